Background: an optimization exercise with open tools, aiming at small area. Do not read the settings as production practice.
The RTL was checked by simulation tests, not by an equivalence proof against the original design.
Order is by start time. A run may have started before the one above it ended, and the first run may already hold edits.
The series may have gaps, and a smaller design here may also do less where the tests do not look.
Power and IR drop assume default switching activity.

$ cat design/flow/config.mk
export PLATFORM = sky130hd
export DESIGN_NAME = STOPWATCH
export DESIGN_NICKNAME = STOPWATCH
export VERILOG_FILES = /design/flow/design.v
export SDC_FILE = /design/flow/constraint.sdc
export NUM_CORES = 4
export LEC_CHECK = 0
export CAP_MARGIN = 20
export CORE_MARGIN = 2
export CORE_UTILIZATION = 40
export SLEW_MARGIN = 20
$ cat design/flow/constraint.sdc
create_clock -name core_clock -period 10.0 [get_ports {in_clk}]
set_input_delay 2.0000 -clock core_clock [delete_from_list [all_inputs] [get_ports {in_clk}]]
set_output_delay 2.0000 -clock core_clock [all_outputs]
set_load 0.01 [all_outputs]
$ cat design/flow/design.v
module MUX2(a0, a1, sel, y);
parameter WIDTH=4;  
input logic [WIDTH-1:0] a0, a1;   
input logic sel;                  
output logic [WIDTH-1:0] y;       
assign y = sel ? a1 : a0;         
endmodule
module MUX4(a0, a1, a2, a3, sel, y);
parameter WIDTH=4;  
input logic [WIDTH-1:0] a0, a1, a2, a3;   
input logic [1:0] sel;                    
output logic [WIDTH-1:0] y;               
wire [3:0] y1, y2;
MUX2 #(WIDTH) M1(a0, a1, sel[0], y1);
MUX2 #(WIDTH) M2(a2, a3, sel[0], y2);
MUX2 #(WIDTH) M3(y1, y2, sel[1], y);
endmodule
module FA(Cin, A, B, Cout, S);
input logic Cin, A, B;    
output logic Cout, S;     
wire w1, w2, w3, w4, o5;
xor M1(w1, A, B);
xor M2(S, w1, Cin);
and M3(w2, A, B);
and M4(w3, A, Cin);
and M5(w4, B, Cin);
or M6(o5, w2, w3);
or M7(Cout, o5, w4);
endmodule
module FA4(Cin, A, B, Cout, S);
input logic [3:0] A, B;   
input logic Cin;          
output logic [3:0] S;     
output logic Cout;        
wire c1, c2, c3;
FA A1(Cin, A[0], B[0], c1, S[0]);    
FA A2(c1, A[1], B[1], c2, S[1]);
FA A3(c2, A[2], B[2], c3, S[2]);
FA A4(c3, A[3], B[3], Cout, S[3]);
endmodule
module Subtractor4(A, B, y);
input logic [3:0] A, B;    
output logic [3:0] y;      
wire Cout;
wire [3:0] B_bar;
not(B_bar[0], B[0]);
not(B_bar[1], B[1]);
not(B_bar[2], B[2]);
not(B_bar[3], B[3]);
FA4 A1(1'b1, A, B_bar, Cout, y);    
endmodule
module Comparator4(A, B, y);
input logic [3:0] A, B;   
output logic y;
wire [3:0] res;           
Subtractor4 M1(A, B, res);    
assign y = res[3];            
endmodule
module AND4_mod (a0, a1, a2, a3, y);
input logic a0, a1, a2, a3;  
output logic y;              
wire w1, w2;
and M1(w1, a0, a1);
and M2(w2, a2, a3);
and M3(y, w1, w2);
endmodule
module OR3_mod(A, B, C, y);
input logic A, B, C;   
output logic y;        
wire w1;
or M1(w1, A, B);
or M2(y, w1, C);
endmodule
module D_FF_SyncR( clk, tick, reset, EN, D, Q);
input logic clk, tick, reset, EN, D;
output logic Q;
always_ff @(posedge clk)
if (tick) begin
  if (reset) Q <= 0;
  else if (EN) Q <= D;
end
endmodule
module DFF_mod( clk, tick, reset, set, EN, D, Q);
input logic clk, tick, reset, EN, D, set;
output logic Q;
always_ff @(posedge clk)
if (set) Q <= 1;
else if (reset) Q <= 0;
else if (tick & EN) Q <= D;
endmodule
module Register4_SyncR( clk, tick, reset, EN, set, out);
input logic clk, tick, reset, EN;
input logic [3:0] set;
output reg [3:0] out;
D_FF_SyncR M1(clk, tick, reset, EN, set[0], out[0]);
D_FF_SyncR M2(clk, tick, reset, EN, set[1], out[1]);
D_FF_SyncR M3(clk, tick, reset, EN, set[2], out[2]);
D_FF_SyncR M4(clk, tick, reset, EN, set[3], out[3]);
endmodule
module JK_FF(clk,tick,reset,EN,J,K,Q);
input logic clk, tick, J,K,reset,EN;   
output logic Q;                  
wire D,and1,not_K,not_Q;
D_FF_SyncR DFF(clk,tick,reset,EN,D,Q);
not gate0(not_K,K);
not gate1(not_Q,Q);
and gate2(and1,not_K,Q);
and gate3(and2,not_Q,J);
or gate4(D,and1,and2);
endmodule
module clckdivider1hz(clock_in,reset,clock_out);
input clock_in;        
input reset;           
output reg clock_out;  
parameter division = 1000;
localparam W = $clog2(division);
reg[W-1:0] counter;   
always @(posedge clock_in)
begin
 counter <= counter + 1'b1;
 if(reset || counter>=(division-1))
  counter <= 0;
 clock_out <= (counter<division/2)?1'b1:1'b0;
end
endmodule
module clckdivider2hz(clock_in,reset,clock_out);
input clock_in;        
input reset;           
output reg clock_out;  
parameter division = 500;
localparam W = $clog2(division);
reg[W-1:0] counter;   
always @(posedge clock_in)
begin
 counter <= counter + 1'b1;
 if(reset || counter>=(division-1))
  counter <= 0;
 clock_out <= (counter<division/2)?1'b1:1'b0;
end
endmodule
module clckdividerhalfhz(clock_in,reset,clock_out);
input clock_in;        
input reset;           
output reg clock_out;  
parameter division = 2000;
localparam W = $clog2(division);
reg[W-1:0] counter;   
always @(posedge clock_in)
begin
 counter <= counter + 1'b1;
 if(reset || counter>=(division-1))
  counter <= 0;
 clock_out <= (counter<division/2)?1'b1:1'b0;
end
endmodule
module clock_dividor(clk,reset,speedup,slowdown,tick);
input clk, reset, speedup, slowdown;   
output tick;                           
wire  w0,w1,w2;                 
wire outputclk;
reg prev;
clckdivider1hz clk1(clk,reset,w0);      
clckdividerhalfhz clk2(clk,reset,w1);   
clckdivider2hz clk3(clk,reset,w2);      
MUX4 #(1) mux(w0,w1,w2,w0,{speedup,slowdown},outputclk);
always @(posedge clk)
 prev <= outputclk;
assign tick = reset | (outputclk & ~prev);
endmodule
module S0_block(clk, tick, reset, start, ups, in_sig_S1, in_comp_sig_S1, out_sig_S1, out_S0);
input logic clk, tick, reset, start, ups, in_sig_S1, in_comp_sig_S1;    
output reg [3:0] out_S0;                                          
output logic out_sig_S1;                                          
wire [3:0] M1_out, M2_out;
wire cout_M2, M3_out, M4_out, M5_out, M6_out, M7_out, M11_out, M13_out, M14_out, M15_out,M16_out;
wire down, reset_signal, enable_signal;
wire [3:0] set_reg;
assign down = ~ups;
MUX2 #(4) M1(4'b1111, 4'b0001, ups, M1_out);
FA4 M2(1'b0, out_S0, M1_out, cout_M2, M2_out);
AND4_mod M3(~out_S0[0], ~out_S0[1], ~out_S0[2], ~out_S0[3], M3_out);
AND4_mod M4(out_S0[0], ~out_S0[1], ~out_S0[2], out_S0[3], M4_out);
and M5(M5_out, ~down, M4_out);
and M6(M6_out, down, M3_out);
and M7(M7_out, ups, M5_out);
or M8(M16_out, M7_out, M6_out);  
and M16(out_sig_S1,M16_out,enable_signal);
OR3_mod M9(M5_out, reset, in_comp_sig_S1, reset_signal);   
and M13(M13_out, ups, in_sig_S1);
and M14(M14_out, M6_out, in_sig_S1);
or M15(M15_out, M13_out, M14_out);
and M10(enable_signal, start, ~M15_out);   
and M11(M11_out, down, M3_out);
MUX2 #(4) M12(M2_out, 4'b1001, M11_out, set_reg);
Register4_SyncR RR(clk, tick, reset_signal, enable_signal, set_reg, out_S0);
endmodule
module S1_block(clk, tick, reset, start, ups, force_reset, in_sig_S0, in_sig_M0, out_sig_S0, out_comp_sig_S0, out_sig_M0, out_S1,M_set, plus_min2);
input logic clk, tick, reset, start, ups, force_reset, in_sig_S0, in_sig_M0,M_set, plus_min2;   
output reg [3:0] out_S1;                                                                  
output logic out_sig_S0, out_comp_sig_S0, out_sig_M0;                                     
wire [3:0] M1_out, M2_out, M3_out;
wire cout_M3, M4_out, M5_out, M6_out, M8_out, M9_out, M10_out, M11_out, M12_out, M13_out, S_3, S_2,M50_out,M66_out;
wire M17_out, M18_out, M19_out, M20_out, M21_out, M22_out, M23_out, M24_out, M26_out, M27_out, M28_out, M30_out, M7_out, M72_out, M71_out;
wire down, reset_signal, enable_signal;
wire [3:0] set_reg;
assign down = ~ups;
MUX2 #(4) M1(4'b1111, 4'b0001, ups, M1_out);
MUX2 #(4) M2(4'b0000, M1_out, in_sig_S0, M2_out);
FA4 M3(1'b0, out_S1, M2_out, cout_M3, M3_out);
AND4_mod M4(out_S1[0], ~out_S1[1], out_S1[2], ~out_S1[3], M4_out);
AND4_mod M5(~out_S1[0], ~out_S1[1], ~out_S1[2], ~out_S1[3], M5_out);
and M6(M6_out, ~down, M4_out);
and M7(M7_out, in_sig_S0, M6_out);  
or M70(reset_signal, M7_out, force_reset);    
and M8(M8_out, ups, M6_out);
and M9(M9_out, down, M5_out);
or M10(M10_out, M9_out, M8_out);   
and M50(M50_out,  M10_out, in_sig_S0);
and M51(out_sig_M0,M50_out,enable_signal);
Comparator4 M11(out_S1, 4'b0010, M11_out);
Comparator4 M12(4'b0010, out_S1, M12_out);
MUX2 #(1) M13(M11_out, M12_out, ups, M13_out);  
and M14(M66_out, M13_out, in_sig_M0);
or M66(out_comp_sig_S0,M66_out,M_set);
and M15(S_3, down, out_comp_sig_S0);   
and M16(S_2, ups, out_comp_sig_S0);     
and M17(M40_out, down, M5_out);
and M40(M17_out, M40_out, in_sig_S0);
and M18(M18_out, ups, reset);
and M19(M19_out, down, reset);
or M20(M20_out, S_2, M19_out);
or M22(M22_out, M18_out, S_3);
or M21(M21_out, M22_out, M20_out);   
and M23(M23_out, ~M22_out, M17_out);  
or M24(M24_out, M23_out, M20_out);   
MUX4 #(4) M25(M3_out, 4'b0101, 4'b0010, 4'b0011, {M21_out, M24_out}, set_reg);   
AND4_mod M26(out_S1[0], out_S1[1], ~out_S1[2], ~out_S1[3], M26_out);
AND4_mod M27(~out_S1[0], out_S1[1], ~out_S1[2], ~out_S1[3], M27_out);
MUX2 #(1) M28(M27_out, M26_out, ups, M28_out);
and M29(out_sig_S0, M28_out, in_sig_M0);   
or M71(M71_out, plus_min2, start);
and M30(M30_out, ~out_sig_S0, start);   
wire M31_out;
or M31(enable_signal, M30_out, reset);
Register4_SyncR RR(clk, tick, reset_signal, 1'b1, set_reg, out_S1);
endmodule
module M0_block(clk, tick, reset, start, ups, plus_min2, force_reset, in_sig_S1, in_sig_M1, out_sig_S1, out_sig_M1, out_M0,M_set);
input logic clk, tick, reset, start, ups, plus_min2, force_reset, in_sig_S1, in_sig_M1;
output reg [3:0] out_M0;
output logic out_sig_S1, out_sig_M1,M_set;
wire [3:0] M1_out, M2_out, M3_out, M4_out, M5_out, M6_out, M17_out, M18_out;
wire cout_M3, cout_M6, M7_out, M8_out, M9_out, M10_out, M11_out, M12_out, M13_out, M14_out, M15_out, M16_out, M20_out,M44_out, M50_out,M67_out;
wire M21_out, M22_out, M23_out, M24_out, M25_out, M26_out,M35_out ,M28_out, M29_out,M36_out,M38_out,M39_out,M40_out,M41_out,M42_out,M43_out; 
wire down, reset_signal, enable_signal,M66_out,M70_out,M30_out;
wire [3:0] set_reg;
assign down = ~ups;
MUX2 #(4) M1(4'b1111, 4'b0001, ups, M1_out);
MUX2 #(4) M2(4'b0000, M1_out, in_sig_S1, M2_out);
FA4 M3(1'b0, out_M0, M2_out, cout_M3, M3_out);
MUX2 #(4) M4(4'b1110, 4'b0010, ups, M4_out);
MUX2 #(4) M5(4'b0000, M4_out, plus_min2, M5_out);
FA4 M6(1'b0, M3_out, M5_out, cout_M6, M6_out);
AND4_mod M7(~M6_out[0], M6_out[1], ~M6_out[2], M6_out[3], M7_out);
AND4_mod M8(M6_out[0], M6_out[1], ~M6_out[2], M6_out[3], M8_out);
AND4_mod M9(~M6_out[0], ~M6_out[1], M6_out[2], M6_out[3], M9_out);
OR3_mod M10(M7_out, M8_out, M9_out, M10_out);
AND4_mod M11(M6_out[0], M6_out[1], M6_out[2], M6_out[3], M11_out);
AND4_mod M12(M6_out[3], M6_out[2], M6_out[1], ~M6_out[0], M12_out);
AND4_mod M13(M6_out[3], M6_out[2], ~M6_out[1], M6_out[0], M13_out);
OR3_mod M14(M11_out, M12_out, M13_out, M14_out);
MUX2 #(1) M15(M14_out, M10_out, ups, M15_out);
and (M39_out,M20_out,ups);
or M16(out_sig_M1, M39_out, M15_out);
MUX2 #(4) M17({~M13_out, M13_out, M13_out, ~M12_out} , {1'b0,1'b0, M9_out, M8_out}, ups, M17_out);
MUX2 #(4) M18(M6_out, M17_out, M15_out, M18_out);
or M67(M67_out,in_sig_S1,reset);
and M66(M66_out,M40_out,M67_out);
or M43(M43_out,M66_out,M41_out);
MUX2 #(4) M19(M18_out, 4'b1001, M43_out, set_reg);  
AND4_mod M20(out_M0[0], ~out_M0[1], ~out_M0[2], out_M0[3], M20_out);
and M38(M38_out,M50_out,~plus_min2);
and M21(M21_out, M38_out, ~in_sig_M1);
and M36(M36_out,M21_out,ups);
and M22(M22_out, ups, reset);
and M44(M44_out,M41_out,down);
OR3_mod M23(M44_out, M36_out, M22_out,M23_out);    
or O1(reset_signal, force_reset, M23_out);
and M24(M24_out, down, reset); 
AND4_mod M25(~out_M0[0], ~out_M0[1], ~out_M0[2], ~out_M0[3], M25_out);
or M26(M26_out, M25_out, M24_out);
and M35(M35_out,M26_out,down);
or M70(M70_out,~plus_min2,down);
and M40(M40_out,M35_out,M70_out);
and M41(M41_out,out_sig_M1,in_sig_M1);
or M42(M42_out,M20_out,M41_out);
MUX2 #(1) M28(M40_out, M20_out, ups, M28_out);
and M27(out_sig_S1, M28_out, in_sig_M1);
and M50(M50_out, out_sig_S1, in_sig_S1);
or M29(M29_out, start, plus_min2);
and M30(M30_out, ~M50_out, M29_out);
or M31(enable_signal, M30_out, reset);   
and Mset(M_set,M15_out,in_sig_M1);    
Register4_SyncR RR(clk, tick, reset_signal, enable_signal, set_reg, out_M0);
endmodule
module M1_block(clk, tick, reset, start, ups, plus_min2, force_reset, in_sig_M0, out_sig_M0, out_M1);
input logic clk, tick, reset, start, ups, plus_min2, force_reset, in_sig_M0;
output reg [3:0] out_M1;
output logic out_sig_M0;
wire [3:0] M1_out, M2_out, M3_out;
wire cout_M3, M4_out, M5_out, M7_out, M8_out, M9_out, M10_out, M12_out,M13_out;
wire down, reset_signal, enable_signal;
wire [3:0] set_reg;
assign down = ~ups;
assign reset_signal = force_reset;
MUX2 #(4) M1(4'b1111, 4'b0001, ups, M1_out);
MUX2 #(4) M2(4'b0000, M1_out, in_sig_M0, M2_out);
FA4 M3(1'b0, out_M1, M2_out, cout_M3, M3_out);
and M4(M4_out, ups, reset);   
and M5(M5_out, down, reset);    
MUX4 #(4) M6(M3_out, 4'b0001, 4'b0100, 4'b0000, {M5_out, M4_out}, set_reg);   
AND4_mod M7(~out_M1[0], ~out_M1[1], out_M1[2], ~out_M1[3], M7_out);
AND4_mod M8(out_M1[0], ~out_M1[1], ~out_M1[2], ~out_M1[3], M8_out);
and M9(M9_out, down, M8_out);
and M10(M10_out, ups, M7_out);
or M11(out_sig_M0, M10_out, M9_out);
and M41(M41_out, out_sig_M0, in_sig_M0);
or M12(M12_out, plus_min2, start);
and M13(M13_out, ~M41_out, M12_out);   
or (enable_signal,M13_out,reset);
Register4_SyncR RR(clk, tick, reset_signal, enable_signal, set_reg, out_M1);
endmodule
module Error1( clk, tick, reset, up, start, err1);
input logic clk, tick, reset, up, start;   
output logic err1;                   
wire M1_out, M2_out, M3_out, M4_out, M5_out, M6_out, M7_out, M8_out;
D_FF_SyncR M1(clk, tick, 1'b0, 1'b1, up, M1_out);
xnor M2(M2_out, M1_out, ~up);
and M3(M3_out, M2_out, start);
D_FF_SyncR M4(clk, tick, reset, 1'b1, M3_out, M4_out);
or M5(M5_out, M4_out, M3_out);
D_FF_SyncR M6(clk, tick, reset, 1'b1, M5_out, M6_out);
or M7(M7_out, M5_out, M6_out);
D_FF_SyncR M8(clk, tick, reset, 1'b1, M7_out, M8_out);
or M9(err1, M7_out, M8_out);
endmodule
module Error1_out(clk, tick, reset, up, start, seven_seg, SI0, SI1, MI0, MI1, SS0_out, SS1_out, MM0_out, MM1_out);
input logic clk, tick, reset, up, start, seven_seg;   
input reg [3:0] SI0, SI1, MI0, MI1;             
output reg [3:0] SS0_out, SS1_out, MM0_out, MM1_out;   
wire M1_out, e7, error1;
wire [3:0] M3_out, M4_out, M6_out, M7_out, M9_out, M10_out, M12_out, M13_out;
Error1 M20( clk, tick, reset, up, start, error1);
JK_FF M1(clk, tick, reset, 1'b1, error1, 1'b1, M1_out);
MUX2 #(1) M2(1'b1, M1_out, error1, e7);
MUX2 #(4) M3(SI0, 4'b0011, error1, M3_out);
MUX2 #(4) M4(4'b0000, 4'b1010, seven_seg, M4_out);
MUX2 #(4) M5(M4_out, M3_out, e7, SS0_out);
MUX2 #(4) M6(SI1, 4'b1111, error1, M6_out);
MUX2 #(4) M7(4'b0000, 4'b1010, seven_seg, M7_out);
MUX2 #(4) M8(M7_out, M6_out, e7, SS1_out);
MUX2 #(4) M9(MI0, 4'b0011, error1, M9_out);
MUX2 #(4) M10(4'b0000, 4'b1010, seven_seg, M10_out);
MUX2 #(4) M11(M10_out, M9_out, e7, MM0_out);
MUX2 #(4) M12(MI1, 4'b1111, error1, M12_out);
MUX2 #(4) M13(4'b0000, 4'b1010, seven_seg, M13_out);
MUX2 #(4) M14(M13_out, M12_out, e7, MM1_out);
endmodule
module seven_seg_decoder(A, c, d, e, b, a, f, g);
input logic [3:0] A;    
output logic a, b, c, d, e, f, g;      
wire M1_out, M2_out, M3_out, M4_out, M6_out, M7_out, M8_out, M9_out, M10_out, M11_out, M13_out, M14_out, M16_out, M17_out, M18_out, M19_out, M20_out, M21_out;
wire M23_out, M24_out, M25_out, M27_out, M28_out, M29_out, M30_out, M31_out, M33_out, M34_out, M35_out, M36_out, M37_out, M38_out;
xor M1(M1_out, A[3], A[1]);
and M2(M2_out, A[2], A[0]);
and M3(M3_out, ~A[3], ~A[2]);
and M4(M4_out, M3_out, ~A[0]);
OR3_mod M5(M1_out, M2_out, M4_out, a);  
and M6(M6_out, ~A[3], ~A[2]);
and M7(M7_out, ~A[2], ~A[1]);
and M8(M8_out, ~A[3], A[1]);
and M9(M9_out, M8_out, A[0]);
and M10(M10_out, ~A[1], ~A[0]);
OR3_mod M11(M10_out, M9_out, M7_out, M11_out);
or M12(b, M11_out, M6_out);   
and M13(M13_out, ~A[3], A[0]);
and M14(M14_out, ~A[3], A[2]);
OR3_mod M15(M13_out, M14_out, ~A[1], c);  
and M16(M16_out, A[3], ~A[1]);
AND4_mod M17(~A[3], ~A[2], ~A[0], 1'b1, M17_out);
AND4_mod M18(~A[3], ~A[2], A[1], 1'b1, M18_out);
AND4_mod M19(~A[3], A[1], ~A[0], 1'b1, M19_out);
AND4_mod M20(A[2], ~A[1], A[0], 1'b1, M20_out);
OR3_mod M21(M16_out, M17_out, M18_out, M21_out);
OR3_mod M22(M21_out, M19_out, M20_out, d);  
and M23(M23_out, A[3], A[2]);
AND4_mod M24(~A[2], ~A[1], ~A[0], 1'b1, M24_out);
AND4_mod M25(~A[3], A[1], ~A[0], 1'b1, M25_out);
OR3_mod M26(M23_out, M24_out, M25_out, e);  
and M27(M27_out, ~A[1], ~A[0]);
and M28(M28_out, A[2], ~A[1]);
and M29(M29_out, A[2], ~A[0]);
and M30(M30_out, A[3], A[0]);
OR3_mod M31(M27_out, M28_out, M29_out, M31_out); 
or M32(f, M31_out, M30_out);  
and M33(M33_out, A[2], ~A[1]);
and M34(M34_out, A[2], ~A[0]);
and M35(M35_out, A[3], ~A[1]);
and M36(M36_out, A[3], A[0]);
AND4_mod M37(~A[3], ~A[2], A[1], 1'b1, M37_out);
OR3_mod M38(M33_out, M34_out, M35_out, M38_out); 
OR3_mod M39(M38_out, M36_out, M37_out, g);   
endmodule
module STOPWATCH_LEDS(in_clk, reset, start, up, plus_min2, speedup, slowdown , SS0, SS1, MM0, MM1);
input logic in_clk, reset, start, up, plus_min2, speedup, slowdown;
output reg [3:0] SS0, SS1, MM0, MM1;
wire ups, sig_S1_S0, sig_S0_S1, comp_sig_S1_S0, sig_S1_M0, sig_M0_M1, sig_M1_M0, sig_M0_S1,setting,M_set, force_reset;
wire [3:0] out_S0, out_S1, out_M0, out_M1;
assign force_reset = 0;
wire tick;
clock_dividor H1(in_clk,~reset,speedup,slowdown,tick);
wire clk;
assign clk = in_clk;
wire seven_segment_flag;
assign seven_segment_flag = 1'b1;
and (setting,up,~reset);
DFF_mod H2(clk, tick, ~reset, setting, ~start, up, ups);
S0_block H3(clk, tick, ~reset, start, ups, sig_S1_S0, comp_sig_S1_S0, sig_S0_S1, out_S0);
S1_block H4(clk, tick, ~reset, start, ups, force_reset, sig_S0_S1, sig_M0_S1, sig_S1_S0, comp_sig_S1_S0, sig_S1_M0, out_S1,M_set, ~plus_min2);
M0_block H5(clk, tick, ~reset, start, ups, ~plus_min2, force_reset, sig_S1_M0, sig_M1_M0, sig_M0_S1, sig_M0_M1, out_M0,M_set);
M1_block H6(clk, tick, ~reset, start, ups, ~plus_min2, force_reset, sig_M0_M1, sig_M1_M0, out_M1);
Error1_out H7(clk, tick, ~reset, up, start, seven_segment_flag, out_S0, out_S1, out_M0, out_M1, SS0, SS1, MM0, MM1);
endmodule
module STOPWATCH(in_clk, reset, start, up, plus_min2, speedup, slowdown,  out_S0, out_S1, out_M0, out_M1);
input logic in_clk, reset, start, up, plus_min2, speedup, slowdown;   
output reg [6:0] out_S0, out_S1, out_M0, out_M1;                      
wire [3:0] SS0, SS1, MM0, MM1;
wire seven_segment_flag;
assign seven_segment_flag = 1'b1;
wire ups, sig_S1_S0, sig_S0_S1, comp_sig_S1_S0, sig_S1_M0, sig_M0_M1, sig_M1_M0, sig_M0_S1,setting,M_set, force_reset;
STOPWATCH_LEDS K1(in_clk, reset, start, up, plus_min2, speedup, slowdown , SS0, SS1, MM0, MM1);  
seven_seg_decoder KS0(SS0, out_S0[0], out_S0[1], out_S0[2], out_S0[3], out_S0[4], out_S0[5] ,out_S0[6]);
seven_seg_decoder KS1(SS1, out_S1[0], out_S1[1], out_S1[2], out_S1[3], out_S1[4], out_S1[5] ,out_S1[6]);
seven_seg_decoder KM0(MM0, out_M0[0], out_M0[1], out_M0[2], out_M0[3], out_M0[4], out_M0[5] ,out_M0[6]);
seven_seg_decoder KM1(MM1, out_M1[0], out_M1[1], out_M1[2], out_M1[3], out_M1[4], out_M1[5] ,out_M1[6]);
endmodule
$ cat design/flow/run.sh
#!/bin/bash
# synth_recipe.tcl (not shown) runs the flow's synth.tcl, then flattens the netlist and writes it again
# the make line also repeats each setting of config.mk as NAME=value (left out here)
make -C /OpenROAD-flow-scripts/flow DESIGN_CONFIG=/design/flow/config.mk WORK_HOME=/design/flow/orfs CLKGATE_MAP_FILE= SYNTH_SCRIPT=/design/flow/synth_recipe.tcl finish
==> results.json, run 1 <==
{
  "status": "no timing/DRC/antenna violations",
  "ant_nets": 0,
  "cts_resized": 0,
  "clk_pin_slew_ns": 0.11,
  "drv_cap": 0,
  "synthesis.area_um2": 4370,
  "synth_area_leaders": "dfxtp_1 (16%), edfxtp_1 (14%), nor2_1 (6.2%)",
  "required_ns": 8.00,
  "cts_root_buffer": "clkbuf_8",
  "cts_tree": "done",
  "drv_slew": 0,
  "cp_max_fo": 18,
  "fin_crit_sh_pct": 75.9,
  "finClkSkew_ns": 0.0122,
  "gp_congestion": 0.833,
  "grt_usage_pct": 16.6,
  "reg.largest.list": "K1.H1.clk2.counter x11, K1.H1.clk1.counter x10, K1.H1.clk3.counter x9",
  "drcViolationCount": 0,
  "fin_cells": 667,
  "dr.pass1.iters": 5,
  "hold_depth": 1,
  "clk_latency_ns": 0.33,
  "core_um2": 10700,
  "clkSinkCount": 56,
  "antenna_found_initial": 0,
  "min_path_type": "register to register",
  "finalSetupViolCount": 0,
  "drive_above_1_share_pct": 3.80,
  "drt_iter0_drc": 275,
  "synth-edff-count": 21,
  "max_freq_ghz": 0.132,
  "cts_setup_buffers": 0,
  "n_fill_cell": 1094,
  "hold_viol_final": 0,
  "synth_cells": 543,
  "port_buffers": 34,
  "nNetsFinal": 555,
  "io_pins": 35,
  "htree_levels": 2,
  "ys_types": 70,
  "p_per_area_nw_per_um2": 134,
  "ys_seq_area_share_pct": 30.4,
  "grt_max_degree": 34,
  "ys_ff_latch": 56,
  "cts_made_buffers": 5,
  "yosys_warnings": 13,
  "worst_setup_path_start_kind": "input port",
  "wl_per_cell_um": 13.9,
  "worst_slew_pin_slew_ns": 1.02,
  "dieArea_um2": 11800,
  "wirelength_mm": 9.25,
  "chipHeight_um": 109,
  "dp_cells": 659,
  "yosys.area.top_type_share_pct": 16.0,
  "reg2regPathDepth": 15,
  "crit_arrival_ns": 5.59,
  "start_util_pct": 40.7,
  "top_register": "K1.H1.clk2.counter",
  "grt_remaining_overflow": 0,
  "synth_nets": 572,
  "cts.path.max_buffers": 2,
  "routed_via_density": 5.49,
  "rsz0062_at_grt": "no",
  "worstSetupEndpointType": "output port",
  "die_width_um": 109,
  "vdd_drop_max_v": 0.0000620,
  "async_flop_share_pct": 0,
  "dp_hpwl_mm": 6.84,
  "relSlewSlack_pct": 31.8,
  "regToRegStartpoint": "K1.H6.RR.M3.Q",
  "critPathLaunch": "up",
  "finalSetupTns_ns": 0,
  "synth_area_per_cell_um2": 8.06,
  "largest_register_ffs": 11,
  "synth_flop_cell": "dfxtp_1",
  "fp-row-count": 38,
  "diodes": 0,
  "power.leakage_nw": 1.75,
  "holdBufCountCts": 0,
  "period_needed_ns": 7.59,
  "grt_pass1_wl_mm": 15.9,
  "syn2layout_area_growth_pct": 6.32,
  "num_vias": 3662,
  "setup.worst_path.class": "input port to output port",
  "hold_start": "K1.H1.clk3.counter[0]",
  "grt_pass1_vias": 3348,
  "yosys.area.top_type": "dfxtp_1"
}
[Yosys cell counts (8+ instances only)]
| library cell | count |
|---|---|
| nor2_1 | 72 |
| nand2_1 | 42 |
| dfxtp_1 | 35 |
| inv_1 | 34 |
| o21ai_0 | 34 |
| buf_4 | 28 |
| a21oi_1 | 26 |
| clkbuf_1 | 23 |
| edfxtp_1 | 21 |
| xnor2_1 | 21 |
| nor3_1 | 19 |
| ha_1 | 15 |
| and3_1 | 12 |
| nand3_1 | 11 |
| xor2_1 | 10 |
| nand4_1 | 9 |
| a31oi_1 | 8 |
| nand2b_1 | 8 |
[area by class of cell]
class                           instances  area [um2]  share of cell area (%)
Inverter                               36         135                    2.91
Clock inverter                          3        33.8                   0.726
Timing Repair Buffer                   35         348                    7.48
Multi-Input combinational cell        392        2560                    55.0
Sequential cell                        56        1330                    28.6
Tap cell                              140         175                    3.77
Clock buffer                            5        68.8                    1.48
[critical path: stages]
cell,delay [ns]
clkdlybuf4s50_1,0.45
xor2_1,0.24
a2111oi_4,0.97
nor2_1,0.39
a21oi_1,0.33
inv_1,0.09
ha_1,0.20
a311oi_1,0.25
o21ai_0,0.14
clkdlybuf4s50_1,0.51
[power breakdown]
group	total [W]	internal (W)	switching [W]
combinational	0.000205	0.0000957	0.000109
sequential	0.000284	0.000253	0.0000312
clock	0.000136	0.0000529	0.0000831
[metal layers]
layer  wire [um]  up-vias  global-route usage (%)
li1            -     1845                       -
met5           0        -                       0
met2        4120      103                    27.1
met4         155        0                    5.68
met3         456       11                    2.11
met1        4520     1703                    22.7
[cell families (layout without fill, tap and decap cells)]
| group | Yosys count | in the layout | synth area share (%) |
|---|---|---|---|
| fa+ha+maj | 22 | 22 | 7.49 |
| simple gates | 206 | 206 | 23.3 |
| xor+xnor | 34 | 34 | 7.67 |
| buf+inv | 95 | 79 | 11.1 |
| compound gates | 128 | 128 | 19.6 |
| flops | 56 | 56 | 30.4 |
| mux | 2 | 2 | 0.458 |
[layout by cell type, fill, tap and decap left out, types with 8 or more instances in the layout]
master and n:
nand2b_1 8, xnor2_1 21, clkdlybuf4s50_1 34, edfxtp_1 21
xor2_1 10, and3_1 12, dfxtp_1 35, nor2_1 72
ha_1 15, a31oi_1 8, nor3_1 19, a21oi_1 26
o21ai_0 34, inv_1 34, nand4_1 9, nand2_1 42
nand3_1 11
[path summary, 6_finish.rpt]
kind                                end  slack, ns
setup / recovery              out_M0[6]       2.41
hold / removal    K1.H1.clk3.counter[0]       0.45
setup reg to reg          K1.H6.RR.M3.Q       4.44
hold reg to reg   K1.H1.clk3.counter[0]       0.45
[per-stage QoR]
stage / cell area, um2 / setup WS (ns) / util, % / total power (W) / hold WS (ns)
after floorplan: 4370 / 3.94 / - / 0.000449 / 0.413
after global placement: 4550 / 2.48 / 42.3 / 0.000488 / 0.424
after detailed placement: 4550 / 2.31 / 42.3 / 0.000493 / 0.434
after CTS: 4650 / 2.41 / 43.3 / 0.000630 / 0.450
after global routing: 4650 / 2.12 / 43.3 / 0.000668 / 0.470
final: 4650 / 2.41 / 43.3 / 0.000625 / 0.448
==> inputs of run 2 (changes only) <==
==> design/flow/design.v (replaced) <==
module clock_dividor(clk, rst, speedup, slowdown, tick);
input  logic clk, rst, speedup, slowdown;    
output logic tick;                           
logic [7:0] lo;
logic [2:0] ph;
logic prev, w, last;
assign last = (lo[7:3] == 5'b11111) & ~lo[1] & lo[0];    
always_comb
  case ({speedup, slowdown})
    2'b01:   w = ~ph[2];
    2'b10:   w = ~ph[0];
    default: w = ~ph[1];
  endcase
always_ff @(posedge clk)
  if (rst) begin
    lo <= 8'd255;
    ph <= 3'd0;
  end else begin
    lo <= last ? 8'd0 : lo + 8'd1;
    ph <= ph + {2'b00, last};
  end
always_ff @(posedge clk)
  prev <= w;
assign tick = w & ~prev;
endmodule
module seven_seg_decoder(v, y);
input  logic [3:0] v;
output logic [6:0] y;
localparam logic [111:0] T = {7'h19, 7'h77, 7'h73, 7'h69, 7'h5b, 7'h5e, 7'h7b, 7'h7f,
                              7'h19, 7'h77, 7'h73, 7'h69, 7'h5b, 7'h5e, 7'h09, 7'h3f};
assign y = T[v*7 +: 7];
endmodule
module seven_seg_decoder6(v, y);
input  logic [2:0] v;
output logic [6:0] y;
localparam logic [55:0] T = {7'h73, 7'h68, 7'h73, 7'h69, 7'h5b, 7'h5e, 7'h09, 7'h3f};
assign y = T[v*7 +: 7];
endmodule
module seven_seg_decoder4(v, y);
input  logic [1:0] v;
output logic [6:0] y;
localparam logic [27:0] T = {7'h69, 7'h5b, 7'h5e, 7'h09};
assign y = T[v*7 +: 7];
endmodule
module STOPWATCH(in_clk, reset, start, up, plus_min2, speedup, slowdown, out_S0, out_S1, out_M0, out_M1);
input  logic in_clk, reset, start, up, plus_min2, speedup, slowdown;
output logic [6:0] out_S0, out_S1, out_M0, out_M1;
logic tick;
clock_dividor div (.clk(in_clk), .rst(~reset), .speedup(speedup), .slowdown(slowdown), .tick(tick));
sw_core core (.clk(in_clk), .tick(tick), .reset(reset), .start(start), .up(up), .plus_min2(plus_min2),
              .out_S0(out_S0), .out_S1(out_S1), .out_M0(out_M0), .out_M1(out_M1));
endmodule
module sw_core(clk, tick, reset, start, up, plus_min2, out_S0, out_S1, out_M0, out_M1);
input  logic clk, tick, reset, start, up, plus_min2;
output logic [6:0] out_S0, out_S1, out_M0, out_M1;
logic rst, pm;
assign rst = ~reset;
assign pm  = ~plus_min2;
logic [3:0] S0, M0;
logic [2:0] S1;
logic [1:0] M1;         
logic ups;              
logic upp;              
logic [1:0] k;          
logic q;                
logic m1_hi, m0_lim, A, B, s0_wrap, en0, C, D, ovf, E, M41, M50, comp, en_M0;
logic [3:0] t, set0, m17;
logic [2:0] s1n;
logic [3:0] s0n;
always_comb begin
  m1_hi   = ups ? (M1 == 2'd3) : (M1 == 2'd0);
  m0_lim  = ups ? (M0 == 4'd9) : (M0 == 4'd0);
  A       = m0_lim & m1_hi;
  B       = (ups ? (S1 == 3'd3) : (S1 == 3'd2)) & A;
  s0_wrap = ups ? (S0 == 4'd9) : (S0 == 4'd0);
  en0     = start & ~(B & (ups | (S0 == 4'd0)));
  C       = s0_wrap & en0;
  D       = (ups ? (S1 == 3'd5) : (S1 == 3'd0)) & C & start & ~B;
  t       = M0 + (D ? (ups ? 4'd1 : 4'd15) : 4'd0) + (pm ? (ups ? 4'd2 : 4'd14) : 4'd0);
  ovf     = ups ? (t == 4'd10 || t == 4'd11 || t == 4'd12) : (t == 4'd13 || t == 4'd14 || t == 4'd15);
  E       = (ups & (M0 == 4'd9)) | ovf;
  case (t)
    4'd10: m17 = 4'd0;  4'd11: m17 = 4'd1;  4'd12: m17 = 4'd2;
    4'd13: m17 = 4'd6;  4'd14: m17 = 4'd8;  default: m17 = 4'd9;
  endcase
  M41     = E & m1_hi;
  M50     = A & D;
  set0    = ((~ups & (M0 == 4'd0) & D) | M41) ? 4'd9 : (ovf ? m17 : t);
  en_M0   = ~M50 & (start | pm);
  comp    = ((ups ? (S1 > 3'd2) : (S1 < 3'd2)) & A) | (ovf & m1_hi);
  if (C & ups & (S1 == 3'd5))           s1n = 3'd0;
  else if (comp)                        s1n = ups ? 3'd3 : 3'd2;
  else if (C & ~ups & (S1 == 3'd0))     s1n = 3'd5;
  else                                  s1n = S1 + (C ? (ups ? 3'd1 : 3'd7) : 3'd0);
  s0n     = (~ups & (S0 == 4'd0)) ? 4'd9 : S0 + (ups ? 4'd1 : 4'd15);
end
logic M3, error1;
assign M3     = (upp ^ up) & start;
assign error1 = M3 | (k != 2'd0);
always_ff @(posedge clk)
  if (rst) begin
    S0  <= 4'd0;
    S1  <= up ? 3'd2 : 3'd3;
    M0  <= up ? 4'd0 : 4'd9;
    M1  <= up ? 2'd0 : 2'd3;
    ups <= up;
    upp <= up;
    k   <= 2'd0;
    q   <= 1'b0;
  end else if (tick) begin
    if ((ups & (S0 == 4'd9)) | comp) S0 <= 4'd0;
    else if (en0)                    S0 <= s0n;
    S1 <= s1n;
    if (~ups & M41)                  M0 <= 4'd0;
    else if (en_M0)                  M0 <= set0;
    if (~M41 & (pm | start))         M1 <= M1 + (E ? (ups ? 2'd1 : 2'd3) : 2'd0);
    if (~start)                      ups <= up;
    upp <= up;
    k   <= M3 ? 2'd3 : (k == 2'd0 ? 2'd0 : k - 2'd1);
    q   <= ~q & error1;
  end
logic [6:0] d_S0, d_S1, d_M0, d_M1;
seven_seg_decoder dS0 (.v(S0), .y(d_S0));
seven_seg_decoder6 dS1 (.v(S1), .y(d_S1));
seven_seg_decoder dM0 (.v(M0), .y(d_M0));
seven_seg_decoder4 dM1 (.v(M1), .y(d_M1));
assign out_S0 = error1 ? (q ? 7'h5b : 7'h00) : d_S0;
assign out_S1 = error1 ? (q ? 7'h74 : 7'h00) : d_S1;
assign out_M0 = error1 ? (q ? 7'h5b : 7'h00) : d_M0;
assign out_M1 = error1 ? (q ? 7'h74 : 7'h00) : d_M1;
endmodule
==> run 2 against run 1 <==
Effect of this change:
- via count fell by 37%
- first-iteration DRC count is 45% lower
- synthesized cell count down 41%
- clock-buffer cell count rose by 1
- wire length down 30%
- area after synthesis fell by 39%
- global-route usage grew 1.7 points
- worst setup slack better by 0.91 ns
- flip-flop and latch count down 26
==> results.json, run 2 <==
{
  "p_int_w": 0.000389,
  "cts_root_buffer": "clkbuf_8",
  "die_width_um": 85.6,
  "ys_seq_area_share_pct": 26.7,
  "clk_pin_slew_ns": 0.07,
  "hold_depth": 1,
  "ys_types": 64,
  "yosys.area.top_type": "dfxtp_1",
  "dp_hpwl_mm": 4.85,
  "r2r_setup_slack_ns": 5.00,
  "layout_common_cells": "clkdlybuf4s50_1 (34), nor2_1 (32), nand2_1 (30)",
  "worstSetupEndpointType": "output port",
  "worstSetupPathDepth": 8,
  "synthesis.area_um2": 2670,
  "drv_slew": 0,
  "yosys.cell_count.top_type": "nor2_1",
  "grt_remaining_overflow": 0,
  "power.switching_w": 0.000275,
  "synth_area_leaders": "dfxtp_1 (14%), edfxtp_1 (12%), ha_1 (12%)",
  "reg.largest.list": "div.lo x8, core.M0 x4, core.S0 x4",
  "hold_start": "div.lo[0]",
  "drt_iter0_drc": 152,
  "regToRegStartpoint": "core.ups",
  "finClkSkew_ns": 0.00475,
  "synth_cells": 322,
  "io_pins": 35,
  "yosys.area.top_type_share_pct": 14.3,
  "gp_congestion": 0.849,
  "cts_tree": "done",
  "path_delay_family": "buffers and inverters",
  "synth_common_cells": "nor2_1 (32), nand2_1 (30), ha_1 (26)",
  "grt_max_degree": 29,
  "start_util_pct": 41.8,
  "worst_slew_pin_slew_ns": 0.815,
  "min_path_type": "register to register",
  "synth_flop_cell": "dfxtp_1",
  "hold_viol_final": 0,
  "async_flop_share_pct": 0,
  "finalWorstSetupSlack_ns": 3.32,
  "crit_arrival_ns": 4.68,
  "switching_share_pct": 41.4,
  "cts.path.max_buffers": 2,
  "cp_slowest_cell": "clkdlybuf4s50_1",
  "path_cells": "clkdlybuf4s50_1 -> xnor2_1 -> nor2_1 -> or3_1 -> inv_1 -> nor2_1 -> a31oi_1 -> clkdlybuf4s50_1",
  "cts_made_buffers": 5,
  "core_um2": 6390,
  "routed_via_density": 5.46,
  "grt_pass1_wl_mm": 10.7,
  "worst_setup_path_start_kind": "input port",
  "p_per_area_nw_per_um2": 213,
  "diodes": 0,
  "wirelength_mm": 6.44,
  "reg2regPathDepth": 13,
  "crit_path_max_incr_delay_ns": 0.56,
  "antenna_found_initial": 0,
  "relSlewSlack_pct": 45.6,
  "finalSetupViolCount": 0,
  "ff_latch_area_um2": 711,
  "drive_above_1_share_pct": 6.90,
  "cp_num_buf_inv": 3,
  "multi_input_area_um2": 1780,
  "dr.pass1.iters": 4,
  "dp_cells": 417,
  "place_ws_ns": 3.34,
  "nNetsFinal": 383,
  "drcViolationCount": 0,
  "period_needed_ns": 6.68,
  "cts_resized": 0,
  "rsz0062_at_grt": "no",
  "finalSetupTns_ns": 0,
  "synth-edff-count": 11,
  "fp-row-count": 29,
  "clkSinkCount": 30,
  "clk_latency_ns": 0.28,
  "wl_per_cell_um": 15.2,
  "ys_ff_latch": 30,
  "grt_usage_pct": 18.3,
  "fin_crit_sh_pct": 66.8,
  "port_buffers": 34,
  "drv_cap": 0,
  "fin_cells": 425,
  "synth_nets": 358,
  "combinationalPowerShare_pct": 52.9,
  "n_fill_cell": 646,
  "p_total_w": 0.000664,
  "r2r-end": "core.M0[2]",
  "vdd_drop_max_v": 0.0000936,
  "chipHeight_um": 85.6,
  "layout_commonest_cell": "clkdlybuf4s50_1",
  "synth_area_per_cell_um2": 8.28,
  "htree_levels": 2,
  "num_vias": 2320,
  "setup.worst_path.class": "input port to output port",
  "max_freq_ghz": 0.150,
  "cp_max_fo": 14,
  "clkPwrFrac_pct": 16.1,
  "status": "no timing/DRC/antenna violations",
  "holdBufCountCts": 0,
  "ant_nets": 0,
  "hold_path_end": "div.lo[0]",
  "p_seq_share_pct": 31.0,
  "cts_setup_buffers": 0,
  "required_ns": 8.00,
  "syn2layout_area_growth_pct": 17.0,
  "top_register": "div.lo",
  "largest_register_ffs": 8,
  "yosys_warnings": 2,
  "power.leakage_nw": 1.31,
  "dieArea_um2": 7340,
  "grt_pass1_vias": 2133
}
==> run 2: routing by layer <==
metal | share of wire, % | track usage [%]
met1 | 51 | 28.0
met2 | 42 | 26.8
met3 | 5.4 | 2.98
met4 | 1.3 | 4.33
met5 | 0 | 0
==> run 2: power groups by stage <==
| stage | Clock [W] | Sequential, W | Combinational (W) |
|---|---|---|---|
| 2_1_floorplan | 0 | 0.000182 | 0.000248 |
| 3_3_place_gp | 0 | 0.000207 | 0.000347 |
| 3_5_place_dp | 0 | 0.000207 | 0.000350 |
| 4_1_cts | 0.000111 | 0.000205 | 0.000352 |
| 5_1_grt | 0.000116 | 0.000211 | 0.000391 |
| 6_report | 0.000107 | 0.000206 | 0.000351 |
==> run 2: layout make-up <==
class                   count  share of cell area [%]
clock buffers               6                    2.65
clock inverters             2                   0.361
inverters                  22                    2.65
multi-input cells         252                    57.1
flip-flops and latches     30                    22.8
well taps                  77                    3.09
repair buffers             36                    11.4
==> run 2: logic make-up after synthesis <==
kind of cell | after synthesis | synth area share, %
AOI/OAI and AO/OA | 93 | 23.7
xor gates and xnor gates | 14 | 4.60
adders and majority gates | 29 | 14.5
buffers and inverters | 40 | 6.52
DFF | 30 | 26.7
muxes | 5 | 1.97
and+or+nand+nor | 111 | 22.1
==> run 2: per-stage QoR <==
| stage | hold WS, ns | util [%] | instance area, um2 |
|---|---|---|---|
| 6_report | 0.426 | 48.9 | 3120 |
| 5_1_grt | 0.472 | 48.9 | 3120 |
| 4_1_cts | 0.428 | 48.9 | 3120 |
| 3_5_place_dp | 0.409 | 47.4 | 3030 |
| 3_3_place_gp | 0.407 | 47.4 | 3030 |
| 2_1_floorplan | 0.392 | - | 2670 |
==> run 2: worst max-delay path by stage <==
stage	from	to
after floorplan	up	out_M1[4]
after global placement	up	out_M0[3]
after detailed placement	up	out_S0[3]
after CTS	up	out_M0[3]
after global routing	start	out_S1[5]
final	up	out_S0[3]
==> inputs of run 3 (changes only) <==
==> design/flow/design.v (replaced) <==
module clock_dividor(clk, rst, speedup, slowdown, tick);
input  logic clk, rst, speedup, slowdown;    
output logic tick;                           
logic [7:0] lo;
logic [2:0] ph;
logic prev, w, last, fb;
assign last = (lo == 8'h67);
assign fb   = lo[7] ^ lo[3] ^ lo[2] ^ lo[1] ^ last;
always_comb
  case ({speedup, slowdown})
    2'b01:   w = ~ph[2];
    2'b10:   w = ~ph[0];
    default: w = ~ph[1];
  endcase
always_ff @(posedge clk) begin
  lo[0]   <= rst | fb;
  lo[2:1] <= lo[1:0];
  lo[3]   <= ~rst & lo[2];
  lo[4]   <= lo[3];
  lo[5]   <= rst | lo[4];
  lo[7:6] <= lo[6:5];
  if (rst) ph <= 3'd0;
  else if (last) begin
    ph[0] <= ~ph[0];
    ph[1] <= ph[1] ^ ph[0];
    ph[2] <= ph[2] ^ (ph[1] & ph[0]);
  end
  prev <= w;
end
assign tick = w & ~prev;
endmodule
module seven_seg_decoder(v, y);
input  logic [3:0] v;
output logic [6:0] y;
assign y[0] = ~((~v[0] & v[1] & ~v[2]));
assign y[1] = ~((~v[0] & ~v[1] & v[2]) | (v[0] & ~v[1] & ~v[2] & ~v[3]) | (v[0] & v[1] & v[2]));
assign y[2] = ~((~v[1] & v[2]) | (v[0]));
assign y[3] = (~v[0] & ~v[1]) | (~v[2]) | (v[0] & v[1]);
assign y[4] = ~((v[0] & ~v[1] & ~v[2] & ~v[3]) | (~v[0] & ~v[1] & v[2]));
assign y[5] = ~((v[1] & ~v[2]) | (v[0] & ~v[2] & ~v[3]) | (v[0] & v[1]));
assign y[6] = ~((~v[1] & ~v[2] & ~v[3]) | (v[0] & v[1] & v[2]));
endmodule
module seven_seg_decoder6(v, y);
input  logic [2:0] v;
output logic [6:0] y;
assign y[0] = ~((~v[0] & v[1]));
assign y[1] = ~((v[0] & ~v[1] & ~v[2]) | (~v[0] & v[2]));
assign y[2] = (~v[0] & ~v[2]);
assign y[3] = ~((v[0] & v[2]));
assign y[4] = ~((v[0] & ~v[1] & ~v[2]) | (~v[0] & v[2]));
assign y[5] = (~v[0] & ~v[1]) | (v[2]);
assign y[6] = ~((~v[1] & ~v[2]));
endmodule
module seven_seg_decoder4(v, y);
input  logic [1:0] v;
output logic [6:0] y;
assign y[0] = ~((v[0] & ~v[1]));
assign y[1] = (v[0] & ~v[1]) | (~v[0] & v[1]);
assign y[2] = (v[0] & ~v[1]);
assign y[3] = 1'b1;
assign y[4] = (v[0] & ~v[1]) | (~v[0] & v[1]);
assign y[5] = (v[0] & v[1]);
assign y[6] = ~((~v[0] & ~v[1]));
endmodule
module STOPWATCH(in_clk, reset, start, up, plus_min2, speedup, slowdown, out_S0, out_S1, out_M0, out_M1);
input  logic in_clk, reset, start, up, plus_min2, speedup, slowdown;
output logic [6:0] out_S0, out_S1, out_M0, out_M1;
logic tick;
clock_dividor div (.clk(in_clk), .rst(~reset), .speedup(speedup), .slowdown(slowdown), .tick(tick));
sw_core core (.clk(in_clk), .tick(tick), .reset(reset), .start(start), .up(up), .plus_min2(plus_min2),
              .out_S0(out_S0), .out_S1(out_S1), .out_M0(out_M0), .out_M1(out_M1));
endmodule
module sw_core(clk, tick, reset, start, up, plus_min2, out_S0, out_S1, out_M0, out_M1);
input  logic clk, tick, reset, start, up, plus_min2;
output logic [6:0] out_S0, out_S1, out_M0, out_M1;
logic rst, pm;
assign rst = ~reset;
assign pm  = ~plus_min2;
logic [3:0] S0, M0;
logic [2:0] S1;
logic [1:0] M1;
logic ups;              
logic upp;              
logic [1:0] k;          
logic q;                
logic m1_hi, m1_step_up, m0_lim, m0_zero, s0_wrap, s0_z, s0_9, s1_b, s1_c, s1_wrap, s1_5;
logic A, B, C, D, E, ovf, M41, comp, en0;
logic [3:0] s0_step, m0_raw, m0_n;
logic [2:0] s1_step;
logic [1:0] m1_step;
assign s0_step[0] = (~S0[0]);
assign s0_step[1] = (~S0[0] & S0[1] & ups) | (~S0[0] & ~S0[1] & S0[2] & ~ups) | (~S0[0] & S0[3] & ~ups) | (S0[0] & S0[1] & ~ups) | (S0[0] & ~S0[1] & ~S0[3] & ups);
assign s0_step[2] = (S0[0] & S0[1] & ~S0[2] & ups) | (S0[0] & ~S0[1] & S0[2]) | (~S0[0] & S0[2] & ups) | (~S0[0] & S0[3] & ~ups) | (S0[1] & S0[2] & ~ups);
assign s0_step[3] = (~S0[0] & ~S0[1] & ~S0[2] & ~S0[3] & ~ups) | (S0[0] & S0[3] & ~ups) | (S0[0] & S0[1] & S0[2] & ups) | (~S0[0] & S0[3] & ups);
assign s0_wrap = (S0[0] & S0[3] & ups) | (~S0[0] & ~S0[1] & ~S0[2] & ~S0[3] & ~ups);
assign s0_z = (~S0[0] & ~S0[1] & ~S0[2] & ~S0[3]);
assign s0_9 = (S0[0] & S0[3]);
assign s1_step[0] = (~S1[0]);
assign s1_step[1] = (S1[0] & ~S1[1] & ~S1[2] & ups) | (S1[0] & S1[1] & ~ups) | (~S1[0] & S1[1] & ups) | (~S1[0] & S1[2] & ~ups);
assign s1_step[2] = (~S1[0] & S1[2] & ups) | (~S1[0] & ~S1[1] & ~S1[2] & ~ups) | (S1[0] & S1[1] & ups) | (S1[0] & S1[2] & ~ups);
assign s1_wrap = (S1[0] & S1[2] & ups) | (~S1[0] & ~S1[1] & ~S1[2] & ~ups);
assign s1_b = (~S1[0] & S1[1] & ~ups) | (S1[0] & S1[1] & ups);
assign s1_c = (~S1[1] & ~S1[2] & ~ups) | (S1[0] & S1[1] & ups) | (S1[2] & ups);
assign s1_5 = (S1[0] & S1[2]);
assign m1_hi = (M1[0] & M1[1] & ups) | (~M1[0] & ~M1[1] & ~ups);
assign m1_step[0] = (~M1[0]);
assign m1_step[1] = (M1[1] & ups) | (M1[0] & ups) | (M1[0] & M1[1]);
assign m0_lim = (M0[0] & M0[3] & ups) | (~M0[0] & ~M0[1] & ~M0[2] & ~M0[3] & ~ups);
assign m0_zero = (~M0[0] & ~M0[1] & ~M0[2] & ~M0[3]);
assign m0_raw[0] = (~M0[0] & D) | (M0[0] & ~D);
assign m0_raw[1] = ~((~M0[1] & ~D & ~pm) | (M0[1] & ~D & pm) | (~M0[1] & ~M0[2] & ~M0[3] & ~ups) | (~M0[0] & M0[3] & ups) | (M0[0] & M0[3] & ~pm) | (~M0[0] & M0[1] & ups & pm) | (~M0[0] & ~M0[1] & ups & ~pm) | (~M0[2] & ~M0[3] & ~ups & pm) | (M0[0] & M0[1] & M0[2] & pm) | (M0[0] & M0[1] & ups & D & ~pm) | (~M0[0] & ~M0[1] & ~ups & D & pm) | (~M0[0] & M0[1] & ~ups & D & ~pm) | (M0[0] & ~M0[1] & ~M0[3] & ups & D & pm) | (M0[3] & ups & ~D) | (M0[0] & ~M0[1] & ~ups & ~pm));
assign m0_raw[2] = (M0[0] & ~M0[1] & M0[2] & ~pm) | (~M0[0] & ~M0[1] & M0[2] & ups) | (~M0[0] & M0[1] & M0[2] & ~pm) | (M0[0] & M0[1] & M0[2] & ~ups) | (M0[0] & M0[1] & ~M0[2] & ups & D) | (M0[0] & ~M0[2] & ~M0[3] & ups & D & pm) | (~M0[0] & M0[3] & ~ups & D) | (M0[1] & ~M0[2] & ups & pm) | (M0[3] & ~ups & pm) | (M0[2] & ~D & ~pm) | (~M0[1] & M0[2] & ups & ~D) | (M0[1] & M0[2] & ~ups & ~D);
assign m0_raw[3] = ~((M0[2] & ~ups) | (~M0[2] & ~M0[3] & ups) | (M0[3] & pm) | (~M0[3] & ~D & ~pm) | (M0[0] & M0[1] & ~M0[2]) | (~M0[0] & ~M0[1] & M0[2]) | (~M0[0] & M0[1] & ~pm) | (M0[0] & ~M0[1] & ~M0[3] & ~pm) | (M0[1] & ~ups & ~D) | (~M0[1] & M0[2] & ~D) | (~M0[0] & M0[3] & ~ups & D) | (M0[0] & M0[1] & D & pm) | (M0[0] & ~M0[2] & ups & D));
assign ovf = ~((~D & ~pm) | (~M0[0] & M0[2]) | (~M0[2] & ~M0[3] & ups) | (~M0[1] & M0[2]) | (M0[3] & ~ups) | (M0[0] & M0[1] & ~ups) | (M0[1] & ~pm) | (M0[1] & ~D) | (M0[0] & ~ups & ~pm) | (~M0[0] & M0[3] & ~pm));
assign E = (M0[0] & M0[1] & M0[2] & ups & D & pm) | (~M0[0] & M0[1] & ~M0[2] & ~ups & D & pm) | (M0[3] & ups & pm) | (~M0[1] & ~M0[2] & ~M0[3] & ~ups & pm) | (M0[0] & M0[3] & ups) | (~M0[0] & ~M0[1] & ~M0[2] & ~M0[3] & ~ups & D);
assign A    = m1_hi & m0_lim;                  
assign B    = A & s1_b;                        
assign en0  = start & ~(B & (ups | s0_z));
assign C    = en0 & s0_wrap;                   
assign D    = C & s1_wrap;                     
assign M41  = E & m1_hi;
assign comp = (s1_c & A) | (ovf & m1_hi);      
assign m0_n = M41 ? 4'd9 : m0_raw;
logic M3, error1;
assign M3     = (upp ^ up) & start;
assign error1 = M3 | k[1] | k[0];
always_ff @(posedge clk)
  if (rst) begin
    S0  <= 4'd0;
    S1  <= up ? 3'd2 : 3'd3;
    M0  <= up ? 4'd0 : 4'd9;
    M1  <= up ? 2'd0 : 2'd3;
    ups <= up;
    upp <= up;
    k   <= 2'd0;
    q   <= 1'b0;
  end else if (tick) begin
    if (comp)                        S0 <= 4'd0;
    else if (en0 | (ups & s0_9))     S0 <= s0_step;
    if (comp & ~(C & ups & s1_5))    S1 <= ups ? 3'd3 : 3'd2;
    else if (C)                      S1 <= s1_step;
    if (~ups & M41)                  M0 <= 4'd0;
    else if (~(A & D) & (start | pm)) M0 <= m0_n;
    if (E & ~m1_hi & (pm | start))   M1 <= m1_step;
    if (~start)                      ups <= up;
    upp  <= up;
    k[1] <= M3 | (k[1] & k[0]);
    k[0] <= M3 | (k[1] & ~k[0]);
    q    <= ~q & error1;
  end
logic [6:0] d_S0, d_S1, d_M0, d_M1;
seven_seg_decoder  dS0 (.v(S0), .y(d_S0));
seven_seg_decoder6 dS1 (.v(S1), .y(d_S1));
seven_seg_decoder  dM0 (.v(M0), .y(d_M0));
seven_seg_decoder4 dM1 (.v(M1), .y(d_M1));
assign out_S0 = error1 ? (q ? 7'h5b : 7'h00) : d_S0;
assign out_S1 = error1 ? (q ? 7'h74 : 7'h00) : d_S1;
assign out_M0 = error1 ? (q ? 7'h5b : 7'h00) : d_M0;
assign out_M1 = error1 ? (q ? 7'h74 : 7'h00) : d_M1;
endmodule
==> design/flow/flow/run.sh (new file) <==
#!/bin/bash
# Own layout flow: the standard layout (standard.sh), with two changes:
#  - synthesis is synth_recipe.tcl with ABC's mapping script replaced by flow/abc_area.script
#    (an area-oriented script); everything before ABC, including the flip-flop mapping and
#    register names, is the standard synthesis unchanged;
#  - the input and output port buffers are sky130_fd_sc_hd__buf_1.
# Each tool's output goes to orfs/logs/ as in the standard flow; make's output to flow_make.log.
set -euo pipefail
W=$PWD
# synthesis script: synth_recipe.tcl with an abc wrapper after its first line
{
  head -n 1 synth_recipe.tcl
  cat <<'T'
proc abc {args} {
  set i [lsearch -exact $args -script]
  if { $i >= 0 } { lset args [expr {$i + 1}] $::env(MY_ABC_SCRIPT) }
  set j [lsearch -exact $args -D]
  if { $j >= 0 } { set args [lreplace $args $j [expr {$j + 1}]] }
  puts "abc with the area script: $args"
  yosys abc {*}$args
}
T
  tail -n +2 synth_recipe.tcl
} > my_synth.tcl
# standard.sh with that synthesis script and the port buffer cell
sed -e "s#SYNTH_SCRIPT=[^ ]*synth_recipe.tcl#SYNTH_SCRIPT=$W/my_synth.tcl MY_ABC_SCRIPT=$W/flow/abc_area.script 'BUFFER_PORTS_ARGS=-buffer_cell sky130_fd_sc_hd__buf_1'#" standard.sh > my_standard.sh
grep -q "my_synth.tcl" my_standard.sh
bash my_standard.sh finish > flow_make.log 2>&1
test -s out/final.def
==> design/flow/flow/abc_area.script (new file) <==
strash; &get -n; &deepsyn -T 20; &put; balance -l; resub -K 6 -l; rewrite -l; resub -K 6 -N 2 -l; refactor -l; resub -K 8 -l; balance -l; resub -K 8 -N 2 -l; rewrite -l; resub -K 10 -l; rewrite -z -l; resub -K 10 -N 2 -l; balance -l; resub -K 12 -l; refactor -z -l; resub -K 12 -N 2 -l; rewrite -z -l; balance -l; dch -f; map -a
==> design/flow/standard.sh (new file) <==
#!/bin/bash
# synth_recipe.tcl (not shown) runs the flow's synth.tcl, then flattens the netlist and writes it again
# the make line also repeats each setting of config.mk as NAME=value (left out here)
make -C /OpenROAD-flow-scripts/flow DESIGN_CONFIG=/design/flow/config.mk WORK_HOME=/design/flow/orfs CLKGATE_MAP_FILE= SYNTH_SCRIPT=/design/flow/synth_recipe.tcl "${@:-finish}"
--- a/design/flow/config.mk
+++ b/design/flow/config.mk
@@ -8,4 +8,5 @@
 export CAP_MARGIN = 20
 export CORE_MARGIN = 2
 export CORE_UTILIZATION = 40
+export CTS_BUF_LIST = sky130_fd_sc_hd__clkbuf_2 sky130_fd_sc_hd__clkbuf_4
 export SLEW_MARGIN = 20
removed: design/flow/run.sh
==> run 3 against run 2 <==
Effect of this change:
- clock power is 34% lower
- flip-flop and latch count stayed put
- area after synthesis is 27% lower
==> results.json, run 3 <==
{
  "status": "no timing/DRC/antenna violations",
  "combinationalPowerShare_pct": 36.7,
  "layout_commonest_cell": "clkinv_1",
  "grt.met1_usage_pct": 26.9,
  "finalSetupTns_ns": 0,
  "largest_register_ffs": 8,
  "post-route-util_pct": 47.0,
  "vdd_drop_max_v": 0.000106,
  "wirelength_mm": 5.02,
  "port_buffers": 34,
  "reg2regPathDepth": 21,
  "synth_nets": 291,
  "reg.largest.list": "div.lo x8, core.M0 x4, core.S0 x4",
  "crit_arrival_ns": 4.34,
  "chipHeight_um": 73.9,
  "worstSetupPathDepth": 10,
  "core_um2": 4720,
  "clk_latency_ns": 0.33,
  "num_vias": 2057,
  "cts_made_buffers": 5,
  "p_per_area_nw_per_um2": 167,
  "routed_via_density": 5.32,
  "drcViolationCount": 0,
  "ys_seq_area_share_pct": 36.4,
  "diodes": 0,
  "power.leakage_nw": 0.813,
  "place_area_um2": 2170,
  "finClkSkew_ns": 0.0121,
  "grt_max_degree": 15,
  "use_met3_pct": 3.84,
  "dp_hpwl_mm": 3.90,
  "synth_flop_cell": "dfxtp_1",
  "yosys.area.top_type": "dfxtp_1",
  "drive_above_1_share_pct": 3.13,
  "path_cells": "buf_1 -> xor2_1 -> nand2_1 -> nand3_1 -> clkinv_1 -> nor2_1 -> clkinv_1 -> nand3_1 -> a21oi_1 -> buf_1",
  "cts_setup_buffers": 0,
  "ant_nets": 0,
  "gp_congestion": 0.902,
  "synthesis.area_um2": 1950,
  "die_width_um": 73.9,
  "required_ns": 8.00,
  "cp_slowest_cell": "nor2_1",
  "synth_area_leaders": "dfxtp_1 (19%), edfxtp_1 (17%), clkinv_1 (9.6%)",
  "path_delay_family": "simple AND/OR/NAND/NOR gates",
  "antenna_found_initial": 0,
  "cts_root_buffer": "clkbuf_4",
  "yosys.cell_count.top_type": "clkinv_1",
  "period_needed_ns": 6.34,
  "p_seq_share_pct": 44.3,
  "n_fill_cell": 495,
  "drt_iter0_drc": 167,
  "cp_max_fo": 11,
  "grt_pass1_vias": 1911,
  "dieArea_um2": 5460,
  "yosys_warnings": 2,
  "cts_resized": 0,
  "cts_tree": "done",
  "crit_path_max_incr_delay_ns": 0.59,
  "htree_levels": 2,
  "top_register": "div.lo",
  "io_pins": 35,
  "synth_area_per_cell_um2": 7.03,
  "drv_cap": 0,
  "cts.path.max_buffers": 2,
  "hold_depth": 0,
  "wl_per_cell_um": 13.0,
  "grt_pass1_wl_mm": 8.62,
  "nNetsFinal": 332,
  "start_util_pct": 41.4,
  "max_freq_ghz": 0.158,
  "rsz0062_at_grt": "no",
  "clkPwrFrac_pct": 19.0,
  "fin_area_um2": 2220,
  "synth-edff-count": 11,
  "worstSetupEndpointType": "output port",
  "hold_viol_final": 0,
  "clk_pin_slew_ns": 0.09,
  "fp-row-count": 25,
  "grt-busiest-layer": "met2",
  "grt_usage_pct": 20.3,
  "setup.worst_path.class": "input port to output port",
  "dr.pass1.iters": 5,
  "ys_types": 30,
  "gr-usage-met2_pct": 33.4,
  "synth_cells": 278,
  "layout_common_cells": "clkinv_1 (51), nand2_1 (40), nor2_1 (39)",
  "min_path_type": "register to register",
  "switching_share_pct": 41.0,
  "syn2layout_area_growth_pct": 13.5,
  "finalSetupViolCount": 0,
  "power.switching_w": 0.000152,
  "clkSinkCount": 30,
  "worst_slew_pin_slew_ns": 0.630,
  "ys_ff_latch": 30,
  "fin_crit_sh_pct": 63.4,
  "async_flop_share_pct": 0,
  "grt_remaining_overflow": 0,
  "synth_common_cells": "clkinv_1 (50), nand2_1 (40), nor2_1 (39)",
  "relSlewSlack_pct": 57.9,
  "yosys.area.top_type_share_pct": 19.5,
  "worst_setup_path_start_kind": "input port",
  "cp_num_buf_inv": 4,
  "drv_slew": 0,
  "holdBufCountCts": 0,
  "p_int_w": 0.000219
}
==> run 3: per-stage QoR <==
stage | hold WS [ns] | worst slack [ns] | power [W] | std cells
2_1_floorplan | 0.331 | 4.44 | 0.000259 | 278
5_1_grt | 0.367 | 3.29 | 0.000402 | 387
4_1_cts | 0.360 | 3.59 | 0.000374 | 387
3_5_place_dp | 0.338 | 3.60 | 0.000302 | 379
3_3_place_gp | 0.335 | 3.77 | 0.000303 | 379
6_report | 0.356 | 3.66 | 0.000370 | 387
==> run 3: power groups by stage <==
stage	registers, W	clock network (W)	logic [W]
2_1_floorplan	0.000162	0	0.0000972
6_report	0.000164	0.0000705	0.000136
3_3_place_gp	0.000167	0	0.000136
5_1_grt	0.000166	0.0000789	0.000157
4_1_cts	0.000164	0.0000741	0.000136
3_5_place_dp	0.000167	0	0.000135
==> run 3: area by class of cell <==
| cell class | count | area, um2 | area share, % |
|---|---|---|---|
| multi-input combinational | 198 | 1060 | 47.6 |
| inverter | 50 | 188 | 8.46 |
| clock inverter | 3 | 15.0 | 0.677 |
| timing repair buffer | 34 | 128 | 5.75 |
| clock buffer | 5 | 37.5 | 1.69 |
| sequential | 30 | 711 | 32.0 |
| tap | 67 | 83.8 | 3.78 |
==> run 3: logic make-up (layout without fill, tap and decap cells) <==
family	Yosys count	count (layout)	share of synthesized area (%)
and+or+nand+nor	104	104	22.1
AOI/OAI and AO/OA	82	82	25.4
xor gates and xnor gates	5	5	2.24
DFF	30	30	36.4
buffers and inverters	50	92	9.60
adders and majority gates	6	6	3.84
muxes	1	1	0.512
==> run 3: routing by layer <==
layer / wire [um] / vias to the layer above / part of all wire [%]
li1: - / 1044 / -
met1: 2340 / 946 / 47
met2: 2340 / 60 / 47
met3: 278 / 7 / 5.5
met4: 51 / 0 / 1.0
met5: 0 / - / 0
==> run 3: final timing paths <==
| path | startpoint | to | slack, ns |
|---|---|---|---|
| worst max-delay path | up | out_S0[1] | 3.66 |
| worst min-delay path | div.lo[5] | div.lo[6] | 0.36 |
| worst max register to register | core.ups | core.S0[3] | 4.97 |
| worst min register to register | div.lo[5] | div.lo[6] | 0.36 |
==> inputs of run 4 (changes only) <==
==> design/flow/flow/abc_area.script (replaced) <==
strash; &get -n; &deepsyn -T 20; &put; balance -l; resub -K 6 -l; rewrite -l; resub -K 6 -N 2 -l; refactor -l; resub -K 8 -l; balance -l; resub -K 8 -N 2 -l; rewrite -l; resub -K 10 -l; rewrite -z -l; resub -K 10 -N 2 -l; balance -l; resub -K 12 -l; refactor -z -l; resub -K 12 -N 2 -l; rewrite -z -l; balance -l; &get -n; &dch -f; &nf -a -R 1000; &put
==> run 4 against run 3 <==
Effect of this change:
- largest cell class unchanged
- final cell count down 10%
- worst hold slack improved by 0.00087 ns
- global-route usage is 1.2 points lower
- flip-flop and latch count unchanged
- sequential power is 4% higher
- clock power shrank 4.1%
- largest power group unchanged
- still clean
- non-clock buffer count did not move
- maximum frequency rose by 3.0%
- core utilization down 0.43 points
==> results.json, run 4 <==
{
  "status": "no timing/DRC/antenna violations",
  "grt_usage_pct": 19.1,
  "cts_resized": 0,
  "layout_commonest_cell": "nand2_1",
  "cts_made_buffers": 5,
  "port_buffers": 34,
  "combinationalPowerShare_pct": 36.0,
  "required_ns": 8.00,
  "drt-met1-wl_mm": 2.33,
  "rsz0062_at_grt": "no",
  "antenna_found_initial": 0,
  "grt_max_degree": 22,
  "clkPwrFrac_pct": 18.2,
  "post_synth_xor_area_fraction_pct": 3.17,
  "period_needed_ns": 6.16,
  "fin_crit_sh_pct": 61.6,
  "finClkSkew_ns": 0.00534,
  "p_int_w": 0.000224,
  "reg2regPathDepth": 14,
  "dr_wl_met2_mm": 2.12,
  "r2r_setup_slack_ns": 5.31,
  "cts_setup_buffers": 0,
  "fin_area_um2": 2180,
  "wl_per_cell_um": 13.6,
  "yosys_warnings": 2,
  "clk_latency_ns": 0.32,
  "synth_area_per_cell_um2": 7.71,
  "io_pins": 35,
  "largest_register_ffs": 8,
  "yosys.area.top_type": "dfxtp_1",
  "hold_path_end": "div.lo[6]",
  "hold_start": "div.lo[5]",
  "muxShareOfSynthArea_pct": 1.03,
  "htree_levels": 2,
  "synthesis.area_um2": 1930,
  "ys_seq_area_share_pct": 36.7,
  "drt_iter0_drc": 120,
  "fp-row-count": 25,
  "chipHeight_um": 73.5,
  "synth-edff-count": 11,
  "dp_hpwl_mm": 3.67,
  "yosys.cell_count.top_type": "nand2_1",
  "max_freq_ghz": 0.162,
  "wirelength_mm": 4.74,
  "die_width_um": 73.5,
  "gp_congestion": 0.850,
  "drv_slew": 0,
  "setup.worst_path.class": "input port to output port",
  "worstSetupEndpointType": "output port",
  "yosys.area.top_type_share_pct": 19.7,
  "worst_slew_pin_slew_ns": 0.910,
  "switching_share_pct": 39.6,
  "hold_depth": 0,
  "vdd_drop_max_v": 0.0000869,
  "synth-compound-area-share_pct": 26.6,
  "hold_viol_final": 0,
  "layout_common_cells": "nand2_1 (40), buf_1 (34), a21oi_1 (26)",
  "ys_types": 43,
  "cts.path.max_buffers": 2,
  "worst_setup_path_start_kind": "input port",
  "drv_cap": 0,
  "num_vias": 1953,
  "synth_cells": 251,
  "synth_common_cells": "nand2_1 (40), a21oi_1 (26), nor2_1 (24)",
  "nNetsFinal": 305,
  "holdBufCountCts": 0,
  "top_register": "div.lo",
  "power.leakage_nw": 0.834,
  "start_util_pct": 41.2,
  "clkSinkCount": 30,
  "r2r-end": "core.S0[1]",
  "regToRegStartpoint": "core.ups",
  "highest_layer": "met4",
  "synthAdderAreaFrac_pct": 3.88,
  "cts_tree": "done",
  "finalSetupTns_ns": 0,
  "grt_pass1_wl_mm": 8.12,
  "power.switching_w": 0.000147,
  "reg.largest.list": "div.lo x8, core.M0 x4, core.S0 x4",
  "ant_nets": 0,
  "synth_top_family_by_area": "compound AO/OA/AOI/OAI gates",
  "grt_pass1_vias": 1752,
  "ys_ff_latch": 30,
  "relSlewSlack_pct": 38.8,
  "cp_max_fo": 13,
  "syn2layout_area_growth_pct": 12.9,
  "synth_nets": 264,
  "synth_area_leaders": "dfxtp_1 (20%), edfxtp_1 (17%), nand2_1 (7.8%)",
  "routed_via_density": 5.63,
  "core_um2": 4690,
  "drcViolationCount": 0,
  "min_path_type": "register to register",
  "synth-simple-area-share_pct": 24.5,
  "n_fill_cell": 489,
  "p_per_area_nw_per_um2": 170,
  "crit_arrival_ns": 4.16,
  "finalSetupViolCount": 0,
  "drive_above_1_share_pct": 2.39,
  "async_flop_share_pct": 0,
  "clk_pin_slew_ns": 0.10,
  "dr_wl_met3_um": 220,
  "p_seq_share_pct": 45.8,
  "cts_root_buffer": "clkbuf_4",
  "diodes": 0,
  "dieArea_um2": 5410,
  "place_area_um2": 2130,
  "dr.pass1.iters": 4,
  "synth_flop_cell": "dfxtp_1",
  "grt_remaining_overflow": 0
}
## run 4: changes by cell type after synthesis, sizes merged, moves of 4 or more
cell,delta
o211ai,-6
nor3,-5
o21ai,-4
nor2,-15
clkinv,-29
or3,+4
nand2b,+8
## run 4: worst max-delay path, cell delays in order
cell and delay (ns):
buf_1 0.21, clkinv_1 0.13, nor2_1 0.14, or3_1 0.34
clkinv_1 0.39, o21ai_0 0.32, o31ai_1 0.14, o21bai_1 0.18
o21a_1 0.15, buf_1 0.14
## run 4: through the flow
stage	hold WS, ns	cells	utilization [%]	worst slack (ns)	power, W
floorplan	0.331	251	-	4.35	0.000263
global placement	0.334	339	45.4	4.01	0.000305
detailed placement	0.340	339	45.4	3.88	0.000306
CTS	0.357	347	46.5	3.87	0.000375
global route	0.365	347	46.5	3.58	0.000402
finish	0.357	347	46.5	3.84	0.000370
## run 4: metal layers
layer / vias to the layer above / track usage [%]
li1: 996 / -
met1: 896 / 27.3
met2: 55 / 29.6
met3: 6 / 2.88
met4: 0 / 5.66
met5: - / 0
## run 4: how the worst max path moves through the flow
stage | endpoint | slack (ns) | cells after the start | start
after floorplan | out_S0[1] | 4.35 | 8 | up
after global placement | out_S0[1] | 4.01 | 10 | start
after detailed placement | out_S0[1] | 3.88 | 10 | start
after CTS | out_S0[1] | 3.87 | 10 | start
after global routing | out_S0[1] | 3.58 | 10 | start
final | out_S0[1] | 3.84 | 10 | start
## run 4: logic make-up (layout without fill, tap and decap cells)
logic type      after synthesis  count (layout)
fa+ha+maj                     6               6
simple gates                103             103
xor+xnor                      7               7
flops                        30              30
compound gates               82              82
mux                           2               2
buf+inv                      21              63
## run 4: cell type report
type	count	area, um2	area share [%]
flip-flops and latches	30	711	32.6
clock inverters	3	16.3	0.745
inverters	21	78.8	3.61
clock buffers	5	37.5	1.72
well taps	54	67.6	3.09
repair buffers	34	128	5.85
multi-input cells	200	1140	52.4
## run 4: power groups by stage
stage	sequential (W)	combinational, W	clock (W)
4_1_cts	0.000170	0.000134	0.0000711
6_report	0.000170	0.000133	0.0000676
2_1_floorplan	0.000166	0.0000969	0
3_5_place_dp	0.000172	0.000134	0
3_3_place_gp	0.000172	0.000133	0
5_1_grt	0.000173	0.000152	0.0000770
==> inputs of run 5 (changes only) <==
--- a/design/flow/config.mk
+++ b/design/flow/config.mk
@@ -8,5 +8,7 @@
 export CAP_MARGIN = 20
 export CORE_MARGIN = 2
 export CORE_UTILIZATION = 40
-export CTS_BUF_LIST = sky130_fd_sc_hd__clkbuf_2 sky130_fd_sc_hd__clkbuf_4
+export CTS_BUF_LIST = sky130_fd_sc_hd__clkbuf_4 sky130_fd_sc_hd__clkbuf_8 sky130_fd_sc_hd__clkbuf_16
+export CTS_CLUSTER_DIAMETER = 200
+export CTS_CLUSTER_SIZE = 30
 export SLEW_MARGIN = 20
==> run 5 against run 4 <==
Effect of this change:
- clock power rose by 38%
- maximum frequency is 0.20% lower
- largest power group unchanged
- via count decreased by 0.10%
- still clean
- critical path type unchanged
- die area did not move
- power up 7.0%
- synthesized cell count unchanged
- cell area grew 1.4%
- global-route usage grew 0.20 points
- final cell count unchanged
- combinational power is essentially flat
==> results.json, run 5 <==
{
  "status": "no timing/DRC/antenna violations",
  "p_per_area_nw_per_um2": 179,
  "gr-usage-met2_pct": 29.8,
  "reg.largest.list": "div.lo x8, core.M0 x4, core.S0 x4",
  "worstSetupEndpointType": "output port",
  "layout_common_cells": "nand2_1 (40), buf_1 (34), a21oi_1 (26)",
  "core_um2": 4690,
  "hold_viol_final": 0,
  "synth_cells": 251,
  "htree_levels": 2,
  "power.leakage_nw": 0.847,
  "synthesis.area_um2": 1930,
  "drive_above_1_share_pct": 2.39,
  "cp_max_fo": 13,
  "finalSetupViolCount": 0,
  "yosys.cell_count.top_type": "nand2_1",
  "synth_flop_cell": "dfxtp_1",
  "multi_input_area_um2": 1140,
  "io_pins": 35,
  "place_area_um2": 2130,
  "antenna_found_initial": 0,
  "path_delay_family": "buffers and inverters",
  "syn2layout_area_growth_pct": 14.5,
  "ff_latch_area_um2": 711,
  "dieArea_um2": 5410,
  "cts_tree": "done",
  "port_buffers": 34,
  "holdBufCountCts": 0,
  "period_needed_ns": 6.17,
  "yosys_warnings": 2,
  "cp_num_buf_inv": 4,
  "finalSetupTns_ns": 0,
  "drcViolationCount": 0,
  "clk_pin_slew_ns": 0.06,
  "synth_area_per_cell_um2": 7.71,
  "nNetsFinal": 305,
  "use_met3_pct": 3.29,
  "cts.path.max_buffers": 2,
  "drv_cap": 0,
  "synth-compound-area-share_pct": 26.6,
  "n_fill_cell": 484,
  "ys_types": 43,
  "grt-busiest-layer": "met2",
  "layout_commonest_cell": "nand2_1",
  "wirelength_mm": 4.80,
  "clkSinkCount": 30,
  "ys_seq_area_share_pct": 36.7,
  "synth_top_family_by_area": "compound AO/OA/AOI/OAI gates",
  "start_util_pct": 41.2,
  "routed_via_density": 5.62,
  "synth-simple-area-share_pct": 24.5,
  "rsz0062_at_grt": "no",
  "p_total_w": 0.000396,
  "clk_latency_ns": 0.28,
  "fin_crit_sh_pct": 61.7,
  "dr.pass1.iters": 4,
  "relSlewSlack_pct": 38.7,
  "wl_per_cell_um": 13.8,
  "vdd_drop_max_v": 0.0000791,
  "yosys.area.top_type_share_pct": 19.7,
  "largest_register_ffs": 8,
  "fp-row-count": 25,
  "cts_setup_buffers": 0,
  "chipHeight_um": 73.5,
  "die_width_um": 73.5,
  "max_freq_ghz": 0.162,
  "muxShareOfSynthArea_pct": 1.03,
  "grt.met1_usage_pct": 27.2,
  "required_ns": 8.00,
  "grt_remaining_overflow": 0,
  "cts_resized": 0,
  "async_flop_share_pct": 0,
  "worst_setup_path_start_kind": "input port",
  "diodes": 0,
  "grt_max_degree": 22,
  "fin_area_um2": 2210,
  "crit_arrival_ns": 4.17,
  "cts_made_buffers": 5,
  "cp_slowest_cell": "clkinv_1",
  "setup.worst_path.class": "input port to output port",
  "crit_path_max_incr_delay_ns": 0.40,
  "grt_usage_pct": 19.3,
  "min_path_type": "register to register",
  "synth-edff-count": 11,
  "synth_nets": 264,
  "gp_congestion": 0.850,
  "synth_area_leaders": "dfxtp_1 (20%), edfxtp_1 (17%), nand2_1 (7.8%)",
  "cts_root_buffer": "clkbuf_8",
  "finClkSkew_ns": 0.00258,
  "ant_nets": 0,
  "drt_iter0_drc": 119,
  "dp_hpwl_mm": 3.67,
  "post-route-util_pct": 47.2,
  "grt_pass1_vias": 1755,
  "grt_pass1_wl_mm": 8.16,
  "post_synth_xor_area_fraction_pct": 3.17,
  "top_register": "div.lo",
  "yosys.area.top_type": "dfxtp_1",
  "ys_ff_latch": 30,
  "num_vias": 1951,
  "path_cells": "buf_1 -> clkinv_1 -> nor2_1 -> or3_1 -> clkinv_1 -> o21ai_0 -> o31ai_1 -> o21bai_1 -> o21a_1 -> buf_1",
  "synthAdderAreaFrac_pct": 3.88,
  "drv_slew": 0,
  "synth_common_cells": "nand2_1 (40), a21oi_1 (26), nor2_1 (24)",
  "worst_slew_pin_slew_ns": 0.911
}
run 5: worst paths after layout:
path	endpoint	slack, ns	cells after the start	from
hold reg to reg	div.lo[6]	0.35	0	div.lo[5]
setup reg to reg	core.S0[1]	5.31	14	core.ups
setup / recovery	out_S0[1]	3.83	10	start
hold / removal	div.lo[6]	0.35	0	div.lo[5]
run 5: cell type report:
type | count | share of cell area, %
Clock inverter | 3 | 0.734
Timing Repair Buffer | 34 | 5.76
Clock buffer | 5 | 3.11
Sequential cell | 30 | 32.1
Tap cell | 54 | 3.05
Inverter | 21 | 3.56
Multi-Input combinational cell | 200 | 51.7
run 5: routing by layer:
layer,part of all wire [%],vias to the layer above
li1,-,1000
met1,49,899
met2,46,47
met3,3.5,5
met4,1.5,0
met5,0,-
run 5: kinds of logic (layout without fill, tap and decap cells):
group | Yosys count | in the layout
compound gates | 82 | 82
simple gates | 103 | 103
xor+xnor | 7 | 7
fa+ha+maj | 6 | 6
flops | 30 | 30
buf+inv | 21 | 63
mux | 2 | 2
run 5: stage by stage:
step / setup slack [ns] / cells / hold slack [ns]
CTS: 3.87 / 347 / 0.352
global route: 3.58 / 347 / 0.359
detailed placement: 3.88 / 339 / 0.340
floorplan: 4.35 / 251 / 0.331
finish: 3.83 / 347 / 0.352
global placement: 4.01 / 339 / 0.334
run 5: power breakdown:
| group | switching (W) | internal [W] | leakage [nW] |
|---|---|---|---|
| Clock | 0.0000456 | 0.0000475 | 0.0416 |
| Sequential | 0.0000228 | 0.000147 | 0.264 |
| Combinational | 0.0000827 | 0.0000507 | 0.541 |
==> inputs of run 6 (changes only) <==
--- a/design/flow/design.v
+++ b/design/flow/design.v
@@ -30,6 +30,17 @@
 assign tick = w & ~prev;
 endmodule
 module seven_seg_decoder(v, y);
+input  logic [3:0] v;
+output logic [6:0] y;
+assign y[0] = ~((~v[0] & v[1] & ~v[2]));
+assign y[1] = ~((~v[0] & ~v[1] & v[2]) | (v[0] & ~v[1] & ~v[2] & ~v[3]) | (v[0] & v[1] & v[2]));
+assign y[2] = ~((~v[1] & v[2]) | (v[0]));
+assign y[3] = (~v[0] & ~v[1]) | (~v[2]) | (v[0] & v[1]);
+assign y[4] = ~((v[0] & ~v[1] & ~v[2] & ~v[3]) | (~v[0] & ~v[1] & v[2]));
+assign y[5] = ~((v[1] & ~v[2]) | (v[0] & ~v[2] & ~v[3]) | (v[0] & v[1]));
+assign y[6] = ~((~v[1] & ~v[2] & ~v[3]) | (v[0] & v[1] & v[2]));
+endmodule
+module seven_seg_decoder_m0(v, y);
 input  logic [3:0] v;
 output logic [6:0] y;
 assign y[0] = ~((~v[0] & v[1] & ~v[2]));
@@ -151,7 +162,7 @@
 logic [6:0] d_S0, d_S1, d_M0, d_M1;
 seven_seg_decoder  dS0 (.v(S0), .y(d_S0));
 seven_seg_decoder6 dS1 (.v(S1), .y(d_S1));
-seven_seg_decoder  dM0 (.v(M0), .y(d_M0));
+seven_seg_decoder_m0 dM0 (.v(M0), .y(d_M0));
 seven_seg_decoder4 dM1 (.v(M1), .y(d_M1));
 assign out_S0 = error1 ? (q ? 7'h5b : 7'h00) : d_S0;
 assign out_S1 = error1 ? (q ? 7'h74 : 7'h00) : d_S1;
==> design/flow/flow/run.sh (replaced) <==
#!/bin/bash
# Own layout flow: the standard layout (standard.sh), with three changes:
#  - synthesis is synth_recipe.tcl with ABC's mapping script replaced by flow/abc_area.script
#    (an area-oriented script); the flip-flop mapping and register names are the standard
#    synthesis's, unchanged;
#  - the input and output port buffers are sky130_fd_sc_hd__buf_1;
#  - no adder extraction (ADDER_MAP_FILE empty): ABC maps all the logic.
# Each tool's output goes to orfs/logs/ as in the standard flow; make's output to flow_make.log.
set -euo pipefail
W=$PWD
# synthesis script: synth_recipe.tcl with an abc wrapper after its first line
{
  head -n 1 synth_recipe.tcl
  cat <<'T'
proc abc {args} {
  set i [lsearch -exact $args -script]
  if { $i >= 0 } { lset args [expr {$i + 1}] $::env(MY_ABC_SCRIPT) }
  set j [lsearch -exact $args -D]
  if { $j >= 0 } { set args [lreplace $args $j [expr {$j + 1}]] }
  puts "abc with the area script: $args"
  yosys abc {*}$args
}
T
  tail -n +2 synth_recipe.tcl
} > my_synth.tcl
# standard.sh with that synthesis script and the port buffer cell
sed -e "s#SYNTH_SCRIPT=[^ ]*synth_recipe.tcl#SYNTH_SCRIPT=$W/my_synth.tcl MY_ABC_SCRIPT=$W/flow/abc_area.script 'BUFFER_PORTS_ARGS=-buffer_cell sky130_fd_sc_hd__buf_1' ADDER_MAP_FILE=#" standard.sh > my_standard.sh
grep -q "my_synth.tcl" my_standard.sh
bash my_standard.sh finish > flow_make.log 2>&1
test -s out/final.def
==> design/flow/config.mk (replaced) <==
export PLATFORM = sky130hd
export DESIGN_NAME = STOPWATCH
export DESIGN_NICKNAME = STOPWATCH
export VERILOG_FILES = /design/flow/design.v
export SDC_FILE = /design/flow/constraint.sdc
export NUM_CORES = 4
export LEC_CHECK = 0
export CAP_MARGIN = 20
export CORE_MARGIN = 2
export CORE_UTILIZATION = 40
export CTS_BUF_LIST = sky130_fd_sc_hd__clkbuf_2 sky130_fd_sc_hd__clkbuf_4
export SLEW_MARGIN = 20
==> run 6 against run 5 <==
Effect of this change:
- still clean
- maximum frequency is 2.3% lower
- area after synthesis is 6.5% lower
- critical path depth is 1 lower
- clock-buffer cell count stayed put
- clock power is 26% lower
- critical path type unchanged
==> results.json, run 6 <==
{
  "status": "no timing/DRC/antenna violations",
  "die_width_um": 71.3,
  "num_vias": 1815,
  "clk_pin_slew_ns": 0.10,
  "synth_area_per_cell_um2": 7.90,
  "ys_seq_area_share_pct": 39.3,
  "dp_cells": 316,
  "grt_pass1_wl_mm": 7.59,
  "p_per_area_nw_per_um2": 198,
  "synthesis.area_um2": 1810,
  "async_flop_share_pct": 0,
  "required_ns": 8.00,
  "port_buffers": 34,
  "yosys_warnings": 2,
  "clk_latency_ns": 0.32,
  "dr.pass1.iters": 4,
  "ys_ff_latch": 30,
  "finalSetupTns_ns": 0,
  "min_path_type": "register to register",
  "grt_remaining_overflow": 0,
  "finalSetupViolCount": 0,
  "yosys.cell_count.top_type": "o21ai_0",
  "fin_cells": 324,
  "power.switching_w": 0.000169,
  "combinationalPowerShare_pct": 38.3,
  "ys_types": 39,
  "rsz0062_at_grt": "no",
  "syn2layout_area_growth_pct": 14.0,
  "io_pins": 35,
  "period_needed_ns": 6.31,
  "cts_root_buffer": "clkbuf_4",
  "layout_common_cells": "buf_1 (34), o21ai_0 (28), nor2_1 (26)",
  "diodes": 0,
  "fp-row-count": 24,
  "cp_max_fo": 15,
  "p_seq_share_pct": 44.8,
  "cts_setup_buffers": 0,
  "cts_resized": 0,
  "drive_above_1_share_pct": 2.94,
  "yosys.area.top_type_share_pct": 21.0,
  "worst_slew_pin_slew_ns": 0.688,
  "drt_iter0_drc": 211,
  "gp_congestion": 0.808,
  "dieArea_um2": 5080,
  "post_synth_xor_area_fraction_pct": 3.39,
  "drv_cap": 0,
  "drv_slew": 0,
  "yosys.area.top_type": "dfxtp_1",
  "hold_start": "div.lo[5]",
  "switching_share_pct": 41.5,
  "antenna_found_initial": 0,
  "fin_area_um2": 2060,
  "synth_top_family_by_area": "compound AO/OA/AOI/OAI gates",
  "drcViolationCount": 0,
  "top_register": "div.lo",
  "cts_made_buffers": 5,
  "wirelength_mm": 4.46,
  "muxShareOfSynthArea_pct": 2.35,
  "grt_usage_pct": 18.7,
  "place_area_um2": 2010,
  "cts_tree": "done",
  "p_int_w": 0.000239,
  "cts.path.max_buffers": 2,
  "layout_commonest_cell": "buf_1",
  "synth_flop_cell": "dfxtp_1",
  "largest_register_ffs": 8,
  "clkPwrFrac_pct": 16.9,
  "regToRegStartpoint": "core.ups",
  "fin_crit_sh_pct": 63.1,
  "holdBufCountCts": 0,
  "dp_hpwl_mm": 3.28,
  "synth-edff-count": 11,
  "synth_cells": 229,
  "nNetsFinal": 278,
  "synth_nets": 236,
  "critPathLaunch": "up",
  "power.leakage_nw": 0.722,
  "worstSetupEndpointType": "output port",
  "routed_via_density": 5.60,
  "finClkSkew_ns": 0.00548,
  "ant_nets": 0,
  "start_util_pct": 41.6,
  "synth-simple-area-share_pct": 23.2,
  "vdd_drop_max_v": 0.000103,
  "grt_max_degree": 21,
  "grt_pass1_vias": 1618,
  "synth_common_cells": "o21ai_0 (28), nor2_1 (26), a21oi_1 (24)",
  "setup.worst_path.class": "input port to output port",
  "synth_area_leaders": "dfxtp_1 (21%), edfxtp_1 (18%), o21ai_0 (7.7%)",
  "htree_levels": 2,
  "max_freq_ghz": 0.158,
  "worst_setup_path_start_kind": "input port",
  "clkSinkCount": 30,
  "synth-compound-area-share_pct": 28.3,
  "chipHeight_um": 71.3,
  "relSlewSlack_pct": 54.0,
  "crit_arrival_ns": 4.31,
  "wl_per_cell_um": 13.8,
  "synthAdderAreaFrac_pct": 0.553,
  "post-route-util_pct": 47.4,
  "core_um2": 4350,
  "hold_viol_final": 0,
  "reg.largest.list": "div.lo x8, core.M0 x4, core.S0 x4"
}
## run 6: final cells by class
type	count	area, um2
clock inverters	3	15.0
clock buffers	5	37.5
flip-flops and latches	30	711
well taps	52	65.1
multi-input cells	185	1050
fillers	448	2290
inverters	14	52.6
repair buffers	35	135
## run 6: per-stage QoR
step | total power (W) | setup WS [ns] | hold WS, ns
5_1_grt | 0.000445 | 3.39 | 0.374
2_1_floorplan | 0.000290 | 4.39 | 0.331
6_report | 0.000408 | 3.69 | 0.355
3_5_place_dp | 0.000340 | 3.71 | 0.340
4_1_cts | 0.000410 | 3.71 | 0.359
3_3_place_gp | 0.000339 | 3.81 | 0.340
## run 6: cell families after synthesis
logic type	count (synthesis)
muxes	4
DFF	30
AOI/OAI and AO/OA	84
xor gates and xnor gates	7
buffers and inverters	14
and+or+nand+nor	89
adders and majority gates	1
## run 6: power groups by stage
| stage | clock network, W | logic, W | registers [W] |
|---|---|---|---|
| 3_5_place_dp | 0 | 0.000155 | 0.000185 |
| 2_1_floorplan | 0 | 0.000113 | 0.000176 |
| 4_1_cts | 0.0000723 | 0.000156 | 0.000182 |
| 3_3_place_gp | 0 | 0.000154 | 0.000185 |
| 6_report | 0.0000690 | 0.000156 | 0.000183 |
| 5_1_grt | 0.0000804 | 0.000177 | 0.000188 |
## run 6: worst paths after layout
kind         cells past startpoint  slack [ns]         end
max                              9        3.69   out_M1[6]
min                              0        0.35   div.lo[6]
min reg2reg                      0        0.35   div.lo[6]
max reg2reg                     10        6.27  core.M1[0]
## run 6: critical path, cell delays in order
cell      delay (ns)
buf_1           0.16
xor2_1          0.14
and2_0          0.17
a21oi_1         0.06
nand2_1         0.38
clkinv_1        0.41
nor2_1          0.64
o21ai_0         0.18
buf_1           0.16
## run 6: metal layers
layer / GRT usage [%] / share of wire, % / routed length [um]
met1: 27.5 / 50 / 2220
met4: 7.55 / 1.8 / 80
met3: 4.64 / 4.3 / 192
met2: 26.3 / 44 / 1970
met5: 0 / 0 / 0
==> inputs of run 7 (changes only) <==
--- a/design/flow/config.mk
+++ b/design/flow/config.mk
@@ -8,5 +8,7 @@
 export CAP_MARGIN = 20
 export CORE_MARGIN = 2
 export CORE_UTILIZATION = 40
-export CTS_BUF_LIST = sky130_fd_sc_hd__clkbuf_2 sky130_fd_sc_hd__clkbuf_4
+export CTS_BUF_LIST = sky130_fd_sc_hd__clkbuf_4
+export CTS_CLUSTER_DIAMETER = 100
+export CTS_CLUSTER_SIZE = 16
 export SLEW_MARGIN = 20
==> run 7 against run 6 <==
Effect of this change:
- worst hold slack better by 0.0017 ns
- clock-buffer cell count did not move
- clock power grew 0.6%
- sequential share of layout area fell by 0.29 points
- sequential power down 4%
- die area rose by 1.3%
- critical endpoint is now out_M1[2]
==> results.json, run 7 <==
{
  "status": "no timing/DRC/antenna violations",
  "finClkSkew_ns": 0.00828,
  "layout_common_cells": "buf_1 (34), a21oi_1 (32), nand2_1 (31)",
  "num_vias": 1830,
  "cts_tree": "done",
  "min_path_type": "register to register",
  "worst_setup_path_start_kind": "input port",
  "fp-row-count": 24,
  "cts_resized": 0,
  "core_um2": 4380,
  "chipHeight_um": 71.7,
  "worst_slew_pin_slew_ns": 0.793,
  "dp_hpwl_mm": 3.30,
  "p_per_area_nw_per_um2": 182,
  "hold_viol_final": 0,
  "layout_commonest_cell": "buf_1",
  "async_flop_share_pct": 0,
  "synthesis.area_um2": 1830,
  "clk_latency_ns": 0.33,
  "rsz0062_at_grt": "no",
  "routed_via_density": 5.45,
  "yosys.cell_count.top_type": "a21oi_1",
  "gp_congestion": 0.867,
  "drive_above_1_share_pct": 2.46,
  "reg2regPathDepth": 13,
  "crit_arrival_ns": 4.16,
  "clk_pin_slew_ns": 0.09,
  "diodes": 0,
  "hold_start": "div.lo[5]",
  "reg.largest.list": "div.lo x8, core.M0 x4, core.S0 x4",
  "p_int_w": 0.000228,
  "cts_setup_buffers": 0,
  "r2r-end": "core.M0[3]",
  "combinationalPowerShare_pct": 35.5,
  "period_needed_ns": 6.16,
  "yosys.area.top_type": "dfxtp_1",
  "relSlewSlack_pct": 47.1,
  "clkPwrFrac_pct": 18.3,
  "synth_nets": 249,
  "drcViolationCount": 0,
  "start_util_pct": 41.8,
  "grt_usage_pct": 17.9,
  "holdBufCountCts": 0,
  "cts_made_buffers": 5,
  "grt_max_degree": 22,
  "clkSinkCount": 30,
  "cp_max_fo": 12,
  "io_pins": 35,
  "vdd_drop_max_v": 0.000100,
  "p_seq_share_pct": 46.2,
  "max_freq_ghz": 0.162,
  "port_buffers": 34,
  "required_ns": 8.00,
  "regToRegStartpoint": "core.ups",
  "grt_remaining_overflow": 0,
  "synth_common_cells": "a21oi_1 (32), nand2_1 (31), nor2_1 (26), o21ai_0 (26), dfxtp_1 (19)",
  "ant_nets": 0,
  "wirelength_mm": 4.40,
  "grt_pass1_vias": 1613,
  "synth-edff-count": 11,
  "worstSetupEndpointType": "output port",
  "drv_cap": 0,
  "die_width_um": 71.7,
  "drt_iter0_drc": 151,
  "finalSetupTns_ns": 0,
  "ys_types": 35,
  "syn2layout_area_growth_pct": 13.4,
  "critPathLaunch": "up",
  "drv_slew": 0,
  "switching_share_pct": 39.7,
  "grt_pass1_wl_mm": 7.34,
  "synth_area_leaders": "dfxtp_1 (21%), edfxtp_1 (18%), a21oi_1 (8.7%)",
  "dieArea_um2": 5140,
  "crit_path_end": "out_M1[2]",
  "finalSetupViolCount": 0,
  "htree_levels": 2,
  "hold_slack_ns": 0.356,
  "largest_register_ffs": 8,
  "yosys.area.top_type_share_pct": 20.7,
  "fin_area_um2": 2080,
  "ys_ff_latch": 30,
  "n_fill_cell": 465,
  "synth_flop_cell": "dfxtp_1",
  "dr.pass1.iters": 4,
  "dp_cells": 328,
  "ys_seq_area_share_pct": 38.7,
  "power.leakage_nw": 0.755,
  "synth_area_per_cell_um2": 7.58,
  "place_area_um2": 2030,
  "cts_root_buffer": "clkbuf_4",
  "top_register": "div.lo",
  "power.switching_w": 0.000150,
  "synth_cells": 242,
  "antenna_found_initial": 0,
  "nNetsFinal": 290,
  "cts.path.max_buffers": 2,
  "yosys_warnings": 2,
  "wl_per_cell_um": 13.1,
  "r2r_setup_slack_ns": 6.09,
  "fin_crit_sh_pct": 61.6,
  "setup.worst_path.class": "input port to output port",
  "fin_cells": 336
}
## run 7: changes by cell type after synthesis, sizes merged, moves of 3 or more
cell,delta
nand2,+9
or2,+3
o31ai,-3
a21oi,+8
a31oi,+3
clkinv,+4
nor3,-3
## run 7: area by class of cell
type	count	area, um2	area share [%]
clock buffers	5	37.5	1.81
clock inverters	3	15.0	0.722
inverters	18	67.6	3.25
multi-input cells	194	1060	50.8
flip-flops and latches	30	711	34.2
well taps	52	65.1	3.13
repair buffers	34	128	6.14
## run 7: worst min-delay path by stage
| stage | slack [ns] | depth (start not counted) | to |
|---|---|---|---|
| after floorplan | 0.33 | 0 | div.lo[6] |
| after global placement | 0.34 | 0 | div.lo[7] |
| after detailed placement | 0.34 | 0 | div.lo[7] |
| after CTS | 0.36 | 0 | div.lo[6] |
| after global routing | 0.37 | 0 | div.lo[6] |
| final | 0.36 | 0 | div.lo[6] |
## run 7: power by group through the flow
stage / Clock (W) / Combinational (W) / Sequential, W
detailed placement: 0 / 0.000134 / 0.000177
global placement: 0 / 0.000134 / 0.000176
CTS: 0.0000719 / 0.000134 / 0.000174
global route: 0.0000770 / 0.000151 / 0.000179
floorplan: 0 / 0.0000983 / 0.000170
finish: 0.0000694 / 0.000134 / 0.000175
## run 7: cells by family after synthesis
logic type	synth area share (%)
AND/OR/NAND/NOR	23.8
AO/OA/AOI/OAI	27.6
flip-flops	38.7
buffers and inverters	3.68
XOR/XNOR	3.82
multiplexers	2.39
## run 7: critical path: stages
cell      delay [ns]
buf_1           0.14
xor2_1          0.14
and2_0          0.16
a21oi_1         0.06
nand2_1         0.30
clkinv_1        0.41
nor2_1          0.64
nor2_1          0.13
buf_1           0.16
## run 7: through the flow
step / total power, W / worst slack [ns] / util (%)
CTS: 0.000381 / 3.84 / 47.4
finish: 0.000378 / 3.84 / 47.4
global route: 0.000407 / 3.52 / 47.4
detailed placement: 0.000311 / 3.85 / 46.2
floorplan: 0.000268 / 4.41 / -
global placement: 0.000310 / 3.89 / 46.2
## run 7: metal layers
| metal | routed length, um | up-vias | share of wire [%] | global-route usage [%] |
|---|---|---|---|---|
| met5 | 0 | - | 0 | 0 |
| met4 | 57 | 0 | 1.3 | 7.76 |
| met3 | 219 | 6 | 5.0 | 4.36 |
| met2 | 1860 | 51 | 42 | 25.0 |
| met1 | 2260 | 809 | 51 | 26.1 |
| li1 | - | 964 | - | - |
==> inputs of run 8 (changes only) <==
--- a/design/flow/config.mk
+++ b/design/flow/config.mk
@@ -8,7 +8,7 @@
 export CAP_MARGIN = 20
 export CORE_MARGIN = 2
 export CORE_UTILIZATION = 40
-export CTS_BUF_LIST = sky130_fd_sc_hd__clkbuf_4
-export CTS_CLUSTER_DIAMETER = 100
-export CTS_CLUSTER_SIZE = 16
+export CTS_BUF_LIST = sky130_fd_sc_hd__clkbuf_8
+export CTS_CLUSTER_DIAMETER = 500
+export CTS_CLUSTER_SIZE = 30
 export SLEW_MARGIN = 20
==> run 8 against run 7 <==
Effect of this change:
- combinational power increased by 16%
- first-iteration DRC count rose by 37%
- core utilization up 0.87 points
- final cell count down 3.6%
- area after synthesis is 1.4% lower
- sequential power increased by 5%
- wire length grew 1.4%
- cell area up 1.1%
- sequential share of layout area is 0.39 points lower
- critical path type unchanged
- critical endpoint is now out_M1[6]
==> results.json, run 8 <==
{
  "combinationalPowerShare_pct": 35.6,
  "die_width_um": 71.3,
  "p_int_w": 0.000268,
  "routed_via_density": 5.59,
  "grt_max_degree": 21,
  "power.switching_w": 0.000171,
  "fin_crit_sh_pct": 63.3,
  "ant_nets": 0,
  "r2r_setup_slack_ns": 6.27,
  "port_buffers": 34,
  "fp-row-count": 24,
  "yosys.cell_count.top_type": "o21ai_0",
  "core_um2": 4350,
  "clkSinkCount": 30,
  "cp_slowest_cell": "nor2_1",
  "reg2regPathDepth": 11,
  "clkPwrFrac_pct": 22.8,
  "fin_area_um2": 2100,
  "finalSetupViolCount": 0,
  "n_fill_cell": 449,
  "synth_nets": 236,
  "synth_cells": 229,
  "htree_levels": 2,
  "period_needed_ns": 6.33,
  "worst_slew_pin_slew_ns": 0.708,
  "drt_iter0_drc": 207,
  "drcViolationCount": 0,
  "yosys.area.top_type_share_pct": 21.0,
  "worst_setup_path_start_kind": "input port",
  "drv_cap": 0,
  "grt_pass1_vias": 1635,
  "chipHeight_um": 71.3,
  "cts_root_buffer": "clkbuf_8",
  "grt_remaining_overflow": 0,
  "finalSetupTns_ns": 0,
  "cp_max_fo": 15,
  "crit_arrival_ns": 4.33,
  "nNetsFinal": 278,
  "yosys.area.top_type": "dfxtp_1",
  "top_register": "div.lo",
  "synthesis.area_um2": 1810,
  "drive_above_1_share_pct": 3.31,
  "synth-edff-count": 11,
  "drv_slew": 0,
  "cts_resized": 0,
  "crit_path_max_incr_delay_ns": 0.65,
  "num_vias": 1810,
  "dp_hpwl_mm": 3.28,
  "reg.largest.list": "div.lo x8, core.M0 x4, core.S0 x4",
  "cp_common_cell": "buf_1",
  "antenna_found_initial": 0,
  "vdd_drop_max_v": 0.000111,
  "min_path_type": "register to register",
  "synth_flop_cell": "dfxtp_1",
  "gp_congestion": 0.808,
  "ys_seq_area_share_pct": 39.3,
  "power.leakage_nw": 0.740,
  "place_area_um2": 2010,
  "hold_path_end": "div.lo[6]",
  "max_freq_ghz": 0.158,
  "cts_made_buffers": 5,
  "ys_types": 39,
  "cts_setup_buffers": 0,
  "p_total_w": 0.000439,
  "wirelength_mm": 4.46,
  "status": "no timing/DRC/antenna violations",
  "regToRegStartpoint": "core.ups",
  "relSlewSlack_pct": 52.6,
  "switching_share_pct": 39.0,
  "hold_start": "div.lo[5]",
  "syn2layout_area_growth_pct": 16.3,
  "synth_common_cells": "o21ai_0 (28), nor2_1 (26), a21oi_1 (24)",
  "io_pins": 35,
  "p_seq_share_pct": 41.6,
  "p_per_area_nw_per_um2": 209,
  "layout_commonest_cell": "buf_1",
  "cts_tree": "done",
  "r2r-end": "core.M0[0]",
  "holdBufCountCts": 0,
  "diodes": 0,
  "largest_register_ffs": 8,
  "finClkSkew_ns": 0.00228,
  "grt_usage_pct": 18.7,
  "async_flop_share_pct": 0,
  "dieArea_um2": 5080,
  "required_ns": 8.00,
  "hold_viol_final": 0,
  "clk_pin_slew_ns": 0.06,
  "layout_common_cells": "buf_1 (34), o21ai_0 (28), nor2_1 (26)",
  "wl_per_cell_um": 13.8,
  "worstSetupEndpointType": "output port",
  "hold_depth": 0,
  "yosys_warnings": 2,
  "start_util_pct": 41.6,
  "setup.worst_path.class": "input port to output port",
  "rsz0062_at_grt": "no",
  "grt_pass1_wl_mm": 7.58,
  "synth_area_leaders": "dfxtp_1 (21%), edfxtp_1 (18%), o21ai_0 (7.7%)",
  "path_cells": "buf_1 -> xor2_1 -> and2_0 -> a21oi_1 -> nand2_1 -> clkinv_1 -> nor2_1 -> o21ai_0 -> buf_1",
  "synth_area_per_cell_um2": 7.90,
  "cts.path.max_buffers": 2,
  "ys_ff_latch": 30,
  "clk_latency_ns": 0.27,
  "dr.pass1.iters": 4
}
## run 8: cell count changes after synthesis, sizes merged, moves of 3 or more
cell / delta
nand2: -9
a21oi: -8
clkinv: -4
a31oi: -3
nor3: +3
o31ai: +3
or2: -3
## run 8: final cells by class
type                            count  area (um2)  share of cell area [%]
Multi-Input combinational cell    185        1050                    49.7
Sequential cell                    30         711                    33.8
Timing Repair Buffer               35         135                    6.42
Tap cell                           52        65.1                    3.09
Clock buffer                        6        82.6                    3.93
Inverter                           14        52.6                    2.50
Clock inverter                      2        11.3                   0.535
## run 8: through the flow
step	utilization (%)	instances	hold WS, ns	setup WS [ns]
floorplan	-	229	0.331	4.39
global placement	46.1	316	0.340	3.81
detailed placement	46.1	316	0.340	3.71
CTS	48.3	324	0.352	3.71
global route	48.3	324	0.368	3.39
finish	48.3	324	0.352	3.67
## run 8: worst max-delay path, delay by kind of cell
kind            cells  cell delay, ns
simple gates        3            1.20
buf+inv             3            0.73
compound gates      2            0.24
xor+xnor            1            0.14
## run 8: worst max-delay path by stage
stage               from        end  depth (start not counted)
floorplan             up  out_S0[4]                          9
global placement      up  out_M1[6]                          9
detailed placement    up  out_M1[6]                          9
CTS                   up  out_M1[6]                          9
global route          up  out_M1[6]                          9
finish                up  out_M1[6]                          9
## run 8: cells by family after synthesis
kind of cell,share of synthesized area [%]
fa+ha+maj,0.553
compound gates,28.3
mux,2.35
xor+xnor,3.39
buf+inv,2.90
flops,39.3
simple gates,23.2
## run 8: power by group through the flow
stage          clock network (W)  logic, W  registers (W)
2_1_floorplan                  0  0.000113       0.000176
3_3_place_gp                   0  0.000154       0.000185
3_5_place_dp                   0  0.000155       0.000185
4_1_cts                 0.000104  0.000156       0.000182
5_1_grt                 0.000112  0.000177       0.000188
6_report                0.000100  0.000156       0.000183
## run 8: metal layers
layer	wire, um	share of wire [%]	vias to the layer above	GRT usage (%)
met4	50	1.1	0	6.92
met1	2180	49	834	27.5
met2	1990	45	39	26.5
met5	0	0	-	0
met3	239	5.4	4	4.64
li1	-	-	933	-
==> inputs of run 9 (changes only) <==
--- a/design/flow/config.mk
+++ b/design/flow/config.mk
@@ -5,10 +5,10 @@
 export SDC_FILE = /design/flow/constraint.sdc
 export NUM_CORES = 4
 export LEC_CHECK = 0
-export CAP_MARGIN = 20
+export CAP_MARGIN = 0
 export CORE_MARGIN = 2
 export CORE_UTILIZATION = 40
 export CTS_BUF_LIST = sky130_fd_sc_hd__clkbuf_8
 export CTS_CLUSTER_DIAMETER = 500
 export CTS_CLUSTER_SIZE = 30
-export SLEW_MARGIN = 20
+export SLEW_MARGIN = 0
==> run 9 against run 8 <==
Effect of this change:
- sequential share of layout area stayed put
- power stayed put
- clock-buffer cell count stayed put
- core utilization stayed put
- final cell count stayed put
- clock skew stayed put
- sequential power hardly changed
- critical endpoint unchanged
==> results.json, run 9 <==
{
  "top_register": "div.lo",
  "wirelength_mm": 4.46,
  "switching_share_pct": 39.0,
  "grt_pass1_wl_mm": 7.58,
  "synth_common_cells": "o21ai_0 (28), nor2_1 (26), a21oi_1 (24)",
  "cts_root_buffer": "clkbuf_8",
  "synth-edff-count": 11,
  "hold_viol_final": 0,
  "finalSetupTns_ns": 0,
  "clk_pin_slew_ns": 0.06,
  "p_int_w": 0.000268,
  "synth_nets": 236,
  "power.switching_w": 0.000171,
  "synthesis.area_um2": 1810,
  "grt_remaining_overflow": 0,
  "period_needed_ns": 6.33,
  "io_pins": 35,
  "htree_levels": 2,
  "drv_cap": 0,
  "p_per_area_nw_per_um2": 209,
  "grt_usage_pct": 18.7,
  "dp_cells": 316,
  "layout_commonest_cell": "buf_1",
  "drive_above_1_share_pct": 3.31,
  "path_cells": "buf_1 -> xor2_1 -> and2_0 -> a21oi_1 -> nand2_1 -> clkinv_1 -> nor2_1 -> o21ai_0 -> buf_1",
  "clkPwrFrac_pct": 22.8,
  "ff_latch_area_um2": 711,
  "required_ns": 8.00,
  "finalSetupViolCount": 0,
  "grt_max_degree": 21,
  "status": "no timing/DRC/antenna violations",
  "fin_area_um2": 2100,
  "yosys.area.top_type_share_pct": 21.0,
  "synth_area_leaders": "dfxtp_1 (21%), edfxtp_1 (18%), o21ai_0 (7.7%)",
  "cp_max_fo": 15,
  "power.leakage_nw": 0.740,
  "ys_seq_area_share_pct": 39.3,
  "yosys_warnings": 2,
  "ys_ff_latch": 30,
  "crit_arrival_ns": 4.33,
  "nNetsFinal": 278,
  "cp_common_cell": "buf_1",
  "n_fill_cell": 449,
  "largest_register_ffs": 8,
  "chipHeight_um": 71.3,
  "cts.path.max_buffers": 2,
  "antenna_found_initial": 0,
  "synth_cells": 229,
  "ant_nets": 0,
  "grt_pass1_vias": 1635,
  "cp_slowest_cell": "nor2_1",
  "relSlewSlack_pct": 52.6,
  "worstSetupEndpointType": "output port",
  "synth_flop_cell": "dfxtp_1",
  "yosys.cell_count.top_type": "o21ai_0",
  "die_width_um": 71.3,
  "vdd_drop_max_v": 0.000111,
  "diodes": 0,
  "min_path_type": "register to register",
  "crit_path_max_incr_delay_ns": 0.65,
  "syn2layout_area_growth_pct": 16.3,
  "place_area_um2": 2010,
  "core_um2": 4350,
  "clkSinkCount": 30,
  "multi_input_area_um2": 1050,
  "dp_hpwl_mm": 3.28,
  "setup.worst_path.class": "input port to output port",
  "worst_slew_pin_slew_ns": 0.708,
  "fin_cells": 324,
  "fin_crit_sh_pct": 63.3,
  "port_buffers": 34,
  "layout_common_cells": "buf_1 (34), o21ai_0 (28), nor2_1 (26)",
  "p_seq_share_pct": 41.6,
  "yosys.area.top_type": "dfxtp_1",
  "dieArea_um2": 5080,
  "async_flop_share_pct": 0,
  "worst_setup_path_start_kind": "input port",
  "cts_setup_buffers": 0,
  "reg2regPathDepth": 11,
  "fp-row-count": 24,
  "finClkSkew_ns": 0.00228,
  "cts_tree": "done",
  "max_freq_ghz": 0.158,
  "cts_resized": 0,
  "post-route-util_pct": 48.3,
  "cts_made_buffers": 5,
  "hold_slack_ns": 0.352,
  "drt_iter0_drc": 207,
  "wl_per_cell_um": 13.8,
  "hold_depth": 0,
  "gp_congestion": 0.808,
  "rsz0062_at_grt": "no",
  "ys_types": 39,
  "combinationalPowerShare_pct": 35.6,
  "dr.pass1.iters": 4,
  "start_util_pct": 41.6,
  "reg.largest.list": "div.lo x8, core.M0 x4, core.S0 x4",
  "drv_slew": 0,
  "routed_via_density": 5.59,
  "holdBufCountCts": 0,
  "num_vias": 1810,
  "clk_latency_ns": 0.27,
  "drcViolationCount": 0,
  "synth_area_per_cell_um2": 7.90
}
## run 9: cell type report
type | count | share of cell area (%)
Multi-Input combinational cell | 185 | 49.7
Sequential cell | 30 | 33.8
Timing Repair Buffer | 35 | 6.42
Clock buffer | 6 | 3.93
Tap cell | 52 | 3.09
Inverter | 14 | 2.50
Clock inverter | 2 | 0.535
## run 9: worst max-delay path, delay by kind of cell
kind	cells	cell delay (ns)
compound gates	2	0.24
xor+xnor	1	0.14
buf+inv	3	0.73
simple gates	3	1.20
## run 9: logic make-up after synthesis
kind of cell,after synthesis,synth area share (%)
buffers and inverters,14,2.90
AO/OA/AOI/OAI,84,28.3
AND/OR/NAND/NOR,89,23.2
flip-flops,30,39.3
XOR/XNOR,7,3.39
multiplexers,4,2.35
adder cells (fa/ha/maj),1,0.553
## run 9: power groups by stage
stage | sequential, W | clock, W | combinational (W)
global placement | 0.000185 | 0 | 0.000154
finish | 0.000183 | 0.000100 | 0.000156
detailed placement | 0.000185 | 0 | 0.000155
global route | 0.000188 | 0.000112 | 0.000177
CTS | 0.000182 | 0.000104 | 0.000156
floorplan | 0.000176 | 0 | 0.000113
## run 9: metrics by stage
stage	setup slack [ns]	power, W
after global placement	3.81	0.000339
final	3.67	0.000439
after detailed placement	3.71	0.000340
after CTS	3.71	0.000442
after global routing	3.39	0.000477
after floorplan	4.39	0.000290
## run 9: layer usage
layer / up-vias / global-route usage [%] / part of all wire [%]
met2: 39 / 26.5 / 45
met4: 0 / 6.92 / 1.1
met5: - / 0 / 0
li1: 933 / - / -
met1: 834 / 27.5 / 49
met3: 4 / 4.64 / 5.4
## run 9: worst paths after layout
kind             start          to  slack, ns
max                 up   out_M1[6]       3.67
min          div.lo[5]   div.lo[6]       0.35
max reg2reg   core.ups  core.M0[0]       6.27
min reg2reg  div.lo[5]   div.lo[6]       0.35
==> inputs of run 10 (changes only) <==
--- a/design/flow/flow/run.sh
+++ b/design/flow/flow/run.sh
@@ -26,5 +26,9 @@
 # standard.sh with that synthesis script and the port buffer cell
 sed -e "s#SYNTH_SCRIPT=[^ ]*synth_recipe.tcl#SYNTH_SCRIPT=$W/my_synth.tcl MY_ABC_SCRIPT=$W/flow/abc_area.script 'BUFFER_PORTS_ARGS=-buffer_cell sky130_fd_sc_hd__buf_1' ADDER_MAP_FILE=#" standard.sh > my_standard.sh
 grep -q "my_synth.tcl" my_standard.sh
+# optional clock tree arguments
+if [[ -f flow/cts_args.txt ]]; then
+  sed -i -e "s#ADDER_MAP_FILE=#ADDER_MAP_FILE= 'CTS_ARGS=$(cat flow/cts_args.txt)'#" my_standard.sh
+fi
 bash my_standard.sh finish > flow_make.log 2>&1
 test -s out/final.def
==> design/flow/flow/cts_args.txt (new file) <==
-buf_list sky130_fd_sc_hd__clkbuf_16 -root_buf sky130_fd_sc_hd__clkbuf_16 -repair_clock_nets
==> design/flow/config.mk (replaced) <==
export PLATFORM = sky130hd
export DESIGN_NAME = STOPWATCH
export DESIGN_NICKNAME = STOPWATCH
export VERILOG_FILES = /design/flow/design.v
export SDC_FILE = /design/flow/constraint.sdc
export NUM_CORES = 4
export LEC_CHECK = 0
export CAP_MARGIN = 20
export CORE_MARGIN = 2
export CORE_UTILIZATION = 40
export CTS_BUF_LIST = sky130_fd_sc_hd__clkbuf_2 sky130_fd_sc_hd__clkbuf_4
export SLEW_MARGIN = 20
==> run 10 against run 9 <==
Effect of this change:
- area after synthesis unchanged
- critical endpoint unchanged
- critical path depth unchanged
- die area did not move
- critical path type unchanged
- clock power rose by 41%
- power up 9.3%
- largest power group unchanged
- wire length is 0.16% lower
- clock skew rose by 0.00066 ns
- core utilization increased by 1.1 points
- register-to-register slack is essentially flat
- maximum frequency hardly changed
==> results.json, run 10 <==
{
  "synth_area_per_cell_um2": 7.90,
  "drv_cap": 0,
  "yosys.cell_count.top_type": "o21ai_0",
  "finalSetupViolCount": 0,
  "required_ns": 8.00,
  "nNetsFinal": 278,
  "p_int_w": 0.000303,
  "synth_cells": 229,
  "relSlewSlack_pct": 51.8,
  "holdBufCountCts": 0,
  "power.switching_w": 0.000176,
  "drcViolationCount": 0,
  "n_fill_cell": 444,
  "grt_max_degree": 21,
  "ys_types": 39,
  "min_path_type": "register to register",
  "p_seq_share_pct": 38.2,
  "cp_max_fo": 15,
  "grt_usage_pct": 18.6,
  "cts.path.max_buffers": 2,
  "clk_latency_ns": 0.27,
  "synth-edff-count": 11,
  "fin_crit_sh_pct": 63.3,
  "yosys_warnings": 2,
  "cts_setup_buffers": 0,
  "crit_arrival_ns": 4.33,
  "p_per_area_nw_per_um2": 223,
  "io_pins": 35,
  "clkPwrFrac_pct": 29.4,
  "grt_remaining_overflow": 0,
  "worstSetupEndpointType": "output port",
  "reg.largest.list": "div.lo x8, core.M0 x4, core.S0 x4",
  "chipHeight_um": 71.3,
  "finalWorstSetupSlack_ns": 3.67,
  "status": "no timing/DRC/antenna violations",
  "combinationalPowerShare_pct": 32.4,
  "yosys.area.top_type": "dfxtp_1",
  "num_vias": 1827,
  "die_width_um": 71.3,
  "period_needed_ns": 6.33,
  "ys_ff_latch": 30,
  "cts_resized": 0,
  "power.leakage_nw": 0.760,
  "top_register": "div.lo",
  "layout_commonest_cell": "buf_1",
  "htree_levels": 2,
  "worst_slew_pin_slew_ns": 0.720,
  "synth_flop_cell": "dfxtp_1",
  "async_flop_share_pct": 0,
  "drt_iter0_drc": 210,
  "synth_nets": 236,
  "max_freq_ghz": 0.158,
  "clkSinkCount": 30,
  "drv_slew": 0,
  "grt_pass1_wl_mm": 7.59,
  "switching_share_pct": 36.8,
  "rsz0062_at_grt": "no",
  "start_util_pct": 41.6,
  "synth_common_cells": "o21ai_0 (28), nor2_1 (26), a21oi_1 (24)",
  "synth_area_leaders": "dfxtp_1 (21%), edfxtp_1 (18%), o21ai_0 (7.7%)",
  "ant_nets": 0,
  "ys_seq_area_share_pct": 39.3,
  "reg2regPathDepth": 11,
  "routed_via_density": 5.64,
  "dp_hpwl_mm": 3.28,
  "hold_viol_final": 0,
  "hold_depth": 0,
  "p_total_w": 0.000480,
  "multi_input_area_um2": 1050,
  "diodes": 0,
  "fp-row-count": 24,
  "vdd_drop_max_v": 0.000137,
  "setup.worst_path.class": "input port to output port",
  "antenna_found_initial": 0,
  "finClkSkew_ns": 0.00294,
  "cts_tree": "done",
  "dieArea_um2": 5080,
  "dr.pass1.iters": 4,
  "cts_made_buffers": 5,
  "finalSetupTns_ns": 0,
  "layout_common_cells": "buf_1 (34), o21ai_0 (28), nor2_1 (26)",
  "wirelength_mm": 4.46,
  "grt_pass1_vias": 1637,
  "place_ws_ns": 3.71,
  "core_um2": 4350,
  "worst_setup_path_start_kind": "input port",
  "synthesis.area_um2": 1810,
  "wl_per_cell_um": 13.8,
  "port_buffers": 34,
  "syn2layout_area_growth_pct": 18.8,
  "yosys.area.top_type_share_pct": 21.0,
  "gp_congestion": 0.808,
  "ff_latch_area_um2": 711,
  "largest_register_ffs": 8,
  "drive_above_1_share_pct": 2.94,
  "clk_pin_slew_ns": 0.05,
  "cts_root_buffer": "clkbuf_16"
}
## run 10: cell count changes in the layout (fill, tap and decap cells not counted), sizes merged
cell,change
clkbuf,-1
clkinv,+1
## run 10: layout make-up
type / instances / share of cell area (%)
Clock buffer: 5 / 5.82
Sequential cell: 30 / 33.1
Inverter: 14 / 2.44
Multi-Input combinational cell: 185 / 48.7
Tap cell: 52 / 3.03
Clock inverter: 3 / 0.698
Timing Repair Buffer: 35 / 6.29
## run 10: final timing paths
| kind | start | endpoint | slack [ns] |
|---|---|---|---|
| max | up | out_M1[6] | 3.67 |
| min | div.lo[5] | div.lo[6] | 0.35 |
| max reg2reg | core.ups | core.M0[0] | 6.26 |
| min reg2reg | div.lo[5] | div.lo[6] | 0.35 |
## run 10: logic make-up after synthesis
kind of cell | share of synthesized area [%]
AND/OR/NAND/NOR | 23.2
XOR/XNOR | 3.39
buffers and inverters | 2.90
flip-flops | 39.3
adder cells (fa/ha/maj) | 0.553
multiplexers | 2.35
AO/OA/AOI/OAI | 28.3
## run 10: worst max-delay path, stage by stage
cell and delay, ns:
buf_1 0.15, xor2_1 0.14, and2_0 0.17, a21oi_1 0.06, nand2_1 0.38, clkinv_1 0.41, nor2_1 0.66, o21ai_0 0.19
buf_1 0.16
## run 10: layer usage
layer | vias up | global-route usage [%] | share of wire, %
li1 | 934 | - | -
met1 | 840 | 27.5 | 48
met2 | 51 | 26.7 | 46
met3 | 2 | 4.50 | 5.7
met4 | 0 | 5.66 | 0.18
met5 | - | 0 | 0
## run 10: stage by stage
stage / hold slack, ns / area (um2) / std cells / utilization (%)
6_report: 0.352 / 2150 / 324 / 49.4
5_1_grt: 0.365 / 2150 / 324 / 49.4
4_1_cts: 0.351 / 2150 / 324 / 49.4
3_5_place_dp: 0.340 / 2010 / 316 / 46.1
3_3_place_gp: 0.340 / 2010 / 316 / 46.1
2_1_floorplan: 0.331 / 1810 / 229 / -
## run 10: power groups by stage
stage	clock (W)	combinational, W	sequential (W)
floorplan	0	0.000113	0.000176
global placement	0	0.000154	0.000185
detailed placement	0	0.000155	0.000185
CTS	0.000145	0.000156	0.000183
global route	0.000152	0.000177	0.000188
finish	0.000141	0.000156	0.000183
==> inputs of run 11 (changes only) <==
==> design/flow/flow/cts_args.txt (replaced) <==
-buf_list sky130_fd_sc_hd__clkbuf_8 -root_buf sky130_fd_sc_hd__clkbuf_8 -sink_clustering_enable -sink_clustering_size 30 -sink_clustering_max_diameter 1000 -sink_clustering_levels 1 -repair_clock_nets
==> run 11 against run 10 <==
Effect of this change:
- combinational power about the same
- cell area decreased by 2.2%
- sequential power about the same
- critical path depth unchanged
- worst hold slack improved by 0.00096 ns
- largest power group unchanged
- maximum frequency about the same
- core utilization decreased by 1.1 points
- die area unchanged
==> results.json, run 11 <==
{
  "status": "no timing/DRC/antenna violations",
  "largest_register_ffs": 8,
  "core_um2": 4350,
  "ant_nets": 0,
  "start_util_pct": 41.6,
  "synthesis.area_um2": 1810,
  "drcViolationCount": 0,
  "cts_setup_buffers": 0,
  "clk_latency_ns": 0.27,
  "dieArea_um2": 5080,
  "min_path_type": "register to register",
  "grt_usage_pct": 18.7,
  "antenna_found_initial": 0,
  "port_buffers": 34,
  "diodes": 0,
  "cts_resized": 0,
  "grt_pass1_vias": 1635,
  "cp_max_fo": 15,
  "dr.pass1.iters": 4,
  "ys_ff_latch": 30,
  "syn2layout_area_growth_pct": 16.3,
  "htree_levels": 2,
  "grt_remaining_overflow": 0,
  "yosys.area.top_type_share_pct": 21.0,
  "drv_slew": 0,
  "routed_via_density": 5.59,
  "crit_path_max_incr_delay_ns": 0.65,
  "reg.largest.list": "div.lo x8, core.M0 x4, core.S0 x4",
  "period_needed_ns": 6.33,
  "dp_hpwl_mm": 3.28,
  "vdd_drop_max_v": 0.000111,
  "synth_area_leaders": "dfxtp_1 (21%), edfxtp_1 (18%), o21ai_0 (7.7%)",
  "cp_common_cell": "buf_1",
  "cp_slowest_cell": "nor2_1",
  "gp_congestion": 0.808,
  "grt_max_degree": 21,
  "relSlewSlack_pct": 52.6,
  "synth_nets": 236,
  "crit_arrival_ns": 4.33,
  "cts.path.max_buffers": 2,
  "drv_cap": 0,
  "synth-edff-count": 11,
  "chipHeight_um": 71.3,
  "layout_commonest_cell": "buf_1",
  "holdBufCountCts": 0,
  "ys_seq_area_share_pct": 39.3,
  "p_per_area_nw_per_um2": 209,
  "nNetsFinal": 278,
  "synth_cells": 229,
  "wirelength_mm": 4.46,
  "cts_made_buffers": 5,
  "cts_tree": "done",
  "hold_viol_final": 0,
  "clk_pin_slew_ns": 0.06,
  "clkSinkCount": 30,
  "worst_slew_pin_slew_ns": 0.708,
  "setup.worst_path.class": "input port to output port",
  "worstSetupEndpointType": "output port",
  "fin_crit_sh_pct": 63.3,
  "io_pins": 35,
  "yosys_warnings": 2,
  "synth_area_per_cell_um2": 7.90,
  "reg2regPathDepth": 11,
  "fp-row-count": 24,
  "num_vias": 1810,
  "place_ws_ns": 3.71,
  "wl_per_cell_um": 13.8,
  "yosys.cell_count.top_type": "o21ai_0",
  "yosys.area.top_type": "dfxtp_1",
  "finalWorstSetupSlack_ns": 3.67,
  "worst_setup_path_start_kind": "input port",
  "finalSetupViolCount": 0,
  "required_ns": 8.00,
  "cts_root_buffer": "clkbuf_8",
  "die_width_um": 71.3,
  "max_freq_ghz": 0.158,
  "power.leakage_nw": 0.740,
  "finClkSkew_ns": 0.00228,
  "top_register": "div.lo",
  "async_flop_share_pct": 0,
  "grt_pass1_wl_mm": 7.58,
  "drive_above_1_share_pct": 3.31,
  "rsz0062_at_grt": "no",
  "ys_types": 39,
  "synth_common_cells": "o21ai_0 (28), nor2_1 (26), a21oi_1 (24)",
  "synth_flop_cell": "dfxtp_1",
  "drt_iter0_drc": 207,
  "layout_common_cells": "buf_1 (34), o21ai_0 (28), nor2_1 (26)",
  "path_cells": "buf_1 -> xor2_1 -> and2_0 -> a21oi_1 -> nand2_1 -> clkinv_1 -> nor2_1 -> o21ai_0 -> buf_1",
  "hold_depth": 0,
  "finalSetupTns_ns": 0
}
[run 11: changes by cell type in the layout (fill, tap and decap cells not counted)]
cell	before	now
clkbuf_8	0	6
clkinv_1	15	14
clkbuf_16	5	0
[run 11: layer usage]
| layer | vias to the layer above | share of wire (%) | global-route usage, % |
|---|---|---|---|
| li1 | 933 | - | - |
| met1 | 834 | 49 | 27.5 |
| met2 | 39 | 45 | 26.5 |
| met3 | 4 | 5.4 | 4.64 |
| met4 | 0 | 1.1 | 6.92 |
| met5 | - | 0 | 0 |
[run 11: path summary, 6_finish.rpt]
kind / from / endpoint / slack, ns
worst max register to register: core.ups / core.M0[0] / 6.27
worst max-delay path: up / out_M1[6] / 3.67
worst min-delay path: div.lo[5] / div.lo[6] / 0.35
worst min register to register: div.lo[5] / div.lo[6] / 0.35
[run 11: cell families after synthesis]
kind of cell               share of synthesized area [%]
DFF                                                 39.3
adders and majority gates                          0.553
buffers and inverters                               2.90
AOI/OAI and AO/OA                                   28.3
xor gates and xnor gates                            3.39
and+or+nand+nor                                     23.2
muxes                                               2.35
[run 11: stage by stage]
stage	total power, W	utilization (%)	std cells	instance area, um2	hold slack, ns
final	0.000439	48.3	324	2100	0.352
after global routing	0.000477	48.3	324	2100	0.368
after CTS	0.000442	48.3	324	2100	0.352
after detailed placement	0.000340	46.1	316	2010	0.340
after global placement	0.000339	46.1	316	2010	0.340
after floorplan	0.000290	-	229	1810	0.331
[run 11: final cells by class]
class | count | area [um2]
clock buffer | 6 | 82.6
multi-input combinational | 185 | 1050
timing repair buffer | 35 | 135
tap | 52 | 65.1
sequential | 30 | 711
inverter | 14 | 52.6
clock inverter | 2 | 11.3
fill | 449 | 2250
[run 11: critical path: cells and delay by family]
family                 cells  cell delay [ns]
buffers and inverters      3             0.73
AND/OR/NAND/NOR            3             1.20
XOR/XNOR                   1             0.14
AO/OA/AOI/OAI              2             0.24
[run 11: power by group]
group          internal [W]  total, W  switching [W]  leakage (nW)
logic             0.0000607  0.000156      0.0000953         0.423
registers          0.000152  0.000183      0.0000310         0.266
clock network     0.0000554  0.000100      0.0000448        0.0515
total              0.000268  0.000439       0.000171         0.740
==> inputs of run 12 (changes only) <==
==> design/flow/flow/abc_area.script (replaced) <==
strash; &get -n; &deepsyn -J 200 -S 2 -T 100; &put; balance -l; resub -K 6 -l; rewrite -l; resub -K 6 -N 2 -l; refactor -l; resub -K 8 -l; balance -l; resub -K 8 -N 2 -l; rewrite -l; resub -K 10 -l; rewrite -z -l; resub -K 10 -N 2 -l; balance -l; resub -K 12 -l; refactor -z -l; resub -K 12 -N 2 -l; rewrite -z -l; balance -l; &get -n; &dch -f; &nf -a -R 1000; &put
removed: design/flow/flow/cts_args.txt
==> run 12 against run 11 <==
Effect of this change:
- clock skew is 0.014 ns higher
- still clean on timing, DRC and antenna
- largest cell class unchanged
- largest power group unchanged
- clock power is 29% lower
- sequential power is 9% lower
- first-iteration DRC count is 16% lower
- worst hold slack worse by 0.014 ns
- die area is 1.4% higher
- power is 21% lower
- global-route usage is 0.45 points higher
- sequential share of layout area is 0.22 points higher
- via count is 4.3% higher
- highest routed layer unchanged
==> results.json, run 12 <==
{
  "drt_iter0_drc": 173,
  "synth_area_leaders": "dfxtp_1 (21%), edfxtp_1 (18%), a21oi_1 (7.4%)",
  "synth_nets": 240,
  "r2r-end": "core.S0[1]",
  "grt_max_degree": 22,
  "cts.path.max_buffers": 2,
  "worst_slew_pin_slew_ns": 0.741,
  "drv_slew": 0,
  "dieArea_um2": 5150,
  "cts_tree": "done",
  "grt_pass1_wl_mm": 7.76,
  "chipHeight_um": 71.8,
  "synth-edff-count": 11,
  "min_path_type": "register to register",
  "hold_depth": 0,
  "r2r_setup_slack_ns": 5.86,
  "finalSetupTns_ns": 0,
  "power.leakage_nw": 0.756,
  "antenna_found_initial": 0,
  "holdBufCountCts": 0,
  "reg.largest.list": "div.lo x8, core.M0 x4, core.S0 x4",
  "synth_top_family_by_area": "compound AO/OA/AOI/OAI gates",
  "synth_flop_cell": "dfxtp_1",
  "yosys.area.top_type": "dfxtp_1",
  "cp_max_fo": 17,
  "hold_path_end": "div.lo[7]",
  "finClkSkew_ns": 0.0162,
  "synthesis.area_um2": 1840,
  "ys_ff_latch": 30,
  "layout_common_cells": "buf_1 (34), nor2_1 (28), a21oi_1 (27)",
  "ys_types": 41,
  "synth_cells": 233,
  "yosys.area.top_type_share_pct": 20.7,
  "yosys_warnings": 2,
  "cts_setup_buffers": 0,
  "routed_via_density": 5.76,
  "core_um2": 4380,
  "cts_resized": 0,
  "relSlewSlack_pct": 50.6,
  "n_fill_cell": 466,
  "nNetsFinal": 282,
  "synth_area_per_cell_um2": 7.88,
  "clkSinkCount": 30,
  "fp-row-count": 24,
  "dr.pass1.iters": 4,
  "synth-simple-area-share_pct": 24.2,
  "hold_start": "div.lo[6]",
  "required_ns": 8.00,
  "io_pins": 35,
  "setup.worst_path.class": "input port to output port",
  "drv_cap": 0,
  "top_register": "div.lo",
  "muxShareOfSynthArea_pct": 2.18,
  "synth-compound-area-share_pct": 29.6,
  "largest_register_ffs": 8,
  "start_util_pct": 41.9,
  "cts_root_buffer": "clkbuf_4",
  "fin_crit_sh_pct": 64.2,
  "htree_levels": 2,
  "reg2regPathDepth": 15,
  "drive_above_1_share_pct": 2.90,
  "cts_made_buffers": 5,
  "num_vias": 1888,
  "place_area_um2": 2040,
  "finalSetupViolCount": 0,
  "period_needed_ns": 6.42,
  "regToRegStartpoint": "core.ups",
  "rsz0062_at_grt": "no",
  "grt_usage_pct": 19.2,
  "drcViolationCount": 0,
  "wl_per_cell_um": 14.3,
  "die_width_um": 71.8,
  "wirelength_mm": 4.68,
  "port_buffers": 34,
  "gp_congestion": 0.919,
  "syn2layout_area_growth_pct": 13.8,
  "p_total_w": 0.000348,
  "yosys.cell_count.top_type": "nor2_1",
  "ant_nets": 0,
  "dp_hpwl_mm": 3.43,
  "clk_latency_ns": 0.35,
  "async_flop_share_pct": 0,
  "diodes": 0,
  "worst_setup_path_start_kind": "input port",
  "layout_commonest_cell": "buf_1",
  "crit_arrival_ns": 4.42,
  "vdd_drop_max_v": 0.000103,
  "grt_remaining_overflow": 0,
  "synth_common_cells": "nor2_1 (28), a21oi_1 (27), nand2_1 (25)",
  "max_freq_ghz": 0.156,
  "ys_seq_area_share_pct": 38.7,
  "status": "no timing/DRC/antenna violations",
  "fin_cells": 328,
  "worstSetupEndpointType": "output port",
  "dp_cells": 320,
  "synthAdderAreaFrac_pct": 0,
  "p_per_area_nw_per_um2": 167,
  "post_synth_xor_area_fraction_pct": 2.86,
  "fin_area_um2": 2090,
  "hold_slack_ns": 0.339,
  "hold_viol_final": 0,
  "grt_pass1_vias": 1636,
  "clk_pin_slew_ns": 0.11
}
## run 12: cell count changes after synthesis, sizes merged, moves of 3 or more
cell	change
a21oi	+3
a22o	+3
a22oi	+3
nand2	+3
nand3	-5
o21ai	-7
or2	+4
or3	-3
## run 12: worst max path at each step
stage	end	slack, ns	from
finish	out_M0[4]	3.58	start
global route	out_M0[4]	3.29	start
CTS	out_M0[4]	3.61	start
detailed placement	out_M0[4]	3.62	start
global placement	out_M0[4]	3.74	start
floorplan	out_M0[4]	4.27	up
## run 12: metal layers
metal  up-vias  GRT usage, %  routed length [um]
met1       855          26.6                2090
met5         -             0                   0
met2        73          29.1                2160
li1        952             -                   -
met4         0          6.92                  82
met3         8          4.50                 340
## run 12: report_power, final
part | total [W] | leakage [nW] | switching (W) | internal (W)
Combinational | 0.000110 | 0.459 | 0.0000660 | 0.0000440
Sequential | 0.000167 | 0.264 | 0.0000223 | 0.000145
Clock | 0.0000712 | 0.0329 | 0.0000449 | 0.0000263
Total | 0.000348 | 0.756 | 0.000133 | 0.000215
## run 12: critical path, stage by stage
cell	delay (ns)
buf_1	0.17
clkinv_1	0.14
nor2_1	0.12
a21oi_1	0.06
nand2_1	0.44
clkinv_1	0.43
nor2_1	0.46
nor3_1	0.10
or2_0	0.23
a21o_1	0.15
buf_1	0.12
## run 12: area by class of cell
type / count / area [um2] / share of cell area [%]
Multi-Input combinational cell: 191 / 1080 / 51.7
Sequential cell: 30 / 711 / 34.0
Timing Repair Buffer: 35 / 135 / 6.47
Tap cell: 52 / 65.1 / 3.11
Inverter: 12 / 45.0 / 2.16
Clock buffer: 5 / 37.5 / 1.80
Clock inverter: 3 / 15.0 / 0.719
## run 12: cell families after synthesis
kind of cell,count (synthesis)
AOI/OAI and AO/OA,87
DFF,30
muxes,4
buffers and inverters,12
and+or+nand+nor,94
xor gates and xnor gates,6
## run 12: per-stage QoR
step                      utilization, %  worst slack (ns)
final                               47.7              3.58
after global routing                47.7              3.29
after CTS                           47.7              3.61
after detailed placement            46.5              3.62
after global placement              46.5              3.74
after floorplan                        -              4.27
==> inputs of run 13 (changes only) <==
--- a/design/flow/config.mk
+++ b/design/flow/config.mk
@@ -7,6 +7,6 @@
 export LEC_CHECK = 0
 export CAP_MARGIN = 20
 export CORE_MARGIN = 2
-export CORE_UTILIZATION = 40
+export CORE_UTILIZATION = 60
 export CTS_BUF_LIST = sky130_fd_sc_hd__clkbuf_2 sky130_fd_sc_hd__clkbuf_4
 export SLEW_MARGIN = 20
==> run 13 against run 12 <==
Effect of this change:
- largest cell class unchanged
- synthesized cell count did not move
- power fell by 0.34%
- critical path type unchanged
- final cell count fell by 5.8%
- largest power group unchanged
- wire length fell by 3.8%
- global-route usage rose by 8.1 points
- flip-flop and latch count did not move
- maximum frequency rose by 0.53%
- still clean
- clock power fell by 3.2%
- area after synthesis did not move
==> results.json, run 13 <==
{
  "status": "no timing/DRC/antenna violations",
  "cts_resized": 0,
  "cts_tree": "done",
  "synth-edff-count": 11,
  "finalWorstSetupSlack_ns": 3.61,
  "dieArea_um2": 3520,
  "p_total_w": 0.000347,
  "ant_nets": 0,
  "dp_hpwl_mm": 3.32,
  "start_util_pct": 61.7,
  "cts_root_buffer": "clkbuf_4",
  "hold_slack_ns": 0.355,
  "fin_crit_sh_pct": 63.9,
  "worstSetupEndpointType": "output port",
  "synth_cells": 233,
  "core_um2": 2980,
  "num_vias": 1904,
  "fp-row-count": 20,
  "ys_seq_area_share_pct": 38.7,
  "synth_area_per_cell_um2": 7.88,
  "port_buffers": 34,
  "cts.path.max_buffers": 2,
  "synth_flop_cell": "dfxtp_1",
  "worstSetupPathDepth": 11,
  "drcViolationCount": 0,
  "min_path_type": "register to register",
  "grt_pass1_wl_mm": 7.27,
  "synthesis.area_um2": 1840,
  "top_register": "div.lo",
  "wirelength_mm": 4.50,
  "grt_max_degree": 22,
  "n_fill_cell": 256,
  "wl_per_cell_um": 14.6,
  "period_needed_ns": 6.39,
  "cts_setup_buffers": 0,
  "post-route-util_pct": 69.4,
  "ys_ff_latch": 30,
  "ys_types": 41,
  "syn2layout_area_growth_pct": 12.5,
  "finClkSkew_ns": 0.00546,
  "grt_usage_pct": 27.3,
  "yosys.area.top_type": "dfxtp_1",
  "antenna_found_initial": 0,
  "drv_slew": 0,
  "drv_cap": 0,
  "cp_num_buf_inv": 4,
  "crit_path_max_incr_delay_ns": 0.44,
  "power.leakage_nw": 0.756,
  "dr.pass1.iters": 4,
  "finalSetupTns_ns": 0,
  "yosys.cell_count.top_type": "nor2_1",
  "clkSinkCount": 30,
  "critPathLaunch": "start",
  "layout_commonest_cell": "buf_1",
  "async_flop_share_pct": 0,
  "diodes": 0,
  "hold_viol_final": 0,
  "reg.largest.list": "div.lo x8, core.M0 x4, core.S0 x4",
  "routed_via_density": 6.16,
  "synth_common_cells": "nor2_1 (28), a21oi_1 (27), nand2_1 (25)",
  "place_ws_ns": 3.67,
  "grt_remaining_overflow": 0,
  "grt_pass1_vias": 1619,
  "clk_pin_slew_ns": 0.09,
  "finalSetupViolCount": 0,
  "rsz0062_at_grt": "no",
  "path_delay_family": "simple AND/OR/NAND/NOR gates",
  "path_cells": "buf_1 -> clkinv_1 -> nor2_1 -> a21oi_1 -> nand2_1 -> clkinv_1 -> nor2_1 -> nor3_1 -> or2_0 -> a21o_1 -> buf_1",
  "p_per_area_nw_per_um2": 168,
  "hold_depth": 0,
  "yosys.area.top_type_share_pct": 20.7,
  "reg2regPathDepth": 15,
  "multi_input_area_um2": 1080,
  "r2r_setup_slack_ns": 5.84,
  "cp_max_fo": 17,
  "worst_setup_path_start_kind": "input port",
  "r2r-end": "core.S0[1]",
  "cp_slowest_cell": "nor2_1",
  "crit_path_end": "out_M0[4]",
  "relSlewSlack_pct": 51.7,
  "largest_register_ffs": 8,
  "ff_latch_area_um2": 711,
  "htree_levels": 2,
  "vdd_drop_max_v": 0.000137,
  "crit_arrival_ns": 4.39,
  "synth_nets": 240,
  "required_ns": 8.00,
  "gp_congestion": 0.886,
  "regToRegStartpoint": "core.ups",
  "layout_common_cells": "buf_1 (34), nor2_1 (28), a21oi_1 (27)",
  "setup.worst_path.class": "input port to output port",
  "worst_slew_pin_slew_ns": 0.724,
  "cts_made_buffers": 5,
  "io_pins": 35,
  "clk_latency_ns": 0.33,
  "max_freq_ghz": 0.157,
  "drive_above_1_share_pct": 2.90,
  "yosys_warnings": 2,
  "drt_iter0_drc": 151,
  "chipHeight_um": 59.3,
  "nNetsFinal": 282,
  "synth_area_leaders": "dfxtp_1 (21%), edfxtp_1 (18%), a21oi_1 (7.4%)",
  "die_width_um": 59.3,
  "holdBufCountCts": 0
}
==> run 13: through the flow <==
stage / std cells / instance area, um2
6_report: 309 / 2070
5_1_grt: 309 / 2070
4_1_cts: 309 / 2070
3_5_place_dp: 301 / 2010
3_3_place_gp: 301 / 2010
2_1_floorplan: 233 / 1840
==> run 13: final cells by class <==
class	count	area share, %
Multi-Input combinational cell	191	52.3
Sequential cell	30	34.4
Timing Repair Buffer	35	6.54
Inverter	12	2.18
Tap cell	33	2.00
Clock buffer	5	1.82
Clock inverter	3	0.727
==> run 13: cells by family (layout without fill, tap and decap cells) <==
family / after synthesis / after routing / share of synthesized area (%)
compound gates: 87 / 87 / 29.6
xor+xnor: 6 / 6 / 2.86
buf+inv: 12 / 55 / 2.45
flops: 30 / 30 / 38.7
mux: 4 / 4 / 2.18
simple gates: 94 / 94 / 24.2
==> run 13: how the worst min path moves through the flow <==
| stage | startpoint | endpoint | slack (ns) |
|---|---|---|---|
| after floorplan | div.lo[5] | div.lo[6] | 0.33 |
| after global placement | div.lo[6] | div.lo[7] | 0.33 |
| after detailed placement | div.lo[5] | div.lo[6] | 0.34 |
| after CTS | div.lo[5] | div.lo[6] | 0.36 |
| after global routing | div.lo[5] | div.lo[6] | 0.36 |
| final | div.lo[5] | div.lo[6] | 0.36 |
==> run 13: metal layers <==
metal  share of wire (%)  global-route usage, %  up-vias
met4                 1.3                   10.4        0
met1                  48                   37.6      872
met5                   0                      0        -
met2                  45                   41.4       67
met3                 5.8                   6.33        8
li1                    -                      -      957
==> run 13: where the power goes <==
part | leakage, nW | internal [W] | switching, W | total [W]
Clock | 0.0329 | 0.0000263 | 0.0000426 | 0.0000689
Combinational | 0.459 | 0.0000440 | 0.0000660 | 0.000110
Sequential | 0.264 | 0.000145 | 0.0000235 | 0.000168
==> inputs of run 14 (changes only) <==
--- a/design/flow/design.v
+++ b/design/flow/design.v
@@ -33,23 +33,23 @@
 input  logic [3:0] v;
 output logic [6:0] y;
 assign y[0] = ~((~v[0] & v[1] & ~v[2]));
-assign y[1] = ~((~v[0] & ~v[1] & v[2]) | (v[0] & ~v[1] & ~v[2] & ~v[3]) | (v[0] & v[1] & v[2]));
-assign y[2] = ~((~v[1] & v[2]) | (v[0]));
-assign y[3] = (~v[0] & ~v[1]) | (~v[2]) | (v[0] & v[1]);
-assign y[4] = ~((v[0] & ~v[1] & ~v[2] & ~v[3]) | (~v[0] & ~v[1] & v[2]));
-assign y[5] = ~((v[1] & ~v[2]) | (v[0] & ~v[2] & ~v[3]) | (v[0] & v[1]));
-assign y[6] = ~((~v[1] & ~v[2] & ~v[3]) | (v[0] & v[1] & v[2]));
+assign y[1] = ~((~v[0] & v[1] & v[2]) | (v[0] & ~v[1] & ~v[3]));
+assign y[2] = ~((v[0]) | (v[1] & v[2]));
+assign y[3] = (v[0] & ~v[1]) | (~v[0] & v[1]) | (~v[2]);
+assign y[4] = ~((v[0] & ~v[1] & ~v[2] & ~v[3]) | (~v[0] & v[1] & v[2]));
+assign y[5] = ~((v[1] & ~v[2]) | (v[0] & ~v[1] & ~v[3]));
+assign y[6] = (v[3]) | (~v[0] & v[2]) | (v[1]);
 endmodule
 module seven_seg_decoder_m0(v, y);
 input  logic [3:0] v;
 output logic [6:0] y;
 assign y[0] = ~((~v[0] & v[1] & ~v[2]));
-assign y[1] = ~((~v[0] & ~v[1] & v[2]) | (v[0] & ~v[1] & ~v[2] & ~v[3]) | (v[0] & v[1] & v[2]));
-assign y[2] = ~((~v[1] & v[2]) | (v[0]));
-assign y[3] = (~v[0] & ~v[1]) | (~v[2]) | (v[0] & v[1]);
-assign y[4] = ~((v[0] & ~v[1] & ~v[2] & ~v[3]) | (~v[0] & ~v[1] & v[2]));
-assign y[5] = ~((v[1] & ~v[2]) | (v[0] & ~v[2] & ~v[3]) | (v[0] & v[1]));
-assign y[6] = ~((~v[1] & ~v[2] & ~v[3]) | (v[0] & v[1] & v[2]));
+assign y[1] = ~((~v[0] & v[1] & v[2]) | (v[0] & ~v[1] & ~v[3]));
+assign y[2] = ~((v[0]) | (v[1] & v[2]));
+assign y[3] = (v[0] & ~v[1]) | (~v[0] & v[1]) | (~v[2]);
+assign y[4] = ~((v[0] & ~v[1] & ~v[2] & ~v[3]) | (~v[0] & v[1] & v[2]));
+assign y[5] = ~((v[1] & ~v[2]) | (v[0] & ~v[1] & ~v[3]));
+assign y[6] = (v[3]) | (~v[0] & v[2]) | (v[1]);
 endmodule
 module seven_seg_decoder6(v, y);
 input  logic [2:0] v;
@@ -100,9 +100,9 @@
 logic [2:0] s1_step;
 logic [1:0] m1_step;
 assign s0_step[0] = (~S0[0]);
-assign s0_step[1] = (~S0[0] & S0[1] & ups) | (~S0[0] & ~S0[1] & S0[2] & ~ups) | (~S0[0] & S0[3] & ~ups) | (S0[0] & S0[1] & ~ups) | (S0[0] & ~S0[1] & ~S0[3] & ups);
-assign s0_step[2] = (S0[0] & S0[1] & ~S0[2] & ups) | (S0[0] & ~S0[1] & S0[2]) | (~S0[0] & S0[2] & ups) | (~S0[0] & S0[3] & ~ups) | (S0[1] & S0[2] & ~ups);
-assign s0_step[3] = (~S0[0] & ~S0[1] & ~S0[2] & ~S0[3] & ~ups) | (S0[0] & S0[3] & ~ups) | (S0[0] & S0[1] & S0[2] & ups) | (~S0[0] & S0[3] & ups);
+assign s0_step[1] = (~S0[0] & S0[2] & ~ups) | (S0[0] & ~S0[2] & ~S0[3] & ups) | (~S0[0] & S0[1] & ups) | (S0[0] & S0[1] & ~ups);
+assign s0_step[2] = ~((~S0[0] & ~S0[2] & ups) | (S0[0] & S0[3]) | (~S0[2] & ~S0[3] & ~ups) | (S0[0] & ~S0[1] & ups) | (~S0[0] & S0[1] & ~ups));
+assign s0_step[3] = (~S0[0] & ~S0[1] & ~S0[2] & ~S0[3] & ~ups) | (S0[0] & ~S0[1] & S0[2] & ups) | (S0[0] & S0[3] & ~ups) | (~S0[0] & S0[3] & ups);
 assign s0_wrap = (S0[0] & S0[3] & ups) | (~S0[0] & ~S0[1] & ~S0[2] & ~S0[3] & ~ups);
 assign s0_z = (~S0[0] & ~S0[1] & ~S0[2] & ~S0[3]);
 assign s0_9 = (S0[0] & S0[3]);
@@ -119,11 +119,11 @@
 assign m0_lim = (M0[0] & M0[3] & ups) | (~M0[0] & ~M0[1] & ~M0[2] & ~M0[3] & ~ups);
 assign m0_zero = (~M0[0] & ~M0[1] & ~M0[2] & ~M0[3]);
 assign m0_raw[0] = (~M0[0] & D) | (M0[0] & ~D);
-assign m0_raw[1] = ~((~M0[1] & ~D & ~pm) | (M0[1] & ~D & pm) | (~M0[1] & ~M0[2] & ~M0[3] & ~ups) | (~M0[0] & M0[3] & ups) | (M0[0] & M0[3] & ~pm) | (~M0[0] & M0[1] & ups & pm) | (~M0[0] & ~M0[1] & ups & ~pm) | (~M0[2] & ~M0[3] & ~ups & pm) | (M0[0] & M0[1] & M0[2] & pm) | (M0[0] & M0[1] & ups & D & ~pm) | (~M0[0] & ~M0[1] & ~ups & D & pm) | (~M0[0] & M0[1] & ~ups & D & ~pm) | (M0[0] & ~M0[1] & ~M0[3] & ups & D & pm) | (M0[3] & ups & ~D) | (M0[0] & ~M0[1] & ~ups & ~pm));
-assign m0_raw[2] = (M0[0] & ~M0[1] & M0[2] & ~pm) | (~M0[0] & ~M0[1] & M0[2] & ups) | (~M0[0] & M0[1] & M0[2] & ~pm) | (M0[0] & M0[1] & M0[2] & ~ups) | (M0[0] & M0[1] & ~M0[2] & ups & D) | (M0[0] & ~M0[2] & ~M0[3] & ups & D & pm) | (~M0[0] & M0[3] & ~ups & D) | (M0[1] & ~M0[2] & ups & pm) | (M0[3] & ~ups & pm) | (M0[2] & ~D & ~pm) | (~M0[1] & M0[2] & ups & ~D) | (M0[1] & M0[2] & ~ups & ~D);
-assign m0_raw[3] = ~((M0[2] & ~ups) | (~M0[2] & ~M0[3] & ups) | (M0[3] & pm) | (~M0[3] & ~D & ~pm) | (M0[0] & M0[1] & ~M0[2]) | (~M0[0] & ~M0[1] & M0[2]) | (~M0[0] & M0[1] & ~pm) | (M0[0] & ~M0[1] & ~M0[3] & ~pm) | (M0[1] & ~ups & ~D) | (~M0[1] & M0[2] & ~D) | (~M0[0] & M0[3] & ~ups & D) | (M0[0] & M0[1] & D & pm) | (M0[0] & ~M0[2] & ups & D));
-assign ovf = ~((~D & ~pm) | (~M0[0] & M0[2]) | (~M0[2] & ~M0[3] & ups) | (~M0[1] & M0[2]) | (M0[3] & ~ups) | (M0[0] & M0[1] & ~ups) | (M0[1] & ~pm) | (M0[1] & ~D) | (M0[0] & ~ups & ~pm) | (~M0[0] & M0[3] & ~pm));
-assign E = (M0[0] & M0[1] & M0[2] & ups & D & pm) | (~M0[0] & M0[1] & ~M0[2] & ~ups & D & pm) | (M0[3] & ups & pm) | (~M0[1] & ~M0[2] & ~M0[3] & ~ups & pm) | (M0[0] & M0[3] & ups) | (~M0[0] & ~M0[1] & ~M0[2] & ~M0[3] & ~ups & D);
+assign m0_raw[1] = ~((~M0[1] & ~D & ~pm) | (M0[2] & ups & pm) | (~M0[2] & ~M0[3] & ~ups & pm) | (M0[3] & ~D) | (M0[3] & ~pm) | (~M0[1] & M0[2] & ups) | (~M0[1] & ~M0[2] & ~M0[3] & ~ups) | (M0[0] & M0[3] & ~ups) | (~M0[0] & M0[3] & ups) | (M0[0] & ~M0[1] & M0[2] & ~pm) | (~M0[0] & ~M0[1] & ups & ~pm) | (M0[0] & M0[2] & ups & D) | (~M0[0] & ~M0[2] & ~M0[3] & ~ups & D) | (~M0[0] & M0[1] & M0[2] & D & pm) | (M0[0] & M0[1] & ups & D & pm));
+assign m0_raw[2] = ~((~M0[2] & ~M0[3] & ~ups) | (M0[3] & ups) | (~M0[2] & ~D & ~pm) | (M0[1] & ~ups & pm) | (~M0[1] & ups & ~D & pm) | (~M0[0] & ~M0[1] & ~M0[3] & D & pm) | (~M0[1] & ~M0[2] & ups & ~pm) | (M0[0] & ~M0[1] & M0[2] & ups & D) | (M0[0] & M0[3] & ~pm) | (~M0[0] & ~M0[2] & ups & ~pm) | (~M0[0] & M0[1] & ~ups & D) | (M0[0] & M0[1] & M0[2] & D & pm));
+assign m0_raw[3] = ~((M0[1] & ~pm) | (M0[2] & ~ups) | (~M0[2] & ~M0[3] & ups) | (M0[3] & pm) | (M0[1] & ~D) | (~M0[3] & ~D & ~pm) | (M0[0] & M0[1] & ~M0[2]) | (~M0[0] & M0[2] & ~pm) | (~M0[0] & M0[1] & M0[2]) | (~M0[0] & M0[3] & ~ups & D) | (M0[0] & ~M0[3] & ~ups & ~pm) | (M0[0] & ~M0[2] & ups & D) | (M0[0] & ~M0[1] & M0[2] & D & pm));
+assign ovf = (~M0[0] & M0[1] & ~M0[2] & ~ups & D & pm) | (M0[3] & ups & pm) | (~M0[1] & ~M0[2] & ~M0[3] & ~ups & pm) | (M0[0] & M0[3] & ups & D) | (~M0[0] & ~M0[1] & ~M0[2] & ~M0[3] & ~ups & D) | (M0[0] & ~M0[1] & M0[2] & ups & D & pm);
+assign E = (~M0[0] & M0[1] & ~M0[2] & ~ups & D & pm) | (M0[3] & ups & pm) | (~M0[1] & ~M0[2] & ~M0[3] & ~ups & pm) | (M0[0] & M0[3] & ups) | (~M0[0] & ~M0[1] & ~M0[2] & ~M0[3] & ~ups & D) | (M0[0] & ~M0[1] & M0[2] & ups & D & pm);
 assign A    = m1_hi & m0_lim;                  
 assign B    = A & s1_b;                        
 assign en0  = start & ~(B & (ups | s0_z));
==> design/flow/flow/run.sh (replaced) <==
#!/bin/bash
# Own layout flow: the standard layout (standard.sh), with three changes:
#  - synthesis is synth_recipe.tcl with ABC's mapping script replaced by flow/abc_area.script
#    (an area-oriented script), run with several random seeds, keeping the smallest result;
#    the flip-flop mapping and register names are the standard synthesis's, unchanged;
#  - the input and output port buffers are sky130_fd_sc_hd__buf_1;
#  - no adder extraction (ADDER_MAP_FILE empty): ABC maps all the logic.
# Each tool's output goes to orfs/logs/ as in the standard flow; make's output to flow_make.log.
set -euo pipefail
W=$PWD
# synthesis script: synth_recipe.tcl with an abc wrapper after its first line
{
  head -n 1 synth_recipe.tcl
  cat <<'T'
# ABC is run with flow/abc_area.script once per seed in MY_ABC_SEEDS (the script's @SEED@), each
# time on the same netlist, and the run with the smallest cell area is kept.
proc abc {args} {
  set j [lsearch -exact $args -D]
  if { $j >= 0 } { set args [lreplace $args $j [expr {$j + 1}]] }
  set lib [lindex $args [expr {[lsearch -exact $args -liberty] + 1}]]
  set i [lsearch -exact $args -script]
  yosys design -save abc_start
  set best_area 1e30
  foreach seed $::env(MY_ABC_SEEDS) {
    set f [open $::env(MY_ABC_SCRIPT) r]
    set text [string map [list @SEED@ $seed] [read $f]]
    close $f
    set script $::env(RESULTS_DIR)/abc_seed$seed.script
    set f [open $script w]
    puts $f $text
    close $f
    lset args [expr {$i + 1}] $script
    yosys design -load abc_start
    puts "abc with the area script, seed $seed: $args"
    yosys abc {*}$args
    yosys tee -q -o $::env(RESULTS_DIR)/abc_seed$seed.stat stat -liberty $lib
    set f [open $::env(RESULTS_DIR)/abc_seed$seed.stat r]
    set area 1e30
    regexp {Chip area for module [^:]*: ([0-9.]+)} [read $f] -> area
    close $f
    puts "abc seed $seed: cell area $area"
    if { $area < $best_area } {
      set best_area $area
      yosys design -save abc_best
    }
  }
  yosys design -load abc_best
  puts "abc: kept cell area $best_area"
}
T
  tail -n +2 synth_recipe.tcl
} > my_synth.tcl
# standard.sh with that synthesis script and the port buffer cell
sed -e "s#SYNTH_SCRIPT=[^ ]*synth_recipe.tcl#SYNTH_SCRIPT=$W/my_synth.tcl MY_ABC_SCRIPT=$W/flow/abc_area.script 'MY_ABC_SEEDS=0 1 2 3 4 5' 'BUFFER_PORTS_ARGS=-buffer_cell sky130_fd_sc_hd__buf_1' ADDER_MAP_FILE=#" standard.sh > my_standard.sh
grep -q "my_synth.tcl" my_standard.sh
# optional clock tree arguments
if [[ -f flow/cts_args.txt ]]; then
  sed -i -e "s#ADDER_MAP_FILE=#ADDER_MAP_FILE= 'CTS_ARGS=$(cat flow/cts_args.txt)'#" my_standard.sh
fi
bash my_standard.sh finish > flow_make.log 2>&1
test -s out/final.def
==> design/flow/flow/abc_area.script (replaced) <==
strash; &get -n; &deepsyn -J 200 -S @SEED@ -T 100; &put; balance -l; resub -K 6 -l; rewrite -l; resub -K 6 -N 2 -l; refactor -l; resub -K 8 -l; balance -l; resub -K 8 -N 2 -l; rewrite -l; resub -K 10 -l; rewrite -z -l; resub -K 10 -N 2 -l; balance -l; resub -K 12 -l; refactor -z -l; resub -K 12 -N 2 -l; rewrite -z -l; balance -l; &get -n; &dch -f; &nf -a -R 1000; &put
--- a/design/flow/config.mk
+++ b/design/flow/config.mk
@@ -7,6 +7,6 @@
 export LEC_CHECK = 0
 export CAP_MARGIN = 20
 export CORE_MARGIN = 2
-export CORE_UTILIZATION = 60
+export CORE_UTILIZATION = 40
 export CTS_BUF_LIST = sky130_fd_sc_hd__clkbuf_2 sky130_fd_sc_hd__clkbuf_4
 export SLEW_MARGIN = 20
==> run 14 against run 13 <==
Effect of this change:
- core utilization fell by 23 points
- still clean
- worst setup slack worse by 0.14 ns
- die area increased by 40%
==> results.json, run 14 <==
{
  "drive_above_1_share_pct": 2.64,
  "synth_area_per_cell_um2": 7.84,
  "yosys.area.top_type": "dfxtp_1",
  "layout_commonest_cell": "buf_1",
  "ant_nets": 0,
  "synth_top_family_by_area": "simple AND/OR/NAND/NOR gates",
  "holdBufCountCts": 0,
  "routed_via_density": 5.48,
  "muxShareOfSynthArea_pct": 2.36,
  "drt_iter0_drc": 110,
  "synth-compound-area-share_pct": 26.0,
  "required_ns": 8.00,
  "clk_pin_slew_ns": 0.10,
  "fp-row-count": 24,
  "p_per_area_nw_per_um2": 169,
  "grt_max_degree": 28,
  "fin_crit_sh_pct": 65.2,
  "finalWorstSetupSlack_ns": 3.48,
  "synthAdderAreaFrac_pct": 0,
  "r2r-end": "core.S0[0]",
  "die_width_um": 70.1,
  "hold_start": "div.lo[6]",
  "cts.path.max_buffers": 2,
  "diodes": 0,
  "nNetsFinal": 271,
  "largest_register_ffs": 8,
  "cts_tree": "done",
  "regToRegStartpoint": "core.ups",
  "worstSetupEndpointType": "output port",
  "grt_pass1_vias": 1572,
  "yosys.area.top_type_share_pct": 21.7,
  "crit_arrival_ns": 4.52,
  "clk_latency_ns": 0.33,
  "hold_path_end": "div.lo[7]",
  "dp_hpwl_mm": 3.07,
  "clkSinkCount": 30,
  "place_ws_ns": 3.45,
  "port_buffers": 34,
  "r2r_setup_slack_ns": 5.90,
  "start_util_pct": 40.7,
  "vdd_drop_max_v": 0.000105,
  "synth_flop_cell": "dfxtp_1",
  "cts_root_buffer": "clkbuf_4",
  "ys_types": 37,
  "reg2regPathDepth": 14,
  "cts_setup_buffers": 0,
  "fin_cells": 317,
  "ys_seq_area_share_pct": 40.6,
  "min_path_type": "register to register",
  "num_vias": 1736,
  "synth_cells": 223,
  "wirelength_mm": 4.17,
  "core_um2": 4290,
  "critPathLaunch": "up",
  "synth-edff-count": 11,
  "setup.worst_path.class": "input port to output port",
  "finalSetupViolCount": 0,
  "finClkSkew_ns": 0.0175,
  "drcViolationCount": 0,
  "cp_max_fo": 19,
  "reg.largest.list": "div.lo x8, core.M0 x4, core.S0 x4",
  "dieArea_um2": 4920,
  "power.leakage_nw": 0.718,
  "dp_cells": 309,
  "chipHeight_um": 70.1,
  "finalSetupTns_ns": 0,
  "drv_slew": 0,
  "synth_common_cells": "nor2_1 (32), a21oi_1 (29), nand2_1 (22)",
  "yosys_warnings": 2,
  "synth-simple-area-share_pct": 26.2,
  "hold_depth": 0,
  "htree_levels": 2,
  "wl_per_cell_um": 13.1,
  "ys_ff_latch": 30,
  "status": "no timing/DRC/antenna violations",
  "cts_made_buffers": 5,
  "post-route-util_pct": 46.5,
  "yosys.cell_count.top_type": "nor2_1",
  "dr.pass1.iters": 4,
  "cts_resized": 0,
  "syn2layout_area_growth_pct": 14.1,
  "grt_usage_pct": 17.4,
  "async_flop_share_pct": 0,
  "gp_congestion": 0.910,
  "period_needed_ns": 6.52,
  "grt_pass1_wl_mm": 6.98,
  "io_pins": 35,
  "post_synth_xor_area_fraction_pct": 2.50,
  "top_register": "div.lo",
  "layout_common_cells": "buf_1 (34), nor2_1 (32), a21oi_1 (29)",
  "grt_remaining_overflow": 0,
  "synthesis.area_um2": 1750,
  "rsz0062_at_grt": "no",
  "synth_area_leaders": "dfxtp_1 (22%), edfxtp_1 (19%), a21oi_1 (8.3%)",
  "relSlewSlack_pct": 43.7,
  "antenna_found_initial": 0,
  "max_freq_ghz": 0.153,
  "drv_cap": 0,
  "hold_viol_final": 0,
  "synth_nets": 230,
  "worst_slew_pin_slew_ns": 0.844,
  "worst_setup_path_start_kind": "input port"
}
[run 14: cell types whose count changed after synthesis, sizes merged, moves of 3 or more]
cell   before  now
o22ai       1    6
a31oi       4    0
a22o        3    0
nand2      25   22
nor2       28   32
or2         4    0
nand3       3    7
o21a        5    0
nor3       10    7
[run 14: how the worst max path moves through the flow]
stage | to | slack [ns] | depth (start not counted)
4_1_cts | out_M0[4] | 3.45 | 10
2_1_floorplan | out_S0[4] | 4.12 | 9
6_report | out_M0[4] | 3.48 | 10
3_3_place_gp | out_M0[4] | 3.57 | 10
3_5_place_dp | out_M0[4] | 3.45 | 10
5_1_grt | out_M0[4] | 3.07 | 10
[run 14: cells by family (layout without fill, tap and decap cells)]
kind of cell / count (synthesis) / in the layout
AOI/OAI and AO/OA: 76 / 76
xor gates and xnor gates: 5 / 5
buffers and inverters: 11 / 53
DFF: 30 / 30
muxes: 4 / 4
and+or+nand+nor: 97 / 97
[run 14: power by group]
| part | internal [W] | switching, W |
|---|---|---|
| Combinational | 0.0000405 | 0.0000626 |
| Sequential | 0.000145 | 0.0000210 |
| Clock | 0.0000261 | 0.0000426 |
| Total | 0.000212 | 0.000126 |
[run 14: area by class of cell]
type                            count  area [um2]
Fill cell                         490        2300
Tap cell                           52        65.1
Sequential cell                    30         711
Clock buffer                        5        37.5
Timing Repair Buffer               34         128
Clock inverter                      3        16.3
Inverter                           11        41.3
Multi-Input combinational cell    182         997
[run 14: critical path, stage by stage]
cell,delay [ns]
buf_1,0.17
xor2_1,0.21
nand2_1,0.08
nand2_1,0.46
clkinv_1,0.31
nor2_1,0.64
nor2_1,0.14
a21o_1,0.22
o21bai_1,0.14
buf_1,0.15
[run 14: stage by stage]
stage	total power [W]	hold WS, ns	area, um2
global route	0.000366	0.351	2000
detailed placement	0.000273	0.347	1940
CTS	0.000344	0.336	2000
global placement	0.000273	0.339	1940
floorplan	0.000238	0.331	1750
finish	0.000338	0.342	2000
[run 14: routing by layer]
| layer | vias up | global-route usage, % | wire length (um) |
|---|---|---|---|
| li1 | 900 | - | - |
| met1 | 784 | 21.6 | 1930 |
| met2 | 42 | 28.9 | 1900 |
| met3 | 10 | 4.18 | 236 |
| met4 | 0 | 7.69 | 91 |
| met5 | - | 0 | 0 |
==> inputs of run 15 (changes only) <==
==> design/flow/design.v (replaced) <==
module clock_dividor(clk, rst, speedup, slowdown, tick);
input  logic clk, rst, speedup, slowdown;    
output logic tick;                           
logic [7:0] lo;
logic [2:0] ph;
logic prev, w, last, fb;
assign last = (lo == 8'h67);
assign fb   = lo[7] ^ lo[3] ^ lo[2] ^ lo[1] ^ last;
always_comb
  case ({speedup, slowdown})
    2'b01:   w = ~ph[2];
    2'b10:   w = ~ph[0];
    default: w = ~ph[1];
  endcase
always_ff @(posedge clk) begin
  lo[0]   <= rst | fb;
  lo[2:1] <= lo[1:0];
  lo[3]   <= ~rst & lo[2];
  lo[4]   <= lo[3];
  lo[5]   <= rst | lo[4];
  lo[7:6] <= lo[6:5];
  if (rst) ph <= 3'd0;
  else if (last) begin
    ph[0] <= ~ph[0];
    ph[1] <= ph[1] ^ ph[0];
    ph[2] <= ph[2] ^ (ph[1] & ph[0]);
  end
  prev <= w;
end
assign tick = w & ~prev;
endmodule
module seven_seg_decoder(v, y);
input  logic [3:0] v;
output logic [6:0] y;
assign y[0] = ~((~v[0] & v[1] & ~v[2]));
assign y[1] = (~v[0] & v[2]) | (v[0] & ~v[1] & ~v[3]) | (v[1] & ~v[2]);
assign y[2] = ~((v[0]) | (~v[1] & ~v[2]));
assign y[3] = ~((v[0] & ~v[1] & ~v[2]) | (~v[0] & v[3]));
assign y[4] = ~((~v[0] & ~v[1] & ~v[2]) | (v[0] & v[1] & v[2]));
assign y[5] = (~v[0] & v[2]) | (~v[1] & ~v[3]);
assign y[6] = ~((v[1] & v[2]) | (v[0] & v[3]));
endmodule
module seven_seg_decoder_m0(v, y);
input  logic [3:0] v;
output logic [6:0] y;
assign y[0] = ~((~v[0] & v[1] & ~v[2]));
assign y[1] = (~v[0] & v[2]) | (v[0] & ~v[1] & ~v[3]) | (v[1] & ~v[2]);
assign y[2] = ~((v[0]) | (~v[1] & ~v[2]));
assign y[3] = ~((v[0] & ~v[1] & ~v[2]) | (~v[0] & v[3]));
assign y[4] = ~((~v[0] & ~v[1] & ~v[2]) | (v[0] & v[1] & v[2]));
assign y[5] = (~v[0] & v[2]) | (~v[1] & ~v[3]);
assign y[6] = ~((v[1] & v[2]) | (v[0] & v[3]));
endmodule
module seven_seg_decoder6(v, y);
input  logic [2:0] v;
output logic [6:0] y;
assign y[0] = ~((~v[0] & v[1]));
assign y[1] = ~((v[0] & ~v[1] & ~v[2]) | (~v[0] & v[2]));
assign y[2] = (~v[0] & ~v[2]);
assign y[3] = ~((v[0] & v[2]));
assign y[4] = ~((v[0] & ~v[1] & ~v[2]) | (~v[0] & v[2]));
assign y[5] = (~v[0] & ~v[1]) | (v[2]);
assign y[6] = ~((~v[1] & ~v[2]));
endmodule
module seven_seg_decoder4(v, y);
input  logic [1:0] v;
output logic [6:0] y;
assign y[0] = ~((v[0] & ~v[1]));
assign y[1] = (v[0] & ~v[1]) | (~v[0] & v[1]);
assign y[2] = (v[0] & ~v[1]);
assign y[3] = 1'b1;
assign y[4] = (v[0] & ~v[1]) | (~v[0] & v[1]);
assign y[5] = (v[0] & v[1]);
assign y[6] = ~((~v[0] & ~v[1]));
endmodule
module STOPWATCH(in_clk, reset, start, up, plus_min2, speedup, slowdown, out_S0, out_S1, out_M0, out_M1);
input  logic in_clk, reset, start, up, plus_min2, speedup, slowdown;
output logic [6:0] out_S0, out_S1, out_M0, out_M1;
logic tick;
clock_dividor div (.clk(in_clk), .rst(~reset), .speedup(speedup), .slowdown(slowdown), .tick(tick));
sw_core core (.clk(in_clk), .tick(tick), .reset(reset), .start(start), .up(up), .plus_min2(plus_min2),
              .out_S0(out_S0), .out_S1(out_S1), .out_M0(out_M0), .out_M1(out_M1));
endmodule
module sw_core(clk, tick, reset, start, up, plus_min2, out_S0, out_S1, out_M0, out_M1);
input  logic clk, tick, reset, start, up, plus_min2;
output logic [6:0] out_S0, out_S1, out_M0, out_M1;
logic rst, pm;
assign rst = ~reset;
assign pm  = ~plus_min2;
logic [3:0] S0, M0;
logic [2:0] S1;
logic [1:0] M1;
logic ups;              
logic upp;              
logic [1:0] k;          
logic q;                
logic m1_hi, m1_step_up, m0_lim, m0_zero, s0_wrap, s0_z, s0_9, s1_b, s1_c, s1_wrap, s1_5;
logic A, B, C, D, E, ovf, M41, comp, en0;
logic [3:0] s0_step, m0_raw, m0_n;
logic [2:0] s1_step;
logic [1:0] m1_step;
assign s0_step[0] = (~S0[0]);
assign s0_step[1] = (~S0[0] & ~S0[2] & ~ups) | (S0[0] & S0[2] & ~S0[3] & ups) | (~S0[0] & S0[1] & ups) | (S0[0] & S0[1] & ~ups);
assign s0_step[2] = (S0[2] & ~S0[3] & ~ups) | (S0[0] & S0[3]) | (~S0[0] & S0[2] & ups) | (S0[0] & ~S0[1] & ups) | (~S0[0] & S0[1] & ~ups);
assign s0_step[3] = (~S0[0] & ~S0[1] & S0[2] & ~S0[3] & ~ups) | (S0[0] & S0[3] & ~ups) | (S0[0] & ~S0[1] & ~S0[2] & ups) | (~S0[0] & S0[3] & ups);
assign s0_wrap = (~S0[0] & S0[1] & S0[2] & ~ups) | (S0[0] & ~S0[1] & S0[2] & ~S0[3] & ups);
assign s0_z = (~S0[0] & S0[1] & S0[2]);
assign s0_9 = (S0[0] & ~S0[1] & S0[2] & ~S0[3]);
assign s1_step[0] = (~S1[0]);
assign s1_step[1] = (S1[0] & ~S1[1] & ~S1[2] & ups) | (S1[0] & S1[1] & ~ups) | (~S1[0] & S1[1] & ups) | (~S1[0] & S1[2] & ~ups);
assign s1_step[2] = (~S1[0] & S1[2] & ups) | (~S1[0] & ~S1[1] & ~S1[2] & ~ups) | (S1[0] & S1[1] & ups) | (S1[0] & S1[2] & ~ups);
assign s1_wrap = (S1[0] & S1[2] & ups) | (~S1[0] & ~S1[1] & ~S1[2] & ~ups);
assign s1_b = (~S1[0] & S1[1] & ~ups) | (S1[0] & S1[1] & ups);
assign s1_c = (~S1[1] & ~S1[2] & ~ups) | (S1[0] & S1[1] & ups) | (S1[2] & ups);
assign s1_5 = (S1[0] & S1[2]);
assign m1_hi = (M1[0] & M1[1] & ups) | (~M1[0] & ~M1[1] & ~ups);
assign m1_step[0] = (~M1[0]);
assign m1_step[1] = (M1[1] & ups) | (M1[0] & ups) | (M1[0] & M1[1]);
assign m0_lim = (~M0[0] & M0[1] & M0[2] & ~ups) | (M0[0] & ~M0[1] & M0[2] & ~M0[3] & ups);
assign m0_zero = (~M0[0] & M0[1] & M0[2]);
assign m0_raw[0] = (~M0[0] & D) | (M0[0] & ~D);
assign m0_raw[1] = ~((~M0[1] & ~D & ~pm) | (~M0[2] & ups & pm) | (M0[2] & ~M0[3] & ~ups & pm) | (M0[3] & ~D) | (M0[3] & ~pm) | (~M0[1] & ~M0[2] & ups) | (~M0[1] & M0[2] & ~ups & ~pm) | (M0[0] & M0[3] & ~ups) | (~M0[0] & M0[3] & ups) | (~M0[0] & ~M0[1] & ups & ~pm) | (M0[0] & ~M0[1] & ~ups & ~pm) | (M0[0] & ~M0[2] & ups & D) | (M0[0] & M0[1] & M0[2] & D & pm) | (~M0[0] & M0[2] & ~ups & D & ~pm) | (~M0[0] & M0[1] & ~ups & D & pm));
assign m0_raw[2] = (M0[2] & ~D & ~pm) | (M0[1] & ~ups & pm) | (M0[3] & ups) | (~M0[1] & M0[2] & ~M0[3] & ~pm) | (~M0[1] & ups & ~D & pm) | (M0[0] & M0[2] & ~M0[3] & ~ups) | (~M0[0] & M0[1] & M0[2] & ~pm) | (~M0[1] & ~M0[2] & ups & pm) | (M0[0] & M0[3] & ~pm) | (~M0[0] & ~M0[1] & M0[2] & ups) | (M0[2] & ~M0[3] & ~ups & ~D) | (~M0[0] & M0[1] & ~ups & D) | (M0[0] & ~M0[1] & ups & D & ~pm) | (M0[0] & ~M0[2] & ups & D & pm) | (~M0[0] & ~M0[1] & ~M0[2] & D & pm);
assign m0_raw[3] = ~((M0[1] & ~ups) | (M0[2] & ~M0[3] & ups) | (~M0[2] & ~ups) | (M0[3] & pm) | (~M0[3] & ~D & ~pm) | (~M0[0] & M0[1]) | (M0[1] & ~pm) | (M0[1] & ~D) | (~M0[0] & ~M0[2] & ~pm) | (M0[0] & M0[2] & ~M0[3] & ~pm) | (~M0[0] & ~ups & D & pm) | (~M0[0] & M0[3] & ~ups & D) | (M0[0] & M0[3] & ups & D) | (M0[0] & ~M0[1] & ups & D & pm));
assign ovf = (~M0[1] & M0[2] & ~M0[3] & ups & pm) | (M0[0] & M0[3] & ups & D & pm) | (M0[1] & M0[2] & ~ups & pm) | (M0[0] & ~M0[1] & M0[2] & ~M0[3] & ups & D) | (~M0[0] & M0[1] & M0[2] & ~ups & D) | (~M0[0] & M0[1] & ~ups & D & pm);
assign E = (~M0[1] & M0[2] & ~M0[3] & ups & pm) | (M0[0] & M0[3] & ups & D & pm) | (M0[0] & ~M0[1] & M0[2] & ~M0[3] & ups) | (M0[1] & M0[2] & ~ups & pm) | (~M0[0] & M0[1] & M0[2] & ~ups & D) | (~M0[0] & M0[1] & ~ups & D & pm);
assign A    = m1_hi & m0_lim;                  
assign B    = A & s1_b;                        
assign en0  = start & ~(B & (ups | s0_z));
assign C    = en0 & s0_wrap;                   
assign D    = C & s1_wrap;                     
assign M41  = E & m1_hi;
assign comp = (s1_c & A) | (ovf & m1_hi);      
assign m0_n = M41 ? 4'd5 : m0_raw;
logic M3, error1;
assign M3     = (upp ^ up) & start;
assign error1 = M3 | k[1] | k[0];
always_ff @(posedge clk)
  if (rst) begin
    S0  <= 4'd6;
    S1  <= up ? 3'd2 : 3'd3;
    M0  <= up ? 4'd6 : 4'd5;
    M1  <= up ? 2'd0 : 2'd3;
    ups <= up;
    upp <= up;
    k   <= 2'd0;
    q   <= 1'b0;
  end else if (tick) begin
    if (comp)                        S0 <= 4'd6;
    else if (en0 | (ups & s0_9))     S0 <= s0_step;
    if (comp & ~(C & ups & s1_5))    S1 <= ups ? 3'd3 : 3'd2;
    else if (C)                      S1 <= s1_step;
    if (~ups & M41)                  M0 <= 4'd6;
    else if (~(A & D) & (start | pm)) M0 <= m0_n;
    if (E & ~m1_hi & (pm | start))   M1 <= m1_step;
    if (~start)                      ups <= up;
    upp  <= up;
    k[1] <= M3 | (k[1] & k[0]);
    k[0] <= M3 | (k[1] & ~k[0]);
    q    <= ~q & error1;
  end
logic [6:0] d_S0, d_S1, d_M0, d_M1;
seven_seg_decoder  dS0 (.v(S0), .y(d_S0));
seven_seg_decoder6 dS1 (.v(S1), .y(d_S1));
seven_seg_decoder_m0 dM0 (.v(M0), .y(d_M0));
seven_seg_decoder4 dM1 (.v(M1), .y(d_M1));
assign out_S0 = error1 ? (q ? 7'h5b : 7'h00) : d_S0;
assign out_S1 = error1 ? (q ? 7'h74 : 7'h00) : d_S1;
assign out_M0 = error1 ? (q ? 7'h5b : 7'h00) : d_M0;
assign out_M1 = error1 ? (q ? 7'h74 : 7'h00) : d_M1;
endmodule
==> run 15 against run 14 <==
Effect of this change:
- combinational power up 6%
- via count increased by 2.9%
- still clean on timing, DRC and antenna
- cell area shrank 1.0%
- synthesized cell count down 1.3%
- clock power up 2%
- highest routed layer unchanged
- power up 2.5%
- clock-buffer cell count unchanged
- critical path depth did not move
==> results.json, run 15 <==
{
  "clkSinkCount": 30,
  "syn2layout_area_growth_pct": 14.0,
  "cts_tree": "done",
  "num_vias": 1787,
  "p_total_w": 0.000346,
  "p_per_area_nw_per_um2": 175,
  "synthesis.area_um2": 1730,
  "drcViolationCount": 0,
  "place_ws_ns": 3.70,
  "crit_path_max_incr_delay_ns": 0.69,
  "start_util_pct": 42.4,
  "port_buffers": 34,
  "yosys.area.top_type_share_pct": 21.9,
  "path_cells": "buf_1 -> xor2_1 -> and2_0 -> a21oi_1 -> nand2_1 -> clkinv_1 -> nor2_1 -> a211oi_1 -> o31a_1 -> buf_1",
  "wl_per_cell_um": 14.6,
  "grt_pass1_wl_mm": 7.39,
  "layout_commonest_cell": "buf_1",
  "hold_depth": 0,
  "max_freq_ghz": 0.157,
  "drv_cap": 0,
  "cp_slowest_cell": "nor2_1",
  "io_pins": 35,
  "synth_nets": 227,
  "diodes": 0,
  "finalSetupViolCount": 0,
  "async_flop_share_pct": 0,
  "finClkSkew_ns": 0.00762,
  "cts_made_buffers": 5,
  "synth_cells": 220,
  "clk_latency_ns": 0.33,
  "nNetsFinal": 268,
  "top_register": "div.lo",
  "period_needed_ns": 6.36,
  "cts_root_buffer": "clkbuf_4",
  "worstSetupEndpointType": "output port",
  "drt_iter0_drc": 100,
  "hold_viol_final": 0,
  "gp_congestion": 0.811,
  "ys_ff_latch": 30,
  "grt_usage_pct": 18.9,
  "cts_setup_buffers": 0,
  "vdd_drop_max_v": 0.000109,
  "synth_flop_cell": "dfxtp_1",
  "drive_above_1_share_pct": 2.67,
  "rsz0062_at_grt": "no",
  "cts.path.max_buffers": 2,
  "dr.pass1.iters": 4,
  "antenna_found_initial": 0,
  "yosys_warnings": 2,
  "cts_resized": 0,
  "regToRegStartpoint": "core.ups",
  "critPathLaunch": "up",
  "min_path_type": "register to register",
  "reg2regPathDepth": 12,
  "ys_types": 39,
  "clk_pin_slew_ns": 0.10,
  "ys_seq_area_share_pct": 41.0,
  "grt_pass1_vias": 1555,
  "yosys.area.top_type": "dfxtp_1",
  "finalWorstSetupSlack_ns": 3.64,
  "dieArea_um2": 4870,
  "r2r-end": "core.S1[0]",
  "required_ns": 8.00,
  "htree_levels": 2,
  "yosys.cell_count.top_type": "nor2_1",
  "wirelength_mm": 4.57,
  "r2r_setup_slack_ns": 6.02,
  "cp_num_buf_inv": 3,
  "status": "no timing/DRC/antenna violations",
  "core_um2": 4090,
  "fin_crit_sh_pct": 63.6,
  "path_delay_family": "simple AND/OR/NAND/NOR gates",
  "layout_common_cells": "buf_1 (34), nor2_1 (28), a21oi_1 (26)",
  "post-route-util_pct": 48.3,
  "die_width_um": 69.8,
  "n_fill_cell": 439,
  "grt_max_degree": 22,
  "ant_nets": 0,
  "worst_setup_path_start_kind": "input port",
  "drv_slew": 0,
  "fp-row-count": 23,
  "cp_common_cell": "buf_1",
  "dp_hpwl_mm": 3.36,
  "worstSetupPathDepth": 10,
  "synth_area_per_cell_um2": 7.88,
  "cp_max_fo": 14,
  "synth_area_leaders": "dfxtp_1 (22%), edfxtp_1 (19%), a21oi_1 (7.5%)",
  "crit_arrival_ns": 4.36,
  "largest_register_ffs": 8,
  "worst_slew_pin_slew_ns": 0.794,
  "chipHeight_um": 69.8,
  "synth-edff-count": 11,
  "crit_path_end": "out_M0[1]",
  "holdBufCountCts": 0,
  "finalSetupTns_ns": 0,
  "power.leakage_nw": 0.705,
  "grt_remaining_overflow": 0,
  "relSlewSlack_pct": 47.1,
  "routed_via_density": 5.73,
  "setup.worst_path.class": "input port to output port",
  "reg.largest.list": "div.lo x8, core.M0 x4, core.S0 x4",
  "synth_common_cells": "nor2_1 (28), a21oi_1 (26), nand2_1 (24)"
}
-- run 15: cells by family (layout without fill, tap and decap cells) --
logic type | count (synthesis) | count (layout) | synth area share (%)
xor gates and xnor gates | 5 | 5 | 2.53
buffers and inverters | 14 | 56 | 3.03
muxes | 2 | 2 | 1.16
and+or+nand+nor | 88 | 88 | 23.7
DFF | 30 | 30 | 41.0
AOI/OAI and AO/OA | 81 | 81 | 28.6
-- run 15: stage by stage --
stage          instance area [um2]  hold slack [ns]  cells
6_report                      1980            0.358    312
5_1_grt                       1980            0.362    312
4_1_cts                       1980            0.360    312
3_5_place_dp                  1920            0.340    304
3_3_place_gp                  1920            0.335    304
2_1_floorplan                 1730            0.331    220
-- run 15: area by class of cell --
class,instances,area (um2),share of cell area [%]
Sequential cell,30,711,36.0
Multi-Input combinational cell,176,970,49.1
Tap cell,50,62.6,3.17
Clock inverter,3,15.0,0.760
Inverter,14,52.6,2.66
Timing Repair Buffer,34,128,6.46
Clock buffer,5,37.5,1.90
-- run 15: where the power goes --
| part | switching, W | total, W | internal, W | leakage (nW) |
|---|---|---|---|---|
| registers | 0.0000220 | 0.000167 | 0.000145 | 0.262 |
| clock network | 0.0000440 | 0.0000703 | 0.0000263 | 0.0329 |
| logic | 0.0000674 | 0.000109 | 0.0000419 | 0.410 |
| total | 0.000133 | 0.000346 | 0.000213 | 0.705 |
-- run 15: worst min path at each step --
stage	start	end
5_1_grt	div.lo[5]	div.lo[6]
6_report	div.lo[5]	div.lo[6]
3_3_place_gp	div.lo[6]	div.lo[7]
2_1_floorplan	div.lo[5]	div.lo[6]
3_5_place_dp	div.lo[5]	div.lo[6]
4_1_cts	div.lo[5]	div.lo[6]
-- run 15: layer usage --
layer	GRT usage [%]	part of all wire, %
met1	25.4	47
met4	5.98	1.6
met2	29.1	43
met3	5.67	8.6
met5	0	0
==> inputs of run 16 (changes only) <==
--- a/design/flow/design.v
+++ b/design/flow/design.v
@@ -54,13 +54,13 @@
 module seven_seg_decoder6(v, y);
 input  logic [2:0] v;
 output logic [6:0] y;
-assign y[0] = ~((~v[0] & v[1]));
-assign y[1] = ~((v[0] & ~v[1] & ~v[2]) | (~v[0] & v[2]));
-assign y[2] = (~v[0] & ~v[2]);
-assign y[3] = ~((v[0] & v[2]));
-assign y[4] = ~((v[0] & ~v[1] & ~v[2]) | (~v[0] & v[2]));
-assign y[5] = (~v[0] & ~v[1]) | (v[2]);
-assign y[6] = ~((~v[1] & ~v[2]));
+assign y[0] = ~((~v[0] & ~v[1] & v[2]));
+assign y[1] = (~v[0] & ~v[1]) | (v[0] & v[1]);
+assign y[2] = (~v[0] & ~v[1]);
+assign y[3] = ~((v[0] & ~v[2]));
+assign y[4] = (~v[0] & ~v[1]) | (v[0] & v[1]);
+assign y[5] = (~v[2]) | (v[0] & ~v[1]);
+assign y[6] = (v[0]) | (~v[1] & v[2]);
 endmodule
 module seven_seg_decoder4(v, y);
 input  logic [1:0] v;
@@ -106,13 +106,13 @@
 assign s0_wrap = (~S0[0] & S0[1] & S0[2] & ~ups) | (S0[0] & ~S0[1] & S0[2] & ~S0[3] & ups);
 assign s0_z = (~S0[0] & S0[1] & S0[2]);
 assign s0_9 = (S0[0] & ~S0[1] & S0[2] & ~S0[3]);
-assign s1_step[0] = (~S1[0]);
-assign s1_step[1] = (S1[0] & ~S1[1] & ~S1[2] & ups) | (S1[0] & S1[1] & ~ups) | (~S1[0] & S1[1] & ups) | (~S1[0] & S1[2] & ~ups);
-assign s1_step[2] = (~S1[0] & S1[2] & ups) | (~S1[0] & ~S1[1] & ~S1[2] & ~ups) | (S1[0] & S1[1] & ups) | (S1[0] & S1[2] & ~ups);
-assign s1_wrap = (S1[0] & S1[2] & ups) | (~S1[0] & ~S1[1] & ~S1[2] & ~ups);
-assign s1_b = (~S1[0] & S1[1] & ~ups) | (S1[0] & S1[1] & ups);
-assign s1_c = (~S1[1] & ~S1[2] & ~ups) | (S1[0] & S1[1] & ups) | (S1[2] & ups);
-assign s1_5 = (S1[0] & S1[2]);
+assign s1_step[0] = (S1[0] & ~S1[1]) | (~S1[1] & S1[2] & ups) | (S1[0] & S1[2] & ups) | (~S1[2] & ~ups);
+assign s1_step[1] = (~S1[1]);
+assign s1_step[2] = (S1[1] & S1[2] & ups) | (~S1[0] & ~S1[1] & S1[2]) | (~S1[0] & ups) | (S1[0] & ~ups);
+assign s1_wrap = (~S1[1] & ~S1[2] & ~ups) | (S1[1] & ~S1[2] & ups);
+assign s1_b = (S1[0] & S1[1] & S1[2] & ups) | (~S1[0] & ~S1[1] & S1[2] & ~ups);
+assign s1_c = ~((~S1[0] & ~S1[1] & S1[2]) | (~S1[0] & ups) | (S1[0] & ~ups));
+assign s1_5 = (S1[0] & ~S1[2]);
 assign m1_hi = (M1[0] & M1[1] & ups) | (~M1[0] & ~M1[1] & ~ups);
 assign m1_step[0] = (~M1[0]);
 assign m1_step[1] = (M1[1] & ups) | (M1[0] & ups) | (M1[0] & M1[1]);
@@ -138,7 +138,7 @@
 always_ff @(posedge clk)
   if (rst) begin
     S0  <= 4'd6;
-    S1  <= up ? 3'd2 : 3'd3;
+    S1  <= up ? 3'd4 : 3'd7;
     M0  <= up ? 4'd6 : 4'd5;
     M1  <= up ? 2'd0 : 2'd3;
     ups <= up;
@@ -148,7 +148,7 @@
   end else if (tick) begin
     if (comp)                        S0 <= 4'd6;
     else if (en0 | (ups & s0_9))     S0 <= s0_step;
-    if (comp & ~(C & ups & s1_5))    S1 <= ups ? 3'd3 : 3'd2;
+    if (comp & ~(C & ups & s1_5))    S1 <= ups ? 3'd7 : 3'd4;
     else if (C)                      S1 <= s1_step;
     if (~ups & M41)                  M0 <= 4'd6;
     else if (~(A & D) & (start | pm)) M0 <= m0_n;
==> run 16 against run 15 <==
Effect of this change:
- worst setup slack gained 0.36 ns
- largest power group unchanged
- non-clock buffer count grew 1
- clock skew grew 0.011 ns
- highest routed layer unchanged
- worst hold slack worse by 0.0095 ns
- final cell count is 2.2% lower
==> results.json, run 16 <==
{
  "chipHeight_um": 69.9,
  "async_flop_share_pct": 0,
  "wirelength_mm": 4.04,
  "fin_crit_sh_pct": 60.0,
  "finClkSkew_ns": 0.0182,
  "cts_made_buffers": 5,
  "yosys.cell_count.top_type": "o21ai_0",
  "layout_commonest_cell": "buf_1",
  "vdd_drop_max_v": 0.000113,
  "dp_cells": 297,
  "grt_pass1_wl_mm": 7.00,
  "top_register": "div.lo",
  "clk_latency_ns": 0.35,
  "dr.pass1.iters": 4,
  "status": "no timing/DRC/antenna violations",
  "clk_pin_slew_ns": 0.11,
  "synth_area_leaders": "dfxtp_1 (22%), edfxtp_1 (19%), o21ai_0 (7.2%)",
  "core_um2": 4090,
  "ant_nets": 0,
  "drive_above_1_share_pct": 3.14,
  "port_buffers": 34,
  "io_pins": 35,
  "routed_via_density": 5.54,
  "layout_common_cells": "buf_1 (34), o21ai_0 (25), nor2_1 (22)",
  "finalSetupViolCount": 0,
  "place_ws_ns": 3.96,
  "hold_viol_final": 0,
  "worst_slew_pin_slew_ns": 0.716,
  "drcViolationCount": 0,
  "ys_types": 44,
  "worst_setup_path_start_kind": "input port",
  "synth_cells": 212,
  "grt_pass1_vias": 1531,
  "cts_root_buffer": "clkbuf_4",
  "power.leakage_nw": 0.722,
  "finalSetupTns_ns": 0,
  "drv_cap": 0,
  "start_util_pct": 42.5,
  "synth_nets": 219,
  "ys_ff_latch": 30,
  "relSlewSlack_pct": 52.3,
  "grt_usage_pct": 17.8,
  "grt_max_degree": 24,
  "dp_hpwl_mm": 3.02,
  "num_vias": 1691,
  "nNetsFinal": 261,
  "synth_common_cells": "o21ai_0 (25), nor2_1 (22), nand2_1 (20)",
  "diodes": 0,
  "synth-edff-count": 11,
  "wl_per_cell_um": 13.2,
  "drv_slew": 0,
  "yosys.area.top_type": "dfxtp_1",
  "holdBufCountCts": 0,
  "yosys.area.top_type_share_pct": 21.9,
  "yosys_warnings": 2,
  "finalWorstSetupSlack_ns": 4.00,
  "p_per_area_nw_per_um2": 171,
  "cts_setup_buffers": 0,
  "largest_register_ffs": 8,
  "synthesis.area_um2": 1740,
  "p_total_w": 0.000340,
  "dieArea_um2": 4880,
  "grt_remaining_overflow": 0,
  "rsz0062_at_grt": "no",
  "reg.largest.list": "div.lo x8, core.M0 x4, core.S0 x4",
  "required_ns": 8.00,
  "cts_resized": 0,
  "syn2layout_area_growth_pct": 14.5,
  "post-route-util_pct": 48.7,
  "cp_max_fo": 14,
  "ys_seq_area_share_pct": 40.9,
  "gp_congestion": 0.809,
  "crit_arrival_ns": 4.00,
  "fin_cells": 305,
  "cts.path.max_buffers": 2,
  "worstSetupEndpointType": "output port",
  "antenna_found_initial": 0,
  "synth_flop_cell": "dfxtp_1",
  "period_needed_ns": 6.00,
  "max_freq_ghz": 0.167,
  "drt_iter0_drc": 128,
  "fp-row-count": 23,
  "cts_tree": "done",
  "clkSinkCount": 30,
  "setup.worst_path.class": "input port to output port",
  "htree_levels": 2,
  "synth_area_per_cell_um2": 8.19,
  "min_path_type": "register to register",
  "die_width_um": 69.9
}
## run 16: logic make-up after synthesis
logic type | synth area share, %
AO/OA/AOI/OAI | 27.2
buffers and inverters | 2.81
AND/OR/NAND/NOR | 22.8
XOR/XNOR | 4.54
flip-flops | 40.9
multiplexers | 1.73
## run 16: cell type report
class	count	area, um2
fillers	427	2100
multi-input cells	169	977
flip-flops and latches	30	711
repair buffers	35	135
well taps	50	62.6
inverters	13	48.8
clock buffers	5	37.5
clock inverters	3	16.3
## run 16: critical path, stage by stage
cell and delay (ns):
buf_1 0.23, xor2_1 0.22, nand2_1 0.09, nand2_1 0.33
clkinv_1 0.32, nor2_1 0.48, o21ai_0 0.17, buf_1 0.15
## run 16: stage by stage
stage / hold WS [ns] / instance area (um2)
global placement: 0.339 / 1930
CTS: 0.353 / 1990
detailed placement: 0.346 / 1930
finish: 0.348 / 1990
global route: 0.363 / 1990
floorplan: 0.331 / 1740
## run 16: routing by layer
metal | vias to the layer above | global-route usage [%] | wire, um
met3 | 7 | 4.47 | 250
li1 | 874 | - | -
met5 | - | 0 | 0
met4 | 0 | 7.05 | 76
met2 | 52 | 28.5 | 1720
met1 | 758 | 23.0 | 1990
## run 16: final timing paths
path / start / end / slack (ns) / cells after the start
setup / recovery: up / out_M1[6] / 4.00 / 8
hold / removal: div.lo[5] / div.lo[6] / 0.35 / 0
hold reg to reg: div.lo[5] / div.lo[6] / 0.35 / 0
setup reg to reg: core.ups / core.S0[2] / 5.63 / 15
## run 16: report_power, final
part | switching (W) | internal (W) | leakage, nW | total (W)
combinational | 0.0000615 | 0.0000442 | 0.432 | 0.000106
sequential | 0.0000193 | 0.000144 | 0.262 | 0.000163
clock | 0.0000449 | 0.0000261 | 0.0286 | 0.0000709

## separate check: timing with driven ports
In the flow no input, the clock included, has a driving cell. The finished layouts below were timed again as built, in two steps. Step 1, drivers: a clkbuf_16 drives in_clk and a buf_2 each remaining input, both assumed. Step 2 times the ports against the registers' clock, not the clock port: input delays grow and output delays shrink by t, the midpoint of the rising clock arrivals with the driver on. a / b / c = ideal / step 1 / step 2; a / b = the first two.
run | shift t [ns] | slack for setup (ns) | hold WS [ns] | worst setup path at the end
run 1 | 0.349 | 2.413 / 2.390 / 2.266 | 0.448 / 0.448 / 0.448 | input to register
run 2 | 0.309 | 3.324 / 3.301 / 3.301 | 0.426 / 0.426 / 0.426 | input to output
run 3 | 0.351 | 3.659 / 3.633 / 3.633 | 0.356 / 0.356 / 0.356 | input to output
run 4 | 0.339 | 3.844 / 3.821 / 3.821 | 0.357 / 0.357 / 0.357 | input to output
run 5 | 0.303 | 3.831 / 3.809 / 3.809 | 0.352 / 0.352 / 0.352 | input to output
run 6 | 0.343 | 3.689 / 3.668 / 3.668 | 0.355 / 0.355 / 0.355 | input to output
run 7 | 0.349 | 3.839 / 3.817 / 3.817 | 0.356 / 0.356 / 0.356 | input to output
run 8 | 0.297 | 3.672 / 3.652 / 3.652 | 0.352 / 0.352 / 0.352 | input to output
run 9 | 0.297 | 3.672 / 3.652 / 3.652 | 0.352 / 0.352 / 0.352 | input to output
run 10 | 0.296 | 3.668 / 3.647 / 3.647 | 0.352 / 0.352 / 0.352 | input to output
run 11 | 0.297 | 3.672 / 3.652 / 3.652 | 0.352 / 0.352 / 0.352 | input to output
run 12 | 0.361 | 3.581 / 3.560 / 3.560 | 0.339 / 0.339 / 0.339 | input to output
run 13 | 0.347 | 3.614 / 3.592 / 3.592 | 0.355 / 0.355 / 0.355 | input to output
run 14 | 0.347 | 3.476 / 3.456 / 3.456 | 0.342 / 0.342 / 0.342 | input to output
run 15 | 0.353 | 3.640 / 3.620 / 3.620 | 0.358 / 0.358 / 0.358 | input to output
run 16 | 0.363 | 4.000 / 3.978 / 3.978 | 0.348 / 0.348 / 0.348 | input to output
After both steps setup and hold are still met in every run listed. The setup slack of run 1, which loses most, moves by -0.023 ns with the drivers and by -0.147 ns with both steps.
